This is an optimization exercise on Yosys and OpenROAD, whose aim is small area and a short achievable clock period, not a production implementation.
At most, simulation tests tie the RTL to the original design; equivalence was not proved.
The runs stand in the order in which they began. Some may have run side by side, so a run need not build on the results above it, and the first need not be the original design.
Not every run is shown, and edits may drop behaviour that the tests do not exercise.
Function not checked in runs 2 to 6: the RTL went through the layout flow alone.

### flow/design.v
module dist_sort (
    input logic        clk, rst,
    input logic [63:0] query,
    input logic [63:0] search_0,
    input logic [63:0] search_1,
    input logic [63:0] search_2,
    input logic [63:0] search_3,
    input logic [63:0] search_4,
    input logic [63:0] search_5,
    input logic [63:0] search_6,
    input logic [63:0] search_7,
    input logic        in_valid,
    output logic [2:0] addr_1st,
    output logic [2:0] addr_2nd,
    output logic       out_valid
);
    localparam N_PIPELINE_STAGES = 4;
    logic [63:0] search_vectors_ff [7:0];
    logic [63:0] query_ff;
    logic [12:0] distances [7:0];
    logic [2:0]  indices [7:0];
    logic [12:0] min_distances_stage1 [3:0];
    logic [2:0]  min_indices_stage1 [3:0];
    logic [12:0] sec_distances_stage1 [3:0];
    logic [2:0]  sec_indices_stage1 [3:0];
    logic [12:0] min_distances_stage2 [1:0];
    logic [2:0]  min_indices_stage2 [1:0];
    logic [12:0] sec_distances_stage2 [1:0];
    logic [2:0]  sec_indices_stage2 [1:0];
    logic [12:0] overall_min_distance;
    logic [2:0]  overall_min_index;
    logic [12:0] overall_second_distance;
    logic [2:0]  overall_second_index;
    logic [N_PIPELINE_STAGES-1:0] pipeline_valid;
    logic in_valid_d1, in_valid_d2;
    always_ff @(posedge clk or posedge rst) begin
        if (rst) begin
            for (int i = 0; i < 8; i++) begin
                search_vectors_ff[i] <= '0;
            end
            query_ff     <= '0;
            in_valid_d1  <= 1'b0;
            in_valid_d2  <= 1'b0;
        end else begin
            search_vectors_ff[0] <= search_0;
            search_vectors_ff[1] <= search_1;
            search_vectors_ff[2] <= search_2;
            search_vectors_ff[3] <= search_3;
            search_vectors_ff[4] <= search_4;
            search_vectors_ff[5] <= search_5;
            search_vectors_ff[6] <= search_6;
            search_vectors_ff[7] <= search_7;
            query_ff             <= query;
            in_valid_d1          <= in_valid;
            in_valid_d2          <= in_valid_d1;
        end
    end
    generate
        genvar idx;
        for (idx = 0; idx < 8; idx = idx + 1) begin : assign_indices
            assign indices[idx] = idx[2:0];
        end
    endgenerate
    generate
        for (idx = 0; idx < 8; idx = idx + 1) begin : calc_dists
            calc_dist u_calc_dist (
                .clk(clk),
                .rst(rst),
                .q(query_ff),
                .s(search_vectors_ff[idx]),
                .distance(distances[idx])
            );
        end
    endgenerate
    always_ff @(posedge clk or posedge rst) begin
        if (rst) begin
            pipeline_valid <= '0;
        end else begin
            pipeline_valid[0] <= in_valid_d1;
            for (int i = 1; i < N_PIPELINE_STAGES; i = i + 1) begin
                pipeline_valid[i] <= pipeline_valid[i-1];
            end
        end
    end
    generate
        for (genvar i = 0; i < 4; i = i + 1) begin : stage1_blocks
            always_ff @(posedge clk or posedge rst) begin
                if (rst) begin
                    min_distances_stage1[i] <= '0;
                    min_indices_stage1[i]   <= '0;
                    sec_distances_stage1[i] <= '0;
                    sec_indices_stage1[i]   <= '0;
                end else if (pipeline_valid[0]) begin
                    if (distances[2*i] < distances[2*i+1] ||
                        (distances[2*i] == distances[2*i+1] && indices[2*i] <= indices[2*i+1])) begin
                        min_distances_stage1[i] <= distances[2*i];
                        min_indices_stage1[i]   <= indices[2*i];
                        sec_distances_stage1[i] <= distances[2*i+1];
                        sec_indices_stage1[i]   <= indices[2*i+1];
                    end else begin
                        min_distances_stage1[i] <= distances[2*i+1];
                        min_indices_stage1[i]   <= indices[2*i+1];
                        sec_distances_stage1[i] <= distances[2*i];
                        sec_indices_stage1[i]   <= indices[2*i];
                    end
                end
            end
        end
    endgenerate
    generate
        for (genvar i = 0; i < 2; i = i + 1) begin : stage2_blocks
            always_ff @(posedge clk or posedge rst) begin
                logic [12:0] dist0, dist1, dist2, dist3;
                logic [2:0]  idx0, idx1, idx2, idx3;
                logic [12:0] min_dist, sec_dist;
                logic [2:0]  min_idx, sec_idx;
                if (rst) begin
                    min_distances_stage2[i] <= '0;
                    min_indices_stage2[i]   <= '0;
                    sec_distances_stage2[i] <= '0;
                    sec_indices_stage2[i]   <= '0;
                end else if (pipeline_valid[1]) begin
                    dist0 = min_distances_stage1[2*i];
                    idx0  = min_indices_stage1[2*i];
                    dist1 = sec_distances_stage1[2*i];
                    idx1  = sec_indices_stage1[2*i];
                    dist2 = min_distances_stage1[2*i+1];
                    idx2  = min_indices_stage1[2*i+1];
                    dist3 = sec_distances_stage1[2*i+1];
                    idx3  = sec_indices_stage1[2*i+1];
                    if (dist0 < dist2 || (dist0 == dist2 && idx0 <= idx2)) begin
                        min_dist = dist0;
                        min_idx  = idx0;
                        sec_dist = dist2;
                        sec_idx  = idx2;
                    end else begin
                        min_dist = dist2;
                        min_idx  = idx2;
                        sec_dist = dist0;
                        sec_idx  = idx0;
                    end
                    if (dist1 < min_dist || (dist1 == min_dist && idx1 < min_idx)) begin
                        sec_dist = min_dist;
                        sec_idx  = min_idx;
                        min_dist = dist1;
                        min_idx  = idx1;
                    end else if ((dist1 < sec_dist || (dist1 == sec_dist && idx1 < sec_idx)) && idx1 != min_idx) begin
                        sec_dist = dist1;
                        sec_idx  = idx1;
                    end
                    if (dist3 < min_dist || (dist3 == min_dist && idx3 < min_idx)) begin
                        sec_dist = min_dist;
                        sec_idx  = min_idx;
                        min_dist = dist3;
                        min_idx  = idx3;
                    end else if ((dist3 < sec_dist || (dist3 == sec_dist && idx3 < sec_idx)) && idx3 != min_idx) begin
                        sec_dist = dist3;
                        sec_idx  = idx3;
                    end
                    if (min_idx == sec_idx) begin
                        sec_dist = 13'h1FFF;
                        sec_idx  = 3'b111;
                        if ((dist0 < sec_dist || (dist0 == sec_dist && idx0 < sec_idx)) && idx0 != min_idx) begin
                            sec_dist = dist0;
                            sec_idx  = idx0;
                        end
                        if ((dist1 < sec_dist || (dist1 == sec_dist && idx1 < sec_idx)) && idx1 != min_idx) begin
                            sec_dist = dist1;
                            sec_idx  = idx1;
                        end
                        if ((dist2 < sec_dist || (dist2 == sec_dist && idx2 < sec_idx)) && idx2 != min_idx) begin
                            sec_dist = dist2;
                            sec_idx  = idx2;
                        end
                        if ((dist3 < sec_dist || (dist3 == sec_dist && idx3 < sec_idx)) && idx3 != min_idx) begin
                            sec_dist = dist3;
                            sec_idx  = idx3;
                        end
                    end
                    min_distances_stage2[i] <= min_dist;
                    min_indices_stage2[i]   <= min_idx;
                    sec_distances_stage2[i] <= sec_dist;
                    sec_indices_stage2[i]   <= sec_idx;
                end
            end
        end
    endgenerate
    always_ff @(posedge clk or posedge rst) begin
        logic [12:0] dist0, dist1, dist2, dist3;
        logic [2:0]  idx0, idx1, idx2, idx3;
        logic [12:0] min_dist, sec_dist;
        logic [2:0]  min_idx, sec_idx;
        if (rst) begin
            overall_min_distance    <= '0;
            overall_min_index       <= '0;
            overall_second_distance <= '0;
            overall_second_index    <= '0;
        end else if (pipeline_valid[2]) begin
            dist0 = min_distances_stage2[0];
            idx0  = min_indices_stage2[0];
            dist1 = sec_distances_stage2[0];
            idx1  = sec_indices_stage2[0];
            dist2 = min_distances_stage2[1];
            idx2  = min_indices_stage2[1];
            dist3 = sec_distances_stage2[1];
            idx3  = sec_indices_stage2[1];
            if (dist0 < dist2 || (dist0 == dist2 && idx0 <= idx2)) begin
                min_dist = dist0;
                min_idx  = idx0;
                sec_dist = dist2;
                sec_idx  = idx2;
            end else begin
                min_dist = dist2;
                min_idx  = idx2;
                sec_dist = dist0;
                sec_idx  = idx0;
            end
            if (dist1 < min_dist || (dist1 == min_dist && idx1 < min_idx)) begin
                sec_dist = min_dist;
                sec_idx  = min_idx;
                min_dist = dist1;
                min_idx  = idx1;
            end else if ((dist1 < sec_dist || (dist1 == sec_dist && idx1 < sec_idx)) && idx1 != min_idx) begin
                sec_dist = dist1;
                sec_idx  = idx1;
            end
            if (dist3 < min_dist || (dist3 == min_dist && idx3 < min_idx)) begin
                sec_dist = min_dist;
                sec_idx  = min_idx;
                min_dist = dist3;
                min_idx  = idx3;
            end else if ((dist3 < sec_dist || (dist3 == sec_dist && idx3 < sec_idx)) && idx3 != min_idx) begin
                sec_dist = dist3;
                sec_idx  = idx3;
            end
            if (min_idx == sec_idx) begin
                sec_dist = 13'h1FFF;
                sec_idx  = 3'b111;
                if ((dist0 < sec_dist || (dist0 == sec_dist && idx0 < sec_idx)) && idx0 != min_idx) begin
                    sec_dist = dist0;
                    sec_idx  = idx0;
                end
                if ((dist1 < sec_dist || (dist1 == sec_dist && idx1 < sec_idx)) && idx1 != min_idx) begin
                    sec_dist = dist1;
                    sec_idx  = idx1;
                end
                if ((dist2 < sec_dist || (dist2 == sec_dist && idx2 < sec_idx)) && idx2 != min_idx) begin
                    sec_dist = dist2;
                    sec_idx  = idx2;
                end
                if ((dist3 < sec_dist || (dist3 == sec_dist && idx3 < sec_idx)) && idx3 != min_idx) begin
                    sec_dist = dist3;
                    sec_idx  = idx3;
                end
            end
            overall_min_distance    <= min_dist;
            overall_min_index       <= min_idx;
            overall_second_distance <= sec_dist;
            overall_second_index    <= sec_idx;
        end
    end
    always_ff @(posedge clk or posedge rst) begin
        if (rst) begin
            addr_1st  <= 3'd0;
            addr_2nd  <= 3'd0;
            out_valid <= 1'b0;
        end else if (pipeline_valid[N_PIPELINE_STAGES-1]) begin
            addr_1st  <= overall_min_index;
            addr_2nd  <= overall_second_index;
            out_valid <= 1'b1;
        end else begin
            addr_1st  <= 3'd0;
            addr_2nd  <= 3'd0;
            out_valid <= 1'b0;
        end
    end
endmodule
module calc_dist (
    input              clk, rst,
    input      [63:0]  q,  
    input      [63:0]  s,  
    output reg [12:0]  distance  
);
    wire [3:0] qi [15:0];
    wire [3:0] si [15:0];
    wire [4:0] qi_ext [15:0];
    wire [4:0] si_ext [15:0];
    wire signed [5:0] diff [15:0];
    wire [9:0] dist_squared [15:0];
    reg [12:0] temp_distance;
    generate
        genvar idx;
        for (idx = 0; idx < 16; idx = idx + 1) begin : compute_elements
            assign qi[idx] = q[63 - idx*4 -: 4];
            assign si[idx] = s[63 - idx*4 -: 4];
            assign qi_ext[idx] = {1'b0, qi[idx]};
            assign si_ext[idx] = {1'b0, si[idx]};
            assign diff[idx] = $signed(qi_ext[idx]) - $signed(si_ext[idx]);
            assign dist_squared[idx] = diff[idx] * diff[idx];
        end
    endgenerate
    always_ff @(posedge clk or posedge rst) begin
        if (rst) begin
            distance <= '0;
        end else begin
            temp_distance = 0;
            for (int i = 0; i < 16; i = i + 1) begin
                temp_distance = temp_distance + dist_squared[i];
            end
            distance <= temp_distance;
        end
    end
endmodule
### flow/run.sh
#!/bin/bash
# synth_recipe.tcl (not shown) runs the flow's synth.tcl, then flattens the netlist and writes it again
# the make line also repeats each setting of config.mk as NAME=value (left out here)
make -C /OpenROAD-flow-scripts/flow DESIGN_CONFIG=/design/flow/config.mk WORK_HOME=/design/flow/orfs CLKGATE_MAP_FILE= SYNTH_SCRIPT=/design/flow/synth_recipe.tcl finish
### flow/config.mk
export PLATFORM = sky130hd
export DESIGN_NAME = dist_sort
export DESIGN_NICKNAME = dist_sort
export VERILOG_FILES = /design/flow/design.v
export SDC_FILE = /design/flow/constraint.sdc
export NUM_CORES = 4
export LEC_CHECK = 0
export CAP_MARGIN = 20
export CORE_MARGIN = 2
export CORE_UTILIZATION = 40
export SLEW_MARGIN = 20
### flow/constraint.sdc
create_clock -name core_clock -period 17.0 [get_ports {clk}]
set_input_delay 3.4000 -clock core_clock [delete_from_list [all_inputs] [get_ports {clk}]]
set_output_delay 3.4000 -clock core_clock [all_outputs]
set_load 0.01 [all_outputs]
==> flow_metrics.tcl, run 1 <==
set metrics [dict create \
    critPathLaunchType "flop" \
    synth_top_family_by_area "adder cells" \
    seqCellArea_sq_um 21930 \
    antenna_found_initial 72 \
    dpl_cell_area_sq_um 189300 \
    wl_met2_um 240500 \
    synth-simple-area-share_pct 7.435 \
    synth_area_leaders "fa_1 33%, ha_1 19%, dfrtp_1 13%, inv_1 8.7%, xnor2_1 5.7%" \
    synth.distinct_cells 100 \
    cts_tree "done" \
    synth_top_flop_cell "dfrtp_1" \
    topRoutingLayerUsed "met5" \
    synth_compound_area_share_pct 10.02 \
    final_area_sq_um 193700 \
    wl_met3_um 26870 \
    synth_area_sq_um 173300 \
    crit_type "reg2reg" \
    clock-root-buffer "clkbuf_16" \
    yosysTopAreaCell "fa_1" \
    num-nets-final 24870 \
    hold_viol_final 0 \
    io_pins 586 \
    core_area_sq_um 431200 \
    htree_levels 3 \
    clock_skew_ns 0.06276 \
    wl_per_cell_um 21.12 \
    endpoint_kind "flop" \
    ys_warn_count 23 \
    gp_congestion 1.021 \
    io_buffers 585 \
    cts.path.max_buffers 4 \
    finalCriticalPeriod_ns 15.88 \
    status "no timing/DRC/antenna violations" \
    drt-met1-wl_um 236600 \
    die_h_um 662.1 \
    drc 0 \
    viasPerCell 4.868 \
    cp.required_ns 17.80 \
    synth.ff_latch_count 874 \
    cap_violations 0 \
    tightest_slew_ns 1.014 \
    setup-violations-final 0 \
    drive_gt1_share_pct 3.710 \
    grt_pass1_wl_um 782600 \
    dp.cells 24430 \
    syn_area_per_cell_sq_um 9.778 \
    arrival_ns 16.68 \
    dp_hpwl_um 445600 \
    yosysTopAreaCellShare_pct 32.54 \
    postCtsHoldBufs 0 \
    ant_nets 0 \
    syn_to_final_growth_pct 11.79 \
    post-route-period-util_pct 93.43 \
    clock_latency_ns 0.93 \
    wl_um 521500 \
    drtPass1Iterations 6 \
    worst_path_most_repeated_cell "o21a_1" \
    grt_max_degree 135 \
    track_usage_pct 24.23 \
    whs_ns 0.3650 \
    slew_viol_final 0 \
    rrSetupSlack_ns 1.12 \
    grt_pass1_vias 124100 \
    synth_mux_area_share_pct 1.418 \
    overflow 0 \
    synthAdderAreaFrac_pct 51.47 \
    synth_xor_area_share_pct 7.952 \
    placementRows 241 \
    fin_cells 24700 \
    ff2ff_path_depth 104 \
    slew-limit-headroom_pct 31.67 \
    start_util_pct 40.18 \
    fillers 41710 \
    critPathMaxStageDelay_ns 0.38 \
    final_common_cell "inv_1" \
    crit_fanout 24 \
    fmax_mhz 62.96 \
    hold_class "reg2reg" \
    clk_pin_slew_ns 0.06 \
    ys_seq_area_share_pct 12.62 \
    die_x_um 662.1 \
    cts_made_buffers 119 \
    final_cell_mix "4,008 x inv_1, 2,816 x fa_1, 2,619 x ha_1" \
    fin_tns_setup_ns 0 \
    drtIter0Drc 7076 \
    synth_edf_count 0 \
    async_reset_ff_share_pct 100.0 \
    synthCells 17720 \
    slowest_stage "dfrtp_1" \
    clock_sinks 874 \
    hold_depth 0 \
    die-area_sq_um 438400 \
    multi_input_area_sq_um 136900 \
    num_vias 120200 \
]
==> critical path: cells and delay by family, from the launching register on <==
kind / cells / cell delay (ns)
AND/OR/NAND/NOR: 25 / 2.65
multiplexers: 2 / 0.19
adder cells (fa/ha/maj): 6 / 1.75
buffers and inverters: 10 / 1.41
flip-flops: 1 / 0.38
AO/OA/AOI/OAI: 61 / 9.39
==> synth_stat cells (6+ instances only) <==
library cell	n
a211o_1	18
a211oi_1	12
a21o_1	757
a21oi_1	1128
a221o_1	13
a221oi_1	7
a311oi_1	6
a31o_2	6
a31oi_1	16
and2_1	428
and3_1	28
and4_1	10
buf_1	15
clkbuf_1	133
dfrtp_1	874
fa_1	2816
ha_1	2620
inv_1	4026
mux2_1	9
mux2_2	39
mux2i_1	190
nand2_1	698
nand2b_1	168
nand3_1	53
nand4_1	49
nand4b_1	11
nor2_1	821
nor2b_1	305
nor3_1	30
nor4_1	13
o211ai_1	11
o21a_1	101
o21ai_0	245
o21ai_1	14
o21bai_1	329
o221ai_1	7
o22ai_1	8
o31a_1	7
o31ai_1	11
or3_1	7
or4_1	9
xnor2_1	1137
xor2_1	436
==> stage by stage <==
step           utilization [%]  setup WS (ns)
5_1_grt                  44.90        -0.1175
2_1_floorplan                -        0.02781
3_5_place_dp             43.89         0.2726
3_3_place_gp             43.89         0.2067
4_1_cts                  44.84         0.1690
6_report                 44.92          1.116
==> routing by layer <==
layer | vias up | GRT usage, %
met4 | 20 | 7.128
met2 | 2322 | 39.25
met5 | - | 0
met3 | 452 | 2.679
met1 | 59860 | 34.17
li1 | 57580 | -
==> cells by family (layout without fill, tap and decap cells) <==
| family | count (synthesis) | after routing |
|---|---|---|
| buf+inv | 4184 | 5158 |
| flops | 874 | 874 |
| compound gates | 2747 | 2747 |
| simple gates | 2661 | 2662 |
| xor+xnor | 1573 | 1573 |
| mux | 239 | 239 |
| other cells | 2 | 297 |
| fa+ha+maj | 5438 | 5438 |
==> state kept, by name, indices dropped and copies added, names as in the netlist <==
| name | flops |
|---|---|
| search_vectors_ff | 512 |
| calc_dists.u_calc_dist.distance | 104 |
| query_ff | 64 |
| min_distances_stage1 | 52 |
| sec_distances_stage1 | 52 |
| min_distances_stage2 | 26 |
| sec_distances_stage2 | 26 |
| sec_indices_stage2 | 6 |
| min_indices_stage1 | 5 |
| min_indices_stage2 | 5 |
| pipeline_valid | 4 |
| sec_indices_stage1 | 4 |
| addr_1st | 3 |
| addr_2nd | 3 |
| overall_min_index | 3 |
| overall_second_index | 3 |
| in_valid_d1 | 1 |
| out_valid | 1 |
==> worst paths after layout <==
check                                           start                         end
setup / recovery           min_distances_stage1[1][1]  sec_distances_stage2[0][2]
hold / removal                            in_valid_d1           pipeline_valid[0]
setup reg to reg           min_distances_stage1[1][1]  sec_distances_stage2[0][2]
hold reg to reg                           in_valid_d1           pipeline_valid[0]
max in group asynchronous                         rst                query_ff[10]
min in group asynchronous                         rst                query_ff[40]
==> final cells by class <==
class                      count  area share (%)
clock buffer                 149           1.674
antenna                       41         0.05297
timing repair buffer         910           4.345
tap                         5710           3.689
multi-input combinational  12920           70.66
sequential                   874           11.32
inverter                    4031           7.814
clock inverter                68          0.4354
==> repair_timing <==
item,4_1_cts,5_1_grt
endpoints found under the setup margin,0,34
resized for setup,0,53
buffers inserted,0,4
Power of run 1 is left out: the tool's default activity adds up to more than one toggle a clock period on the data nets, which glitch-free logic cannot reach.
## Run 2: large edit since run 1, in outline
flow/design.v: 313 -> 1898 lines; modules unchanged: 0
  dist_sort: edited, 277 -> 1862 lines, shown in part
  sqdiff: new, 32 lines
  fa: new, 4 lines
  removed: calc_dist
==> module dist_sort as of run 2, first 53 of 1862 lines <==
module dist_sort (
    input logic        clk, rst,
    input logic [63:0] query,
    input logic [63:0] search_0,
    input logic [63:0] search_1,
    input logic [63:0] search_2,
    input logic [63:0] search_3,
    input logic [63:0] search_4,
    input logic [63:0] search_5,
    input logic [63:0] search_6,
    input logic [63:0] search_7,
    input logic        in_valid,
    output logic [2:0] addr_1st,
    output logic [2:0] addr_2nd,
    output logic       out_valid
);
    logic [63:0] q_r;
    logic [63:0] s_r [8];
    always_ff @(posedge clk) begin
        q_r <= query;
        s_r[0] <= search_0;
        s_r[1] <= search_1;
        s_r[2] <= search_2;
        s_r[3] <= search_3;
        s_r[4] <= search_4;
        s_r[5] <= search_5;
        s_r[6] <= search_6;
        s_r[7] <= search_7;
    end
    logic v0, v1, v2;
    always_ff @(posedge clk or posedge rst)
        if (rst) begin
            v0 <= 1'b0; v1 <= 1'b0; v2 <= 1'b0;
        end else begin
            v0 <= in_valid; v1 <= v0; v2 <= v1;
        end
    wire [63:0] nq = ~q_r;
    wire [6:0] sq_0_0;
    sqdiff u_sq_0_0 (.na(nq[3:0]), .b(s_r[0][3:0]), .y(sq_0_0));
    wire [6:0] sq_0_1;
    sqdiff u_sq_0_1 (.na(nq[7:4]), .b(s_r[0][7:4]), .y(sq_0_1));
    wire [6:0] sq_0_2;
    sqdiff u_sq_0_2 (.na(nq[11:8]), .b(s_r[0][11:8]), .y(sq_0_2));
    wire [6:0] sq_0_3;
    sqdiff u_sq_0_3 (.na(nq[15:12]), .b(s_r[0][15:12]), .y(sq_0_3));
    wire [6:0] sq_0_4;
    sqdiff u_sq_0_4 (.na(nq[19:16]), .b(s_r[0][19:16]), .y(sq_0_4));
    wire [6:0] sq_0_5;
    sqdiff u_sq_0_5 (.na(nq[23:20]), .b(s_r[0][23:20]), .y(sq_0_5));
    wire [6:0] sq_0_6;
    sqdiff u_sq_0_6 (.na(nq[27:24]), .b(s_r[0][27:24]), .y(sq_0_6));
    wire [6:0] sq_0_7;
    sqdiff u_sq_0_7 (.na(nq[31:28]), .b(s_r[0][31:28]), .y(sq_0_7));
==> module sqdiff as of run 2 <==
module sqdiff (input logic [3:0] na, input logic [3:0] b, output logic [6:0] y);
    logic [3:0] t; logic c1, c2, c3, c;
    assign t[0] = b[0] ^ na[0]; assign c1 = b[0] & na[0];
    fa u1 (.a(b[1]), .b(na[1]), .c(c1), .s(t[1]), .co(c2));
    fa u2 (.a(b[2]), .b(na[2]), .c(c2), .s(t[2]), .co(c3));
    fa u3 (.a(b[3]), .b(na[3]), .c(c3), .s(t[3]), .co(c));
    logic [3:0] m;
    assign m[0] = ~t[0];
    assign m[1] = ~(t[1] ^ (c & ~t[0]));
    assign m[2] = ~(t[2] ^ (c & ~(t[1] & t[0])));
    assign m[3] = ~(t[3] ^ (c & ~(t[2] & t[1] & t[0])));
    logic [7:0] sq;
    always_comb case (m)
        4'd0: sq = 8'd0;
        4'd1: sq = 8'd1;
        4'd2: sq = 8'd4;
        4'd3: sq = 8'd9;
        4'd4: sq = 8'd16;
        4'd5: sq = 8'd25;
        4'd6: sq = 8'd36;
        4'd7: sq = 8'd49;
        4'd8: sq = 8'd64;
        4'd9: sq = 8'd81;
        4'd10: sq = 8'd100;
        4'd11: sq = 8'd121;
        4'd12: sq = 8'd144;
        4'd13: sq = 8'd169;
        4'd14: sq = 8'd196;
        4'd15: sq = 8'd225;
    endcase
    assign y = {sq[7:2], sq[0]};
endmodule
==> module fa as of run 2 <==
module fa (input logic a, input logic b, input logic c, output logic s, output logic co);
    assign s = a ^ b ^ c;
    assign co = (a & b) | (c & (a ^ b));
endmodule
--- a/flow/config.mk
+++ b/flow/config.mk
@@ -9,3 +9,5 @@
 export CORE_MARGIN = 2
 export CORE_UTILIZATION = 40
 export SLEW_MARGIN = 20
+export SYNTH_HIERARCHICAL = 1
+export SYNTH_MINIMUM_KEEP_SIZE = 0
==> flow_metrics.tcl, run 2 <==
set metrics [dict create \
    status "no timing/DRC/antenna violations" \
    slowest_stage "fa_1" \
    yosysMostFrequentCell "fa_1" \
    die_x_um 425.3 \
    endpoint_kind "flop" \
    die_h_um 425.3 \
    fin_tns_setup_ns 0 \
    critPathMaxStageDelay_ns 0.55 \
    top_regs "s_r x512, ra x88, q_r x64" \
    worst_path_most_repeated_cell "fa_1" \
    setup-violations-final 0 \
    post_cts_buffers 0 \
    wl_um 256000 \
    slew-limit-headroom_pct 13.49 \
    tightest_slew_ns 1.281 \
    hold_viol_final 0 \
    antenna_found_initial 22 \
    track_usage_pct 28.30 \
    synth.ff_latch_count 729 \
    start_util_pct 40.27 \
    drtIter0Drc 4853 \
    critPathTopFamily "adder cells" \
    slew_viol_final 0 \
    cts_made_buffers 84 \
    drive_gt1_share_pct 7.669 \
    synthCells 6668 \
    hold_depth 0 \
    dp_hpwl_um 202500 \
    ys_seq_area_share_pct 20.57 \
    clock_sinks 729 \
    critPathLaunchType "flop" \
    synth_area_sq_um 71000 \
    finalCriticalPeriod_ns 6.597 \
    ys_warn_count 18 \
    viasPerCell 5.512 \
    clock_skew_ns 0.02872 \
    post-route-period-util_pct 38.80 \
    postCtsHoldBufs 0 \
    die-area_sq_um 180900 \
    syn_to_final_growth_pct 14.73 \
    cap_violations 0 \
    grt_pass1_vias 53360 \
    grt_pass1_wl_um 363900 \
    drc 0 \
    arrival_ns 7.20 \
    placementRows 154 \
    min_to "v2" \
    worstHoldStart "v1" \
    io_pins 586 \
    htree_levels 3 \
    clock-root-buffer "clkbuf_16" \
    whs_ns 0.3487 \
    core_area_sq_um 176300 \
    yosysTopAreaCell "fa_1" \
    rrSetupSlack_ns 10.40 \
    ant_nets 0 \
    fillers 16240 \
    synth_area_leaders "fa_1 33%, dfxtp_1 20%, ha_1 8.0%, a21oi_1 6.0%, xor2_1 3.5%" \
    rr_startpoint "ra[7][4]" \
    r2r-end "addr_2nd[1]" \
    clk_pin_slew_ns 0.06 \
    num-nets-final 9362 \
    fmax_mhz 151.6 \
    syn_area_per_cell_sq_um 10.65 \
    final_cell_mix "1,164 x fa_1, 851 x a21oi_1, 726 x dfxtp_1" \
    synth_edf_count 0 \
    synth.distinct_cells 88 \
    cts_tree "done" \
    largest_register_ffs 512 \
    path_buf_inv 3 \
    clock_latency_ns 0.74 \
    async_reset_ff_share_pct 0.4115 \
    synth_top_flop_cell "dfxtp_1" \
    grt_max_degree 19 \
    drtPass1Iterations 7 \
    regMostFlops "s_r" \
    cts.repair.resized 0 \
    ff2ff_path_depth 24 \
    cp.required_ns 17.61 \
    crit_fanout 7 \
    wl_per_cell_um 26.71 \
    overflow 0 \
    yosys-top-cells-count "1,164 x fa_1, 852 x a21oi_1, 726 x dfxtp_1, 453 x ha_1, 442 x inv_1" \
    cp_cell_sequence "ha_1, and3_1, a31oi_1, nor2_1, nor2_1, nor2b_1, o21a_1, o21ai_0, nand2_1, ha_1, a21o_1, maj3_1, nand2_1, o21ai_0, o32a_1, fa_1, inv_1, fa_1, inv_1, fa_1, inv_1, fa_1, nor3_1, or4_1" \
    cts.path.max_buffers 3 \
    crit_type "reg2reg" \
    rsz0062_at_grt "no" \
    num_vias 52820 \
    hold_class "reg2reg" \
    io_buffers 585 \
    final_common_cell "fa_1" \
    yosysTopAreaCellShare_pct 32.82 \
    gp_congestion 0.9923 \
]
==> run 2: cell count changes after synthesis, sizes merged, moves of 268 or more <==
cell,delta
inv,-3583
ha,-2167
fa,-1652
xnor2,-1040
dfrtp,-871
dfxtp,+726
a21o,-725
nor2,-622
and2,-428
nand2,-378
a21oi,-276
nor2b,-268
==> run 2: worst max-delay path by stage <==
stage	slack, ns	cells after the start	end	startpoint
6_report	10.40	24	addr_2nd[1]	ra[7][4]
5_1_grt	9.98	24	addr_2nd[1]	ra[7][4]
4_1_cts	10.44	24	addr_2nd[1]	ra[7][4]
3_5_place_dp	10.44	24	addr_2nd[1]	ra[7][4]
3_3_place_gp	10.45	24	addr_2nd[1]	ra[7][4]
2_1_floorplan	11.21	19	addr_2nd[2]	ra[5][6]
==> run 2: final cells by class <==
type / count / area, sq um / area share, %
well taps: 2340 / 2928 / 3.594
inverters: 448 / 1682 / 2.064
multi-input cells: 5215 / 52620 / 64.59
repair buffers: 688 / 6629 / 8.138
flip-flops and latches: 729 / 14610 / 17.93
clock buffers: 107 / 2362 / 2.900
clock inverters: 50 / 620.6 / 0.7618
diodes: 6 / 15.01 / 0.01843
==> run 2: layer usage <==
| metal | share of wire, % | global-route usage [%] |
|---|---|---|
| met1 | 42 | 37.59 |
| met2 | 45 | 43.98 |
| met3 | 7.7 | 5.652 |
| met4 | 5.5 | 14.09 |
| met5 | 0.040 | 0 |
==> run 2: cell families (layout without fill, tap and decap cells) <==
kind of cell	after synthesis	in the layout	share of synthesized area, %
compound gates	1626	1626	14.83
xor+xnor	384	384	4.895
fa+ha+maj	1779	1779	43.31
buf+inv	724	1293	5.427
flops	729	729	20.57
mux	2	2	0.02820
other cells	0	6	0
simple gates	1424	1424	10.93
==> run 2: modules after synthesis (local to each module, per instance) <==
module	cells inside	cell area (sq um)
sqdiff	26	172.7
dist_sort	2204	26160
fa	1	20.02
==> run 2: metrics by stage <==
stage                     std cells  worst slack, ns  utilization, %  instance area, sq um
after floorplan                6668            11.21               -                 71000
after global placement         9419            10.45           44.50                 78460
after detailed placement       9420            10.44           44.50                 78460
after CTS                      9577            10.44           46.20                 81450
after global routing           9580            9.975           46.20                 81450
final                          9583            10.40           46.20                 81460
Power of run 2 is left out for the same reason.
--- run 3: outline of the changes from run 2 ---
flow/design.v: 1898 -> 2265 lines; modules unchanged: 1
  dist_sort: edited, 1862 -> 2226 lines, shown in part
  absdiff: new, 13 lines
  square: new, 22 lines
  removed: sqdiff
==> module dist_sort, changes in run 3, first 41 of 3909 lines <==
@@ -14,1841 +14,2201 @@
     output logic [2:0] addr_2nd,
     output logic       out_valid
 );
-    logic [63:0] q_r;
-    logic [63:0] s_r [8];
+    wire [63:0] nq = ~query;
+    logic [3:0] m_r [8][16];
+    wire [3:0] m_0_0;
+    absdiff u_ad_0_0 (.na(nq[3:0]), .b(search_0[3:0]), .m(m_0_0));
+    wire [3:0] m_0_1;
+    absdiff u_ad_0_1 (.na(nq[7:4]), .b(search_0[7:4]), .m(m_0_1));
+    wire [3:0] m_0_2;
+    absdiff u_ad_0_2 (.na(nq[11:8]), .b(search_0[11:8]), .m(m_0_2));
+    wire [3:0] m_0_3;
+    absdiff u_ad_0_3 (.na(nq[15:12]), .b(search_0[15:12]), .m(m_0_3));
+    wire [3:0] m_0_4;
+    absdiff u_ad_0_4 (.na(nq[19:16]), .b(search_0[19:16]), .m(m_0_4));
+    wire [3:0] m_0_5;
+    absdiff u_ad_0_5 (.na(nq[23:20]), .b(search_0[23:20]), .m(m_0_5));
+    wire [3:0] m_0_6;
+    absdiff u_ad_0_6 (.na(nq[27:24]), .b(search_0[27:24]), .m(m_0_6));
+    wire [3:0] m_0_7;
+    absdiff u_ad_0_7 (.na(nq[31:28]), .b(search_0[31:28]), .m(m_0_7));
+    wire [3:0] m_0_8;
+    absdiff u_ad_0_8 (.na(nq[35:32]), .b(search_0[35:32]), .m(m_0_8));
+    wire [3:0] m_0_9;
+    absdiff u_ad_0_9 (.na(nq[39:36]), .b(search_0[39:36]), .m(m_0_9));
+    wire [3:0] m_0_10;
+    absdiff u_ad_0_10 (.na(nq[43:40]), .b(search_0[43:40]), .m(m_0_10));
+    wire [3:0] m_0_11;
+    absdiff u_ad_0_11 (.na(nq[47:44]), .b(search_0[47:44]), .m(m_0_11));
+    wire [3:0] m_0_12;
+    absdiff u_ad_0_12 (.na(nq[51:48]), .b(search_0[51:48]), .m(m_0_12));
+    wire [3:0] m_0_13;
+    absdiff u_ad_0_13 (.na(nq[55:52]), .b(search_0[55:52]), .m(m_0_13));
+    wire [3:0] m_0_14;
+    absdiff u_ad_0_14 (.na(nq[59:56]), .b(search_0[59:56]), .m(m_0_14));
+    wire [3:0] m_0_15;
+    absdiff u_ad_0_15 (.na(nq[63:60]), .b(search_0[63:60]), .m(m_0_15));
+    wire [3:0] m_1_0;
==> module absdiff as of run 3 <==
module absdiff (input logic [3:0] na, input logic [3:0] b, output logic [3:0] m);
    logic [3:0] t; logic c;
    logic c1, c2, c3;
    assign t[0] = b[0] ^ na[0];
    assign c1 = b[0] & na[0];
    fa u1 (.a(b[1]), .b(na[1]), .c(c1), .s(t[1]), .co(c2));
    fa u2 (.a(b[2]), .b(na[2]), .c(c2), .s(t[2]), .co(c3));
    fa u3 (.a(b[3]), .b(na[3]), .c(c3), .s(t[3]), .co(c));
    assign m[0] = ~t[0];
    assign m[1] = ~(t[1] ^ (c & ~t[0]));
    assign m[2] = ~(t[2] ^ (c & ~(t[1] & t[0])));
    assign m[3] = ~(t[3] ^ (c & ~(t[2] & t[1] & t[0])));
endmodule
==> module square as of run 3 <==
module square (input logic [3:0] m, output logic [6:0] y);
    logic [7:0] sq;
    always_comb case (m)
        4'd0: sq = 8'd0;
        4'd1: sq = 8'd1;
        4'd2: sq = 8'd4;
        4'd3: sq = 8'd9;
        4'd4: sq = 8'd16;
        4'd5: sq = 8'd25;
        4'd6: sq = 8'd36;
        4'd7: sq = 8'd49;
        4'd8: sq = 8'd64;
        4'd9: sq = 8'd81;
        4'd10: sq = 8'd100;
        4'd11: sq = 8'd121;
        4'd12: sq = 8'd144;
        4'd13: sq = 8'd169;
        4'd14: sq = 8'd196;
        4'd15: sq = 8'd225;
    endcase
    assign y = {sq[7:2], sq[0]};
endmodule
==> flow_metrics.tcl, run 3 <==
set metrics [dict create \
    status "no timing/DRC/antenna violations" \
    cts.repair.resized 0 \
    wl_um 241600 \
    syn_area_per_cell_sq_um 10.96 \
    synth.distinct_cells 86 \
    worstHoldStart "v[0]" \
    gp_congestion 0.9673 \
    wl_per_cell_um 27.05 \
    globalRouteMet1Util_pct 37.00 \
    fmax_mhz 169.0 \
    die_h_um 414.0 \
    rsz0062_at_grt "no" \
    cts_made_buffers 78 \
    ant_nets 0 \
    yosysTopAreaCell "fa_1" \
    setup-violations-final 0 \
    hold_class "reg2reg" \
    crit_type "in2reg" \
    clock_skew_ns 0.02954 \
    tightest_slew_ns 1.093 \
    crit_fanout 8 \
    yosysMostFrequentCell "fa_1" \
    cp.required_ns 17.61 \
    synth_compound_area_share_pct 9.346 \
    io_buffers 585 \
    start_util_pct 40.26 \
    met3_usage_pct 4.974 \
    drive_gt1_share_pct 7.469 \
    largest_register_ffs 512 \
    hold_viol_final 0 \
    viasPerCell 5.339 \
    syn_to_final_growth_pct 15.55 \
    critPathMaxStageDelay_ns 0.53 \
    fin_tns_setup_ns 0 \
    grt_max_degree 17 \
    die-area_sq_um 171400 \
    clock_sinks 617 \
    post_cts_buffers 0 \
    grt_most_used_layer "met2" \
    ys_seq_area_share_pct 18.39 \
    async_reset_ff_share_pct 0.4862 \
    htree_levels 3 \
    num-nets-final 8600 \
    use_met2_pct 45.92 \
    arrival_ns 6.52 \
    min_to "v[1]" \
    final_cell_mix "1,164 x fa_1, 614 x dfxtp_1, 585 x clkdlybuf4s50_1" \
    synth_mux_area_share_pct 7.859 \
    clock-root-buffer "clkbuf_16" \
    synth_edf_count 0 \
    r2r-end "d[4][9]" \
    ys_warn_count 16 \
    placementRows 150 \
    synth_xor_area_share_pct 5.848 \
    drtIter0Drc 3546 \
    finalCriticalPeriod_ns 5.916 \
    overflow 0 \
    drtPass1Iterations 8 \
    endpoint_kind "flop" \
    cts.path.max_buffers 3 \
    synth_top_family_by_area "adder cells" \
    critPathLaunchType "input pin" \
    yosysTopAreaCellShare_pct 34.65 \
    grt_pass1_vias 50040 \
    synthCells 6134 \
    synthAdderAreaFrac_pct 39.87 \
    slowest_stage "fa_1" \
    synth.ff_latch_count 617 \
    die_x_um 414.0 \
    rrSetupSlack_ns 11.17 \
    slew_viol_final 0 \
    yosys-top-cells-count "1,164 x fa_1, 614 x dfxtp_1, 436 x inv_1, 384 x mux2i_1, 365 x nand2_1" \
    synth_area_sq_um 67250 \
    fillers 15480 \
    clk_pin_slew_ns 0.06 \
    synth_top_flop_cell "dfxtp_1" \
    cap_violations 0 \
    dp_hpwl_um 197000 \
    cts_tree "done" \
    antenna_found_initial 23 \
    clock_latency_ns 0.69 \
    drc 0 \
    cp_cell_sequence "clkdlybuf4s50_1, inv_1, ha_1, fa_1, fa_1, fa_1, and2b_1, a211oi_2" \
    num_vias 47690 \
    ff2ff_path_depth 14 \
    slew-limit-headroom_pct 26.59 \
    track_usage_pct 28.23 \
    hold_depth 0 \
    postCtsHoldBufs 0 \
    regMostFlops "m_r" \
    synth_area_leaders "fa_1 35%, dfxtp_1 18%, mux2i_1 5.7%, xnor2_1 4.0%, ha_1 3.7%" \
    post-route-period-util_pct 34.80 \
    rr_startpoint "m_r[65][0]" \
    grt_pass1_wl_um 348300 \
    top_regs "m_r x512, d x96" \
    io_pins 586 \
    synth-simple-area-share_pct 14.32 \
    worst_path_most_repeated_cell "fa_1" \
    final_common_cell "fa_1" \
    core_area_sq_um 167000 \
]
[run 3: changes by cell type after synthesis, moves of 129 or more]
| cell | change |
|---|---|
| mux2i_1 | +382 |
| and2b_1 | +133 |
| ha_1 | -254 |
| clkbuf_2 | -129 |
| xor2_1 | -142 |
| xnor2_1 | +219 |
| a211oi_2 | +129 |
| o21bai_1 | -133 |
| nor3_1 | -133 |
| a21oi_1 | -772 |
[run 3: area by class of cell]
| class | instances | area, sq um | area share [%] |
|---|---|---|---|
| Tap cell | 2204 | 2758 | 3.549 |
| Antenna cell | 8 | 20.02 | 0.02576 |
| Timing Repair Buffer | 640 | 6289 | 8.093 |
| Inverter | 446 | 1674 | 2.155 |
| Multi-Input combinational cell | 4875 | 51950 | 66.86 |
| Clock buffer | 103 | 2167 | 2.789 |
| Sequential cell | 617 | 12370 | 15.92 |
| Clock inverter | 40 | 476.7 | 0.6135 |
[run 3: cell families after synthesis]
logic type,count (synthesis)
simple gates,1673
fa+ha+maj,1461
compound gates,780
buf+inv,642
flops,617
mux,512
xor+xnor,449
[run 3: per-stage QoR]
stage / cells / utilization (%) / hold slack, ns / area (sq um) / setup slack [ns]
after floorplan: 6134 / - / 0.3312 / 67250 / 11.61
after global placement: 8781 / 44.90 / 0.3388 / 75000 / 10.49
after detailed placement: 8782 / 44.92 / 0.3364 / 75030 / 10.44
after CTS: 8925 / 46.50 / 0.3600 / 77670 / 10.97
after global routing: 8928 / 46.51 / 0.3647 / 77690 / 10.83
final: 8933 / 46.52 / 0.3563 / 77700 / 11.08
[run 3: worst max-delay path by stage]
stage                   start     endpoint  slack, ns  depth (start not counted)
CTS                   d[0][0]  addr_2nd[2]      10.97                         18
detailed placement  query[16]  m_r[100][3]      10.44                          8
floorplan            query[0]    m_r[0][3]      11.61                          7
finish              query[16]  m_r[100][3]      11.08                          8
global placement    query[12]   m_r[51][3]      10.49                          8
global route          d[0][0]  addr_2nd[2]      10.83                         18
[run 3: Yosys stat by module, one instance, submodules excluded]
module / times used / cell area [sq um]
dist_sort: 1 / 21120
square: 128 / 93.84
absdiff: 128 / 88.84
fa: 1136 / 20.02
[run 3: metal layers]
metal / up-vias / wire [um]
met2: 1506 / 112600
met3: 367 / 14830
met4: 10 / 11350
met5: - / 55
met1: 24210 / 102800
li1: 21600 / -
[run 3: worst max-delay path: cells and delay by family]
kind / cells / cell delay [ns]
adder cells (fa/ha/maj): 4 / 1.74
AO/OA/AOI/OAI: 1 / 0.21
buffers and inverters: 2 / 0.93
AND/OR/NAND/NOR: 1 / 0.20
Power of run 3 is left out for the same reason.
==> inputs of run 4 (changes only) <==
--- a/flow/design.v
+++ b/flow/design.v
@@ -2190,16 +2190,10 @@
         d[7] <= ra_7 + rb_7;
     end
     logic le [8][8];
-    logic [11:0] nd [8];
-    always_comb for (int i = 0; i < 8; i++) nd[i] = ~d[i];
     always_comb begin
         for (int i = 0; i < 8; i++)
-            for (int j = 0; j < 8; j++) begin
-                logic cy;
-                cy = 1'b1;   
-                for (int k = 0; k < 12; k++) cy = (d[j][k] & nd[i][k]) | (cy & (d[j][k] | nd[i][k]));
-                le[i][j] = (i < j) ? cy : 1'b0;
-            end
+            for (int j = 0; j < 8; j++)
+                le[i][j] = (i < j) ? d[i] <= d[j] : 1'b0;
     end
     logic [7:0] first, second;
     always_comb begin
==> flow_metrics.tcl, run 4 <==
set metrics [dict create \
    overflow 0 \
    clock-root-buffer "clkbuf_16" \
    final_cell_mix "1,164 x fa_1, 614 x dfxtp_1, 585 x clkdlybuf4s50_1" \
    rr_startpoint "m_r[97][0]" \
    slew-limit-headroom_pct 18.51 \
    synth_edf_count 0 \
    slowest_stage "fa_1" \
    globalRouteMet1Util_pct 35.15 \
    syn_to_final_growth_pct 15.92 \
    placementRows 152 \
    cp.required_ns 17.59 \
    synth.distinct_cells 57 \
    clk_pin_slew_ns 0.06 \
    grt_max_degree 13 \
    synth-simple-area-share_pct 13.80 \
    ys_warn_count 14 \
    track_usage_pct 27.03 \
    synth_area_leaders "fa_1 34%, dfxtp_1 18%, ha_1 9.6%, mux2i_1 5.5%, xnor2_1 4.0%" \
    yosys-top-cells-count "1,164 x fa_1, 614 x dfxtp_1, 533 x ha_1, 441 x inv_1, 384 x mux2i_1" \
    clock_sinks 617 \
    grt_pass1_vias 50540 \
    viasPerCell 5.250 \
    async_reset_ff_share_pct 0.4862 \
    regMostFlops "m_r" \
    rsz0062_at_grt "no" \
    die_h_um 420.3 \
    htree_levels 3 \
    cap_violations 0 \
    status "no timing/DRC/antenna violations" \
    cts.repair.resized 0 \
    synth_area_sq_um 69330 \
    cts_made_buffers 80 \
    wl_um 238600 \
    endpoint_kind "flop" \
    synthCells 6187 \
    worst_path_most_repeated_cell "fa_1" \
    largest_register_ffs 512 \
    synth_top_flop_cell "dfxtp_1" \
    setup-violations-final 0 \
    synth.ff_latch_count 617 \
    crit_type "in2reg" \
    crit_fanout 8 \
    met3_usage_pct 4.616 \
    start_util_pct 40.32 \
    syn_area_per_cell_sq_um 11.21 \
    critPathMaxStageDelay_ns 0.54 \
    ant_nets 0 \
    synth_mux_area_share_pct 7.623 \
    synthAdderAreaFrac_pct 43.23 \
    synth_xor_area_share_pct 5.761 \
    io_buffers 585 \
    fmax_mhz 167.6 \
    yosysTopAreaCellShare_pct 33.61 \
    gp_congestion 0.9563 \
    cts_tree "done" \
    setup_ws_ns 11.03 \
    num_vias 48160 \
    wl_per_cell_um 26.01 \
    grt_pass1_wl_um 339900 \
    io_pins 586 \
    post_cts_buffers 0 \
    hold_class "reg2reg" \
    clock_latency_ns 0.70 \
    num-nets-final 9063 \
    postCtsHoldBufs 0 \
    clock_skew_ns 0.03542 \
    cp_cell_sequence "clkdlybuf4s50_1, inv_1, ha_1, fa_1, fa_1, fa_1, and2b_1, a211oi_2" \
    dp_hpwl_um 195800 \
    core_area_sq_um 171900 \
    slew_viol_final 0 \
    fin_tns_setup_ns 0 \
    worstHoldStart "v[1]" \
    die-area_sq_um 176700 \
    post-route-period-util_pct 35.10 \
    top_regs "m_r x512, d x96" \
    yosysMostFrequentCell "fa_1" \
    drtIter0Drc 3125 \
    crit_start "query[12]" \
    ys_seq_area_share_pct 17.84 \
    tightest_slew_ns 1.221 \
    fillers 15850 \
    yosysTopAreaCell "fa_1" \
    drc 0 \
    drtPass1Iterations 5 \
    drive_gt1_share_pct 6.682 \
    use_met2_pct 43.69 \
    finalCriticalPeriod_ns 5.968 \
    arrival_ns 6.56 \
    antenna_found_initial 20 \
    synth_top_family_by_area "adder cells" \
    cts.path.max_buffers 3 \
    grt_most_used_layer "met2" \
    die_x_um 420.3 \
    pre_cts_ws_ns 10.37 \
    synth_compound_area_share_pct 7.974 \
    final_common_cell "fa_1" \
    hold_viol_final 0 \
    critPathLaunchType "input pin" \
]
==> run 4: cell count changes in the layout (fill, tap and decap cells not counted), sizes merged, moves of 16 or more <==
| cell | change |
|---|---|
| nand3 | +20 |
| nand2 | -51 |
| o21ai | -24 |
| nand4 | +74 |
| a21oi | +63 |
| a21o | +23 |
| nand2b | -18 |
| nor2 | -62 |
| maj3 | -98 |
| o22ai | -19 |
| ha | +334 |
| a31oi | -16 |
==> run 4: worst max-delay path: cells and delay by family <==
family                   cells  cell delay [ns]
buffers and inverters        2             0.94
AND/OR/NAND/NOR              1             0.20
adder cells (fa/ha/maj)      4             1.77
AO/OA/AOI/OAI                1             0.22
==> run 4: logic make-up after synthesis <==
family | count (synthesis)
compound gates | 709
xor+xnor | 456
fa+ha+maj | 1697
buf+inv | 569
flops | 617
mux | 512
simple gates | 1627
==> run 4: through the flow <==
step	instances	utilization, %	hold slack, ns	cell area (sq um)
final	9174	46.74	0.3464	80360
after global routing	9169	46.73	0.3503	80350
after CTS	9164	46.73	0.3485	80340
after detailed placement	9015	45.12	0.3371	77570
after global placement	9015	45.12	0.3406	77570
after floorplan	6187	-	0.3312	69330
==> run 4: layer usage <==
metal	part of all wire (%)	wire, um
met5	0.10	239
met1	43	101600
met4	5.1	12080
met2	46	110400
met3	6.0	14350
==> run 4: cell type report <==
cell class / instances / area (sq um) / area share (%)
timing repair buffer: 646 / 6314 / 7.857
sequential: 617 / 12370 / 15.39
clock inverter: 46 / 571.8 / 0.7115
inverter: 441 / 1655 / 2.060
antenna: 10 / 25.02 / 0.03114
multi-input combinational: 5001 / 54350 / 67.63
tap: 2310 / 2890 / 3.597
clock buffer: 103 / 2190 / 2.725
==> run 4: worst paths after layout <==
kind / endpoint / slack [ns] / cells after the start
min in group asynchronous: v[1] / 2.91 / 2
worst max-delay path: m_r[19][3] / 11.03 / 8
worst max register to register: d[6][11] / 11.31 / 15
worst min register to register: v[2] / 0.35 / 0
worst min-delay path: v[2] / 0.35 / 0
max in group asynchronous: v[0] / 13.97 / 2
==> run 4: modules after synthesis (local to each module, per instance) <==
module     area, sq um  times used  cells inside
fa               20.02        1136             1
square           93.84         128            13
absdiff          88.84         128            11
dist_sort        23200           1          1979
Power of run 4 is left out for the same reason.
==> inputs of run 5 (changes only) <==
--- a/flow/design.v
+++ b/flow/design.v
@@ -403,261 +403,389 @@
         m_r[7][15] <= m_7_15;
     end
     wire [6:0] sq_0_0;
-    square u_sq_0_0 (.m(m_r[0][0]), .y(sq_0_0));
+    square u_sq_0_0 (.m(m_r[0][0]), .y(sq_0_0[6:1]));
+    assign sq_0_0[0] = m_r[0][0][0];
     wire [6:0] sq_0_1;
-    square u_sq_0_1 (.m(m_r[0][1]), .y(sq_0_1));
+    square u_sq_0_1 (.m(m_r[0][1]), .y(sq_0_1[6:1]));
+    assign sq_0_1[0] = m_r[0][1][0];
     wire [6:0] sq_0_2;
-    square u_sq_0_2 (.m(m_r[0][2]), .y(sq_0_2));
+    square u_sq_0_2 (.m(m_r[0][2]), .y(sq_0_2[6:1]));
+    assign sq_0_2[0] = m_r[0][2][0];
     wire [6:0] sq_0_3;
-    square u_sq_0_3 (.m(m_r[0][3]), .y(sq_0_3));
+    square u_sq_0_3 (.m(m_r[0][3]), .y(sq_0_3[6:1]));
+    assign sq_0_3[0] = m_r[0][3][0];
     wire [6:0] sq_0_4;
-    square u_sq_0_4 (.m(m_r[0][4]), .y(sq_0_4));
+    square u_sq_0_4 (.m(m_r[0][4]), .y(sq_0_4[6:1]));
+    assign sq_0_4[0] = m_r[0][4][0];
     wire [6:0] sq_0_5;
-    square u_sq_0_5 (.m(m_r[0][5]), .y(sq_0_5));
+    square u_sq_0_5 (.m(m_r[0][5]), .y(sq_0_5[6:1]));
+    assign sq_0_5[0] = m_r[0][5][0];
     wire [6:0] sq_0_6;
-    square u_sq_0_6 (.m(m_r[0][6]), .y(sq_0_6));
+    square u_sq_0_6 (.m(m_r[0][6]), .y(sq_0_6[6:1]));
+    assign sq_0_6[0] = m_r[0][6][0];
     wire [6:0] sq_0_7;
-    square u_sq_0_7 (.m(m_r[0][7]), .y(sq_0_7));
+    square u_sq_0_7 (.m(m_r[0][7]), .y(sq_0_7[6:1]));
+    assign sq_0_7[0] = m_r[0][7][0];
     wire [6:0] sq_0_8;
-    square u_sq_0_8 (.m(m_r[0][8]), .y(sq_0_8));
+    square u_sq_0_8 (.m(m_r[0][8]), .y(sq_0_8[6:1]));
+    assign sq_0_8[0] = m_r[0][8][0];
     wire [6:0] sq_0_9;
-    square u_sq_0_9 (.m(m_r[0][9]), .y(sq_0_9));
+    square u_sq_0_9 (.m(m_r[0][9]), .y(sq_0_9[6:1]));
+    assign sq_0_9[0] = m_r[0][9][0];
     wire [6:0] sq_0_10;
-    square u_sq_0_10 (.m(m_r[0][10]), .y(sq_0_10));
+    square u_sq_0_10 (.m(m_r[0][10]), .y(sq_0_10[6:1]));
+    assign sq_0_10[0] = m_r[0][10][0];
     wire [6:0] sq_0_11;
-    square u_sq_0_11 (.m(m_r[0][11]), .y(sq_0_11));
+    square u_sq_0_11 (.m(m_r[0][11]), .y(sq_0_11[6:1]));
+    assign sq_0_11[0] = m_r[0][11][0];
     wire [6:0] sq_0_12;
-    square u_sq_0_12 (.m(m_r[0][12]), .y(sq_0_12));
+    square u_sq_0_12 (.m(m_r[0][12]), .y(sq_0_12[6:1]));
+    assign sq_0_12[0] = m_r[0][12][0];
     wire [6:0] sq_0_13;
-    square u_sq_0_13 (.m(m_r[0][13]), .y(sq_0_13));
+    square u_sq_0_13 (.m(m_r[0][13]), .y(sq_0_13[6:1]));
+    assign sq_0_13[0] = m_r[0][13][0];
     wire [6:0] sq_0_14;
-    square u_sq_0_14 (.m(m_r[0][14]), .y(sq_0_14));
+    square u_sq_0_14 (.m(m_r[0][14]), .y(sq_0_14[6:1]));
+    assign sq_0_14[0] = m_r[0][14][0];
     wire [6:0] sq_0_15;
-    square u_sq_0_15 (.m(m_r[0][15]), .y(sq_0_15));
+    square u_sq_0_15 (.m(m_r[0][15]), .y(sq_0_15[6:1]));
+    assign sq_0_15[0] = m_r[0][15][0];
     wire [6:0] sq_1_0;
-    square u_sq_1_0 (.m(m_r[1][0]), .y(sq_1_0));
+    square u_sq_1_0 (.m(m_r[1][0]), .y(sq_1_0[6:1]));
+    assign sq_1_0[0] = m_r[1][0][0];
     wire [6:0] sq_1_1;
-    square u_sq_1_1 (.m(m_r[1][1]), .y(sq_1_1));
+    square u_sq_1_1 (.m(m_r[1][1]), .y(sq_1_1[6:1]));
+    assign sq_1_1[0] = m_r[1][1][0];
     wire [6:0] sq_1_2;
-    square u_sq_1_2 (.m(m_r[1][2]), .y(sq_1_2));
+    square u_sq_1_2 (.m(m_r[1][2]), .y(sq_1_2[6:1]));
+    assign sq_1_2[0] = m_r[1][2][0];
     wire [6:0] sq_1_3;
-    square u_sq_1_3 (.m(m_r[1][3]), .y(sq_1_3));
+    square u_sq_1_3 (.m(m_r[1][3]), .y(sq_1_3[6:1]));
+    assign sq_1_3[0] = m_r[1][3][0];
     wire [6:0] sq_1_4;
-    square u_sq_1_4 (.m(m_r[1][4]), .y(sq_1_4));
+    square u_sq_1_4 (.m(m_r[1][4]), .y(sq_1_4[6:1]));
+    assign sq_1_4[0] = m_r[1][4][0];
     wire [6:0] sq_1_5;
-    square u_sq_1_5 (.m(m_r[1][5]), .y(sq_1_5));
+    square u_sq_1_5 (.m(m_r[1][5]), .y(sq_1_5[6:1]));
+    assign sq_1_5[0] = m_r[1][5][0];
     wire [6:0] sq_1_6;
-    square u_sq_1_6 (.m(m_r[1][6]), .y(sq_1_6));
+    square u_sq_1_6 (.m(m_r[1][6]), .y(sq_1_6[6:1]));
+    assign sq_1_6[0] = m_r[1][6][0];
     wire [6:0] sq_1_7;
-    square u_sq_1_7 (.m(m_r[1][7]), .y(sq_1_7));
+    square u_sq_1_7 (.m(m_r[1][7]), .y(sq_1_7[6:1]));
+    assign sq_1_7[0] = m_r[1][7][0];
     wire [6:0] sq_1_8;
-    square u_sq_1_8 (.m(m_r[1][8]), .y(sq_1_8));
+    square u_sq_1_8 (.m(m_r[1][8]), .y(sq_1_8[6:1]));
+    assign sq_1_8[0] = m_r[1][8][0];
     wire [6:0] sq_1_9;
-    square u_sq_1_9 (.m(m_r[1][9]), .y(sq_1_9));
+    square u_sq_1_9 (.m(m_r[1][9]), .y(sq_1_9[6:1]));
+    assign sq_1_9[0] = m_r[1][9][0];
     wire [6:0] sq_1_10;
-    square u_sq_1_10 (.m(m_r[1][10]), .y(sq_1_10));
+    square u_sq_1_10 (.m(m_r[1][10]), .y(sq_1_10[6:1]));
+    assign sq_1_10[0] = m_r[1][10][0];
     wire [6:0] sq_1_11;
-    square u_sq_1_11 (.m(m_r[1][11]), .y(sq_1_11));
+    square u_sq_1_11 (.m(m_r[1][11]), .y(sq_1_11[6:1]));
+    assign sq_1_11[0] = m_r[1][11][0];
     wire [6:0] sq_1_12;
-    square u_sq_1_12 (.m(m_r[1][12]), .y(sq_1_12));
+    square u_sq_1_12 (.m(m_r[1][12]), .y(sq_1_12[6:1]));
+    assign sq_1_12[0] = m_r[1][12][0];
     wire [6:0] sq_1_13;
-    square u_sq_1_13 (.m(m_r[1][13]), .y(sq_1_13));
+    square u_sq_1_13 (.m(m_r[1][13]), .y(sq_1_13[6:1]));
+    assign sq_1_13[0] = m_r[1][13][0];
     wire [6:0] sq_1_14;
-    square u_sq_1_14 (.m(m_r[1][14]), .y(sq_1_14));
+    square u_sq_1_14 (.m(m_r[1][14]), .y(sq_1_14[6:1]));
+    assign sq_1_14[0] = m_r[1][14][0];
     wire [6:0] sq_1_15;
-    square u_sq_1_15 (.m(m_r[1][15]), .y(sq_1_15));
+    square u_sq_1_15 (.m(m_r[1][15]), .y(sq_1_15[6:1]));
+    assign sq_1_15[0] = m_r[1][15][0];
     wire [6:0] sq_2_0;
-    square u_sq_2_0 (.m(m_r[2][0]), .y(sq_2_0));
+    square u_sq_2_0 (.m(m_r[2][0]), .y(sq_2_0[6:1]));
+    assign sq_2_0[0] = m_r[2][0][0];
     wire [6:0] sq_2_1;
-    square u_sq_2_1 (.m(m_r[2][1]), .y(sq_2_1));
+    square u_sq_2_1 (.m(m_r[2][1]), .y(sq_2_1[6:1]));
+    assign sq_2_1[0] = m_r[2][1][0];
     wire [6:0] sq_2_2;
-    square u_sq_2_2 (.m(m_r[2][2]), .y(sq_2_2));
+    square u_sq_2_2 (.m(m_r[2][2]), .y(sq_2_2[6:1]));
+    assign sq_2_2[0] = m_r[2][2][0];
     wire [6:0] sq_2_3;
-    square u_sq_2_3 (.m(m_r[2][3]), .y(sq_2_3));
+    square u_sq_2_3 (.m(m_r[2][3]), .y(sq_2_3[6:1]));
+    assign sq_2_3[0] = m_r[2][3][0];
     wire [6:0] sq_2_4;
-    square u_sq_2_4 (.m(m_r[2][4]), .y(sq_2_4));
+    square u_sq_2_4 (.m(m_r[2][4]), .y(sq_2_4[6:1]));
+    assign sq_2_4[0] = m_r[2][4][0];
     wire [6:0] sq_2_5;
-    square u_sq_2_5 (.m(m_r[2][5]), .y(sq_2_5));
+    square u_sq_2_5 (.m(m_r[2][5]), .y(sq_2_5[6:1]));
+    assign sq_2_5[0] = m_r[2][5][0];
     wire [6:0] sq_2_6;
-    square u_sq_2_6 (.m(m_r[2][6]), .y(sq_2_6));
+    square u_sq_2_6 (.m(m_r[2][6]), .y(sq_2_6[6:1]));
+    assign sq_2_6[0] = m_r[2][6][0];
     wire [6:0] sq_2_7;
-    square u_sq_2_7 (.m(m_r[2][7]), .y(sq_2_7));
+    square u_sq_2_7 (.m(m_r[2][7]), .y(sq_2_7[6:1]));
+    assign sq_2_7[0] = m_r[2][7][0];
     wire [6:0] sq_2_8;
-    square u_sq_2_8 (.m(m_r[2][8]), .y(sq_2_8));
+    square u_sq_2_8 (.m(m_r[2][8]), .y(sq_2_8[6:1]));
+    assign sq_2_8[0] = m_r[2][8][0];
     wire [6:0] sq_2_9;
-    square u_sq_2_9 (.m(m_r[2][9]), .y(sq_2_9));
+    square u_sq_2_9 (.m(m_r[2][9]), .y(sq_2_9[6:1]));
+    assign sq_2_9[0] = m_r[2][9][0];
     wire [6:0] sq_2_10;
-    square u_sq_2_10 (.m(m_r[2][10]), .y(sq_2_10));
+    square u_sq_2_10 (.m(m_r[2][10]), .y(sq_2_10[6:1]));
+    assign sq_2_10[0] = m_r[2][10][0];
     wire [6:0] sq_2_11;
-    square u_sq_2_11 (.m(m_r[2][11]), .y(sq_2_11));
+    square u_sq_2_11 (.m(m_r[2][11]), .y(sq_2_11[6:1]));
+    assign sq_2_11[0] = m_r[2][11][0];
     wire [6:0] sq_2_12;
-    square u_sq_2_12 (.m(m_r[2][12]), .y(sq_2_12));
+    square u_sq_2_12 (.m(m_r[2][12]), .y(sq_2_12[6:1]));
+    assign sq_2_12[0] = m_r[2][12][0];
     wire [6:0] sq_2_13;
-    square u_sq_2_13 (.m(m_r[2][13]), .y(sq_2_13));
+    square u_sq_2_13 (.m(m_r[2][13]), .y(sq_2_13[6:1]));
+    assign sq_2_13[0] = m_r[2][13][0];
     wire [6:0] sq_2_14;
-    square u_sq_2_14 (.m(m_r[2][14]), .y(sq_2_14));
+    square u_sq_2_14 (.m(m_r[2][14]), .y(sq_2_14[6:1]));
+    assign sq_2_14[0] = m_r[2][14][0];
     wire [6:0] sq_2_15;
-    square u_sq_2_15 (.m(m_r[2][15]), .y(sq_2_15));
+    square u_sq_2_15 (.m(m_r[2][15]), .y(sq_2_15[6:1]));
+    assign sq_2_15[0] = m_r[2][15][0];
     wire [6:0] sq_3_0;
-    square u_sq_3_0 (.m(m_r[3][0]), .y(sq_3_0));
+    square u_sq_3_0 (.m(m_r[3][0]), .y(sq_3_0[6:1]));
+    assign sq_3_0[0] = m_r[3][0][0];
     wire [6:0] sq_3_1;
-    square u_sq_3_1 (.m(m_r[3][1]), .y(sq_3_1));
+    square u_sq_3_1 (.m(m_r[3][1]), .y(sq_3_1[6:1]));
+    assign sq_3_1[0] = m_r[3][1][0];
     wire [6:0] sq_3_2;
-    square u_sq_3_2 (.m(m_r[3][2]), .y(sq_3_2));
+    square u_sq_3_2 (.m(m_r[3][2]), .y(sq_3_2[6:1]));
+    assign sq_3_2[0] = m_r[3][2][0];
     wire [6:0] sq_3_3;
-    square u_sq_3_3 (.m(m_r[3][3]), .y(sq_3_3));
+    square u_sq_3_3 (.m(m_r[3][3]), .y(sq_3_3[6:1]));
+    assign sq_3_3[0] = m_r[3][3][0];
     wire [6:0] sq_3_4;
-    square u_sq_3_4 (.m(m_r[3][4]), .y(sq_3_4));
+    square u_sq_3_4 (.m(m_r[3][4]), .y(sq_3_4[6:1]));
+    assign sq_3_4[0] = m_r[3][4][0];
     wire [6:0] sq_3_5;
-    square u_sq_3_5 (.m(m_r[3][5]), .y(sq_3_5));
+    square u_sq_3_5 (.m(m_r[3][5]), .y(sq_3_5[6:1]));
+    assign sq_3_5[0] = m_r[3][5][0];
     wire [6:0] sq_3_6;
-    square u_sq_3_6 (.m(m_r[3][6]), .y(sq_3_6));
+    square u_sq_3_6 (.m(m_r[3][6]), .y(sq_3_6[6:1]));
+    assign sq_3_6[0] = m_r[3][6][0];
     wire [6:0] sq_3_7;
-    square u_sq_3_7 (.m(m_r[3][7]), .y(sq_3_7));
+    square u_sq_3_7 (.m(m_r[3][7]), .y(sq_3_7[6:1]));
+    assign sq_3_7[0] = m_r[3][7][0];
     wire [6:0] sq_3_8;
-    square u_sq_3_8 (.m(m_r[3][8]), .y(sq_3_8));
+    square u_sq_3_8 (.m(m_r[3][8]), .y(sq_3_8[6:1]));
+    assign sq_3_8[0] = m_r[3][8][0];
     wire [6:0] sq_3_9;
-    square u_sq_3_9 (.m(m_r[3][9]), .y(sq_3_9));
+    square u_sq_3_9 (.m(m_r[3][9]), .y(sq_3_9[6:1]));
+    assign sq_3_9[0] = m_r[3][9][0];
     wire [6:0] sq_3_10;
-    square u_sq_3_10 (.m(m_r[3][10]), .y(sq_3_10));
+    square u_sq_3_10 (.m(m_r[3][10]), .y(sq_3_10[6:1]));
+    assign sq_3_10[0] = m_r[3][10][0];
     wire [6:0] sq_3_11;
-    square u_sq_3_11 (.m(m_r[3][11]), .y(sq_3_11));
+    square u_sq_3_11 (.m(m_r[3][11]), .y(sq_3_11[6:1]));
+    assign sq_3_11[0] = m_r[3][11][0];
     wire [6:0] sq_3_12;
-    square u_sq_3_12 (.m(m_r[3][12]), .y(sq_3_12));
+    square u_sq_3_12 (.m(m_r[3][12]), .y(sq_3_12[6:1]));
+    assign sq_3_12[0] = m_r[3][12][0];
     wire [6:0] sq_3_13;
-    square u_sq_3_13 (.m(m_r[3][13]), .y(sq_3_13));
+    square u_sq_3_13 (.m(m_r[3][13]), .y(sq_3_13[6:1]));
+    assign sq_3_13[0] = m_r[3][13][0];
     wire [6:0] sq_3_14;
-    square u_sq_3_14 (.m(m_r[3][14]), .y(sq_3_14));
+    square u_sq_3_14 (.m(m_r[3][14]), .y(sq_3_14[6:1]));
+    assign sq_3_14[0] = m_r[3][14][0];
     wire [6:0] sq_3_15;
-    square u_sq_3_15 (.m(m_r[3][15]), .y(sq_3_15));
+    square u_sq_3_15 (.m(m_r[3][15]), .y(sq_3_15[6:1]));
+    assign sq_3_15[0] = m_r[3][15][0];
     wire [6:0] sq_4_0;
-    square u_sq_4_0 (.m(m_r[4][0]), .y(sq_4_0));
+    square u_sq_4_0 (.m(m_r[4][0]), .y(sq_4_0[6:1]));
+    assign sq_4_0[0] = m_r[4][0][0];
     wire [6:0] sq_4_1;
-    square u_sq_4_1 (.m(m_r[4][1]), .y(sq_4_1));
+    square u_sq_4_1 (.m(m_r[4][1]), .y(sq_4_1[6:1]));
+    assign sq_4_1[0] = m_r[4][1][0];
     wire [6:0] sq_4_2;
-    square u_sq_4_2 (.m(m_r[4][2]), .y(sq_4_2));
+    square u_sq_4_2 (.m(m_r[4][2]), .y(sq_4_2[6:1]));
+    assign sq_4_2[0] = m_r[4][2][0];
     wire [6:0] sq_4_3;
-    square u_sq_4_3 (.m(m_r[4][3]), .y(sq_4_3));
+    square u_sq_4_3 (.m(m_r[4][3]), .y(sq_4_3[6:1]));
+    assign sq_4_3[0] = m_r[4][3][0];
     wire [6:0] sq_4_4;
-    square u_sq_4_4 (.m(m_r[4][4]), .y(sq_4_4));
+    square u_sq_4_4 (.m(m_r[4][4]), .y(sq_4_4[6:1]));
+    assign sq_4_4[0] = m_r[4][4][0];
     wire [6:0] sq_4_5;
-    square u_sq_4_5 (.m(m_r[4][5]), .y(sq_4_5));
+    square u_sq_4_5 (.m(m_r[4][5]), .y(sq_4_5[6:1]));
+    assign sq_4_5[0] = m_r[4][5][0];
     wire [6:0] sq_4_6;
-    square u_sq_4_6 (.m(m_r[4][6]), .y(sq_4_6));
+    square u_sq_4_6 (.m(m_r[4][6]), .y(sq_4_6[6:1]));
+    assign sq_4_6[0] = m_r[4][6][0];
     wire [6:0] sq_4_7;
-    square u_sq_4_7 (.m(m_r[4][7]), .y(sq_4_7));
+    square u_sq_4_7 (.m(m_r[4][7]), .y(sq_4_7[6:1]));
+    assign sq_4_7[0] = m_r[4][7][0];
     wire [6:0] sq_4_8;
-    square u_sq_4_8 (.m(m_r[4][8]), .y(sq_4_8));
+    square u_sq_4_8 (.m(m_r[4][8]), .y(sq_4_8[6:1]));
+    assign sq_4_8[0] = m_r[4][8][0];
     wire [6:0] sq_4_9;
-    square u_sq_4_9 (.m(m_r[4][9]), .y(sq_4_9));
+    square u_sq_4_9 (.m(m_r[4][9]), .y(sq_4_9[6:1]));
+    assign sq_4_9[0] = m_r[4][9][0];
     wire [6:0] sq_4_10;
-    square u_sq_4_10 (.m(m_r[4][10]), .y(sq_4_10));
+    square u_sq_4_10 (.m(m_r[4][10]), .y(sq_4_10[6:1]));
+    assign sq_4_10[0] = m_r[4][10][0];
     wire [6:0] sq_4_11;
-    square u_sq_4_11 (.m(m_r[4][11]), .y(sq_4_11));
+    square u_sq_4_11 (.m(m_r[4][11]), .y(sq_4_11[6:1]));
+    assign sq_4_11[0] = m_r[4][11][0];
     wire [6:0] sq_4_12;
-    square u_sq_4_12 (.m(m_r[4][12]), .y(sq_4_12));
+    square u_sq_4_12 (.m(m_r[4][12]), .y(sq_4_12[6:1]));
+    assign sq_4_12[0] = m_r[4][12][0];
     wire [6:0] sq_4_13;
-    square u_sq_4_13 (.m(m_r[4][13]), .y(sq_4_13));
+    square u_sq_4_13 (.m(m_r[4][13]), .y(sq_4_13[6:1]));
+    assign sq_4_13[0] = m_r[4][13][0];
     wire [6:0] sq_4_14;
-    square u_sq_4_14 (.m(m_r[4][14]), .y(sq_4_14));
+    square u_sq_4_14 (.m(m_r[4][14]), .y(sq_4_14[6:1]));
+    assign sq_4_14[0] = m_r[4][14][0];
     wire [6:0] sq_4_15;
-    square u_sq_4_15 (.m(m_r[4][15]), .y(sq_4_15));
+    square u_sq_4_15 (.m(m_r[4][15]), .y(sq_4_15[6:1]));
+    assign sq_4_15[0] = m_r[4][15][0];
     wire [6:0] sq_5_0;
-    square u_sq_5_0 (.m(m_r[5][0]), .y(sq_5_0));
+    square u_sq_5_0 (.m(m_r[5][0]), .y(sq_5_0[6:1]));
+    assign sq_5_0[0] = m_r[5][0][0];
     wire [6:0] sq_5_1;
-    square u_sq_5_1 (.m(m_r[5][1]), .y(sq_5_1));
+    square u_sq_5_1 (.m(m_r[5][1]), .y(sq_5_1[6:1]));
+    assign sq_5_1[0] = m_r[5][1][0];
     wire [6:0] sq_5_2;
-    square u_sq_5_2 (.m(m_r[5][2]), .y(sq_5_2));
+    square u_sq_5_2 (.m(m_r[5][2]), .y(sq_5_2[6:1]));
+    assign sq_5_2[0] = m_r[5][2][0];
     wire [6:0] sq_5_3;
-    square u_sq_5_3 (.m(m_r[5][3]), .y(sq_5_3));
+    square u_sq_5_3 (.m(m_r[5][3]), .y(sq_5_3[6:1]));
+    assign sq_5_3[0] = m_r[5][3][0];
     wire [6:0] sq_5_4;
-    square u_sq_5_4 (.m(m_r[5][4]), .y(sq_5_4));
+    square u_sq_5_4 (.m(m_r[5][4]), .y(sq_5_4[6:1]));
+    assign sq_5_4[0] = m_r[5][4][0];
     wire [6:0] sq_5_5;
-    square u_sq_5_5 (.m(m_r[5][5]), .y(sq_5_5));
+    square u_sq_5_5 (.m(m_r[5][5]), .y(sq_5_5[6:1]));
+    assign sq_5_5[0] = m_r[5][5][0];
     wire [6:0] sq_5_6;
-    square u_sq_5_6 (.m(m_r[5][6]), .y(sq_5_6));
+    square u_sq_5_6 (.m(m_r[5][6]), .y(sq_5_6[6:1]));
+    assign sq_5_6[0] = m_r[5][6][0];
     wire [6:0] sq_5_7;
-    square u_sq_5_7 (.m(m_r[5][7]), .y(sq_5_7));
+    square u_sq_5_7 (.m(m_r[5][7]), .y(sq_5_7[6:1]));
+    assign sq_5_7[0] = m_r[5][7][0];
     wire [6:0] sq_5_8;
-    square u_sq_5_8 (.m(m_r[5][8]), .y(sq_5_8));
+    square u_sq_5_8 (.m(m_r[5][8]), .y(sq_5_8[6:1]));
+    assign sq_5_8[0] = m_r[5][8][0];
     wire [6:0] sq_5_9;
-    square u_sq_5_9 (.m(m_r[5][9]), .y(sq_5_9));
+    square u_sq_5_9 (.m(m_r[5][9]), .y(sq_5_9[6:1]));
+    assign sq_5_9[0] = m_r[5][9][0];
     wire [6:0] sq_5_10;
-    square u_sq_5_10 (.m(m_r[5][10]), .y(sq_5_10));
+    square u_sq_5_10 (.m(m_r[5][10]), .y(sq_5_10[6:1]));
+    assign sq_5_10[0] = m_r[5][10][0];
     wire [6:0] sq_5_11;
-    square u_sq_5_11 (.m(m_r[5][11]), .y(sq_5_11));
+    square u_sq_5_11 (.m(m_r[5][11]), .y(sq_5_11[6:1]));
+    assign sq_5_11[0] = m_r[5][11][0];
     wire [6:0] sq_5_12;
-    square u_sq_5_12 (.m(m_r[5][12]), .y(sq_5_12));
+    square u_sq_5_12 (.m(m_r[5][12]), .y(sq_5_12[6:1]));
+    assign sq_5_12[0] = m_r[5][12][0];
     wire [6:0] sq_5_13;
-    square u_sq_5_13 (.m(m_r[5][13]), .y(sq_5_13));
+    square u_sq_5_13 (.m(m_r[5][13]), .y(sq_5_13[6:1]));
+    assign sq_5_13[0] = m_r[5][13][0];
     wire [6:0] sq_5_14;
-    square u_sq_5_14 (.m(m_r[5][14]), .y(sq_5_14));
+    square u_sq_5_14 (.m(m_r[5][14]), .y(sq_5_14[6:1]));
+    assign sq_5_14[0] = m_r[5][14][0];
     wire [6:0] sq_5_15;
-    square u_sq_5_15 (.m(m_r[5][15]), .y(sq_5_15));
+    square u_sq_5_15 (.m(m_r[5][15]), .y(sq_5_15[6:1]));
+    assign sq_5_15[0] = m_r[5][15][0];
     wire [6:0] sq_6_0;
-    square u_sq_6_0 (.m(m_r[6][0]), .y(sq_6_0));
+    square u_sq_6_0 (.m(m_r[6][0]), .y(sq_6_0[6:1]));
+    assign sq_6_0[0] = m_r[6][0][0];
     wire [6:0] sq_6_1;
-    square u_sq_6_1 (.m(m_r[6][1]), .y(sq_6_1));
+    square u_sq_6_1 (.m(m_r[6][1]), .y(sq_6_1[6:1]));
+    assign sq_6_1[0] = m_r[6][1][0];
     wire [6:0] sq_6_2;
-    square u_sq_6_2 (.m(m_r[6][2]), .y(sq_6_2));
+    square u_sq_6_2 (.m(m_r[6][2]), .y(sq_6_2[6:1]));
+    assign sq_6_2[0] = m_r[6][2][0];
     wire [6:0] sq_6_3;
-    square u_sq_6_3 (.m(m_r[6][3]), .y(sq_6_3));
+    square u_sq_6_3 (.m(m_r[6][3]), .y(sq_6_3[6:1]));
+    assign sq_6_3[0] = m_r[6][3][0];
     wire [6:0] sq_6_4;
-    square u_sq_6_4 (.m(m_r[6][4]), .y(sq_6_4));
+    square u_sq_6_4 (.m(m_r[6][4]), .y(sq_6_4[6:1]));
+    assign sq_6_4[0] = m_r[6][4][0];
     wire [6:0] sq_6_5;
-    square u_sq_6_5 (.m(m_r[6][5]), .y(sq_6_5));
+    square u_sq_6_5 (.m(m_r[6][5]), .y(sq_6_5[6:1]));
+    assign sq_6_5[0] = m_r[6][5][0];
     wire [6:0] sq_6_6;
-    square u_sq_6_6 (.m(m_r[6][6]), .y(sq_6_6));
+    square u_sq_6_6 (.m(m_r[6][6]), .y(sq_6_6[6:1]));
+    assign sq_6_6[0] = m_r[6][6][0];
     wire [6:0] sq_6_7;
-    square u_sq_6_7 (.m(m_r[6][7]), .y(sq_6_7));
+    square u_sq_6_7 (.m(m_r[6][7]), .y(sq_6_7[6:1]));
+    assign sq_6_7[0] = m_r[6][7][0];
     wire [6:0] sq_6_8;
-    square u_sq_6_8 (.m(m_r[6][8]), .y(sq_6_8));
+    square u_sq_6_8 (.m(m_r[6][8]), .y(sq_6_8[6:1]));
+    assign sq_6_8[0] = m_r[6][8][0];
     wire [6:0] sq_6_9;
-    square u_sq_6_9 (.m(m_r[6][9]), .y(sq_6_9));
+    square u_sq_6_9 (.m(m_r[6][9]), .y(sq_6_9[6:1]));
+    assign sq_6_9[0] = m_r[6][9][0];
     wire [6:0] sq_6_10;
-    square u_sq_6_10 (.m(m_r[6][10]), .y(sq_6_10));
+    square u_sq_6_10 (.m(m_r[6][10]), .y(sq_6_10[6:1]));
+    assign sq_6_10[0] = m_r[6][10][0];
     wire [6:0] sq_6_11;
-    square u_sq_6_11 (.m(m_r[6][11]), .y(sq_6_11));
+    square u_sq_6_11 (.m(m_r[6][11]), .y(sq_6_11[6:1]));
+    assign sq_6_11[0] = m_r[6][11][0];
     wire [6:0] sq_6_12;
-    square u_sq_6_12 (.m(m_r[6][12]), .y(sq_6_12));
+    square u_sq_6_12 (.m(m_r[6][12]), .y(sq_6_12[6:1]));
+    assign sq_6_12[0] = m_r[6][12][0];
     wire [6:0] sq_6_13;
-    square u_sq_6_13 (.m(m_r[6][13]), .y(sq_6_13));
+    square u_sq_6_13 (.m(m_r[6][13]), .y(sq_6_13[6:1]));
+    assign sq_6_13[0] = m_r[6][13][0];
     wire [6:0] sq_6_14;
-    square u_sq_6_14 (.m(m_r[6][14]), .y(sq_6_14));
+    square u_sq_6_14 (.m(m_r[6][14]), .y(sq_6_14[6:1]));
+    assign sq_6_14[0] = m_r[6][14][0];
     wire [6:0] sq_6_15;
-    square u_sq_6_15 (.m(m_r[6][15]), .y(sq_6_15));
+    square u_sq_6_15 (.m(m_r[6][15]), .y(sq_6_15[6:1]));
+    assign sq_6_15[0] = m_r[6][15][0];
     wire [6:0] sq_7_0;
-    square u_sq_7_0 (.m(m_r[7][0]), .y(sq_7_0));
+    square u_sq_7_0 (.m(m_r[7][0]), .y(sq_7_0[6:1]));
+    assign sq_7_0[0] = m_r[7][0][0];
     wire [6:0] sq_7_1;
-    square u_sq_7_1 (.m(m_r[7][1]), .y(sq_7_1));
+    square u_sq_7_1 (.m(m_r[7][1]), .y(sq_7_1[6:1]));
+    assign sq_7_1[0] = m_r[7][1][0];
     wire [6:0] sq_7_2;
-    square u_sq_7_2 (.m(m_r[7][2]), .y(sq_7_2));
+    square u_sq_7_2 (.m(m_r[7][2]), .y(sq_7_2[6:1]));
+    assign sq_7_2[0] = m_r[7][2][0];
     wire [6:0] sq_7_3;
-    square u_sq_7_3 (.m(m_r[7][3]), .y(sq_7_3));
+    square u_sq_7_3 (.m(m_r[7][3]), .y(sq_7_3[6:1]));
+    assign sq_7_3[0] = m_r[7][3][0];
     wire [6:0] sq_7_4;
-    square u_sq_7_4 (.m(m_r[7][4]), .y(sq_7_4));
+    square u_sq_7_4 (.m(m_r[7][4]), .y(sq_7_4[6:1]));
+    assign sq_7_4[0] = m_r[7][4][0];
     wire [6:0] sq_7_5;
-    square u_sq_7_5 (.m(m_r[7][5]), .y(sq_7_5));
+    square u_sq_7_5 (.m(m_r[7][5]), .y(sq_7_5[6:1]));
+    assign sq_7_5[0] = m_r[7][5][0];
     wire [6:0] sq_7_6;
-    square u_sq_7_6 (.m(m_r[7][6]), .y(sq_7_6));
+    square u_sq_7_6 (.m(m_r[7][6]), .y(sq_7_6[6:1]));
+    assign sq_7_6[0] = m_r[7][6][0];
     wire [6:0] sq_7_7;
-    square u_sq_7_7 (.m(m_r[7][7]), .y(sq_7_7));
+    square u_sq_7_7 (.m(m_r[7][7]), .y(sq_7_7[6:1]));
+    assign sq_7_7[0] = m_r[7][7][0];
     wire [6:0] sq_7_8;
-    square u_sq_7_8 (.m(m_r[7][8]), .y(sq_7_8));
+    square u_sq_7_8 (.m(m_r[7][8]), .y(sq_7_8[6:1]));
+    assign sq_7_8[0] = m_r[7][8][0];
     wire [6:0] sq_7_9;
-    square u_sq_7_9 (.m(m_r[7][9]), .y(sq_7_9));
+    square u_sq_7_9 (.m(m_r[7][9]), .y(sq_7_9[6:1]));
+    assign sq_7_9[0] = m_r[7][9][0];
     wire [6:0] sq_7_10;
-    square u_sq_7_10 (.m(m_r[7][10]), .y(sq_7_10));
+    square u_sq_7_10 (.m(m_r[7][10]), .y(sq_7_10[6:1]));
+    assign sq_7_10[0] = m_r[7][10][0];
     wire [6:0] sq_7_11;
-    square u_sq_7_11 (.m(m_r[7][11]), .y(sq_7_11));
+    square u_sq_7_11 (.m(m_r[7][11]), .y(sq_7_11[6:1]));
+    assign sq_7_11[0] = m_r[7][11][0];
     wire [6:0] sq_7_12;
-    square u_sq_7_12 (.m(m_r[7][12]), .y(sq_7_12));
+    square u_sq_7_12 (.m(m_r[7][12]), .y(sq_7_12[6:1]));
+    assign sq_7_12[0] = m_r[7][12][0];
     wire [6:0] sq_7_13;
-    square u_sq_7_13 (.m(m_r[7][13]), .y(sq_7_13));
+    square u_sq_7_13 (.m(m_r[7][13]), .y(sq_7_13[6:1]));
+    assign sq_7_13[0] = m_r[7][13][0];
     wire [6:0] sq_7_14;
-    square u_sq_7_14 (.m(m_r[7][14]), .y(sq_7_14));
+    square u_sq_7_14 (.m(m_r[7][14]), .y(sq_7_14[6:1]));
+    assign sq_7_14[0] = m_r[7][14][0];
     wire [6:0] sq_7_15;
-    square u_sq_7_15 (.m(m_r[7][15]), .y(sq_7_15));
+    square u_sq_7_15 (.m(m_r[7][15]), .y(sq_7_15[6:1]));
+    assign sq_7_15[0] = m_r[7][15][0];
     wire t0_s1, t0_c1;
     fa u_t0_s1 (.a(sq_0_0[0]), .b(sq_0_1[0]), .c(sq_0_2[0]), .s(t0_s1), .co(t0_c1));
     wire t0_s2, t0_c2;
@@ -2190,10 +2318,16 @@
         d[7] <= ra_7 + rb_7;
     end
     logic le [8][8];
+    logic [11:0] nd [8];
+    always_comb for (int i = 0; i < 8; i++) nd[i] = ~d[i];
     always_comb begin
         for (int i = 0; i < 8; i++)
-            for (int j = 0; j < 8; j++)
-                le[i][j] = (i < j) ? d[i] <= d[j] : 1'b0;
+            for (int j = 0; j < 8; j++) begin
+                logic cy;
+                cy = 1'b1;   
+                for (int k = 0; k < 12; k++) cy = (d[j][k] & nd[i][k]) | (cy & (d[j][k] | nd[i][k]));
+                le[i][j] = (i < j) ? cy : 1'b0;
+            end
     end
     logic [7:0] first, second;
     always_comb begin
@@ -2235,7 +2369,7 @@
     assign m[2] = ~(t[2] ^ (c & ~(t[1] & t[0])));
     assign m[3] = ~(t[3] ^ (c & ~(t[2] & t[1] & t[0])));
 endmodule
-module square (input logic [3:0] m, output logic [6:0] y);
+module square (input logic [3:0] m, output logic [5:0] y);
     logic [7:0] sq;
     always_comb case (m)
         4'd0: sq = 8'd0;
@@ -2255,5 +2389,5 @@
         4'd14: sq = 8'd196;
         4'd15: sq = 8'd225;
     endcase
-    assign y = {sq[7:2], sq[0]};
+    assign y = sq[7:2];
 endmodule
--- a/flow/config.mk
+++ b/flow/config.mk
@@ -5,6 +5,7 @@
 export SDC_FILE = /design/flow/constraint.sdc
 export NUM_CORES = 4
 export LEC_CHECK = 0
+export ABC_AREA = 1
 export CAP_MARGIN = 20
 export CORE_MARGIN = 2
 export CORE_UTILIZATION = 40
==> flow_metrics.tcl, run 5 <==
set metrics [dict create \
    num-nets-final 10600 \
    synth.ff_latch_count 617 \
    io_buffers 585 \
    die_h_um 404.7 \
    clock_skew_ns 0.02831 \
    rsz0062_at_grt "no" \
    regMostFlops "m_r" \
    htree_levels 3 \
    cp.required_ns 17.56 \
    postCtsHoldBufs 0 \
    drtIter0Drc 4203 \
    viasPerCell 4.989 \
    fmax_mhz 172.4 \
    grt_pass1_vias 53820 \
    num_vias 53940 \
    synth_area_sq_um 64220 \
    largest_register_ffs 512 \
    clk_pin_slew_ns 0.06 \
    cts_made_buffers 79 \
    core_area_sq_um 160000 \
    ys_seq_area_share_pct 19.26 \
    wl_um 238200 \
    start_util_pct 40.13 \
    yosysTopAreaCellShare_pct 36.29 \
    wl_per_cell_um 22.03 \
    fillers 15410 \
    top_regs "m_r x512, d x96" \
    yosys-top-cells-count "2,522 x nand2_1, 1,196 x inv_1, 1,164 x fa_1, 838 x nand3_1, 614 x dfxtp_1" \
    drtPass1Iterations 6 \
    yosysMostFrequentCell "nand2_1" \
    drc 0 \
    endpoint_kind "flop" \
    hold_class "reg2reg" \
    crit_type "in2reg" \
    clock_sinks 617 \
    synth_edf_count 0 \
    slowest_stage "inv_1" \
    final_cell_mix "2,522 x nand2_1, 1,192 x inv_1, 1,164 x fa_1" \
    post_cts_buffers 0 \
    synthCells 7993 \
    slew_viol_final 0 \
    cts_tree "done" \
    setup-violations-final 0 \
    hold_viol_final 0 \
    grt_pass1_wl_um 344000 \
    slew-limit-headroom_pct 15.07 \
    arrival_ns 6.36 \
    finalCriticalPeriod_ns 5.800 \
    worst_path_most_repeated_cell "fa_1" \
    syn_area_per_cell_sq_um 8.034 \
    final_common_cell "nand2_1" \
    clock-root-buffer "clkbuf_16" \
    post-route-period-util_pct 34.12 \
    critPathMaxStageDelay_ns 0.54 \
    grt_max_degree 15 \
    overflow 0 \
    yosysTopAreaCell "fa_1" \
    track_usage_pct 29.22 \
    cp_cell_sequence "clkdlybuf4s50_1, inv_1, ha_1, fa_1, fa_1, fa_1, inv_1, nand3_1, nand2_1" \
    placementRows 147 \
    synth_top_flop_cell "dfxtp_1" \
    fin_tns_setup_ns 0 \
    antenna_found_initial 14 \
    syn_to_final_growth_pct 17.73 \
    synth.distinct_cells 42 \
    cts.repair.resized 0 \
    synth_area_leaders "fa_1 36%, dfxtp_1 19%, nand2_1 15%, inv_1 7.0%, nand3_1 6.5%" \
    status "no timing/DRC/antenna violations" \
    crit_fanout 8 \
    die-area_sq_um 163800 \
    dp_hpwl_um 196200 \
    drive_gt1_share_pct 7.166 \
    gp_congestion 0.9795 \
    die_x_um 404.7 \
    critPathLaunchType "input pin" \
    async_reset_ff_share_pct 0.4862 \
    cts.path.max_buffers 3 \
    cap_violations 0 \
    clock_latency_ns 0.69 \
    ant_nets 0 \
    io_pins 586 \
    ys_warn_count 16 \
    tightest_slew_ns 1.273 \
]
run 5: cell types whose count changed after synthesis, moves of 256 or more:
cell / previous run / this run
nand2_1: 314 / 2522
and2b_1: 256 / 0
nand3_1: 182 / 838
inv_2: 0 / 281
inv_1: 441 / 1196
ha_1: 533 / 199
mux2i_1: 384 / 0
xnor2_1: 313 / 6
run 5: routing by layer:
layer  global-route usage, %  share of wire, %  wire (um)
met1                   39.02                43     102100
met2                   44.84                44     104200
met3                   5.515               7.2      17060
met4                   15.91               6.2      14810
met5                       0            0.0055         13
run 5: final timing paths:
| kind | start | to | slack [ns] | depth (start not counted) |
|---|---|---|---|---|
| min reg2reg | v[1] | v[2] | 0.35 | 0 |
| max reg2reg | m_r[89][1] | d[5][11] | 11.32 | 18 |
| min | v[1] | v[2] | 0.35 | 0 |
| min in group asynchronous | rst | v[0] | 2.88 | 2 |
| max in group asynchronous | rst | v[2] | 13.99 | 2 |
| max | query[16] | m_r[116][3] | 11.20 | 9 |
run 5: area by class of cell:
type,count,area (sq um),area share (%)
antenna,4,10.01,0.01324
clock inverter,37,534.3,0.7067
timing repair buffer,645,6306,8.341
multi-input combinational,5831,45960,60.79
tap,2086,2610,3.452
inverter,1488,5587,7.389
sequential,617,12370,16.36
clock buffer,104,2233,2.954
run 5: logic make-up (layout without fill, tap and decap cells):
family / count (synthesis) / after routing / share of synthesized area, %
compound gates: 458 / 458 / 4.193
fa+ha+maj: 1363 / 1363 / 40.16
buf+inv: 1545 / 2274 / 9.177
xor+xnor: 199 / 199 / 2.714
other cells: 0 / 4 / 0
simple gates: 3811 / 3811 / 24.49
flops: 617 / 617 / 19.26
run 5: worst max-delay path, delay by kind of cell:
| family | cells | cell delay (ns) |
|---|---|---|
| adders and majority gates | 4 | 1.78 |
| and+or+nand+nor | 2 | 0.11 |
| buffers and inverters | 3 | 1.04 |
run 5: per-stage QoR:
step	setup slack, ns	hold slack, ns	cell area (sq um)	util, %	instances
after floorplan	11.80	0.3312	64220	-	7993
after global placement	10.64	0.3365	72830	45.51	10670
after detailed placement	10.61	0.3357	72830	45.51	10670
after CTS	11.33	0.3495	75590	47.24	10810
after global routing	11.17	0.3561	75590	47.24	10810
final	11.20	0.3462	75600	47.25	10810
run 5: per-module statistics from Yosys (local to each module, per instance):
module	copies in the design	cell area (sq um)
absdiff	128	78.83
square	128	81.33
fa	1136	20.02
dist_sort	1	20980
Power of run 5 is left out for the same reason.
==> inputs of run 6 (changes only) <==
--- a/flow/config.mk
+++ b/flow/config.mk
@@ -8,7 +8,8 @@
 export ABC_AREA = 1
 export CAP_MARGIN = 20
 export CORE_MARGIN = 2
-export CORE_UTILIZATION = 40
+export CORE_UTILIZATION = 60
+export CTS_BUF_LIST = sky130_fd_sc_hd__clkbuf_4 sky130_fd_sc_hd__clkbuf_8
 export SLEW_MARGIN = 20
 export SYNTH_HIERARCHICAL = 1
 export SYNTH_MINIMUM_KEEP_SIZE = 0
==> flow_metrics.tcl, run 6 <==
set metrics [dict create \
    slowest_stage "inv_1" \
    yosys-top-cells-count "2,522 x nand2_1, 1,196 x inv_1, 1,164 x fa_1, 838 x nand3_1, 614 x dfxtp_1" \
    synth_area_leaders "fa_1 36%, dfxtp_1 19%, nand2_1 15%, inv_1 7.0%, nand3_1 6.5%" \
    top_regs "m_r x512, d x96" \
    hold_viol_final 0 \
    synth_top_flop_cell "dfxtp_1" \
    htree_levels 3 \
    drtIter0Drc 5789 \
    synth_area_sq_um 64220 \
    wl_per_cell_um 22.09 \
    clock_skew_ns 0.05724 \
    slew-limit-headroom_pct 16.38 \
    yosysTopAreaCellShare_pct 36.29 \
    largest_register_ffs 512 \
    core_area_sq_um 106600 \
    die_h_um 331.2 \
    synth.distinct_cells 42 \
    yosysTopAreaCell "fa_1" \
    synth_edf_count 0 \
    final_common_cell "nand2_1" \
    overflow 0 \
    postCtsHoldBufs 0 \
    dp_hpwl_um 180200 \
    clock_sinks 617 \
    ys_seq_area_share_pct 19.26 \
    cap_violations 0 \
    finalCriticalPeriod_ns 5.719 \
    synthCells 7993 \
    critPathMaxStageDelay_ns 0.53 \
    gp_congestion 1.028 \
    drtPass1Iterations 8 \
    clock-root-buffer "clkbuf_8" \
    antenna_found_initial 13 \
    ant_nets 0 \
    syn_to_final_growth_pct 16.05 \
    fillers 8617 \
    status "no timing/DRC/antenna violations" \
    yosysMostFrequentCell "nand2_1" \
    wl_um 225200 \
    worst_path_most_repeated_cell "fa_1" \
    arrival_ns 6.42 \
    async_reset_ff_share_pct 0.4862 \
    cts.path.max_buffers 3 \
    clk_pin_slew_ns 0.06 \
    clock_latency_ns 0.81 \
    crit_type "in2reg" \
    critPathLaunchType "input pin" \
    ys_warn_count 16 \
    synth.ff_latch_count 617 \
    track_usage_pct 41.38 \
    drive_gt1_share_pct 7.946 \
    fin_tns_setup_ns 0 \
    grt_max_degree 16 \
    final_cell_mix "2,522 x nand2_1, 1,189 x inv_1, 1,164 x fa_1" \
    die-area_sq_um 109700 \
    post-route-period-util_pct 33.64 \
    drc 0 \
    io_pins 586 \
    hold_class "reg2reg" \
    tightest_slew_ns 1.253 \
    grt_pass1_wl_um 327600 \
    num-nets-final 10640 \
    cp_cell_sequence "clkdlybuf4s50_1, inv_1, ha_1, fa_1, fa_1, fa_1, nand2_1, nand3_1, nand2_1" \
    placementRows 120 \
    num_vias 55800 \
    cts_made_buffers 109 \
    die_x_um 331.2 \
    regMostFlops "m_r" \
    io_buffers 585 \
    endpoint_kind "flop" \
    crit_fanout 8 \
    cts_tree "done" \
    slew_viol_final 0 \
    rsz0062_at_grt "no" \
    cp.required_ns 17.71 \
    viasPerCell 5.473 \
    start_util_pct 60.24 \
    grt_pass1_vias 55000 \
    syn_area_per_cell_sq_um 8.034 \
    cts.repair.resized 0 \
    fmax_mhz 174.8 \
    post_cts_buffers 0 \
    setup-violations-final 0 \
]
[run 6: cell counts after synthesis]
Identical to the previous run, type by type.
[run 6: path summary, 6_finish.rpt]
check	end	depth (start not counted)	slack, ns	start
setup / recovery	m_r[111][3]	9	11.28	query[60]
hold / removal	v[2]	0	0.36	v[1]
setup reg to reg	d[5][11]	18	11.52	m_r[81][2]
hold reg to reg	v[2]	0	0.36	v[1]
max in group asynchronous	v[0]	2	14.12	rst
min in group asynchronous	v[1]	2	2.75	rst
[run 6: cell families after synthesis]
logic type / count (synthesis) / share of synthesized area, %
adder cells (fa/ha/maj): 1363 / 40.16
flip-flops: 617 / 19.26
XOR/XNOR: 199 / 2.714
AND/OR/NAND/NOR: 3811 / 24.49
buffers and inverters: 1545 / 9.177
AO/OA/AOI/OAI: 458 / 4.193
[run 6: area by class of cell]
class / instances / area [sq um] / share of cell area (%)
antenna: 9 / 22.52 / 0.03022
inverter: 1488 / 5587 / 7.497
multi-input combinational: 5831 / 45960 / 61.67
sequential: 617 / 12370 / 16.60
clock inverter: 52 / 579.3 / 0.7774
timing repair buffer: 647 / 6321 / 8.482
tap: 1403 / 1755 / 2.356
clock buffer: 149 / 1932 / 2.592
[run 6: routing by layer]
layer  global-route usage, %  wire, um  vias up  share of wire [%]
li1                        -         -    25850                  -
met1                   53.34     86730    26480                 39
met2                   61.43     96970     2847                 43
met3                   11.00     23690      624                 11
met4                   27.91     17780        6                7.9
met5                       0        34        -              0.015
[run 6: metrics by stage]
stage / setup WS [ns] / area, sq um / cells / util, % / hold WS, ns
finish: 11.28 / 74520 / 10200 / 69.90 / 0.3596
global route: 11.30 / 74500 / 10190 / 69.89 / 0.3724
CTS: 11.41 / 74500 / 10190 / 69.88 / 0.3661
detailed placement: 10.57 / 71990 / 9986 / 67.53 / 0.3435
global placement: 10.64 / 71990 / 9986 / 67.53 / 0.3358
floorplan: 11.80 / 64220 / 7993 / - / 0.3312
[run 6: Yosys stat by module, one instance, submodules excluded]
module	times used	flops+latches	cells	area, sq um
absdiff	128	0	16	78.83
dist_sort	1	617	2249	20980
fa	1136	0	1	20.02
square	128	0	20	81.33
[run 6: worst max-delay path, delay by kind of cell]
kind,cells,cell delay (ns)
adders and majority gates,4,1.74
buffers and inverters,2,0.98
and+or+nand+nor,3,0.29
Power of run 6 is left out for the same reason.
==> inputs of run 7 (changes only) <==
--- a/flow/design.v
+++ b/flow/design.v
@@ -2336,7 +2336,7 @@
             for (int i = 0; i < 8; i++)
                 lose[i] = (i < j) ? le[i][j] : (i > j) ? ~le[j][i] : 1'b0;
             first[j] = lose == 8'd0;
-            second[j] = $onehot(lose);
+            second[j] = (lose != 8'd0) && ((lose & (lose - 8'd1)) == 8'd0);
         end
     end
     function automatic logic [2:0] enc(input logic [7:0] oh);
--- a/flow/config.mk
+++ b/flow/config.mk
@@ -8,8 +8,7 @@
 export ABC_AREA = 1
 export CAP_MARGIN = 20
 export CORE_MARGIN = 2
-export CORE_UTILIZATION = 60
-export CTS_BUF_LIST = sky130_fd_sc_hd__clkbuf_4 sky130_fd_sc_hd__clkbuf_8
+export CORE_UTILIZATION = 40
 export SLEW_MARGIN = 20
 export SYNTH_HIERARCHICAL = 1
 export SYNTH_MINIMUM_KEEP_SIZE = 0
==> flow_metrics.tcl, run 7 <==
set metrics [dict create \
    largest_register_ffs 512 \
    viasPerCell 4.999 \
    fin_tns_setup_ns 0 \
    critPathLaunchType "input pin" \
    drtPass1Iterations 8 \
    ys_warn_count 16 \
    whs_ns 0.3573 \
    finalCriticalPeriod_ns 5.758 \
    syn_area_per_cell_sq_um 7.936 \
    htree_levels 3 \
    synthCells 8063 \
    antenna_found_initial 11 \
    ff2ff_path_depth 18 \
    grt_pass1_wl_um 354100 \
    die-area_sq_um 163200 \
    postCtsHoldBufs 0 \
    cts.path.max_buffers 3 \
    synth_area_leaders "fa_1 36%, dfxtp_1 19%, nand2_1 15%, inv_1 7.1%, nand3_1 6.7%" \
    synth_area_sq_um 63990 \
    overflow 0 \
    cap_violations 0 \
    yosysTopAreaCell "fa_1" \
    status "no timing/DRC/antenna violations" \
    dp_hpwl_um 198700 \
    crit_type "in2reg" \
    cts.repair.resized 0 \
    post-route-period-util_pct 33.87 \
    synth.ff_latch_count 617 \
    dp.cells 10700 \
    synth.distinct_cells 37 \
    utilization_pct 47.43 \
    slew-limit-headroom_pct 18.06 \
    core_area_sq_um 158600 \
    drtIter0Drc 4124 \
    rsz0062_at_grt "no" \
    ys_seq_area_share_pct 19.33 \
    hold_class "reg2reg" \
    syn_to_final_growth_pct 17.55 \
    endpoint_kind "flop" \
    rr_startpoint "m_r[32][2]" \
    ant_nets 0 \
    yosysMostFrequentCell "nand2_1" \
    io_pins 586 \
    synth_top_flop_cell "dfxtp_1" \
    cts_made_buffers 80 \
    placementRows 146 \
    top_regs "m_r x512, d x96" \
    worstHoldStart "v[1]" \
    crit_fanout 8 \
    grt_max_degree 15 \
    fin_cells 10860 \
    clock-root-buffer "clkbuf_16" \
    final_cell_mix "2,563 x nand2_1, 1,172 x inv_1, 1,136 x fa_1" \
    gp_congestion 0.9740 \
    synth_edf_count 0 \
    grt_pass1_vias 54600 \
    hold_depth 0 \
    async_reset_ff_share_pct 0.4862 \
    setup-violations-final 0 \
    num_vias 54270 \
    wl_um 245200 \
    hold_viol_final 0 \
    clock_skew_ns 0.04709 \
    rrSetupSlack_ns 11.46 \
    arrival_ns 6.32 \
    clock_latency_ns 0.70 \
    io_buffers 585 \
    start_util_pct 40.35 \
    post_cts_buffers 0 \
    cp.required_ns 17.56 \
    cts_tree "done" \
    regMostFlops "m_r" \
    fmax_mhz 173.7 \
    track_usage_pct 30.21 \
    final_common_cell "nand2_1" \
    min_to "v[2]" \
    drive_gt1_share_pct 7.101 \
    die_h_um 404.0 \
    clock_sinks 617 \
    drc 0 \
    clk_pin_slew_ns 0.06 \
    wl_per_cell_um 22.58 \
    slew_viol_final 0 \
    yosys-top-cells-count "2,563 x nand2_1, 1,205 x inv_1, 1,136 x fa_1, 861 x nand3_1, 614 x dfxtp_1" \
    tightest_slew_ns 1.228 \
    num-nets-final 10620 \
    die_x_um 404.0 \
    yosysTopAreaCellShare_pct 35.54 \
    r2r-end "d[2][11]" \
]
-- run 7: cell types whose count changed after synthesis, moves of 14 or more --
cell / previous run / this run
buf_2: 20 / 39
fa_1: 1164 / 1136
nand2_1: 2522 / 2563
nand3_1: 838 / 861
nor2_1: 307 / 333
o21ai_0: 42 / 28
o22ai_1: 195 / 212
-- run 7: cell families (layout without fill, tap and decap cells) --
family / Yosys count / in the layout / share of synthesized area [%]
flops: 617 / 617 / 19.33
xor+xnor: 197 / 197 / 2.697
fa+ha+maj: 1328 / 1328 / 39.30
other cells: 0 / 11 / 0
simple gates: 3911 / 3911 / 25.24
buf+inv: 1547 / 2258 / 9.204
compound gates: 463 / 463 / 4.230
-- run 7: worst max path at each step --
stage	startpoint	endpoint	slack, ns	cells past startpoint
final	query[48]	m_r[92][3]	11.24	9
after floorplan	query[0]	m_r[0][3]	11.80	8
after CTS	query[48]	m_r[92][3]	11.33	9
after detailed placement	query[48]	m_r[92][3]	10.59	9
after global routing	m_r[32][2]	d[2][11]	11.00	19
after global placement	query[56]	m_r[78][3]	10.65	9
-- run 7: per-module statistics from Yosys, one instance, submodules excluded --
module | flops+latches | copies in the design | area, sq um
fa | 0 | 1136 | 20.02
square | 0 | 128 | 81.33
dist_sort | 617 | 1 | 20740
absdiff | 0 | 128 | 78.83
-- run 7: worst max-delay path, stage by stage --
cell and delay (ns):
clkdlybuf4s50_1 0.45, inv_1 0.50, ha_1 0.45, fa_1 0.39, fa_1 0.40, fa_1 0.52
inv_1 0.05, nand3_1 0.07, nand2_1 0.06
-- run 7: metrics by stage --
step	cell area, sq um	worst slack (ns)
final	75210	11.24
after global routing	75190	11.00
after CTS	75190	11.33
after detailed placement	72430	10.59
after global placement	72430	10.65
after floorplan	63990	11.80
-- run 7: cell type report --
cell class	count	area, sq um
flip-flops and latches	617	12370
clock inverters	42	486.7
diodes	11	27.53
clock buffers	104	2266
inverters	1485	5574
multi-input cells	5899	45730
fillers	15280	83350
repair buffers	627	6171
well taps	2072	2592
-- run 7: per-layer routing --
layer	track usage [%]	share of wire, %
met2	47.54	44
met3	5.869	6.5
met1	39.84	43
met5	0	0
met4	14.87	6.0
Power of run 7 is left out for the same reason.
==> inputs of run 8 (changes only) <==
==> flow/flow/run.sh (new file) <==
#!/bin/bash
# The standard layout (standard.sh: synthesis to final layout), with every input and
# output port buffered by the platform's smallest buffer instead of the default choice.
set -euo pipefail
export BUFFER_PORTS_ARGS="-buffer_cell sky130_fd_sc_hd__buf_1"
bash standard.sh > standard.log 2>&1
==> flow/standard.sh (new file) <==
#!/bin/bash
# synth_recipe.tcl (not shown) runs the flow's synth.tcl, then flattens the netlist and writes it again
# the make line also repeats each setting of config.mk as NAME=value (left out here)
make -C /OpenROAD-flow-scripts/flow DESIGN_CONFIG=/design/flow/config.mk WORK_HOME=/design/flow/orfs CLKGATE_MAP_FILE= SYNTH_SCRIPT=/design/flow/synth_recipe.tcl "${@:-finish}"
removed: flow/run.sh
==> flow_metrics.tcl, run 8 <==
set metrics [dict create \
    status "no timing/DRC/antenna violations" \
    grt_pass1_wl_um 346300 \
    synth_top_flop_cell "dfxtp_1" \
    cp_cell_sequence "nand2_2, nand3_1, nand2_1, fa_1, fa_1, fa_1, fa_1, fa_1, fa_1, ha_1, nand2_1, o21bai_1, a21oi_1, o21bai_1, a21oi_1, o21bai_1" \
    placementRows 146 \
    synthCells 8063 \
    syn_to_final_growth_pct 11.56 \
    dp_hpwl_um 194300 \
    synth_area_leaders "fa_1 36%, dfxtp_1 19%, nand2_1 15%, inv_1 7.1%, nand3_1 6.7%" \
    clock_skew_ns 0.03500 \
    hold_class "reg2reg" \
    wl_um 238800 \
    start_util_pct 40.35 \
    cts.path.max_buffers 3 \
    drive_gt1_share_pct 6.982 \
    io_buffers 585 \
    crit_fanout 5 \
    cp.required_ns 17.48 \
    async_reset_ff_share_pct 0.4862 \
    synth.ff_latch_count 617 \
    yosysMostFrequentCell "nand2_1" \
    synth.distinct_cells 37 \
    synth_area_sq_um 63990 \
    clock-root-buffer "clkbuf_16" \
    track_usage_pct 29.42 \
    htree_levels 3 \
    ant_nets 0 \
    pre_cts_ws_ns 10.96 \
    finalCriticalPeriod_ns 5.457 \
    gp_congestion 0.9979 \
    multi_input_area_sq_um 45730 \
    final_cell_mix "2,563 x nand2_1, 1,172 x inv_1, 1,136 x fa_1" \
    cts.repair.resized 0 \
    io_pins 586 \
    postCtsHoldBufs 0 \
    endpoint_kind "flop" \
    utilization_pct 45.02 \
    clock_sinks 617 \
    drtPass1Iterations 7 \
    num_vias 54350 \
    yosysTopAreaCell "fa_1" \
    slew_viol_final 0 \
    fillers 15700 \
    clk_pin_slew_ns 0.06 \
    post-route-period-util_pct 32.10 \
    antenna_found_initial 13 \
    grt_max_degree 15 \
    yosys-top-cells-count "2,563 x nand2_1, 1,205 x inv_1, 1,136 x fa_1, 861 x nand3_1, 614 x dfxtp_1" \
    worst_path_most_repeated_cell "fa_1" \
    cts_tree "done" \
    cap_violations 0 \
    die_h_um 404.0 \
    wl_per_cell_um 22.03 \
    setup-violations-final 0 \
    path_buf_inv 0 \
    slowest_stage "o21bai_1" \
    synth_edf_count 0 \
    fin_tns_setup_ns 0 \
    critPathMaxStageDelay_ns 0.66 \
    regMostFlops "m_r" \
    final_common_cell "nand2_1" \
    hold_viol_final 0 \
    viasPerCell 5.014 \
    seqCellArea_sq_um 12370 \
    ys_warn_count 16 \
    rsz0062_at_grt "no" \
    slew-limit-headroom_pct 19.95 \
    yosysTopAreaCellShare_pct 35.54 \
    ys_seq_area_share_pct 19.33 \
    crit_type "reg2reg" \
    num-nets-final 10610 \
    fmax_mhz 183.3 \
    die-area_sq_um 163200 \
    crit_cells 16 \
    arrival_ns 5.93 \
    overflow 0 \
    critPathLaunchType "flop" \
    cts_made_buffers 77 \
    top_regs "m_r x512, d x96" \
    drc 0 \
    hold_depth 0 \
    syn_area_per_cell_sq_um 7.936 \
    die_x_um 404.0 \
    largest_register_ffs 512 \
    grt_pass1_vias 54570 \
    post_cts_buffers 0 \
    setup_ws_ns 11.54 \
    drtIter0Drc 4042 \
    critPathTopFamily "adder cells" \
    core_area_sq_um 158600 \
    tightest_slew_ns 1.201 \
    clock_latency_ns 0.70 \
    ff2ff_path_depth 16 \
]
[run 8: worst paths after layout]
kind | startpoint | to | slack [ns]
max in group asynchronous | rst | v[2] | 14.32
max reg2reg | m_r[16][2] | d[1][11] | 11.54
min in group asynchronous | rst | v[0] | 2.55
max | m_r[16][2] | d[1][11] | 11.54
min reg2reg | v[1] | v[2] | 0.35
min | v[1] | v[2] | 0.35
[run 8: layout make-up]
| type | count | area share, % |
|---|---|---|
| diodes | 2 | 0.007011 |
| clock buffers | 103 | 3.048 |
| clock inverters | 34 | 0.5977 |
| inverters | 1485 | 7.809 |
| multi-input cells | 5899 | 64.06 |
| flip-flops and latches | 617 | 17.33 |
| well taps | 2072 | 3.632 |
| repair buffers | 627 | 3.518 |
[run 8: cell families (layout without fill, tap and decap cells)]
| family | after synthesis | after routing | synth area share [%] |
|---|---|---|---|
| compound gates | 463 | 463 | 4.230 |
| xor+xnor | 197 | 197 | 2.697 |
| fa+ha+maj | 1328 | 1328 | 39.30 |
| buf+inv | 1547 | 2249 | 9.204 |
| flops | 617 | 617 | 19.33 |
| other cells | 0 | 2 | 0 |
| simple gates | 3911 | 3911 | 25.24 |
[run 8: worst register-to-register path, stage by stage, from the launching register on]
cell	delay [ns]
dfxtp_1	0.42
nand2_2	0.10
nand3_1	0.09
nand2_1	0.07
fa_1	0.56
fa_1	0.47
fa_1	0.50
fa_1	0.41
fa_1	0.51
fa_1	0.43
ha_1	0.34
nand2_1	0.06
o21bai_1	0.22
a21oi_1	0.10
o21bai_1	0.20
a21oi_1	0.09
o21bai_1	0.66
[run 8: modules after synthesis (local to each module, per instance)]
module / cells / times used / flops+latches / cell area [sq um]
dist_sort: 2319 / 1 / 617 / 20740
square: 20 / 128 / 0 / 81.33
absdiff: 16 / 128 / 0 / 78.83
fa: 1 / 1136 / 0 / 20.02
[run 8: per-stage QoR]
stage / hold WS, ns / std cells / instance area, sq um
CTS: 0.3521 / 10840 / 71380
detailed placement: 0.3397 / 10700 / 68770
floorplan: 0.3312 / 8063 / 63990
finish: 0.3497 / 10840 / 71380
global placement: 0.3371 / 10700 / 68770
global route: 0.3667 / 10840 / 71380
[run 8: layer usage]
metal  GRT usage (%)  up-vias  share of wire (%)  wire, um
li1                -    25910                  -         -
met1           38.53    26200                 42    100800
met2           46.57     1843                 45    107200
met3           6.165      390                7.3     17470
met4           13.86       10                5.6     13320
met5               0        -              0.029        69
Power of run 8 is left out for the same reason.
==> inputs of run 9 (changes only) <==
--- a/flow/config.mk
+++ b/flow/config.mk
@@ -9,6 +9,6 @@
 export CAP_MARGIN = 20
 export CORE_MARGIN = 2
 export CORE_UTILIZATION = 40
-export SLEW_MARGIN = 20
+export SLEW_MARGIN = 80
 export SYNTH_HIERARCHICAL = 1
 export SYNTH_MINIMUM_KEEP_SIZE = 0
==> flow_metrics.tcl, run 9 <==
set metrics [dict create \
    clock_latency_ns 0.69 \
    antenna_found_initial 12 \
    final_cell_mix "2,562 x nand2_1, 1,156 x inv_1, 1,136 x fa_1" \
    die_x_um 404.0 \
    cts.repair.resized 0 \
    arrival_ns 5.84 \
    rr_startpoint "m_r[118][2]" \
    setup_ws_ns 11.75 \
    yosysMostFrequentCell "nand2_1" \
    syn_area_per_cell_sq_um 7.936 \
    critPathLaunchType "flop" \
    io_buffers 585 \
    start_util_pct 40.35 \
    rrSetupSlack_ns 11.75 \
    clock-root-buffer "clkbuf_16" \
    wl_per_cell_um 21.98 \
    met3_usage_pct 6.141 \
    num-nets-final 10670 \
    clock_skew_ns 0.03554 \
    hold_viol_final 0 \
    fmax_mhz 190.3 \
    crit_fanout 5 \
    clock_sinks 617 \
    placementRows 146 \
    die-area_sq_um 163200 \
    yosysTopAreaCellShare_pct 35.54 \
    die_h_um 404.0 \
    crit_end "d[7][10]" \
    ys_seq_area_share_pct 19.33 \
    postCtsHoldBufs 0 \
    cts.path.max_buffers 3 \
    largest_register_ffs 512 \
    pre_cts_ws_ns 11.23 \
    post_cts_buffers 0 \
    cp_cell_sequence "inv_1, nand2_1, nand2_1, nand2_1, inv_1, fa_1, fa_1, fa_1, fa_1, fa_1, fa_1, ha_1, nand2_1, inv_1, a21oi_1, inv_1, a21oi_2, inv_1, a21oi_1, nor2_1, nor2_1, xor2_2" \
    track_usage_pct 29.67 \
    cp.required_ns 17.59 \
    ys_warn_count 16 \
    slew_viol_final 0 \
    cap_violations 0 \
    ff2ff_path_depth 22 \
    synthCells 8063 \
    core_area_sq_um 158600 \
    dp_hpwl_um 208500 \
    num_vias 54710 \
    endpoint_kind "flop" \
    top_regs "m_r x512, d x96" \
    drtIter0Drc 4176 \
    status "no timing/DRC/antenna violations" \
    yosys-top-cells-count "2,563 x nand2_1, 1,205 x inv_1, 1,136 x fa_1, 861 x nand3_1, 614 x dfxtp_1" \
    fin_cells 10900 \
    cts_made_buffers 78 \
    cts_tree "done" \
    synth.ff_latch_count 617 \
    setup-violations-final 0 \
    fin_tns_setup_ns 0 \
    async_reset_ff_share_pct 0.4862 \
    crit_start "m_r[118][2]" \
    grt_max_degree 15 \
    finalCriticalPeriod_ns 5.254 \
    r2r-end "d[7][10]" \
    synth_area_sq_um 63990 \
    synth_top_flop_cell "dfxtp_1" \
    grt_most_used_layer "met2" \
    critPathMaxStageDelay_ns 0.58 \
    crit_type "reg2reg" \
    slew-limit-headroom_pct 77.95 \
    rsz0062_at_grt "no" \
    post-route-period-util_pct 30.90 \
    dp.cells 10750 \
    gp_congestion 0.9979 \
    drive_gt1_share_pct 10.44 \
    clk_pin_slew_ns 0.06 \
    slowest_stage "fa_1" \
    wl_um 239700 \
    tightest_slew_ns 0.3308 \
    globalRouteMet1Util_pct 38.83 \
    grt_pass1_vias 55250 \
    hold_class "reg2reg" \
    final_common_cell "nand2_1" \
    synth_area_leaders "fa_1 36%, dfxtp_1 19%, nand2_1 15%, inv_1 7.1%, nand3_1 6.7%" \
    synth.distinct_cells 37 \
    regMostFlops "m_r" \
    use_met2_pct 46.90 \
    syn_to_final_growth_pct 15.57 \
    drtPass1Iterations 6 \
    ant_nets 0 \
    viasPerCell 5.019 \
    grt_pass1_wl_um 349800 \
    htree_levels 3 \
    yosysTopAreaCell "fa_1" \
    synth_edf_count 0 \
    drc 0 \
    overflow 0 \
    worst_path_most_repeated_cell "fa_1" \
    io_pins 586 \
]
==> run 9: cell families after synthesis <==
logic type / share of synthesized area, %
and+or+nand+nor: 25.24
buffers and inverters: 9.204
DFF: 19.33
xor gates and xnor gates: 2.697
adders and majority gates: 39.30
AOI/OAI and AO/OA: 4.230
==> run 9: worst min path at each step <==
stage | startpoint | end | cells after the start | slack (ns)
after floorplan | v[0] | v[1] | 0 | 0.33
after global placement | v[1] | v[2] | 0 | 0.34
after detailed placement | v[1] | v[2] | 0 | 0.34
after CTS | v[0] | v[1] | 0 | 0.36
after global routing | v[0] | v[1] | 0 | 0.36
final | v[0] | v[1] | 0 | 0.35
==> run 9: metrics by stage <==
stage	hold WS (ns)	utilization [%]	instance area, sq um
2_1_floorplan	0.3312	-	63990
3_3_place_gp	0.3371	43.37	68770
3_5_place_dp	0.3371	44.79	71020
4_1_cts	0.3606	46.50	73740
5_1_grt	0.3636	46.63	73930
6_report	0.3548	46.64	73950
==> run 9: area by class of cell <==
cell class              count  area, sq um
clock inverters            29        410.4
repair buffers            683         4158
inverters                1485         5738
fillers                 15430        84610
well taps                2072         2592
multi-input cells        5899        46190
flip-flops and latches    617        12540
clock buffers             112         2306
diodes                      5        12.51
==> run 9: per-module statistics from Yosys, one instance, submodules excluded <==
| module | cells inside | times used | cell area (sq um) |
|---|---|---|---|
| dist_sort | 2319 | 1 | 20740 |
| absdiff | 16 | 128 | 78.83 |
| square | 20 | 128 | 81.33 |
| fa | 1 | 1136 | 20.02 |
==> run 9: worst max-delay path, delay by kind of cell (launching register included) <==
family | cells | cell delay, ns
adder cells (fa/ha/maj) | 7 | 3.21
AO/OA/AOI/OAI | 3 | 0.47
AND/OR/NAND/NOR | 6 | 0.43
flip-flops | 1 | 0.42
buffers and inverters | 5 | 0.35
XOR/XNOR | 1 | 0.25
==> run 9: routing by layer <==
metal,part of all wire (%),vias to the layer above
li1,-,26030
met1,42,26420
met2,45,1883
met3,7.2,377
met4,5.5,2
met5,0.0058,-
Power of run 9 is left out for the same reason.
==> inputs of run 10 (changes only) <==
--- a/flow/config.mk
+++ b/flow/config.mk
@@ -6,9 +6,10 @@
 export NUM_CORES = 4
 export LEC_CHECK = 0
 export ABC_AREA = 1
-export CAP_MARGIN = 20
+export CAP_MARGIN = 50
 export CORE_MARGIN = 2
-export CORE_UTILIZATION = 40
-export SLEW_MARGIN = 80
+export CORE_UTILIZATION = 55
+export CTS_BUF_LIST = sky130_fd_sc_hd__clkbuf_4 sky130_fd_sc_hd__clkbuf_8
+export SLEW_MARGIN = 70
 export SYNTH_HIERARCHICAL = 1
 export SYNTH_MINIMUM_KEEP_SIZE = 0
==> flow_metrics.tcl, run 10 <==
set metrics [dict create \
    setup-violations-final 0 \
    die_h_um 345.1 \
    drtPass1Iterations 9 \
    slowest_stage "fa_1" \
    track_usage_pct 37.19 \
    antenna_found_initial 16 \
    regMostFlops "m_r" \
    top_regs "m_r x512, d x96" \
    largest_register_ffs 512 \
    yosys-top-cells-count "2,563 x nand2_1, 1,205 x inv_1, 1,136 x fa_1, 861 x nand3_1, 614 x dfxtp_1" \
    post-route-period-util_pct 31.60 \
    synth_compound_area_share_pct 4.230 \
    critPathMaxStageDelay_ns 0.54 \
    grt_pass1_wl_um 322700 \
    die-area_sq_um 119100 \
    slew_viol_final 0 \
    gp_congestion 1.009 \
    yosysTopAreaCellShare_pct 35.54 \
    cts.path.max_buffers 3 \
    wl_per_cell_um 21.23 \
    synthCells 8063 \
    start_util_pct 55.29 \
    fin_tns_setup_ns 0 \
    overflow 0 \
    final_cell_mix "2,563 x nand2_1, 1,178 x inv_1, 1,136 x fa_1" \
    drive_gt1_share_pct 8.280 \
    clock_latency_ns 0.82 \
    critPathTopFamily "adder cells" \
    rsz0062_at_grt "no" \
    clk_pin_slew_ns 0.06 \
    path_buf_inv 5 \
    cp.required_ns 17.63 \
    clock_sinks 617 \
    grt_max_degree 17 \
    synth_xor_area_share_pct 2.697 \
    cts_made_buffers 110 \
    endpoint_kind "flop" \
    crit_type "reg2reg" \
    clock-root-buffer "clkbuf_8" \
    cap_violations 0 \
    dp_hpwl_um 176900 \
    crit_fanout 5 \
    hold_class "reg2reg" \
    clock_skew_ns 0.05065 \
    synth_area_sq_um 63990 \
    yosysTopAreaCell "fa_1" \
    tightest_slew_ns 0.4912 \
    core_area_sq_um 115700 \
    num-nets-final 10660 \
    grt_pass1_vias 53090 \
    synth_edf_count 0 \
    worst_path_most_repeated_cell "fa_1" \
    cp_cell_sequence "inv_1, nand2_1, nand2_1, nand2_1, inv_1, fa_1, fa_1, fa_1, fa_1, fa_1, fa_1, ha_1, nand2_1, inv_1, a21oi_1, inv_1, a21oi_1, inv_1, a21oi_1, nor2_1, nor2_1, xor2_1" \
    arrival_ns 6.00 \
    viasPerCell 5.301 \
    wl_um 220300 \
    synth-simple-area-share_pct 25.24 \
    synth.ff_latch_count 617 \
    synth_mux_area_share_pct 0 \
    drtIter0Drc 4751 \
    io_buffers 585 \
    synth_area_leaders "fa_1 36%, dfxtp_1 19%, nand2_1 15%, inv_1 7.1%, nand3_1 6.7%" \
    die_x_um 345.1 \
    yosysMostFrequentCell "nand2_1" \
    final_common_cell "nand2_1" \
    postCtsHoldBufs 0 \
    io_pins 586 \
    synthAdderAreaFrac_pct 39.30 \
    syn_area_per_cell_sq_um 7.936 \
    placementRows 125 \
    ys_warn_count 16 \
    critPathLaunchType "flop" \
    slew-limit-headroom_pct 67.26 \
    hold_viol_final 0 \
    synth_top_family_by_area "adder cells" \
    cts.repair.resized 0 \
    drc 0 \
    ant_nets 0 \
    htree_levels 3 \
    status "no timing/DRC/antenna violations" \
    num_vias 55010 \
    post_cts_buffers 0 \
    synth_top_flop_cell "dfxtp_1" \
    ys_seq_area_share_pct 19.33 \
    async_reset_ff_share_pct 0.4862 \
    finalCriticalPeriod_ns 5.371 \
    cts_tree "done" \
    fmax_mhz 186.2 \
    synth.distinct_cells 37 \
    syn_to_final_growth_pct 11.33 \
]
## run 10: cell counts after synthesis
No cell type changed its count.
## run 10: modules after synthesis, one instance, submodules excluded
module	flip-flops and latches	times used
dist_sort	617	1
square	0	128
absdiff	0	128
fa	0	1136
## run 10: final cells by class
type,count,area (sq um)
Timing Repair Buffer,642,2826
Inverter,1485,5613
Clock inverter,42,590.6
Tap cell,1524,1907
Clock buffer,156,2022
Fill cell,10440,44500
Sequential cell,617,12390
Antenna cell,13,32.53
Multi-Input combinational cell,5899,45850
## run 10: through the flow
stage	util, %	instance area [sq um]	hold WS [ns]	setup WS, ns	cells
floorplan	-	63990	0.3312	11.80	8063
global placement	58.91	68190	0.3345	11.04	10170
detailed placement	59.21	68520	0.3410	11.34	10170
CTS	61.46	71140	0.3510	11.67	10360
global route	61.53	71210	0.3621	11.38	10370
finish	61.55	71230	0.3456	11.63	10380
## run 10: per-layer routing
layer	vias to the layer above	track usage (%)	wire, um
li1	26040	-	-
met5	-	0	70
met4	12	24.36	17020
met1	26110	49.62	90060
met3	531	8.310	20090
met2	2322	54.74	93090
## run 10: worst paths after layout
path,from,to,slack [ns],depth (start not counted)
max,m_r[112][2],d[7][10],11.63,22
min,v[0],v[1],0.35,0
max reg2reg,m_r[112][2],d[7][10],11.63,22
min reg2reg,v[0],v[1],0.35,0
max in group asynchronous,rst,v[0],14.46,2
min in group asynchronous,rst,v[2],2.41,2
## run 10: kinds of logic after synthesis
logic type               after synthesis
flip-flops                           617
buffers and inverters               1547
adder cells (fa/ha/maj)             1328
XOR/XNOR                             197
AO/OA/AOI/OAI                        463
AND/OR/NAND/NOR                     3911
## run 10: worst register-to-register path, cell delays in order (launching register included)
cell and delay, ns:
dfxtp_1 0.41, inv_1 0.08, nand2_1 0.06, nand2_1 0.05, nand2_1 0.05, inv_1 0.05, fa_1 0.54, fa_1 0.47
fa_1 0.45, fa_1 0.45, fa_1 0.51, fa_1 0.42, ha_1 0.30, nand2_1 0.07, inv_1 0.07, a21oi_1 0.15
inv_1 0.05, a21oi_1 0.25, inv_1 0.08, a21oi_1 0.15, nor2_1 0.06, nor2_1 0.11, xor2_1 0.38
Power of run 10 is left out for the same reason.
==> inputs of run 11 (changes only) <==
--- a/flow/design.v
+++ b/flow/design.v
@@ -817,13 +817,13 @@
     wire t0_s15, t0_c15;
     fa u_t0_s15 (.a(sq_0_12[1]), .b(sq_0_13[1]), .c(sq_0_14[1]), .s(t0_s15), .co(t0_c15));
     wire t0_s16, t0_c16;
-    fa u_t0_s16 (.a(sq_0_15[1]), .b(t0_s11), .c(t0_s12), .s(t0_s16), .co(t0_c16));
+    fa u_t0_s16 (.a(sq_0_15[1]), .b(t0_c8), .c(t0_s11), .s(t0_s16), .co(t0_c16));
     wire t0_s17, t0_c17;
-    fa u_t0_s17 (.a(t0_s13), .b(t0_s14), .c(t0_s15), .s(t0_s17), .co(t0_c17));
+    fa u_t0_s17 (.a(t0_s12), .b(t0_s13), .c(t0_s14), .s(t0_s17), .co(t0_c17));
     wire t0_s18, t0_c18;
-    fa u_t0_s18 (.a(t0_c8), .b(t0_s16), .c(t0_s17), .s(t0_s18), .co(t0_c18));
+    fa u_t0_s18 (.a(t0_s15), .b(t0_c9), .c(t0_s16), .s(t0_s18), .co(t0_c18));
     wire t0_s19, t0_c19;
-    fa u_t0_s19 (.a(t0_c9), .b(t0_s18), .c(t0_c10), .s(t0_s19), .co(t0_c19));
+    fa u_t0_s19 (.a(t0_s17), .b(t0_c10), .c(t0_s18), .s(t0_s19), .co(t0_c19));
     wire t0_s20, t0_c20;
     fa u_t0_s20 (.a(sq_0_0[2]), .b(sq_0_1[2]), .c(sq_0_2[2]), .s(t0_s20), .co(t0_c20));
     wire t0_s21, t0_c21;
@@ -841,13 +841,13 @@
     wire t0_s27, t0_c27;
     fa u_t0_s27 (.a(t0_s20), .b(t0_s21), .c(t0_s22), .s(t0_s27), .co(t0_c27));
     wire t0_s28, t0_c28;
-    fa u_t0_s28 (.a(t0_s23), .b(t0_s24), .c(t0_c16), .s(t0_s28), .co(t0_c28));
+    fa u_t0_s28 (.a(t0_s23), .b(t0_s24), .c(t0_s25), .s(t0_s28), .co(t0_c28));
     wire t0_s29, t0_c29;
-    fa u_t0_s29 (.a(t0_c17), .b(t0_s25), .c(t0_s26), .s(t0_s29), .co(t0_c29));
+    fa u_t0_s29 (.a(t0_s26), .b(t0_c16), .c(t0_c17), .s(t0_s29), .co(t0_c29));
     wire t0_s30, t0_c30;
     fa u_t0_s30 (.a(t0_s27), .b(t0_c18), .c(t0_s28), .s(t0_s30), .co(t0_c30));
     wire t0_s31, t0_c31;
-    fa u_t0_s31 (.a(t0_s29), .b(t0_s30), .c(t0_c19), .s(t0_s31), .co(t0_c31));
+    fa u_t0_s31 (.a(t0_s29), .b(t0_c19), .c(t0_s30), .s(t0_s31), .co(t0_c31));
     wire t0_s32, t0_c32;
     fa u_t0_s32 (.a(sq_0_0[3]), .b(sq_0_1[3]), .c(sq_0_2[3]), .s(t0_s32), .co(t0_c32));
     wire t0_s33, t0_c33;
@@ -867,13 +867,13 @@
     wire t0_s40, t0_c40;
     fa u_t0_s40 (.a(t0_s35), .b(t0_s36), .c(t0_c25), .s(t0_s40), .co(t0_c40));
     wire t0_s41, t0_c41;
-    fa u_t0_s41 (.a(t0_c26), .b(t0_c27), .c(t0_s37), .s(t0_s41), .co(t0_c41));
+    fa u_t0_s41 (.a(t0_c26), .b(t0_s37), .c(t0_s38), .s(t0_s41), .co(t0_c41));
     wire t0_s42, t0_c42;
-    fa u_t0_s42 (.a(t0_s38), .b(t0_s39), .c(t0_c28), .s(t0_s42), .co(t0_c42));
+    fa u_t0_s42 (.a(t0_c27), .b(t0_s39), .c(t0_s40), .s(t0_s42), .co(t0_c42));
     wire t0_s43, t0_c43;
-    fa u_t0_s43 (.a(t0_c29), .b(t0_s40), .c(t0_s41), .s(t0_s43), .co(t0_c43));
+    fa u_t0_s43 (.a(t0_c28), .b(t0_c29), .c(t0_s41), .s(t0_s43), .co(t0_c43));
     wire t0_s44, t0_c44;
-    fa u_t0_s44 (.a(t0_s42), .b(t0_c30), .c(t0_s43), .s(t0_s44), .co(t0_c44));
+    fa u_t0_s44 (.a(t0_c30), .b(t0_s42), .c(t0_s43), .s(t0_s44), .co(t0_c44));
     wire t0_s45, t0_c45;
     fa u_t0_s45 (.a(sq_0_0[4]), .b(sq_0_1[4]), .c(sq_0_2[4]), .s(t0_s45), .co(t0_c45));
     wire t0_s46, t0_c46;
@@ -893,11 +893,11 @@
     wire t0_s53, t0_c53;
     fa u_t0_s53 (.a(t0_s48), .b(t0_s49), .c(t0_c37), .s(t0_s53), .co(t0_c53));
     wire t0_s54, t0_c54;
-    fa u_t0_s54 (.a(t0_c38), .b(t0_c39), .c(t0_s50), .s(t0_s54), .co(t0_c54));
+    fa u_t0_s54 (.a(t0_c38), .b(t0_s50), .c(t0_s51), .s(t0_s54), .co(t0_c54));
     wire t0_s55, t0_c55;
-    fa u_t0_s55 (.a(t0_s51), .b(t0_s52), .c(t0_c40), .s(t0_s55), .co(t0_c55));
+    fa u_t0_s55 (.a(t0_c39), .b(t0_s52), .c(t0_c40), .s(t0_s55), .co(t0_c55));
     wire t0_s56, t0_c56;
-    fa u_t0_s56 (.a(t0_c41), .b(t0_s53), .c(t0_s54), .s(t0_s56), .co(t0_c56));
+    fa u_t0_s56 (.a(t0_s53), .b(t0_c41), .c(t0_s54), .s(t0_s56), .co(t0_c56));
     wire t0_s57, t0_c57;
     fa u_t0_s57 (.a(t0_c42), .b(t0_s55), .c(t0_c43), .s(t0_s57), .co(t0_c57));
     wire t0_s58, t0_c58;
@@ -921,11 +921,11 @@
     wire t0_s67, t0_c67;
     fa u_t0_s67 (.a(t0_s62), .b(t0_s63), .c(t0_c50), .s(t0_s67), .co(t0_c67));
     wire t0_s68, t0_c68;
-    fa u_t0_s68 (.a(t0_c51), .b(t0_c52), .c(t0_s64), .s(t0_s68), .co(t0_c68));
+    fa u_t0_s68 (.a(t0_c51), .b(t0_s64), .c(t0_s65), .s(t0_s68), .co(t0_c68));
     wire t0_s69, t0_c69;
-    fa u_t0_s69 (.a(t0_s65), .b(t0_s66), .c(t0_c53), .s(t0_s69), .co(t0_c69));
+    fa u_t0_s69 (.a(t0_c52), .b(t0_s66), .c(t0_c53), .s(t0_s69), .co(t0_c69));
     wire t0_s70, t0_c70;
-    fa u_t0_s70 (.a(t0_c54), .b(t0_s67), .c(t0_s68), .s(t0_s70), .co(t0_c70));
+    fa u_t0_s70 (.a(t0_s67), .b(t0_c54), .c(t0_s68), .s(t0_s70), .co(t0_c70));
     wire t0_s71, t0_c71;
     fa u_t0_s71 (.a(t0_c55), .b(t0_s69), .c(t0_c56), .s(t0_s71), .co(t0_c71));
     wire t0_s72, t0_c72;
@@ -949,11 +949,11 @@
     wire t0_s81, t0_c81;
     fa u_t0_s81 (.a(t0_s76), .b(t0_s77), .c(t0_c64), .s(t0_s81), .co(t0_c81));
     wire t0_s82, t0_c82;
-    fa u_t0_s82 (.a(t0_c65), .b(t0_c66), .c(t0_s78), .s(t0_s82), .co(t0_c82));
+    fa u_t0_s82 (.a(t0_c65), .b(t0_s78), .c(t0_s79), .s(t0_s82), .co(t0_c82));
     wire t0_s83, t0_c83;
-    fa u_t0_s83 (.a(t0_s79), .b(t0_s80), .c(t0_c67), .s(t0_s83), .co(t0_c83));
+    fa u_t0_s83 (.a(t0_c66), .b(t0_s80), .c(t0_c67), .s(t0_s83), .co(t0_c83));
     wire t0_s84, t0_c84;
-    fa u_t0_s84 (.a(t0_c68), .b(t0_s81), .c(t0_s82), .s(t0_s84), .co(t0_c84));
+    fa u_t0_s84 (.a(t0_s81), .b(t0_c68), .c(t0_s82), .s(t0_s84), .co(t0_c84));
     wire t0_s85, t0_c85;
     fa u_t0_s85 (.a(t0_c69), .b(t0_s83), .c(t0_c70), .s(t0_s85), .co(t0_c85));
     wire t0_s86, t0_c86;
@@ -963,13 +963,13 @@
     wire t0_s88, t0_c88;
     fa u_t0_s88 (.a(t0_c76), .b(t0_c77), .c(t0_c78), .s(t0_s88), .co(t0_c88));
     wire t0_s89, t0_c89;
-    fa u_t0_s89 (.a(t0_c79), .b(t0_c80), .c(t0_s87), .s(t0_s89), .co(t0_c89));
+    fa u_t0_s89 (.a(t0_c79), .b(t0_s87), .c(t0_c80), .s(t0_s89), .co(t0_c89));
     wire t0_s90, t0_c90;
-    fa u_t0_s90 (.a(t0_c81), .b(t0_c82), .c(t0_s88), .s(t0_s90), .co(t0_c90));
+    fa u_t0_s90 (.a(t0_c81), .b(t0_s88), .c(t0_c82), .s(t0_s90), .co(t0_c90));
     wire t0_s91, t0_c91;
-    fa u_t0_s91 (.a(t0_s89), .b(t0_c83), .c(t0_s90), .s(t0_s91), .co(t0_c91));
+    fa u_t0_s91 (.a(t0_s89), .b(t0_c83), .c(t0_c84), .s(t0_s91), .co(t0_c91));
     wire t0_s92, t0_c92;
-    fa u_t0_s92 (.a(t0_c84), .b(t0_c85), .c(t0_s91), .s(t0_s92), .co(t0_c92));
+    fa u_t0_s92 (.a(t0_s90), .b(t0_c85), .c(t0_s91), .s(t0_s92), .co(t0_c92));
     wire t0_s93, t0_c93;
     fa u_t0_s93 (.a(t0_c87), .b(t0_c88), .c(t0_c89), .s(t0_s93), .co(t0_c93));
     wire t0_s94, t0_c94;
@@ -1005,13 +1005,13 @@
     wire t1_s109, t1_c109;
     fa u_t1_s109 (.a(sq_1_12[1]), .b(sq_1_13[1]), .c(sq_1_14[1]), .s(t1_s109), .co(t1_c109));
     wire t1_s110, t1_c110;
-    fa u_t1_s110 (.a(sq_1_15[1]), .b(t1_s105), .c(t1_s106), .s(t1_s110), .co(t1_c110));
+    fa u_t1_s110 (.a(sq_1_15[1]), .b(t1_c102), .c(t1_s105), .s(t1_s110), .co(t1_c110));
     wire t1_s111, t1_c111;
-    fa u_t1_s111 (.a(t1_s107), .b(t1_s108), .c(t1_s109), .s(t1_s111), .co(t1_c111));
+    fa u_t1_s111 (.a(t1_s106), .b(t1_s107), .c(t1_s108), .s(t1_s111), .co(t1_c111));
     wire t1_s112, t1_c112;
-    fa u_t1_s112 (.a(t1_c102), .b(t1_s110), .c(t1_s111), .s(t1_s112), .co(t1_c112));
+    fa u_t1_s112 (.a(t1_s109), .b(t1_c103), .c(t1_s110), .s(t1_s112), .co(t1_c112));
     wire t1_s113, t1_c113;
-    fa u_t1_s113 (.a(t1_c103), .b(t1_s112), .c(t1_c104), .s(t1_s113), .co(t1_c113));
+    fa u_t1_s113 (.a(t1_s111), .b(t1_c104), .c(t1_s112), .s(t1_s113), .co(t1_c113));
     wire t1_s114, t1_c114;
     fa u_t1_s114 (.a(sq_1_0[2]), .b(sq_1_1[2]), .c(sq_1_2[2]), .s(t1_s114), .co(t1_c114));
     wire t1_s115, t1_c115;
@@ -1029,13 +1029,13 @@
     wire t1_s121, t1_c121;
     fa u_t1_s121 (.a(t1_s114), .b(t1_s115), .c(t1_s116), .s(t1_s121), .co(t1_c121));
     wire t1_s122, t1_c122;
-    fa u_t1_s122 (.a(t1_s117), .b(t1_s118), .c(t1_c110), .s(t1_s122), .co(t1_c122));
+    fa u_t1_s122 (.a(t1_s117), .b(t1_s118), .c(t1_s119), .s(t1_s122), .co(t1_c122));
     wire t1_s123, t1_c123;
-    fa u_t1_s123 (.a(t1_c111), .b(t1_s119), .c(t1_s120), .s(t1_s123), .co(t1_c123));
+    fa u_t1_s123 (.a(t1_s120), .b(t1_c110), .c(t1_c111), .s(t1_s123), .co(t1_c123));
     wire t1_s124, t1_c124;
     fa u_t1_s124 (.a(t1_s121), .b(t1_c112), .c(t1_s122), .s(t1_s124), .co(t1_c124));
     wire t1_s125, t1_c125;
-    fa u_t1_s125 (.a(t1_s123), .b(t1_s124), .c(t1_c113), .s(t1_s125), .co(t1_c125));
+    fa u_t1_s125 (.a(t1_s123), .b(t1_c113), .c(t1_s124), .s(t1_s125), .co(t1_c125));
     wire t1_s126, t1_c126;
     fa u_t1_s126 (.a(sq_1_0[3]), .b(sq_1_1[3]), .c(sq_1_2[3]), .s(t1_s126), .co(t1_c126));
     wire t1_s127, t1_c127;
@@ -1055,13 +1055,13 @@
     wire t1_s134, t1_c134;
     fa u_t1_s134 (.a(t1_s129), .b(t1_s130), .c(t1_c119), .s(t1_s134), .co(t1_c134));
     wire t1_s135, t1_c135;
-    fa u_t1_s135 (.a(t1_c120), .b(t1_c121), .c(t1_s131), .s(t1_s135), .co(t1_c135));
+    fa u_t1_s135 (.a(t1_c120), .b(t1_s131), .c(t1_s132), .s(t1_s135), .co(t1_c135));
     wire t1_s136, t1_c136;
-    fa u_t1_s136 (.a(t1_s132), .b(t1_s133), .c(t1_c122), .s(t1_s136), .co(t1_c136));
+    fa u_t1_s136 (.a(t1_c121), .b(t1_s133), .c(t1_s134), .s(t1_s136), .co(t1_c136));
     wire t1_s137, t1_c137;
-    fa u_t1_s137 (.a(t1_c123), .b(t1_s134), .c(t1_s135), .s(t1_s137), .co(t1_c137));
+    fa u_t1_s137 (.a(t1_c122), .b(t1_c123), .c(t1_s135), .s(t1_s137), .co(t1_c137));
     wire t1_s138, t1_c138;
-    fa u_t1_s138 (.a(t1_s136), .b(t1_c124), .c(t1_s137), .s(t1_s138), .co(t1_c138));
+    fa u_t1_s138 (.a(t1_c124), .b(t1_s136), .c(t1_s137), .s(t1_s138), .co(t1_c138));
     wire t1_s139, t1_c139;
     fa u_t1_s139 (.a(sq_1_0[4]), .b(sq_1_1[4]), .c(sq_1_2[4]), .s(t1_s139), .co(t1_c139));
     wire t1_s140, t1_c140;
@@ -1081,11 +1081,11 @@
     wire t1_s147, t1_c147;
     fa u_t1_s147 (.a(t1_s142), .b(t1_s143), .c(t1_c131), .s(t1_s147), .co(t1_c147));
     wire t1_s148, t1_c148;
-    fa u_t1_s148 (.a(t1_c132), .b(t1_c133), .c(t1_s144), .s(t1_s148), .co(t1_c148));
+    fa u_t1_s148 (.a(t1_c132), .b(t1_s144), .c(t1_s145), .s(t1_s148), .co(t1_c148));
     wire t1_s149, t1_c149;
-    fa u_t1_s149 (.a(t1_s145), .b(t1_s146), .c(t1_c134), .s(t1_s149), .co(t1_c149));
+    fa u_t1_s149 (.a(t1_c133), .b(t1_s146), .c(t1_c134), .s(t1_s149), .co(t1_c149));
     wire t1_s150, t1_c150;
-    fa u_t1_s150 (.a(t1_c135), .b(t1_s147), .c(t1_s148), .s(t1_s150), .co(t1_c150));
+    fa u_t1_s150 (.a(t1_s147), .b(t1_c135), .c(t1_s148), .s(t1_s150), .co(t1_c150));
     wire t1_s151, t1_c151;
     fa u_t1_s151 (.a(t1_c136), .b(t1_s149), .c(t1_c137), .s(t1_s151), .co(t1_c151));
     wire t1_s152, t1_c152;
@@ -1109,11 +1109,11 @@
     wire t1_s161, t1_c161;
     fa u_t1_s161 (.a(t1_s156), .b(t1_s157), .c(t1_c144), .s(t1_s161), .co(t1_c161));
     wire t1_s162, t1_c162;
-    fa u_t1_s162 (.a(t1_c145), .b(t1_c146), .c(t1_s158), .s(t1_s162), .co(t1_c162));
+    fa u_t1_s162 (.a(t1_c145), .b(t1_s158), .c(t1_s159), .s(t1_s162), .co(t1_c162));
     wire t1_s163, t1_c163;
-    fa u_t1_s163 (.a(t1_s159), .b(t1_s160), .c(t1_c147), .s(t1_s163), .co(t1_c163));
+    fa u_t1_s163 (.a(t1_c146), .b(t1_s160), .c(t1_c147), .s(t1_s163), .co(t1_c163));
     wire t1_s164, t1_c164;
-    fa u_t1_s164 (.a(t1_c148), .b(t1_s161), .c(t1_s162), .s(t1_s164), .co(t1_c164));
+    fa u_t1_s164 (.a(t1_s161), .b(t1_c148), .c(t1_s162), .s(t1_s164), .co(t1_c164));
     wire t1_s165, t1_c165;
     fa u_t1_s165 (.a(t1_c149), .b(t1_s163), .c(t1_c150), .s(t1_s165), .co(t1_c165));
     wire t1_s166, t1_c166;
@@ -1137,11 +1137,11 @@
     wire t1_s175, t1_c175;
     fa u_t1_s175 (.a(t1_s170), .b(t1_s171), .c(t1_c158), .s(t1_s175), .co(t1_c175));
     wire t1_s176, t1_c176;
-    fa u_t1_s176 (.a(t1_c159), .b(t1_c160), .c(t1_s172), .s(t1_s176), .co(t1_c176));
+    fa u_t1_s176 (.a(t1_c159), .b(t1_s172), .c(t1_s173), .s(t1_s176), .co(t1_c176));
     wire t1_s177, t1_c177;
-    fa u_t1_s177 (.a(t1_s173), .b(t1_s174), .c(t1_c161), .s(t1_s177), .co(t1_c177));
+    fa u_t1_s177 (.a(t1_c160), .b(t1_s174), .c(t1_c161), .s(t1_s177), .co(t1_c177));
     wire t1_s178, t1_c178;
-    fa u_t1_s178 (.a(t1_c162), .b(t1_s175), .c(t1_s176), .s(t1_s178), .co(t1_c178));
+    fa u_t1_s178 (.a(t1_s175), .b(t1_c162), .c(t1_s176), .s(t1_s178), .co(t1_c178));
     wire t1_s179, t1_c179;
     fa u_t1_s179 (.a(t1_c163), .b(t1_s177), .c(t1_c164), .s(t1_s179), .co(t1_c179));
     wire t1_s180, t1_c180;
@@ -1151,13 +1151,13 @@
     wire t1_s182, t1_c182;
     fa u_t1_s182 (.a(t1_c170), .b(t1_c171), .c(t1_c172), .s(t1_s182), .co(t1_c182));
     wire t1_s183, t1_c183;
-    fa u_t1_s183 (.a(t1_c173), .b(t1_c174), .c(t1_s181), .s(t1_s183), .co(t1_c183));
+    fa u_t1_s183 (.a(t1_c173), .b(t1_s181), .c(t1_c174), .s(t1_s183), .co(t1_c183));
     wire t1_s184, t1_c184;
-    fa u_t1_s184 (.a(t1_c175), .b(t1_c176), .c(t1_s182), .s(t1_s184), .co(t1_c184));
+    fa u_t1_s184 (.a(t1_c175), .b(t1_s182), .c(t1_c176), .s(t1_s184), .co(t1_c184));
     wire t1_s185, t1_c185;
-    fa u_t1_s185 (.a(t1_s183), .b(t1_c177), .c(t1_s184), .s(t1_s185), .co(t1_c185));
+    fa u_t1_s185 (.a(t1_s183), .b(t1_c177), .c(t1_c178), .s(t1_s185), .co(t1_c185));
     wire t1_s186, t1_c186;
-    fa u_t1_s186 (.a(t1_c178), .b(t1_c179), .c(t1_s185), .s(t1_s186), .co(t1_c186));
+    fa u_t1_s186 (.a(t1_s184), .b(t1_c179), .c(t1_s185), .s(t1_s186), .co(t1_c186));
     wire t1_s187, t1_c187;
     fa u_t1_s187 (.a(t1_c181), .b(t1_c182), .c(t1_c183), .s(t1_s187), .co(t1_c187));
     wire t1_s188, t1_c188;
@@ -1193,13 +1193,13 @@
     wire t2_s203, t2_c203;
     fa u_t2_s203 (.a(sq_2_12[1]), .b(sq_2_13[1]), .c(sq_2_14[1]), .s(t2_s203), .co(t2_c203));
     wire t2_s204, t2_c204;
-    fa u_t2_s204 (.a(sq_2_15[1]), .b(t2_s199), .c(t2_s200), .s(t2_s204), .co(t2_c204));
+    fa u_t2_s204 (.a(sq_2_15[1]), .b(t2_c196), .c(t2_s199), .s(t2_s204), .co(t2_c204));
     wire t2_s205, t2_c205;
-    fa u_t2_s205 (.a(t2_s201), .b(t2_s202), .c(t2_s203), .s(t2_s205), .co(t2_c205));
+    fa u_t2_s205 (.a(t2_s200), .b(t2_s201), .c(t2_s202), .s(t2_s205), .co(t2_c205));
     wire t2_s206, t2_c206;
-    fa u_t2_s206 (.a(t2_c196), .b(t2_s204), .c(t2_s205), .s(t2_s206), .co(t2_c206));
+    fa u_t2_s206 (.a(t2_s203), .b(t2_c197), .c(t2_s204), .s(t2_s206), .co(t2_c206));
     wire t2_s207, t2_c207;
-    fa u_t2_s207 (.a(t2_c197), .b(t2_s206), .c(t2_c198), .s(t2_s207), .co(t2_c207));
+    fa u_t2_s207 (.a(t2_s205), .b(t2_c198), .c(t2_s206), .s(t2_s207), .co(t2_c207));
     wire t2_s208, t2_c208;
     fa u_t2_s208 (.a(sq_2_0[2]), .b(sq_2_1[2]), .c(sq_2_2[2]), .s(t2_s208), .co(t2_c208));
     wire t2_s209, t2_c209;
@@ -1217,13 +1217,13 @@
     wire t2_s215, t2_c215;
     fa u_t2_s215 (.a(t2_s208), .b(t2_s209), .c(t2_s210), .s(t2_s215), .co(t2_c215));
     wire t2_s216, t2_c216;
-    fa u_t2_s216 (.a(t2_s211), .b(t2_s212), .c(t2_c204), .s(t2_s216), .co(t2_c216));
+    fa u_t2_s216 (.a(t2_s211), .b(t2_s212), .c(t2_s213), .s(t2_s216), .co(t2_c216));
     wire t2_s217, t2_c217;
-    fa u_t2_s217 (.a(t2_c205), .b(t2_s213), .c(t2_s214), .s(t2_s217), .co(t2_c217));
+    fa u_t2_s217 (.a(t2_s214), .b(t2_c204), .c(t2_c205), .s(t2_s217), .co(t2_c217));
     wire t2_s218, t2_c218;
     fa u_t2_s218 (.a(t2_s215), .b(t2_c206), .c(t2_s216), .s(t2_s218), .co(t2_c218));
     wire t2_s219, t2_c219;
-    fa u_t2_s219 (.a(t2_s217), .b(t2_s218), .c(t2_c207), .s(t2_s219), .co(t2_c219));
+    fa u_t2_s219 (.a(t2_s217), .b(t2_c207), .c(t2_s218), .s(t2_s219), .co(t2_c219));
     wire t2_s220, t2_c220;
     fa u_t2_s220 (.a(sq_2_0[3]), .b(sq_2_1[3]), .c(sq_2_2[3]), .s(t2_s220), .co(t2_c220));
     wire t2_s221, t2_c221;
@@ -1243,13 +1243,13 @@
     wire t2_s228, t2_c228;
     fa u_t2_s228 (.a(t2_s223), .b(t2_s224), .c(t2_c213), .s(t2_s228), .co(t2_c228));
     wire t2_s229, t2_c229;
-    fa u_t2_s229 (.a(t2_c214), .b(t2_c215), .c(t2_s225), .s(t2_s229), .co(t2_c229));
+    fa u_t2_s229 (.a(t2_c214), .b(t2_s225), .c(t2_s226), .s(t2_s229), .co(t2_c229));
     wire t2_s230, t2_c230;
-    fa u_t2_s230 (.a(t2_s226), .b(t2_s227), .c(t2_c216), .s(t2_s230), .co(t2_c230));
+    fa u_t2_s230 (.a(t2_c215), .b(t2_s227), .c(t2_s228), .s(t2_s230), .co(t2_c230));
     wire t2_s231, t2_c231;
-    fa u_t2_s231 (.a(t2_c217), .b(t2_s228), .c(t2_s229), .s(t2_s231), .co(t2_c231));
+    fa u_t2_s231 (.a(t2_c216), .b(t2_c217), .c(t2_s229), .s(t2_s231), .co(t2_c231));
     wire t2_s232, t2_c232;
-    fa u_t2_s232 (.a(t2_s230), .b(t2_c218), .c(t2_s231), .s(t2_s232), .co(t2_c232));
+    fa u_t2_s232 (.a(t2_c218), .b(t2_s230), .c(t2_s231), .s(t2_s232), .co(t2_c232));
     wire t2_s233, t2_c233;
     fa u_t2_s233 (.a(sq_2_0[4]), .b(sq_2_1[4]), .c(sq_2_2[4]), .s(t2_s233), .co(t2_c233));
     wire t2_s234, t2_c234;
@@ -1269,11 +1269,11 @@
     wire t2_s241, t2_c241;
     fa u_t2_s241 (.a(t2_s236), .b(t2_s237), .c(t2_c225), .s(t2_s241), .co(t2_c241));
     wire t2_s242, t2_c242;
-    fa u_t2_s242 (.a(t2_c226), .b(t2_c227), .c(t2_s238), .s(t2_s242), .co(t2_c242));
+    fa u_t2_s242 (.a(t2_c226), .b(t2_s238), .c(t2_s239), .s(t2_s242), .co(t2_c242));
     wire t2_s243, t2_c243;
-    fa u_t2_s243 (.a(t2_s239), .b(t2_s240), .c(t2_c228), .s(t2_s243), .co(t2_c243));
+    fa u_t2_s243 (.a(t2_c227), .b(t2_s240), .c(t2_c228), .s(t2_s243), .co(t2_c243));
     wire t2_s244, t2_c244;
-    fa u_t2_s244 (.a(t2_c229), .b(t2_s241), .c(t2_s242), .s(t2_s244), .co(t2_c244));
+    fa u_t2_s244 (.a(t2_s241), .b(t2_c229), .c(t2_s242), .s(t2_s244), .co(t2_c244));
     wire t2_s245, t2_c245;
     fa u_t2_s245 (.a(t2_c230), .b(t2_s243), .c(t2_c231), .s(t2_s245), .co(t2_c245));
     wire t2_s246, t2_c246;
@@ -1297,11 +1297,11 @@
     wire t2_s255, t2_c255;
     fa u_t2_s255 (.a(t2_s250), .b(t2_s251), .c(t2_c238), .s(t2_s255), .co(t2_c255));
     wire t2_s256, t2_c256;
-    fa u_t2_s256 (.a(t2_c239), .b(t2_c240), .c(t2_s252), .s(t2_s256), .co(t2_c256));
+    fa u_t2_s256 (.a(t2_c239), .b(t2_s252), .c(t2_s253), .s(t2_s256), .co(t2_c256));
     wire t2_s257, t2_c257;
-    fa u_t2_s257 (.a(t2_s253), .b(t2_s254), .c(t2_c241), .s(t2_s257), .co(t2_c257));
+    fa u_t2_s257 (.a(t2_c240), .b(t2_s254), .c(t2_c241), .s(t2_s257), .co(t2_c257));
     wire t2_s258, t2_c258;
-    fa u_t2_s258 (.a(t2_c242), .b(t2_s255), .c(t2_s256), .s(t2_s258), .co(t2_c258));
+    fa u_t2_s258 (.a(t2_s255), .b(t2_c242), .c(t2_s256), .s(t2_s258), .co(t2_c258));
     wire t2_s259, t2_c259;
     fa u_t2_s259 (.a(t2_c243), .b(t2_s257), .c(t2_c244), .s(t2_s259), .co(t2_c259));
     wire t2_s260, t2_c260;
@@ -1325,11 +1325,11 @@
     wire t2_s269, t2_c269;
     fa u_t2_s269 (.a(t2_s264), .b(t2_s265), .c(t2_c252), .s(t2_s269), .co(t2_c269));
     wire t2_s270, t2_c270;
-    fa u_t2_s270 (.a(t2_c253), .b(t2_c254), .c(t2_s266), .s(t2_s270), .co(t2_c270));
+    fa u_t2_s270 (.a(t2_c253), .b(t2_s266), .c(t2_s267), .s(t2_s270), .co(t2_c270));
     wire t2_s271, t2_c271;
-    fa u_t2_s271 (.a(t2_s267), .b(t2_s268), .c(t2_c255), .s(t2_s271), .co(t2_c271));
+    fa u_t2_s271 (.a(t2_c254), .b(t2_s268), .c(t2_c255), .s(t2_s271), .co(t2_c271));
     wire t2_s272, t2_c272;
-    fa u_t2_s272 (.a(t2_c256), .b(t2_s269), .c(t2_s270), .s(t2_s272), .co(t2_c272));
+    fa u_t2_s272 (.a(t2_s269), .b(t2_c256), .c(t2_s270), .s(t2_s272), .co(t2_c272));
     wire t2_s273, t2_c273;
     fa u_t2_s273 (.a(t2_c257), .b(t2_s271), .c(t2_c258), .s(t2_s273), .co(t2_c273));
     wire t2_s274, t2_c274;
@@ -1339,13 +1339,13 @@
     wire t2_s276, t2_c276;
     fa u_t2_s276 (.a(t2_c264), .b(t2_c265), .c(t2_c266), .s(t2_s276), .co(t2_c276));
     wire t2_s277, t2_c277;
-    fa u_t2_s277 (.a(t2_c267), .b(t2_c268), .c(t2_s275), .s(t2_s277), .co(t2_c277));
+    fa u_t2_s277 (.a(t2_c267), .b(t2_s275), .c(t2_c268), .s(t2_s277), .co(t2_c277));
     wire t2_s278, t2_c278;
-    fa u_t2_s278 (.a(t2_c269), .b(t2_c270), .c(t2_s276), .s(t2_s278), .co(t2_c278));
+    fa u_t2_s278 (.a(t2_c269), .b(t2_s276), .c(t2_c270), .s(t2_s278), .co(t2_c278));
     wire t2_s279, t2_c279;
-    fa u_t2_s279 (.a(t2_s277), .b(t2_c271), .c(t2_s278), .s(t2_s279), .co(t2_c279));
+    fa u_t2_s279 (.a(t2_s277), .b(t2_c271), .c(t2_c272), .s(t2_s279), .co(t2_c279));
     wire t2_s280, t2_c280;
-    fa u_t2_s280 (.a(t2_c272), .b(t2_c273), .c(t2_s279), .s(t2_s280), .co(t2_c280));
+    fa u_t2_s280 (.a(t2_s278), .b(t2_c273), .c(t2_s279), .s(t2_s280), .co(t2_c280));
     wire t2_s281, t2_c281;
     fa u_t2_s281 (.a(t2_c275), .b(t2_c276), .c(t2_c277), .s(t2_s281), .co(t2_c281));
     wire t2_s282, t2_c282;
@@ -1381,13 +1381,13 @@
     wire t3_s297, t3_c297;
     fa u_t3_s297 (.a(sq_3_12[1]), .b(sq_3_13[1]), .c(sq_3_14[1]), .s(t3_s297), .co(t3_c297));
     wire t3_s298, t3_c298;
-    fa u_t3_s298 (.a(sq_3_15[1]), .b(t3_s293), .c(t3_s294), .s(t3_s298), .co(t3_c298));
+    fa u_t3_s298 (.a(sq_3_15[1]), .b(t3_c290), .c(t3_s293), .s(t3_s298), .co(t3_c298));
     wire t3_s299, t3_c299;
-    fa u_t3_s299 (.a(t3_s295), .b(t3_s296), .c(t3_s297), .s(t3_s299), .co(t3_c299));
+    fa u_t3_s299 (.a(t3_s294), .b(t3_s295), .c(t3_s296), .s(t3_s299), .co(t3_c299));
     wire t3_s300, t3_c300;
-    fa u_t3_s300 (.a(t3_c290), .b(t3_s298), .c(t3_s299), .s(t3_s300), .co(t3_c300));
+    fa u_t3_s300 (.a(t3_s297), .b(t3_c291), .c(t3_s298), .s(t3_s300), .co(t3_c300));
     wire t3_s301, t3_c301;
-    fa u_t3_s301 (.a(t3_c291), .b(t3_s300), .c(t3_c292), .s(t3_s301), .co(t3_c301));
+    fa u_t3_s301 (.a(t3_s299), .b(t3_c292), .c(t3_s300), .s(t3_s301), .co(t3_c301));
     wire t3_s302, t3_c302;
     fa u_t3_s302 (.a(sq_3_0[2]), .b(sq_3_1[2]), .c(sq_3_2[2]), .s(t3_s302), .co(t3_c302));
     wire t3_s303, t3_c303;
@@ -1405,13 +1405,13 @@
     wire t3_s309, t3_c309;
     fa u_t3_s309 (.a(t3_s302), .b(t3_s303), .c(t3_s304), .s(t3_s309), .co(t3_c309));
     wire t3_s310, t3_c310;
-    fa u_t3_s310 (.a(t3_s305), .b(t3_s306), .c(t3_c298), .s(t3_s310), .co(t3_c310));
+    fa u_t3_s310 (.a(t3_s305), .b(t3_s306), .c(t3_s307), .s(t3_s310), .co(t3_c310));
     wire t3_s311, t3_c311;
-    fa u_t3_s311 (.a(t3_c299), .b(t3_s307), .c(t3_s308), .s(t3_s311), .co(t3_c311));
+    fa u_t3_s311 (.a(t3_s308), .b(t3_c298), .c(t3_c299), .s(t3_s311), .co(t3_c311));
     wire t3_s312, t3_c312;
     fa u_t3_s312 (.a(t3_s309), .b(t3_c300), .c(t3_s310), .s(t3_s312), .co(t3_c312));
     wire t3_s313, t3_c313;
-    fa u_t3_s313 (.a(t3_s311), .b(t3_s312), .c(t3_c301), .s(t3_s313), .co(t3_c313));
+    fa u_t3_s313 (.a(t3_s311), .b(t3_c301), .c(t3_s312), .s(t3_s313), .co(t3_c313));
     wire t3_s314, t3_c314;
     fa u_t3_s314 (.a(sq_3_0[3]), .b(sq_3_1[3]), .c(sq_3_2[3]), .s(t3_s314), .co(t3_c314));
     wire t3_s315, t3_c315;
@@ -1431,13 +1431,13 @@
     wire t3_s322, t3_c322;
     fa u_t3_s322 (.a(t3_s317), .b(t3_s318), .c(t3_c307), .s(t3_s322), .co(t3_c322));
     wire t3_s323, t3_c323;
-    fa u_t3_s323 (.a(t3_c308), .b(t3_c309), .c(t3_s319), .s(t3_s323), .co(t3_c323));
+    fa u_t3_s323 (.a(t3_c308), .b(t3_s319), .c(t3_s320), .s(t3_s323), .co(t3_c323));
     wire t3_s324, t3_c324;
-    fa u_t3_s324 (.a(t3_s320), .b(t3_s321), .c(t3_c310), .s(t3_s324), .co(t3_c324));
+    fa u_t3_s324 (.a(t3_c309), .b(t3_s321), .c(t3_s322), .s(t3_s324), .co(t3_c324));
     wire t3_s325, t3_c325;
-    fa u_t3_s325 (.a(t3_c311), .b(t3_s322), .c(t3_s323), .s(t3_s325), .co(t3_c325));
+    fa u_t3_s325 (.a(t3_c310), .b(t3_c311), .c(t3_s323), .s(t3_s325), .co(t3_c325));
     wire t3_s326, t3_c326;
-    fa u_t3_s326 (.a(t3_s324), .b(t3_c312), .c(t3_s325), .s(t3_s326), .co(t3_c326));
+    fa u_t3_s326 (.a(t3_c312), .b(t3_s324), .c(t3_s325), .s(t3_s326), .co(t3_c326));
     wire t3_s327, t3_c327;
     fa u_t3_s327 (.a(sq_3_0[4]), .b(sq_3_1[4]), .c(sq_3_2[4]), .s(t3_s327), .co(t3_c327));
     wire t3_s328, t3_c328;
@@ -1457,11 +1457,11 @@
     wire t3_s335, t3_c335;
     fa u_t3_s335 (.a(t3_s330), .b(t3_s331), .c(t3_c319), .s(t3_s335), .co(t3_c335));
     wire t3_s336, t3_c336;
-    fa u_t3_s336 (.a(t3_c320), .b(t3_c321), .c(t3_s332), .s(t3_s336), .co(t3_c336));
+    fa u_t3_s336 (.a(t3_c320), .b(t3_s332), .c(t3_s333), .s(t3_s336), .co(t3_c336));
     wire t3_s337, t3_c337;
-    fa u_t3_s337 (.a(t3_s333), .b(t3_s334), .c(t3_c322), .s(t3_s337), .co(t3_c337));
+    fa u_t3_s337 (.a(t3_c321), .b(t3_s334), .c(t3_c322), .s(t3_s337), .co(t3_c337));
     wire t3_s338, t3_c338;
-    fa u_t3_s338 (.a(t3_c323), .b(t3_s335), .c(t3_s336), .s(t3_s338), .co(t3_c338));
+    fa u_t3_s338 (.a(t3_s335), .b(t3_c323), .c(t3_s336), .s(t3_s338), .co(t3_c338));
     wire t3_s339, t3_c339;
     fa u_t3_s339 (.a(t3_c324), .b(t3_s337), .c(t3_c325), .s(t3_s339), .co(t3_c339));
     wire t3_s340, t3_c340;
@@ -1485,11 +1485,11 @@
     wire t3_s349, t3_c349;
     fa u_t3_s349 (.a(t3_s344), .b(t3_s345), .c(t3_c332), .s(t3_s349), .co(t3_c349));
     wire t3_s350, t3_c350;
-    fa u_t3_s350 (.a(t3_c333), .b(t3_c334), .c(t3_s346), .s(t3_s350), .co(t3_c350));
+    fa u_t3_s350 (.a(t3_c333), .b(t3_s346), .c(t3_s347), .s(t3_s350), .co(t3_c350));
     wire t3_s351, t3_c351;
-    fa u_t3_s351 (.a(t3_s347), .b(t3_s348), .c(t3_c335), .s(t3_s351), .co(t3_c351));
+    fa u_t3_s351 (.a(t3_c334), .b(t3_s348), .c(t3_c335), .s(t3_s351), .co(t3_c351));
     wire t3_s352, t3_c352;
-    fa u_t3_s352 (.a(t3_c336), .b(t3_s349), .c(t3_s350), .s(t3_s352), .co(t3_c352));
+    fa u_t3_s352 (.a(t3_s349), .b(t3_c336), .c(t3_s350), .s(t3_s352), .co(t3_c352));
     wire t3_s353, t3_c353;
     fa u_t3_s353 (.a(t3_c337), .b(t3_s351), .c(t3_c338), .s(t3_s353), .co(t3_c353));
     wire t3_s354, t3_c354;
@@ -1513,11 +1513,11 @@
     wire t3_s363, t3_c363;
     fa u_t3_s363 (.a(t3_s358), .b(t3_s359), .c(t3_c346), .s(t3_s363), .co(t3_c363));
     wire t3_s364, t3_c364;
-    fa u_t3_s364 (.a(t3_c347), .b(t3_c348), .c(t3_s360), .s(t3_s364), .co(t3_c364));
+    fa u_t3_s364 (.a(t3_c347), .b(t3_s360), .c(t3_s361), .s(t3_s364), .co(t3_c364));
     wire t3_s365, t3_c365;
-    fa u_t3_s365 (.a(t3_s361), .b(t3_s362), .c(t3_c349), .s(t3_s365), .co(t3_c365));
+    fa u_t3_s365 (.a(t3_c348), .b(t3_s362), .c(t3_c349), .s(t3_s365), .co(t3_c365));
     wire t3_s366, t3_c366;
-    fa u_t3_s366 (.a(t3_c350), .b(t3_s363), .c(t3_s364), .s(t3_s366), .co(t3_c366));
+    fa u_t3_s366 (.a(t3_s363), .b(t3_c350), .c(t3_s364), .s(t3_s366), .co(t3_c366));
     wire t3_s367, t3_c367;
     fa u_t3_s367 (.a(t3_c351), .b(t3_s365), .c(t3_c352), .s(t3_s367), .co(t3_c367));
     wire t3_s368, t3_c368;
@@ -1527,13 +1527,13 @@
     wire t3_s370, t3_c370;
     fa u_t3_s370 (.a(t3_c358), .b(t3_c359), .c(t3_c360), .s(t3_s370), .co(t3_c370));
     wire t3_s371, t3_c371;
-    fa u_t3_s371 (.a(t3_c361), .b(t3_c362), .c(t3_s369), .s(t3_s371), .co(t3_c371));
+    fa u_t3_s371 (.a(t3_c361), .b(t3_s369), .c(t3_c362), .s(t3_s371), .co(t3_c371));
     wire t3_s372, t3_c372;
-    fa u_t3_s372 (.a(t3_c363), .b(t3_c364), .c(t3_s370), .s(t3_s372), .co(t3_c372));
+    fa u_t3_s372 (.a(t3_c363), .b(t3_s370), .c(t3_c364), .s(t3_s372), .co(t3_c372));
     wire t3_s373, t3_c373;
-    fa u_t3_s373 (.a(t3_s371), .b(t3_c365), .c(t3_s372), .s(t3_s373), .co(t3_c373));
+    fa u_t3_s373 (.a(t3_s371), .b(t3_c365), .c(t3_c366), .s(t3_s373), .co(t3_c373));
     wire t3_s374, t3_c374;
-    fa u_t3_s374 (.a(t3_c366), .b(t3_c367), .c(t3_s373), .s(t3_s374), .co(t3_c374));
+    fa u_t3_s374 (.a(t3_s372), .b(t3_c367), .c(t3_s373), .s(t3_s374), .co(t3_c374));
     wire t3_s375, t3_c375;
     fa u_t3_s375 (.a(t3_c369), .b(t3_c370), .c(t3_c371), .s(t3_s375), .co(t3_c375));
     wire t3_s376, t3_c376;
@@ -1569,13 +1569,13 @@
     wire t4_s391, t4_c391;
     fa u_t4_s391 (.a(sq_4_12[1]), .b(sq_4_13[1]), .c(sq_4_14[1]), .s(t4_s391), .co(t4_c391));
     wire t4_s392, t4_c392;
-    fa u_t4_s392 (.a(sq_4_15[1]), .b(t4_s387), .c(t4_s388), .s(t4_s392), .co(t4_c392));
+    fa u_t4_s392 (.a(sq_4_15[1]), .b(t4_c384), .c(t4_s387), .s(t4_s392), .co(t4_c392));
     wire t4_s393, t4_c393;
-    fa u_t4_s393 (.a(t4_s389), .b(t4_s390), .c(t4_s391), .s(t4_s393), .co(t4_c393));
+    fa u_t4_s393 (.a(t4_s388), .b(t4_s389), .c(t4_s390), .s(t4_s393), .co(t4_c393));
     wire t4_s394, t4_c394;
-    fa u_t4_s394 (.a(t4_c384), .b(t4_s392), .c(t4_s393), .s(t4_s394), .co(t4_c394));
+    fa u_t4_s394 (.a(t4_s391), .b(t4_c385), .c(t4_s392), .s(t4_s394), .co(t4_c394));
     wire t4_s395, t4_c395;
-    fa u_t4_s395 (.a(t4_c385), .b(t4_s394), .c(t4_c386), .s(t4_s395), .co(t4_c395));
+    fa u_t4_s395 (.a(t4_s393), .b(t4_c386), .c(t4_s394), .s(t4_s395), .co(t4_c395));
     wire t4_s396, t4_c396;
     fa u_t4_s396 (.a(sq_4_0[2]), .b(sq_4_1[2]), .c(sq_4_2[2]), .s(t4_s396), .co(t4_c396));
     wire t4_s397, t4_c397;
@@ -1593,13 +1593,13 @@
     wire t4_s403, t4_c403;
     fa u_t4_s403 (.a(t4_s396), .b(t4_s397), .c(t4_s398), .s(t4_s403), .co(t4_c403));
     wire t4_s404, t4_c404;
-    fa u_t4_s404 (.a(t4_s399), .b(t4_s400), .c(t4_c392), .s(t4_s404), .co(t4_c404));
+    fa u_t4_s404 (.a(t4_s399), .b(t4_s400), .c(t4_s401), .s(t4_s404), .co(t4_c404));
     wire t4_s405, t4_c405;
-    fa u_t4_s405 (.a(t4_c393), .b(t4_s401), .c(t4_s402), .s(t4_s405), .co(t4_c405));
+    fa u_t4_s405 (.a(t4_s402), .b(t4_c392), .c(t4_c393), .s(t4_s405), .co(t4_c405));
     wire t4_s406, t4_c406;
     fa u_t4_s406 (.a(t4_s403), .b(t4_c394), .c(t4_s404), .s(t4_s406), .co(t4_c406));
     wire t4_s407, t4_c407;
-    fa u_t4_s407 (.a(t4_s405), .b(t4_s406), .c(t4_c395), .s(t4_s407), .co(t4_c407));
+    fa u_t4_s407 (.a(t4_s405), .b(t4_c395), .c(t4_s406), .s(t4_s407), .co(t4_c407));
     wire t4_s408, t4_c408;
     fa u_t4_s408 (.a(sq_4_0[3]), .b(sq_4_1[3]), .c(sq_4_2[3]), .s(t4_s408), .co(t4_c408));
     wire t4_s409, t4_c409;
@@ -1619,13 +1619,13 @@
     wire t4_s416, t4_c416;
     fa u_t4_s416 (.a(t4_s411), .b(t4_s412), .c(t4_c401), .s(t4_s416), .co(t4_c416));
     wire t4_s417, t4_c417;
-    fa u_t4_s417 (.a(t4_c402), .b(t4_c403), .c(t4_s413), .s(t4_s417), .co(t4_c417));
+    fa u_t4_s417 (.a(t4_c402), .b(t4_s413), .c(t4_s414), .s(t4_s417), .co(t4_c417));
     wire t4_s418, t4_c418;
-    fa u_t4_s418 (.a(t4_s414), .b(t4_s415), .c(t4_c404), .s(t4_s418), .co(t4_c418));
+    fa u_t4_s418 (.a(t4_c403), .b(t4_s415), .c(t4_s416), .s(t4_s418), .co(t4_c418));
     wire t4_s419, t4_c419;
-    fa u_t4_s419 (.a(t4_c405), .b(t4_s416), .c(t4_s417), .s(t4_s419), .co(t4_c419));
+    fa u_t4_s419 (.a(t4_c404), .b(t4_c405), .c(t4_s417), .s(t4_s419), .co(t4_c419));
     wire t4_s420, t4_c420;
-    fa u_t4_s420 (.a(t4_s418), .b(t4_c406), .c(t4_s419), .s(t4_s420), .co(t4_c420));
+    fa u_t4_s420 (.a(t4_c406), .b(t4_s418), .c(t4_s419), .s(t4_s420), .co(t4_c420));
     wire t4_s421, t4_c421;
     fa u_t4_s421 (.a(sq_4_0[4]), .b(sq_4_1[4]), .c(sq_4_2[4]), .s(t4_s421), .co(t4_c421));
     wire t4_s422, t4_c422;
@@ -1645,11 +1645,11 @@
     wire t4_s429, t4_c429;
     fa u_t4_s429 (.a(t4_s424), .b(t4_s425), .c(t4_c413), .s(t4_s429), .co(t4_c429));
     wire t4_s430, t4_c430;
-    fa u_t4_s430 (.a(t4_c414), .b(t4_c415), .c(t4_s426), .s(t4_s430), .co(t4_c430));
+    fa u_t4_s430 (.a(t4_c414), .b(t4_s426), .c(t4_s427), .s(t4_s430), .co(t4_c430));
     wire t4_s431, t4_c431;
-    fa u_t4_s431 (.a(t4_s427), .b(t4_s428), .c(t4_c416), .s(t4_s431), .co(t4_c431));
+    fa u_t4_s431 (.a(t4_c415), .b(t4_s428), .c(t4_c416), .s(t4_s431), .co(t4_c431));
     wire t4_s432, t4_c432;
-    fa u_t4_s432 (.a(t4_c417), .b(t4_s429), .c(t4_s430), .s(t4_s432), .co(t4_c432));
+    fa u_t4_s432 (.a(t4_s429), .b(t4_c417), .c(t4_s430), .s(t4_s432), .co(t4_c432));
     wire t4_s433, t4_c433;
     fa u_t4_s433 (.a(t4_c418), .b(t4_s431), .c(t4_c419), .s(t4_s433), .co(t4_c433));
     wire t4_s434, t4_c434;
@@ -1673,11 +1673,11 @@
     wire t4_s443, t4_c443;
     fa u_t4_s443 (.a(t4_s438), .b(t4_s439), .c(t4_c426), .s(t4_s443), .co(t4_c443));
     wire t4_s444, t4_c444;
-    fa u_t4_s444 (.a(t4_c427), .b(t4_c428), .c(t4_s440), .s(t4_s444), .co(t4_c444));
+    fa u_t4_s444 (.a(t4_c427), .b(t4_s440), .c(t4_s441), .s(t4_s444), .co(t4_c444));
     wire t4_s445, t4_c445;
-    fa u_t4_s445 (.a(t4_s441), .b(t4_s442), .c(t4_c429), .s(t4_s445), .co(t4_c445));
+    fa u_t4_s445 (.a(t4_c428), .b(t4_s442), .c(t4_c429), .s(t4_s445), .co(t4_c445));
     wire t4_s446, t4_c446;
-    fa u_t4_s446 (.a(t4_c430), .b(t4_s443), .c(t4_s444), .s(t4_s446), .co(t4_c446));
+    fa u_t4_s446 (.a(t4_s443), .b(t4_c430), .c(t4_s444), .s(t4_s446), .co(t4_c446));
     wire t4_s447, t4_c447;
     fa u_t4_s447 (.a(t4_c431), .b(t4_s445), .c(t4_c432), .s(t4_s447), .co(t4_c447));
     wire t4_s448, t4_c448;
@@ -1701,11 +1701,11 @@
     wire t4_s457, t4_c457;
     fa u_t4_s457 (.a(t4_s452), .b(t4_s453), .c(t4_c440), .s(t4_s457), .co(t4_c457));
     wire t4_s458, t4_c458;
-    fa u_t4_s458 (.a(t4_c441), .b(t4_c442), .c(t4_s454), .s(t4_s458), .co(t4_c458));
+    fa u_t4_s458 (.a(t4_c441), .b(t4_s454), .c(t4_s455), .s(t4_s458), .co(t4_c458));
     wire t4_s459, t4_c459;
-    fa u_t4_s459 (.a(t4_s455), .b(t4_s456), .c(t4_c443), .s(t4_s459), .co(t4_c459));
+    fa u_t4_s459 (.a(t4_c442), .b(t4_s456), .c(t4_c443), .s(t4_s459), .co(t4_c459));
     wire t4_s460, t4_c460;
-    fa u_t4_s460 (.a(t4_c444), .b(t4_s457), .c(t4_s458), .s(t4_s460), .co(t4_c460));
+    fa u_t4_s460 (.a(t4_s457), .b(t4_c444), .c(t4_s458), .s(t4_s460), .co(t4_c460));
     wire t4_s461, t4_c461;
     fa u_t4_s461 (.a(t4_c445), .b(t4_s459), .c(t4_c446), .s(t4_s461), .co(t4_c461));
     wire t4_s462, t4_c462;
@@ -1715,13 +1715,13 @@
     wire t4_s464, t4_c464;
     fa u_t4_s464 (.a(t4_c452), .b(t4_c453), .c(t4_c454), .s(t4_s464), .co(t4_c464));
     wire t4_s465, t4_c465;
-    fa u_t4_s465 (.a(t4_c455), .b(t4_c456), .c(t4_s463), .s(t4_s465), .co(t4_c465));
+    fa u_t4_s465 (.a(t4_c455), .b(t4_s463), .c(t4_c456), .s(t4_s465), .co(t4_c465));
     wire t4_s466, t4_c466;
-    fa u_t4_s466 (.a(t4_c457), .b(t4_c458), .c(t4_s464), .s(t4_s466), .co(t4_c466));
+    fa u_t4_s466 (.a(t4_c457), .b(t4_s464), .c(t4_c458), .s(t4_s466), .co(t4_c466));
     wire t4_s467, t4_c467;
-    fa u_t4_s467 (.a(t4_s465), .b(t4_c459), .c(t4_s466), .s(t4_s467), .co(t4_c467));
+    fa u_t4_s467 (.a(t4_s465), .b(t4_c459), .c(t4_c460), .s(t4_s467), .co(t4_c467));
     wire t4_s468, t4_c468;
-    fa u_t4_s468 (.a(t4_c460), .b(t4_c461), .c(t4_s467), .s(t4_s468), .co(t4_c468));
+    fa u_t4_s468 (.a(t4_s466), .b(t4_c461), .c(t4_s467), .s(t4_s468), .co(t4_c468));
     wire t4_s469, t4_c469;
     fa u_t4_s469 (.a(t4_c463), .b(t4_c464), .c(t4_c465), .s(t4_s469), .co(t4_c469));
     wire t4_s470, t4_c470;
@@ -1757,13 +1757,13 @@
     wire t5_s485, t5_c485;
     fa u_t5_s485 (.a(sq_5_12[1]), .b(sq_5_13[1]), .c(sq_5_14[1]), .s(t5_s485), .co(t5_c485));
     wire t5_s486, t5_c486;
-    fa u_t5_s486 (.a(sq_5_15[1]), .b(t5_s481), .c(t5_s482), .s(t5_s486), .co(t5_c486));
+    fa u_t5_s486 (.a(sq_5_15[1]), .b(t5_c478), .c(t5_s481), .s(t5_s486), .co(t5_c486));
     wire t5_s487, t5_c487;
-    fa u_t5_s487 (.a(t5_s483), .b(t5_s484), .c(t5_s485), .s(t5_s487), .co(t5_c487));
+    fa u_t5_s487 (.a(t5_s482), .b(t5_s483), .c(t5_s484), .s(t5_s487), .co(t5_c487));
     wire t5_s488, t5_c488;
-    fa u_t5_s488 (.a(t5_c478), .b(t5_s486), .c(t5_s487), .s(t5_s488), .co(t5_c488));
+    fa u_t5_s488 (.a(t5_s485), .b(t5_c479), .c(t5_s486), .s(t5_s488), .co(t5_c488));
     wire t5_s489, t5_c489;
-    fa u_t5_s489 (.a(t5_c479), .b(t5_s488), .c(t5_c480), .s(t5_s489), .co(t5_c489));
+    fa u_t5_s489 (.a(t5_s487), .b(t5_c480), .c(t5_s488), .s(t5_s489), .co(t5_c489));
     wire t5_s490, t5_c490;
     fa u_t5_s490 (.a(sq_5_0[2]), .b(sq_5_1[2]), .c(sq_5_2[2]), .s(t5_s490), .co(t5_c490));
     wire t5_s491, t5_c491;
@@ -1781,13 +1781,13 @@
     wire t5_s497, t5_c497;
     fa u_t5_s497 (.a(t5_s490), .b(t5_s491), .c(t5_s492), .s(t5_s497), .co(t5_c497));
     wire t5_s498, t5_c498;
-    fa u_t5_s498 (.a(t5_s493), .b(t5_s494), .c(t5_c486), .s(t5_s498), .co(t5_c498));
+    fa u_t5_s498 (.a(t5_s493), .b(t5_s494), .c(t5_s495), .s(t5_s498), .co(t5_c498));
     wire t5_s499, t5_c499;
-    fa u_t5_s499 (.a(t5_c487), .b(t5_s495), .c(t5_s496), .s(t5_s499), .co(t5_c499));
+    fa u_t5_s499 (.a(t5_s496), .b(t5_c486), .c(t5_c487), .s(t5_s499), .co(t5_c499));
     wire t5_s500, t5_c500;
     fa u_t5_s500 (.a(t5_s497), .b(t5_c488), .c(t5_s498), .s(t5_s500), .co(t5_c500));
     wire t5_s501, t5_c501;
-    fa u_t5_s501 (.a(t5_s499), .b(t5_s500), .c(t5_c489), .s(t5_s501), .co(t5_c501));
+    fa u_t5_s501 (.a(t5_s499), .b(t5_c489), .c(t5_s500), .s(t5_s501), .co(t5_c501));
     wire t5_s502, t5_c502;
     fa u_t5_s502 (.a(sq_5_0[3]), .b(sq_5_1[3]), .c(sq_5_2[3]), .s(t5_s502), .co(t5_c502));
     wire t5_s503, t5_c503;
@@ -1807,13 +1807,13 @@
     wire t5_s510, t5_c510;
     fa u_t5_s510 (.a(t5_s505), .b(t5_s506), .c(t5_c495), .s(t5_s510), .co(t5_c510));
     wire t5_s511, t5_c511;
-    fa u_t5_s511 (.a(t5_c496), .b(t5_c497), .c(t5_s507), .s(t5_s511), .co(t5_c511));
+    fa u_t5_s511 (.a(t5_c496), .b(t5_s507), .c(t5_s508), .s(t5_s511), .co(t5_c511));
     wire t5_s512, t5_c512;
-    fa u_t5_s512 (.a(t5_s508), .b(t5_s509), .c(t5_c498), .s(t5_s512), .co(t5_c512));
+    fa u_t5_s512 (.a(t5_c497), .b(t5_s509), .c(t5_s510), .s(t5_s512), .co(t5_c512));
     wire t5_s513, t5_c513;
-    fa u_t5_s513 (.a(t5_c499), .b(t5_s510), .c(t5_s511), .s(t5_s513), .co(t5_c513));
+    fa u_t5_s513 (.a(t5_c498), .b(t5_c499), .c(t5_s511), .s(t5_s513), .co(t5_c513));
     wire t5_s514, t5_c514;
-    fa u_t5_s514 (.a(t5_s512), .b(t5_c500), .c(t5_s513), .s(t5_s514), .co(t5_c514));
+    fa u_t5_s514 (.a(t5_c500), .b(t5_s512), .c(t5_s513), .s(t5_s514), .co(t5_c514));
     wire t5_s515, t5_c515;
     fa u_t5_s515 (.a(sq_5_0[4]), .b(sq_5_1[4]), .c(sq_5_2[4]), .s(t5_s515), .co(t5_c515));
     wire t5_s516, t5_c516;
@@ -1833,11 +1833,11 @@
     wire t5_s523, t5_c523;
     fa u_t5_s523 (.a(t5_s518), .b(t5_s519), .c(t5_c507), .s(t5_s523), .co(t5_c523));
     wire t5_s524, t5_c524;
-    fa u_t5_s524 (.a(t5_c508), .b(t5_c509), .c(t5_s520), .s(t5_s524), .co(t5_c524));
+    fa u_t5_s524 (.a(t5_c508), .b(t5_s520), .c(t5_s521), .s(t5_s524), .co(t5_c524));
     wire t5_s525, t5_c525;
-    fa u_t5_s525 (.a(t5_s521), .b(t5_s522), .c(t5_c510), .s(t5_s525), .co(t5_c525));
+    fa u_t5_s525 (.a(t5_c509), .b(t5_s522), .c(t5_c510), .s(t5_s525), .co(t5_c525));
     wire t5_s526, t5_c526;
-    fa u_t5_s526 (.a(t5_c511), .b(t5_s523), .c(t5_s524), .s(t5_s526), .co(t5_c526));
+    fa u_t5_s526 (.a(t5_s523), .b(t5_c511), .c(t5_s524), .s(t5_s526), .co(t5_c526));
     wire t5_s527, t5_c527;
     fa u_t5_s527 (.a(t5_c512), .b(t5_s525), .c(t5_c513), .s(t5_s527), .co(t5_c527));
     wire t5_s528, t5_c528;
@@ -1861,11 +1861,11 @@
     wire t5_s537, t5_c537;
     fa u_t5_s537 (.a(t5_s532), .b(t5_s533), .c(t5_c520), .s(t5_s537), .co(t5_c537));
     wire t5_s538, t5_c538;
-    fa u_t5_s538 (.a(t5_c521), .b(t5_c522), .c(t5_s534), .s(t5_s538), .co(t5_c538));
+    fa u_t5_s538 (.a(t5_c521), .b(t5_s534), .c(t5_s535), .s(t5_s538), .co(t5_c538));
     wire t5_s539, t5_c539;
-    fa u_t5_s539 (.a(t5_s535), .b(t5_s536), .c(t5_c523), .s(t5_s539), .co(t5_c539));
+    fa u_t5_s539 (.a(t5_c522), .b(t5_s536), .c(t5_c523), .s(t5_s539), .co(t5_c539));
     wire t5_s540, t5_c540;
-    fa u_t5_s540 (.a(t5_c524), .b(t5_s537), .c(t5_s538), .s(t5_s540), .co(t5_c540));
+    fa u_t5_s540 (.a(t5_s537), .b(t5_c524), .c(t5_s538), .s(t5_s540), .co(t5_c540));
     wire t5_s541, t5_c541;
     fa u_t5_s541 (.a(t5_c525), .b(t5_s539), .c(t5_c526), .s(t5_s541), .co(t5_c541));
     wire t5_s542, t5_c542;
@@ -1889,11 +1889,11 @@
     wire t5_s551, t5_c551;
     fa u_t5_s551 (.a(t5_s546), .b(t5_s547), .c(t5_c534), .s(t5_s551), .co(t5_c551));
     wire t5_s552, t5_c552;
-    fa u_t5_s552 (.a(t5_c535), .b(t5_c536), .c(t5_s548), .s(t5_s552), .co(t5_c552));
+    fa u_t5_s552 (.a(t5_c535), .b(t5_s548), .c(t5_s549), .s(t5_s552), .co(t5_c552));
     wire t5_s553, t5_c553;
-    fa u_t5_s553 (.a(t5_s549), .b(t5_s550), .c(t5_c537), .s(t5_s553), .co(t5_c553));
+    fa u_t5_s553 (.a(t5_c536), .b(t5_s550), .c(t5_c537), .s(t5_s553), .co(t5_c553));
     wire t5_s554, t5_c554;
-    fa u_t5_s554 (.a(t5_c538), .b(t5_s551), .c(t5_s552), .s(t5_s554), .co(t5_c554));
+    fa u_t5_s554 (.a(t5_s551), .b(t5_c538), .c(t5_s552), .s(t5_s554), .co(t5_c554));
     wire t5_s555, t5_c555;
     fa u_t5_s555 (.a(t5_c539), .b(t5_s553), .c(t5_c540), .s(t5_s555), .co(t5_c555));
     wire t5_s556, t5_c556;
@@ -1903,13 +1903,13 @@
     wire t5_s558, t5_c558;
     fa u_t5_s558 (.a(t5_c546), .b(t5_c547), .c(t5_c548), .s(t5_s558), .co(t5_c558));
     wire t5_s559, t5_c559;
-    fa u_t5_s559 (.a(t5_c549), .b(t5_c550), .c(t5_s557), .s(t5_s559), .co(t5_c559));
+    fa u_t5_s559 (.a(t5_c549), .b(t5_s557), .c(t5_c550), .s(t5_s559), .co(t5_c559));
     wire t5_s560, t5_c560;
-    fa u_t5_s560 (.a(t5_c551), .b(t5_c552), .c(t5_s558), .s(t5_s560), .co(t5_c560));
+    fa u_t5_s560 (.a(t5_c551), .b(t5_s558), .c(t5_c552), .s(t5_s560), .co(t5_c560));
     wire t5_s561, t5_c561;
-    fa u_t5_s561 (.a(t5_s559), .b(t5_c553), .c(t5_s560), .s(t5_s561), .co(t5_c561));
+    fa u_t5_s561 (.a(t5_s559), .b(t5_c553), .c(t5_c554), .s(t5_s561), .co(t5_c561));
     wire t5_s562, t5_c562;
-    fa u_t5_s562 (.a(t5_c554), .b(t5_c555), .c(t5_s561), .s(t5_s562), .co(t5_c562));
+    fa u_t5_s562 (.a(t5_s560), .b(t5_c555), .c(t5_s561), .s(t5_s562), .co(t5_c562));
     wire t5_s563, t5_c563;
     fa u_t5_s563 (.a(t5_c557), .b(t5_c558), .c(t5_c559), .s(t5_s563), .co(t5_c563));
     wire t5_s564, t5_c564;
@@ -1945,13 +1945,13 @@
     wire t6_s579, t6_c579;
     fa u_t6_s579 (.a(sq_6_12[1]), .b(sq_6_13[1]), .c(sq_6_14[1]), .s(t6_s579), .co(t6_c579));
     wire t6_s580, t6_c580;
-    fa u_t6_s580 (.a(sq_6_15[1]), .b(t6_s575), .c(t6_s576), .s(t6_s580), .co(t6_c580));
+    fa u_t6_s580 (.a(sq_6_15[1]), .b(t6_c572), .c(t6_s575), .s(t6_s580), .co(t6_c580));
     wire t6_s581, t6_c581;
-    fa u_t6_s581 (.a(t6_s577), .b(t6_s578), .c(t6_s579), .s(t6_s581), .co(t6_c581));
+    fa u_t6_s581 (.a(t6_s576), .b(t6_s577), .c(t6_s578), .s(t6_s581), .co(t6_c581));
     wire t6_s582, t6_c582;
-    fa u_t6_s582 (.a(t6_c572), .b(t6_s580), .c(t6_s581), .s(t6_s582), .co(t6_c582));
+    fa u_t6_s582 (.a(t6_s579), .b(t6_c573), .c(t6_s580), .s(t6_s582), .co(t6_c582));
     wire t6_s583, t6_c583;
-    fa u_t6_s583 (.a(t6_c573), .b(t6_s582), .c(t6_c574), .s(t6_s583), .co(t6_c583));
+    fa u_t6_s583 (.a(t6_s581), .b(t6_c574), .c(t6_s582), .s(t6_s583), .co(t6_c583));
     wire t6_s584, t6_c584;
     fa u_t6_s584 (.a(sq_6_0[2]), .b(sq_6_1[2]), .c(sq_6_2[2]), .s(t6_s584), .co(t6_c584));
     wire t6_s585, t6_c585;
@@ -1969,13 +1969,13 @@
     wire t6_s591, t6_c591;
     fa u_t6_s591 (.a(t6_s584), .b(t6_s585), .c(t6_s586), .s(t6_s591), .co(t6_c591));
     wire t6_s592, t6_c592;
-    fa u_t6_s592 (.a(t6_s587), .b(t6_s588), .c(t6_c580), .s(t6_s592), .co(t6_c592));
+    fa u_t6_s592 (.a(t6_s587), .b(t6_s588), .c(t6_s589), .s(t6_s592), .co(t6_c592));
     wire t6_s593, t6_c593;
-    fa u_t6_s593 (.a(t6_c581), .b(t6_s589), .c(t6_s590), .s(t6_s593), .co(t6_c593));
+    fa u_t6_s593 (.a(t6_s590), .b(t6_c580), .c(t6_c581), .s(t6_s593), .co(t6_c593));
     wire t6_s594, t6_c594;
     fa u_t6_s594 (.a(t6_s591), .b(t6_c582), .c(t6_s592), .s(t6_s594), .co(t6_c594));
     wire t6_s595, t6_c595;
-    fa u_t6_s595 (.a(t6_s593), .b(t6_s594), .c(t6_c583), .s(t6_s595), .co(t6_c595));
+    fa u_t6_s595 (.a(t6_s593), .b(t6_c583), .c(t6_s594), .s(t6_s595), .co(t6_c595));
     wire t6_s596, t6_c596;
     fa u_t6_s596 (.a(sq_6_0[3]), .b(sq_6_1[3]), .c(sq_6_2[3]), .s(t6_s596), .co(t6_c596));
     wire t6_s597, t6_c597;
@@ -1995,13 +1995,13 @@
     wire t6_s604, t6_c604;
     fa u_t6_s604 (.a(t6_s599), .b(t6_s600), .c(t6_c589), .s(t6_s604), .co(t6_c604));
     wire t6_s605, t6_c605;
-    fa u_t6_s605 (.a(t6_c590), .b(t6_c591), .c(t6_s601), .s(t6_s605), .co(t6_c605));
+    fa u_t6_s605 (.a(t6_c590), .b(t6_s601), .c(t6_s602), .s(t6_s605), .co(t6_c605));
     wire t6_s606, t6_c606;
-    fa u_t6_s606 (.a(t6_s602), .b(t6_s603), .c(t6_c592), .s(t6_s606), .co(t6_c606));
+    fa u_t6_s606 (.a(t6_c591), .b(t6_s603), .c(t6_s604), .s(t6_s606), .co(t6_c606));
     wire t6_s607, t6_c607;
-    fa u_t6_s607 (.a(t6_c593), .b(t6_s604), .c(t6_s605), .s(t6_s607), .co(t6_c607));
+    fa u_t6_s607 (.a(t6_c592), .b(t6_c593), .c(t6_s605), .s(t6_s607), .co(t6_c607));
     wire t6_s608, t6_c608;
-    fa u_t6_s608 (.a(t6_s606), .b(t6_c594), .c(t6_s607), .s(t6_s608), .co(t6_c608));
+    fa u_t6_s608 (.a(t6_c594), .b(t6_s606), .c(t6_s607), .s(t6_s608), .co(t6_c608));
     wire t6_s609, t6_c609;
     fa u_t6_s609 (.a(sq_6_0[4]), .b(sq_6_1[4]), .c(sq_6_2[4]), .s(t6_s609), .co(t6_c609));
     wire t6_s610, t6_c610;
@@ -2021,11 +2021,11 @@
     wire t6_s617, t6_c617;
     fa u_t6_s617 (.a(t6_s612), .b(t6_s613), .c(t6_c601), .s(t6_s617), .co(t6_c617));
     wire t6_s618, t6_c618;
-    fa u_t6_s618 (.a(t6_c602), .b(t6_c603), .c(t6_s614), .s(t6_s618), .co(t6_c618));
+    fa u_t6_s618 (.a(t6_c602), .b(t6_s614), .c(t6_s615), .s(t6_s618), .co(t6_c618));
     wire t6_s619, t6_c619;
-    fa u_t6_s619 (.a(t6_s615), .b(t6_s616), .c(t6_c604), .s(t6_s619), .co(t6_c619));
+    fa u_t6_s619 (.a(t6_c603), .b(t6_s616), .c(t6_c604), .s(t6_s619), .co(t6_c619));
     wire t6_s620, t6_c620;
-    fa u_t6_s620 (.a(t6_c605), .b(t6_s617), .c(t6_s618), .s(t6_s620), .co(t6_c620));
+    fa u_t6_s620 (.a(t6_s617), .b(t6_c605), .c(t6_s618), .s(t6_s620), .co(t6_c620));
     wire t6_s621, t6_c621;
     fa u_t6_s621 (.a(t6_c606), .b(t6_s619), .c(t6_c607), .s(t6_s621), .co(t6_c621));
     wire t6_s622, t6_c622;
@@ -2049,11 +2049,11 @@
     wire t6_s631, t6_c631;
     fa u_t6_s631 (.a(t6_s626), .b(t6_s627), .c(t6_c614), .s(t6_s631), .co(t6_c631));
     wire t6_s632, t6_c632;
-    fa u_t6_s632 (.a(t6_c615), .b(t6_c616), .c(t6_s628), .s(t6_s632), .co(t6_c632));
+    fa u_t6_s632 (.a(t6_c615), .b(t6_s628), .c(t6_s629), .s(t6_s632), .co(t6_c632));
     wire t6_s633, t6_c633;
-    fa u_t6_s633 (.a(t6_s629), .b(t6_s630), .c(t6_c617), .s(t6_s633), .co(t6_c633));
+    fa u_t6_s633 (.a(t6_c616), .b(t6_s630), .c(t6_c617), .s(t6_s633), .co(t6_c633));
     wire t6_s634, t6_c634;
-    fa u_t6_s634 (.a(t6_c618), .b(t6_s631), .c(t6_s632), .s(t6_s634), .co(t6_c634));
+    fa u_t6_s634 (.a(t6_s631), .b(t6_c618), .c(t6_s632), .s(t6_s634), .co(t6_c634));
     wire t6_s635, t6_c635;
     fa u_t6_s635 (.a(t6_c619), .b(t6_s633), .c(t6_c620), .s(t6_s635), .co(t6_c635));
     wire t6_s636, t6_c636;
@@ -2077,11 +2077,11 @@
     wire t6_s645, t6_c645;
     fa u_t6_s645 (.a(t6_s640), .b(t6_s641), .c(t6_c628), .s(t6_s645), .co(t6_c645));
     wire t6_s646, t6_c646;
-    fa u_t6_s646 (.a(t6_c629), .b(t6_c630), .c(t6_s642), .s(t6_s646), .co(t6_c646));
+    fa u_t6_s646 (.a(t6_c629), .b(t6_s642), .c(t6_s643), .s(t6_s646), .co(t6_c646));
     wire t6_s647, t6_c647;
-    fa u_t6_s647 (.a(t6_s643), .b(t6_s644), .c(t6_c631), .s(t6_s647), .co(t6_c647));
+    fa u_t6_s647 (.a(t6_c630), .b(t6_s644), .c(t6_c631), .s(t6_s647), .co(t6_c647));
     wire t6_s648, t6_c648;
-    fa u_t6_s648 (.a(t6_c632), .b(t6_s645), .c(t6_s646), .s(t6_s648), .co(t6_c648));
+    fa u_t6_s648 (.a(t6_s645), .b(t6_c632), .c(t6_s646), .s(t6_s648), .co(t6_c648));
     wire t6_s649, t6_c649;
     fa u_t6_s649 (.a(t6_c633), .b(t6_s647), .c(t6_c634), .s(t6_s649), .co(t6_c649));
     wire t6_s650, t6_c650;
@@ -2091,13 +2091,13 @@
     wire t6_s652, t6_c652;
     fa u_t6_s652 (.a(t6_c640), .b(t6_c641), .c(t6_c642), .s(t6_s652), .co(t6_c652));
     wire t6_s653, t6_c653;
-    fa u_t6_s653 (.a(t6_c643), .b(t6_c644), .c(t6_s651), .s(t6_s653), .co(t6_c653));
+    fa u_t6_s653 (.a(t6_c643), .b(t6_s651), .c(t6_c644), .s(t6_s653), .co(t6_c653));
     wire t6_s654, t6_c654;
-    fa u_t6_s654 (.a(t6_c645), .b(t6_c646), .c(t6_s652), .s(t6_s654), .co(t6_c654));
+    fa u_t6_s654 (.a(t6_c645), .b(t6_s652), .c(t6_c646), .s(t6_s654), .co(t6_c654));
     wire t6_s655, t6_c655;
-    fa u_t6_s655 (.a(t6_s653), .b(t6_c647), .c(t6_s654), .s(t6_s655), .co(t6_c655));
+    fa u_t6_s655 (.a(t6_s653), .b(t6_c647), .c(t6_c648), .s(t6_s655), .co(t6_c655));
     wire t6_s656, t6_c656;
-    fa u_t6_s656 (.a(t6_c648), .b(t6_c649), .c(t6_s655), .s(t6_s656), .co(t6_c656));
+    fa u_t6_s656 (.a(t6_s654), .b(t6_c649), .c(t6_s655), .s(t6_s656), .co(t6_c656));
     wire t6_s657, t6_c657;
     fa u_t6_s657 (.a(t6_c651), .b(t6_c652), .c(t6_c653), .s(t6_s657), .co(t6_c657));
     wire t6_s658, t6_c658;
@@ -2133,13 +2133,13 @@
     wire t7_s673, t7_c673;
     fa u_t7_s673 (.a(sq_7_12[1]), .b(sq_7_13[1]), .c(sq_7_14[1]), .s(t7_s673), .co(t7_c673));
     wire t7_s674, t7_c674;
-    fa u_t7_s674 (.a(sq_7_15[1]), .b(t7_s669), .c(t7_s670), .s(t7_s674), .co(t7_c674));
+    fa u_t7_s674 (.a(sq_7_15[1]), .b(t7_c666), .c(t7_s669), .s(t7_s674), .co(t7_c674));
     wire t7_s675, t7_c675;
-    fa u_t7_s675 (.a(t7_s671), .b(t7_s672), .c(t7_s673), .s(t7_s675), .co(t7_c675));
+    fa u_t7_s675 (.a(t7_s670), .b(t7_s671), .c(t7_s672), .s(t7_s675), .co(t7_c675));
     wire t7_s676, t7_c676;
-    fa u_t7_s676 (.a(t7_c666), .b(t7_s674), .c(t7_s675), .s(t7_s676), .co(t7_c676));
+    fa u_t7_s676 (.a(t7_s673), .b(t7_c667), .c(t7_s674), .s(t7_s676), .co(t7_c676));
     wire t7_s677, t7_c677;
-    fa u_t7_s677 (.a(t7_c667), .b(t7_s676), .c(t7_c668), .s(t7_s677), .co(t7_c677));
+    fa u_t7_s677 (.a(t7_s675), .b(t7_c668), .c(t7_s676), .s(t7_s677), .co(t7_c677));
     wire t7_s678, t7_c678;
     fa u_t7_s678 (.a(sq_7_0[2]), .b(sq_7_1[2]), .c(sq_7_2[2]), .s(t7_s678), .co(t7_c678));
     wire t7_s679, t7_c679;
@@ -2157,13 +2157,13 @@
     wire t7_s685, t7_c685;
     fa u_t7_s685 (.a(t7_s678), .b(t7_s679), .c(t7_s680), .s(t7_s685), .co(t7_c685));
     wire t7_s686, t7_c686;
-    fa u_t7_s686 (.a(t7_s681), .b(t7_s682), .c(t7_c674), .s(t7_s686), .co(t7_c686));
+    fa u_t7_s686 (.a(t7_s681), .b(t7_s682), .c(t7_s683), .s(t7_s686), .co(t7_c686));
     wire t7_s687, t7_c687;
-    fa u_t7_s687 (.a(t7_c675), .b(t7_s683), .c(t7_s684), .s(t7_s687), .co(t7_c687));
+    fa u_t7_s687 (.a(t7_s684), .b(t7_c674), .c(t7_c675), .s(t7_s687), .co(t7_c687));
     wire t7_s688, t7_c688;
     fa u_t7_s688 (.a(t7_s685), .b(t7_c676), .c(t7_s686), .s(t7_s688), .co(t7_c688));
     wire t7_s689, t7_c689;
-    fa u_t7_s689 (.a(t7_s687), .b(t7_s688), .c(t7_c677), .s(t7_s689), .co(t7_c689));
+    fa u_t7_s689 (.a(t7_s687), .b(t7_c677), .c(t7_s688), .s(t7_s689), .co(t7_c689));
     wire t7_s690, t7_c690;
     fa u_t7_s690 (.a(sq_7_0[3]), .b(sq_7_1[3]), .c(sq_7_2[3]), .s(t7_s690), .co(t7_c690));
     wire t7_s691, t7_c691;
@@ -2183,13 +2183,13 @@
     wire t7_s698, t7_c698;
     fa u_t7_s698 (.a(t7_s693), .b(t7_s694), .c(t7_c683), .s(t7_s698), .co(t7_c698));
     wire t7_s699, t7_c699;
-    fa u_t7_s699 (.a(t7_c684), .b(t7_c685), .c(t7_s695), .s(t7_s699), .co(t7_c699));
+    fa u_t7_s699 (.a(t7_c684), .b(t7_s695), .c(t7_s696), .s(t7_s699), .co(t7_c699));
     wire t7_s700, t7_c700;
-    fa u_t7_s700 (.a(t7_s696), .b(t7_s697), .c(t7_c686), .s(t7_s700), .co(t7_c700));
+    fa u_t7_s700 (.a(t7_c685), .b(t7_s697), .c(t7_s698), .s(t7_s700), .co(t7_c700));
     wire t7_s701, t7_c701;
-    fa u_t7_s701 (.a(t7_c687), .b(t7_s698), .c(t7_s699), .s(t7_s701), .co(t7_c701));
+    fa u_t7_s701 (.a(t7_c686), .b(t7_c687), .c(t7_s699), .s(t7_s701), .co(t7_c701));
     wire t7_s702, t7_c702;
-    fa u_t7_s702 (.a(t7_s700), .b(t7_c688), .c(t7_s701), .s(t7_s702), .co(t7_c702));
+    fa u_t7_s702 (.a(t7_c688), .b(t7_s700), .c(t7_s701), .s(t7_s702), .co(t7_c702));
     wire t7_s703, t7_c703;
     fa u_t7_s703 (.a(sq_7_0[4]), .b(sq_7_1[4]), .c(sq_7_2[4]), .s(t7_s703), .co(t7_c703));
     wire t7_s704, t7_c704;
@@ -2209,11 +2209,11 @@
     wire t7_s711, t7_c711;
     fa u_t7_s711 (.a(t7_s706), .b(t7_s707), .c(t7_c695), .s(t7_s711), .co(t7_c711));
     wire t7_s712, t7_c712;
-    fa u_t7_s712 (.a(t7_c696), .b(t7_c697), .c(t7_s708), .s(t7_s712), .co(t7_c712));
+    fa u_t7_s712 (.a(t7_c696), .b(t7_s708), .c(t7_s709), .s(t7_s712), .co(t7_c712));
     wire t7_s713, t7_c713;
-    fa u_t7_s713 (.a(t7_s709), .b(t7_s710), .c(t7_c698), .s(t7_s713), .co(t7_c713));
+    fa u_t7_s713 (.a(t7_c697), .b(t7_s710), .c(t7_c698), .s(t7_s713), .co(t7_c713));
     wire t7_s714, t7_c714;
-    fa u_t7_s714 (.a(t7_c699), .b(t7_s711), .c(t7_s712), .s(t7_s714), .co(t7_c714));
+    fa u_t7_s714 (.a(t7_s711), .b(t7_c699), .c(t7_s712), .s(t7_s714), .co(t7_c714));
     wire t7_s715, t7_c715;
     fa u_t7_s715 (.a(t7_c700), .b(t7_s713), .c(t7_c701), .s(t7_s715), .co(t7_c715));
     wire t7_s716, t7_c716;
@@ -2237,11 +2237,11 @@
     wire t7_s725, t7_c725;
     fa u_t7_s725 (.a(t7_s720), .b(t7_s721), .c(t7_c708), .s(t7_s725), .co(t7_c725));
     wire t7_s726, t7_c726;
-    fa u_t7_s726 (.a(t7_c709), .b(t7_c710), .c(t7_s722), .s(t7_s726), .co(t7_c726));
+    fa u_t7_s726 (.a(t7_c709), .b(t7_s722), .c(t7_s723), .s(t7_s726), .co(t7_c726));
     wire t7_s727, t7_c727;
-    fa u_t7_s727 (.a(t7_s723), .b(t7_s724), .c(t7_c711), .s(t7_s727), .co(t7_c727));
+    fa u_t7_s727 (.a(t7_c710), .b(t7_s724), .c(t7_c711), .s(t7_s727), .co(t7_c727));
     wire t7_s728, t7_c728;
-    fa u_t7_s728 (.a(t7_c712), .b(t7_s725), .c(t7_s726), .s(t7_s728), .co(t7_c728));
+    fa u_t7_s728 (.a(t7_s725), .b(t7_c712), .c(t7_s726), .s(t7_s728), .co(t7_c728));
     wire t7_s729, t7_c729;
     fa u_t7_s729 (.a(t7_c713), .b(t7_s727), .c(t7_c714), .s(t7_s729), .co(t7_c729));
     wire t7_s730, t7_c730;
@@ -2265,11 +2265,11 @@
     wire t7_s739, t7_c739;
     fa u_t7_s739 (.a(t7_s734), .b(t7_s735), .c(t7_c722), .s(t7_s739), .co(t7_c739));
     wire t7_s740, t7_c740;
-    fa u_t7_s740 (.a(t7_c723), .b(t7_c724), .c(t7_s736), .s(t7_s740), .co(t7_c740));
+    fa u_t7_s740 (.a(t7_c723), .b(t7_s736), .c(t7_s737), .s(t7_s740), .co(t7_c740));
     wire t7_s741, t7_c741;
-    fa u_t7_s741 (.a(t7_s737), .b(t7_s738), .c(t7_c725), .s(t7_s741), .co(t7_c741));
+    fa u_t7_s741 (.a(t7_c724), .b(t7_s738), .c(t7_c725), .s(t7_s741), .co(t7_c741));
     wire t7_s742, t7_c742;
-    fa u_t7_s742 (.a(t7_c726), .b(t7_s739), .c(t7_s740), .s(t7_s742), .co(t7_c742));
+    fa u_t7_s742 (.a(t7_s739), .b(t7_c726), .c(t7_s740), .s(t7_s742), .co(t7_c742));
     wire t7_s743, t7_c743;
     fa u_t7_s743 (.a(t7_c727), .b(t7_s741), .c(t7_c728), .s(t7_s743), .co(t7_c743));
     wire t7_s744, t7_c744;
@@ -2279,44 +2279,220 @@
     wire t7_s746, t7_c746;
     fa u_t7_s746 (.a(t7_c734), .b(t7_c735), .c(t7_c736), .s(t7_s746), .co(t7_c746));
     wire t7_s747, t7_c747;
-    fa u_t7_s747 (.a(t7_c737), .b(t7_c738), .c(t7_s745), .s(t7_s747), .co(t7_c747));
+    fa u_t7_s747 (.a(t7_c737), .b(t7_s745), .c(t7_c738), .s(t7_s747), .co(t7_c747));
     wire t7_s748, t7_c748;
-    fa u_t7_s748 (.a(t7_c739), .b(t7_c740), .c(t7_s746), .s(t7_s748), .co(t7_c748));
+    fa u_t7_s748 (.a(t7_c739), .b(t7_s746), .c(t7_c740), .s(t7_s748), .co(t7_c748));
     wire t7_s749, t7_c749;
-    fa u_t7_s749 (.a(t7_s747), .b(t7_c741), .c(t7_s748), .s(t7_s749), .co(t7_c749));
+    fa u_t7_s749 (.a(t7_s747), .b(t7_c741), .c(t7_c742), .s(t7_s749), .co(t7_c749));
     wire t7_s750, t7_c750;
-    fa u_t7_s750 (.a(t7_c742), .b(t7_c743), .c(t7_s749), .s(t7_s750), .co(t7_c750));
+    fa u_t7_s750 (.a(t7_s748), .b(t7_c743), .c(t7_s749), .s(t7_s750), .co(t7_c750));
     wire t7_s751, t7_c751;
     fa u_t7_s751 (.a(t7_c745), .b(t7_c746), .c(t7_c747), .s(t7_s751), .co(t7_c751));
     wire t7_s752, t7_c752;
     fa u_t7_s752 (.a(t7_c748), .b(t7_s751), .c(t7_c749), .s(t7_s752), .co(t7_c752));
-    wire [11:0] ra_0 = {1'b0, t0_c93, t0_c92, t0_c86, t0_c72, t0_c58, t0_s58, t0_s44, t0_s31, t0_s19, t0_s10, t0_s6};
-    wire [11:0] rb_0 = {1'b0, t0_c94, t0_s94, t0_s92, t0_s86, t0_s72, 1'b0, t0_c31, 1'b0, 1'b0, 1'b0, t0_s7};
-    wire [11:0] ra_1 = {1'b0, t1_c187, t1_c186, t1_c180, t1_c166, t1_c152, t1_s152, t1_s138, t1_s125, t1_s113, t1_s104, t1_s100};
-    wire [11:0] rb_1 = {1'b0, t1_c188, t1_s188, t1_s186, t1_s180, t1_s166, 1'b0, t1_c125, 1'b0, 1'b0, 1'b0, t1_s101};
-    wire [11:0] ra_2 = {1'b0, t2_c281, t2_c280, t2_c274, t2_c260, t2_c246, t2_s246, t2_s232, t2_s219, t2_s207, t2_s198, t2_s194};
-    wire [11:0] rb_2 = {1'b0, t2_c282, t2_s282, t2_s280, t2_s274, t2_s260, 1'b0, t2_c219, 1'b0, 1'b0, 1'b0, t2_s195};
-    wire [11:0] ra_3 = {1'b0, t3_c375, t3_c374, t3_c368, t3_c354, t3_c340, t3_s340, t3_s326, t3_s313, t3_s301, t3_s292, t3_s288};
-    wire [11:0] rb_3 = {1'b0, t3_c376, t3_s376, t3_s374, t3_s368, t3_s354, 1'b0, t3_c313, 1'b0, 1'b0, 1'b0, t3_s289};
-    wire [11:0] ra_4 = {1'b0, t4_c469, t4_c468, t4_c462, t4_c448, t4_c434, t4_s434, t4_s420, t4_s407, t4_s395, t4_s386, t4_s382};
-    wire [11:0] rb_4 = {1'b0, t4_c470, t4_s470, t4_s468, t4_s462, t4_s448, 1'b0, t4_c407, 1'b0, 1'b0, 1'b0, t4_s383};
-    wire [11:0] ra_5 = {1'b0, t5_c563, t5_c562, t5_c556, t5_c542, t5_c528, t5_s528, t5_s514, t5_s501, t5_s489, t5_s480, t5_s476};
-    wire [11:0] rb_5 = {1'b0, t5_c564, t5_s564, t5_s562, t5_s556, t5_s542, 1'b0, t5_c501, 1'b0, 1'b0, 1'b0, t5_s477};
-    wire [11:0] ra_6 = {1'b0, t6_c657, t6_c656, t6_c650, t6_c636, t6_c622, t6_s622, t6_s608, t6_s595, t6_s583, t6_s574, t6_s570};
-    wire [11:0] rb_6 = {1'b0, t6_c658, t6_s658, t6_s656, t6_s650, t6_s636, 1'b0, t6_c595, 1'b0, 1'b0, 1'b0, t6_s571};
-    wire [11:0] ra_7 = {1'b0, t7_c751, t7_c750, t7_c744, t7_c730, t7_c716, t7_s716, t7_s702, t7_s689, t7_s677, t7_s668, t7_s664};
-    wire [11:0] rb_7 = {1'b0, t7_c752, t7_s752, t7_s750, t7_s744, t7_s730, 1'b0, t7_c689, 1'b0, 1'b0, 1'b0, t7_s665};
-    logic [11:0] d [8];
+    logic [1:0] p0_0;
+    logic [0:0] p0_1;
+    logic [0:0] p0_2;
+    logic [0:0] p0_3;
+    logic [1:0] p0_4;
+    logic [0:0] p0_5;
+    logic [1:0] p0_6;
+    logic [1:0] p0_7;
+    logic [1:0] p0_8;
+    logic [1:0] p0_9;
+    logic [1:0] p0_10;
+    logic [1:0] p1_0;
+    logic [0:0] p1_1;
+    logic [0:0] p1_2;
+    logic [0:0] p1_3;
+    logic [1:0] p1_4;
+    logic [0:0] p1_5;
+    logic [1:0] p1_6;
+    logic [1:0] p1_7;
+    logic [1:0] p1_8;
+    logic [1:0] p1_9;
+    logic [1:0] p1_10;
+    logic [1:0] p2_0;
+    logic [0:0] p2_1;
+    logic [0:0] p2_2;
+    logic [0:0] p2_3;
+    logic [1:0] p2_4;
+    logic [0:0] p2_5;
+    logic [1:0] p2_6;
+    logic [1:0] p2_7;
+    logic [1:0] p2_8;
+    logic [1:0] p2_9;
+    logic [1:0] p2_10;
+    logic [1:0] p3_0;
+    logic [0:0] p3_1;
+    logic [0:0] p3_2;
+    logic [0:0] p3_3;
+    logic [1:0] p3_4;
+    logic [0:0] p3_5;
+    logic [1:0] p3_6;
+    logic [1:0] p3_7;
+    logic [1:0] p3_8;
+    logic [1:0] p3_9;
+    logic [1:0] p3_10;
+    logic [1:0] p4_0;
+    logic [0:0] p4_1;
+    logic [0:0] p4_2;
+    logic [0:0] p4_3;
+    logic [1:0] p4_4;
+    logic [0:0] p4_5;
+    logic [1:0] p4_6;
+    logic [1:0] p4_7;
+    logic [1:0] p4_8;
+    logic [1:0] p4_9;
+    logic [1:0] p4_10;
+    logic [1:0] p5_0;
+    logic [0:0] p5_1;
+    logic [0:0] p5_2;
+    logic [0:0] p5_3;
+    logic [1:0] p5_4;
+    logic [0:0] p5_5;
+    logic [1:0] p5_6;
+    logic [1:0] p5_7;
+    logic [1:0] p5_8;
+    logic [1:0] p5_9;
+    logic [1:0] p5_10;
+    logic [1:0] p6_0;
+    logic [0:0] p6_1;
+    logic [0:0] p6_2;
+    logic [0:0] p6_3;
+    logic [1:0] p6_4;
+    logic [0:0] p6_5;
+    logic [1:0] p6_6;
+    logic [1:0] p6_7;
+    logic [1:0] p6_8;
+    logic [1:0] p6_9;
+    logic [1:0] p6_10;
+    logic [1:0] p7_0;
+    logic [0:0] p7_1;
+    logic [0:0] p7_2;
+    logic [0:0] p7_3;
+    logic [1:0] p7_4;
+    logic [0:0] p7_5;
+    logic [1:0] p7_6;
+    logic [1:0] p7_7;
+    logic [1:0] p7_8;
+    logic [1:0] p7_9;
+    logic [1:0] p7_10;
     always_ff @(posedge clk) begin
-        d[0] <= ra_0 + rb_0;
-        d[1] <= ra_1 + rb_1;
-        d[2] <= ra_2 + rb_2;
-        d[3] <= ra_3 + rb_3;
-        d[4] <= ra_4 + rb_4;
-        d[5] <= ra_5 + rb_5;
-        d[6] <= ra_6 + rb_6;
-        d[7] <= ra_7 + rb_7;
+        p0_0 <= {t0_s7, t0_s6};
+        p0_1 <= {t0_s10};
+        p0_2 <= {t0_s19};
+        p0_3 <= {t0_s31};
+        p0_4 <= {t0_s44, t0_c31};
+        p0_5 <= {t0_s58};
+        p0_6 <= {t0_s72, t0_c58};
+        p0_7 <= {t0_s86, t0_c72};
+        p0_8 <= {t0_s92, t0_c86};
+        p0_9 <= {t0_s94, t0_c92};
+        p0_10 <= {t0_c94, t0_c93};
+        p1_0 <= {t1_s101, t1_s100};
+        p1_1 <= {t1_s104};
+        p1_2 <= {t1_s113};
+        p1_3 <= {t1_s125};
+        p1_4 <= {t1_s138, t1_c125};
+        p1_5 <= {t1_s152};
+        p1_6 <= {t1_s166, t1_c152};
+        p1_7 <= {t1_s180, t1_c166};
+        p1_8 <= {t1_s186, t1_c180};
+        p1_9 <= {t1_s188, t1_c186};
+        p1_10 <= {t1_c188, t1_c187};
+        p2_0 <= {t2_s195, t2_s194};
+        p2_1 <= {t2_s198};
+        p2_2 <= {t2_s207};
+        p2_3 <= {t2_s219};
+        p2_4 <= {t2_s232, t2_c219};
+        p2_5 <= {t2_s246};
+        p2_6 <= {t2_s260, t2_c246};
+        p2_7 <= {t2_s274, t2_c260};
+        p2_8 <= {t2_s280, t2_c274};
+        p2_9 <= {t2_s282, t2_c280};
+        p2_10 <= {t2_c282, t2_c281};
+        p3_0 <= {t3_s289, t3_s288};
+        p3_1 <= {t3_s292};
+        p3_2 <= {t3_s301};
+        p3_3 <= {t3_s313};
+        p3_4 <= {t3_s326, t3_c313};
+        p3_5 <= {t3_s340};
+        p3_6 <= {t3_s354, t3_c340};
+        p3_7 <= {t3_s368, t3_c354};
+        p3_8 <= {t3_s374, t3_c368};
+        p3_9 <= {t3_s376, t3_c374};
+        p3_10 <= {t3_c376, t3_c375};
+        p4_0 <= {t4_s383, t4_s382};
+        p4_1 <= {t4_s386};
+        p4_2 <= {t4_s395};
+        p4_3 <= {t4_s407};
+        p4_4 <= {t4_s420, t4_c407};
+        p4_5 <= {t4_s434};
+        p4_6 <= {t4_s448, t4_c434};
+        p4_7 <= {t4_s462, t4_c448};
+        p4_8 <= {t4_s468, t4_c462};
+        p4_9 <= {t4_s470, t4_c468};
+        p4_10 <= {t4_c470, t4_c469};
+        p5_0 <= {t5_s477, t5_s476};
+        p5_1 <= {t5_s480};
+        p5_2 <= {t5_s489};
+        p5_3 <= {t5_s501};
+        p5_4 <= {t5_s514, t5_c501};
+        p5_5 <= {t5_s528};
+        p5_6 <= {t5_s542, t5_c528};
+        p5_7 <= {t5_s556, t5_c542};
+        p5_8 <= {t5_s562, t5_c556};
+        p5_9 <= {t5_s564, t5_c562};
+        p5_10 <= {t5_c564, t5_c563};
+        p6_0 <= {t6_s571, t6_s570};
+        p6_1 <= {t6_s574};
+        p6_2 <= {t6_s583};
+        p6_3 <= {t6_s595};
+        p6_4 <= {t6_s608, t6_c595};
+        p6_5 <= {t6_s622};
+        p6_6 <= {t6_s636, t6_c622};
+        p6_7 <= {t6_s650, t6_c636};
+        p6_8 <= {t6_s656, t6_c650};
+        p6_9 <= {t6_s658, t6_c656};
+        p6_10 <= {t6_c658, t6_c657};
+        p7_0 <= {t7_s665, t7_s664};
+        p7_1 <= {t7_s668};
+        p7_2 <= {t7_s677};
+        p7_3 <= {t7_s689};
+        p7_4 <= {t7_s702, t7_c689};
+        p7_5 <= {t7_s716};
+        p7_6 <= {t7_s730, t7_c716};
+        p7_7 <= {t7_s744, t7_c730};
+        p7_8 <= {t7_s750, t7_c744};
+        p7_9 <= {t7_s752, t7_c750};
+        p7_10 <= {t7_c752, t7_c751};
     end
+    wire [11:0] ra_0 = {1'b0, p0_10[0], p0_9[0], p0_8[0], p0_7[0], p0_6[0], p0_5[0], p0_4[0], p0_3[0], p0_2[0], p0_1[0], p0_0[0]};
+    wire [11:0] rb_0 = {1'b0, p0_10[1], p0_9[1], p0_8[1], p0_7[1], p0_6[1], 1'b0, p0_4[1], 1'b0, 1'b0, 1'b0, p0_0[1]};
+    wire [11:0] ra_1 = {1'b0, p1_10[0], p1_9[0], p1_8[0], p1_7[0], p1_6[0], p1_5[0], p1_4[0], p1_3[0], p1_2[0], p1_1[0], p1_0[0]};
+    wire [11:0] rb_1 = {1'b0, p1_10[1], p1_9[1], p1_8[1], p1_7[1], p1_6[1], 1'b0, p1_4[1], 1'b0, 1'b0, 1'b0, p1_0[1]};
+    wire [11:0] ra_2 = {1'b0, p2_10[0], p2_9[0], p2_8[0], p2_7[0], p2_6[0], p2_5[0], p2_4[0], p2_3[0], p2_2[0], p2_1[0], p2_0[0]};
+    wire [11:0] rb_2 = {1'b0, p2_10[1], p2_9[1], p2_8[1], p2_7[1], p2_6[1], 1'b0, p2_4[1], 1'b0, 1'b0, 1'b0, p2_0[1]};
+    wire [11:0] ra_3 = {1'b0, p3_10[0], p3_9[0], p3_8[0], p3_7[0], p3_6[0], p3_5[0], p3_4[0], p3_3[0], p3_2[0], p3_1[0], p3_0[0]};
+    wire [11:0] rb_3 = {1'b0, p3_10[1], p3_9[1], p3_8[1], p3_7[1], p3_6[1], 1'b0, p3_4[1], 1'b0, 1'b0, 1'b0, p3_0[1]};
+    wire [11:0] ra_4 = {1'b0, p4_10[0], p4_9[0], p4_8[0], p4_7[0], p4_6[0], p4_5[0], p4_4[0], p4_3[0], p4_2[0], p4_1[0], p4_0[0]};
+    wire [11:0] rb_4 = {1'b0, p4_10[1], p4_9[1], p4_8[1], p4_7[1], p4_6[1], 1'b0, p4_4[1], 1'b0, 1'b0, 1'b0, p4_0[1]};
+    wire [11:0] ra_5 = {1'b0, p5_10[0], p5_9[0], p5_8[0], p5_7[0], p5_6[0], p5_5[0], p5_4[0], p5_3[0], p5_2[0], p5_1[0], p5_0[0]};
+    wire [11:0] rb_5 = {1'b0, p5_10[1], p5_9[1], p5_8[1], p5_7[1], p5_6[1], 1'b0, p5_4[1], 1'b0, 1'b0, 1'b0, p5_0[1]};
+    wire [11:0] ra_6 = {1'b0, p6_10[0], p6_9[0], p6_8[0], p6_7[0], p6_6[0], p6_5[0], p6_4[0], p6_3[0], p6_2[0], p6_1[0], p6_0[0]};
+    wire [11:0] rb_6 = {1'b0, p6_10[1], p6_9[1], p6_8[1], p6_7[1], p6_6[1], 1'b0, p6_4[1], 1'b0, 1'b0, 1'b0, p6_0[1]};
+    wire [11:0] ra_7 = {1'b0, p7_10[0], p7_9[0], p7_8[0], p7_7[0], p7_6[0], p7_5[0], p7_4[0], p7_3[0], p7_2[0], p7_1[0], p7_0[0]};
+    wire [11:0] rb_7 = {1'b0, p7_10[1], p7_9[1], p7_8[1], p7_7[1], p7_6[1], 1'b0, p7_4[1], 1'b0, 1'b0, 1'b0, p7_0[1]};
+    logic [11:0] d [8];
+    assign d[0] = ra_0 + rb_0;
+    assign d[1] = ra_1 + rb_1;
+    assign d[2] = ra_2 + rb_2;
+    assign d[3] = ra_3 + rb_3;
+    assign d[4] = ra_4 + rb_4;
+    assign d[5] = ra_5 + rb_5;
+    assign d[6] = ra_6 + rb_6;
+    assign d[7] = ra_7 + rb_7;
     logic le [8][8];
     logic [11:0] nd [8];
     always_comb for (int i = 0; i < 8; i++) nd[i] = ~d[i];
--- a/flow/config.mk
+++ b/flow/config.mk
@@ -8,7 +8,7 @@
 export ABC_AREA = 1
 export CAP_MARGIN = 50
 export CORE_MARGIN = 2
-export CORE_UTILIZATION = 55
+export CORE_UTILIZATION = 65
 export CTS_BUF_LIST = sky130_fd_sc_hd__clkbuf_4 sky130_fd_sc_hd__clkbuf_8
 export SLEW_MARGIN = 70
 export SYNTH_HIERARCHICAL = 1
==> flow_metrics.tcl, run 11 <==
set metrics [dict create \
    drive_gt1_share_pct 8.845 \
    overflow 0 \
    globalRouteMet1Util_pct 56.42 \
    synth.ff_latch_count 665 \
    syn_to_final_growth_pct 12.13 \
    yosys-top-cells-count "2,962 x nand2_1, 1,136 x fa_1, 1,054 x inv_1, 1,014 x nand3_1, 662 x dfxtp_1" \
    clock_latency_ns 0.83 \
    fin_tns_setup_ns 0 \
    fmax_mhz 195.7 \
    htree_levels 3 \
    drc 0 \
    synth_top_flop_cell "dfxtp_1" \
    grt_most_used_layer "met2" \
    die-area_sq_um 104400 \
    clk_pin_slew_ns 0.06 \
    yosysTopAreaCell "fa_1" \
    drtIter0Drc 6915 \
    viasPerCell 5.651 \
    post_cts_buffers 0 \
    grt_pass1_wl_um 348000 \
    crit_type "in2reg" \
    arrival_ns 5.80 \
    syn_area_per_cell_sq_um 7.875 \
    largest_register_ffs 512 \
    clock_skew_ns 0.06738 \
    die_x_um 323.1 \
    synth_xor_area_share_pct 2.472 \
    synth_area_leaders "fa_1 34%, dfxtp_1 20%, nand2_1 17%, nand3_1 7.7%, inv_1 6.0%" \
    io_buffers 585 \
    status "no timing/DRC/antenna violations" \
    cp.required_ns 17.69 \
    start_util_pct 65.32 \
    final_cell_mix "2,954 x nand2_1, 1,136 x fa_1, 1,048 x inv_1" \
    synth_compound_area_share_pct 2.958 \
    clock-root-buffer "clkbuf_8" \
    clock_sinks 665 \
    async_reset_ff_share_pct 0.4511 \
    cap_violations 0 \
    setup-violations-final 0 \
    core_area_sq_um 101300 \
    cts.path.max_buffers 3 \
    io_pins 586 \
    synth_edf_count 0 \
    crit_fanout 8 \
    regMostFlops "m_r" \
    antenna_found_initial 18 \
    final_common_cell "nand2_1" \
    synth_mux_area_share_pct 0 \
    use_met2_pct 65.88 \
    synth.distinct_cells 43 \
    num-nets-final 11080 \
    slew_viol_final 0 \
    cts_tree "done" \
    placementRows 117 \
    rsz0062_at_grt "no" \
    ant_nets 0 \
    hold_viol_final 0 \
    cts_made_buffers 112 \
    dp_hpwl_um 188800 \
    hold_class "reg2reg" \
    synthCells 8402 \
    critPathLaunchType "input pin" \
    synth-simple-area-share_pct 28.66 \
    endpoint_kind "flop" \
    wl_um 237500 \
    finalCriticalPeriod_ns 5.110 \
    met3_usage_pct 17.61 \
    num_vias 60160 \
    die_h_um 323.1 \
    drtPass1Iterations 7 \
    slew-limit-headroom_pct 66.41 \
    ys_warn_count 16 \
    synth_top_family_by_area "adder cells" \
    tightest_slew_ns 0.5039 \
    yosysMostFrequentCell "nand2_1" \
    wl_per_cell_um 22.31 \
    ys_seq_area_share_pct 20.14 \
    track_usage_pct 45.97 \
    post-route-period-util_pct 30.06 \
    cts.repair.resized 0 \
    synth_area_sq_um 66170 \
    synthAdderAreaFrac_pct 38.10 \
    grt_max_degree 16 \
    gp_congestion 1.047 \
    postCtsHoldBufs 0 \
    yosysTopAreaCellShare_pct 34.37 \
    grt_pass1_vias 59280 \
]
## run 11: cell count changes after synthesis, moves of 33 or more
cell     change
a22oi_1     +55
buf_2       -33
dfxtp_1     +48
inv_1      -151
nand2_1    +399
nand3_1    +153
nor2_1      +53
o22ai_1    -212
xor2_1      -46
## run 11: worst paths after layout
check	start	to	slack [ns]	depth (start not counted)
worst max-delay path	query[28]	m_r[71][1]	11.89	9
worst min-delay path	v[1]	v[2]	0.36	0
worst max register to register	p2_0[0]	addr_2nd[1]	13.01	26
worst min register to register	v[1]	v[2]	0.36	0
max in group asynchronous	rst	v[0]	14.44	2
min in group asynchronous	rst	v[1]	2.44	2
## run 11: area by class of cell
type | instances | area, sq um
flip-flops and latches | 665 | 13330
multi-input cells | 6388 | 48210
repair buffers | 657 | 2997
well taps | 1368 | 1712
diodes | 18 | 45.04
clock inverters | 42 | 713.2
fillers | 7665 | 27110
inverters | 1339 | 5044
clock buffers | 168 | 2137
## run 11: worst max-delay path: stages
cell     delay (ns)
buf_1          0.07
inv_1          0.03
buf_4          0.29
ha_1           0.27
fa_1           0.39
fa_1           0.41
fa_1           0.48
nand2_1        0.19
xor2_1         0.27
## run 11: metal layers
layer  share of wire (%)  up-vias  routed length [um]
met3                  14     1003               33260
met2                  41     3667               97940
met5                0.14        -                 335
li1                    -    27290                   -
met4                 9.0       10               21300
met1                  36    28190               84670
## run 11: modules after synthesis (local to each module, per instance)
module     copies in the design  flops+latches  cells  area, sq um
square                      128              0     20        81.33
dist_sort                     1            665   2658        22920
absdiff                     128              0     16        78.83
fa                         1136              0      1        20.02
## run 11: kinds of logic after synthesis
kind of cell | Yosys count
buffers and inverters | 1349
adders and majority gates | 1333
xor gates and xnor gates | 164
and+or+nand+nor | 4565
DFF | 665
AOI/OAI and AO/OA | 326
## run 11: per-stage QoR
| stage | std cells | hold slack (ns) | worst slack [ns] | utilization (%) | instance area, sq um |
|---|---|---|---|---|---|
| global placement | 10410 | 0.3393 | 11.02 | 69.58 | 70490 |
| finish | 10650 | 0.3560 | 11.89 | 73.24 | 74190 |
| detailed placement | 10410 | 0.3363 | 11.32 | 70.18 | 71090 |
| global route | 10640 | 0.3648 | 11.94 | 73.22 | 74170 |
| floorplan | 8402 | 0.3312 | 11.80 | - | 66170 |
| CTS | 10620 | 0.3629 | 12.15 | 72.99 | 73940 |
Power of run 11 is not shown: the default activity estimate is doubtful for this run.
==> inputs of run 12 (changes only) <==
--- a/flow/config.mk
+++ b/flow/config.mk
@@ -8,7 +8,7 @@
 export ABC_AREA = 1
 export CAP_MARGIN = 50
 export CORE_MARGIN = 2
-export CORE_UTILIZATION = 65
+export CORE_UTILIZATION = 55
 export CTS_BUF_LIST = sky130_fd_sc_hd__clkbuf_4 sky130_fd_sc_hd__clkbuf_8
 export SLEW_MARGIN = 70
 export SYNTH_HIERARCHICAL = 1
==> flow_metrics.tcl, run 12 <==
set metrics [dict create \
    clock_latency_ns 0.88 \
    die-area_sq_um 123100 \
    cp.required_ns 17.75 \
    rr_startpoint "m_r[7][1]" \
    arrival_ns 5.64 \
    hold_class "reg2reg" \
    fmax_mhz 204.8 \
    io_pins 586 \
    die_x_um 350.8 \
    post-route-period-util_pct 28.72 \
    drtPass1Iterations 6 \
    yosys-top-cells-count "2,962 x nand2_1, 1,136 x fa_1, 1,054 x inv_1, 1,014 x nand3_1, 662 x dfxtp_1" \
    yosysMostFrequentCell "nand2_1" \
    viasPerCell 5.367 \
    slew-limit-headroom_pct 67.26 \
    drc 0 \
    grt_pass1_vias 56660 \
    ys_seq_area_share_pct 20.14 \
    synthCells 8402 \
    track_usage_pct 38.53 \
    synth_edf_count 0 \
    clock_skew_ns 0.05938 \
    rsz0062_at_grt "no" \
    die_h_um 350.8 \
    grt_max_degree 17 \
    synth_top_flop_cell "dfxtp_1" \
    dp_hpwl_um 191600 \
    gp_congestion 1.026 \
    utilization_pct 62.15 \
    grt_pass1_wl_um 342000 \
    worstHoldStart "v[1]" \
    endpoint_kind "flop" \
    status "no timing/DRC/antenna violations" \
    crit_fanout 5 \
    cts.path.max_buffers 3 \
    critPathLaunchType "input pin" \
    htree_levels 3 \
    cts_made_buffers 117 \
    placementRows 127 \
    async_reset_ff_share_pct 0.4511 \
    yosysTopAreaCell "fa_1" \
    cts_tree "done" \
    postCtsHoldBufs 0 \
    clock_sinks 665 \
    syn_area_per_cell_sq_um 7.875 \
    cts.repair.resized 0 \
    yosysTopAreaCellShare_pct 34.37 \
    synth_area_leaders "fa_1 34%, dfxtp_1 20%, nand2_1 17%, nand3_1 7.7%, inv_1 6.0%" \
    drive_gt1_share_pct 8.962 \
    num-nets-final 11090 \
    core_area_sq_um 119700 \
    wl_um 234900 \
    ys_warn_count 16 \
    wl_per_cell_um 21.58 \
    synth.ff_latch_count 665 \
    setup-violations-final 0 \
    regMostFlops "m_r" \
    final_common_cell "nand2_1" \
    synth_area_sq_um 66170 \
    post_cts_buffers 0 \
    cap_violations 0 \
    clock-root-buffer "clkbuf_8" \
    ant_nets 0 \
    clk_pin_slew_ns 0.06 \
    syn_to_final_growth_pct 12.39 \
    io_buffers 585 \
    antenna_found_initial 14 \
    largest_register_ffs 512 \
    finalCriticalPeriod_ns 4.883 \
    hold_viol_final 0 \
    fin_cells 10890 \
    drtIter0Drc 5238 \
    num_vias 58430 \
    tightest_slew_ns 0.4911 \
    start_util_pct 55.30 \
    final_cell_mix "2,950 x nand2_1, 1,136 x fa_1, 1,043 x inv_1" \
    dp.cells 10660 \
    synth.distinct_cells 43 \
    crit_start "query[4]" \
    slew_viol_final 0 \
    fin_tns_setup_ns 0 \
    overflow 0 \
    crit_type "in2reg" \
]
run 12: Yosys stat by module, one instance, submodules excluded:
module     copies in the design  area [sq um]
dist_sort                     1         22920
fa                         1136         20.02
square                      128         81.33
absdiff                     128         78.83
run 12: kinds of logic after synthesis:
group | after synthesis | synth area share (%)
AOI/OAI and AO/OA | 326 | 2.958
adders and majority gates | 1333 | 38.10
and+or+nand+nor | 4565 | 28.66
xor gates and xnor gates | 164 | 2.472
buffers and inverters | 1349 | 7.668
DFF | 665 | 20.14
run 12: final timing paths:
| kind | end | slack (ns) | cells after the start |
|---|---|---|---|
| worst max register to register | p0_6[1] | 13.15 | 11 |
| worst max-delay path | m_r[113][1] | 12.12 | 10 |
| max in group asynchronous | v[0] | 14.50 | 2 |
| worst min register to register | v[2] | 0.36 | 0 |
| worst min-delay path | v[2] | 0.36 | 0 |
| min in group asynchronous | v[1] | 2.38 | 2 |
run 12: per-stage QoR:
| step | hold WS [ns] | cell area (sq um) | setup WS [ns] |
|---|---|---|---|
| after detailed placement | 0.3371 | 71510 | 11.31 |
| final | 0.3578 | 74370 | 12.12 |
| after global routing | 0.3674 | 74350 | 12.06 |
| after CTS | 0.3613 | 74130 | 12.18 |
| after global placement | 0.3412 | 70820 | 11.00 |
| after floorplan | 0.3312 | 66170 | 11.80 |
run 12: final cells by class:
type	count	area [sq um]
multi-input cells	6388	48290
fillers	10730	45290
flip-flops and latches	665	13330
inverters	1339	5034
repair buffers	662	3042
clock buffers	176	2278
well taps	1612	2017
clock inverters	31	346.6
diodes	13	32.53
run 12: per-layer routing:
metal  share of wire (%)  GRT usage (%)  wire, um  vias to the layer above
met2                  42          56.43     98920                     2689
met5               0.066         0.3925       155                        -
li1                    -              -         -                    27310
met4                 6.4          23.03     15090                        8
met1                  41          50.59     96080                    27850
met3                  10          11.32     24620                      566
run 12: worst max-delay path: stages:
cell and delay, ns:
buf_1 0.06, inv_1 0.04, buf_4 0.19, buf_16 0.18
ha_1 0.22, fa_1 0.40, fa_1 0.39, fa_1 0.46
nand2_1 0.13, xor2_1 0.15
Power of run 12 is not shown: the default activity estimate is doubtful for this run.
==> inputs of run 13 (changes only) <==
--- a/flow/config.mk
+++ b/flow/config.mk
@@ -10,6 +10,7 @@
 export CORE_MARGIN = 2
 export CORE_UTILIZATION = 55
 export CTS_BUF_LIST = sky130_fd_sc_hd__clkbuf_4 sky130_fd_sc_hd__clkbuf_8
+export PLACE_DENSITY = 0.7
 export SLEW_MARGIN = 70
 export SYNTH_HIERARCHICAL = 1
 export SYNTH_MINIMUM_KEEP_SIZE = 0
==> flow_metrics.tcl, run 13 <==
set metrics [dict create \
    endpoint_kind "flop" \
    post_cts_buffers 0 \
    slew_viol_final 0 \
    dp.cells 10670 \
    yosysTopAreaCell "fa_1" \
    largest_register_ffs 512 \
    die-area_sq_um 123100 \
    fin_tns_setup_ns 0 \
    final_cell_mix "2,950 x nand2_1, 1,136 x fa_1, 1,052 x inv_1" \
    postCtsHoldBufs 0 \
    start_util_pct 55.30 \
    viasPerCell 5.356 \
    wl_um 237500 \
    final_common_cell "nand2_1" \
    num_vias 58380 \
    htree_levels 3 \
    io_pins 586 \
    fin_cells 10900 \
    crit_fanout 5 \
    slew-limit-headroom_pct 66.76 \
    antenna_found_initial 19 \
    placementRows 127 \
    drtIter0Drc 5669 \
    crit_type "in2reg" \
    rsz0062_at_grt "no" \
    clock_skew_ns 0.07456 \
    grt_pass1_wl_um 345300 \
    grt_max_degree 19 \
    wl_per_cell_um 21.79 \
    yosys-top-cells-count "2,962 x nand2_1, 1,136 x fa_1, 1,054 x inv_1, 1,014 x nand3_1, 662 x dfxtp_1" \
    setup-violations-final 0 \
    hold_viol_final 0 \
    ys_warn_count 16 \
    cts.path.max_buffers 3 \
    final_area_sq_um 74640 \
    syn_area_per_cell_sq_um 7.875 \
    grt_pass1_vias 56310 \
    clock_latency_ns 0.85 \
    clock-root-buffer "clkbuf_8" \
    die_x_um 350.8 \
    drtPass1Iterations 8 \
    cts_tree "done" \
    yosysMostFrequentCell "nand2_1" \
    ys_seq_area_share_pct 20.14 \
    fillers 10600 \
    clock_sinks 665 \
    drc 0 \
    async_reset_ff_share_pct 0.4511 \
    num-nets-final 11090 \
    clk_pin_slew_ns 0.06 \
    setup_ws_ns 11.97 \
    overflow 0 \
    drive_gt1_share_pct 9.107 \
    cts_made_buffers 118 \
    finalCriticalPeriod_ns 5.025 \
    track_usage_pct 38.89 \
    regMostFlops "m_r" \
    syn_to_final_growth_pct 12.81 \
    tightest_slew_ns 0.4986 \
    yosysTopAreaCellShare_pct 34.37 \
    synth_top_flop_cell "dfxtp_1" \
    ant_nets 0 \
    core_area_sq_um 119700 \
    synth_edf_count 0 \
    cap_violations 0 \
    post-route-period-util_pct 29.56 \
    status "no timing/DRC/antenna violations" \
    synth_area_leaders "fa_1 34%, dfxtp_1 20%, nand2_1 17%, nand3_1 7.7%, inv_1 6.0%" \
    synth.distinct_cells 43 \
    fmax_mhz 199.0 \
    pre_cts_ws_ns 11.22 \
    die_h_um 350.8 \
    io_buffers 585 \
    synth_area_sq_um 66170 \
    hold_class "reg2reg" \
    dpl_cell_area_sq_um 71710 \
    synthCells 8402 \
    critPathLaunchType "input pin" \
    gp_congestion 1.012 \
    dp_hpwl_um 191700 \
    arrival_ns 5.71 \
    synth.ff_latch_count 665 \
    cts.repair.resized 0 \
    cp.required_ns 17.68 \
]
run 13: cell counts after synthesis:
Identical to the previous run, type by type.
run 13: critical path, stage by stage:
cell and delay, ns:
buf_1 0.09, inv_2 0.19, buf_4 0.32, ha_1 0.23, fa_1 0.38, fa_1 0.40
fa_1 0.52, inv_1 0.05, nand3_1 0.07, nand2_1 0.05
run 13: layout make-up:
cell class / count / area, sq um / area share [%]
Inverter: 1339 / 5031 / 6.740
Multi-Input combinational cell: 6388 / 48310 / 64.72
Tap cell: 1612 / 2017 / 2.702
Antenna cell: 8 / 20.02 / 0.02682
Clock buffer: 175 / 2221 / 2.975
Sequential cell: 665 / 13330 / 17.86
Clock inverter: 46 / 596.8 / 0.7996
Timing Repair Buffer: 666 / 3120 / 4.181
run 13: cell families after synthesis:
family          synth area share, %
compound gates                2.958
xor+xnor                      2.472
fa+ha+maj                     38.10
buf+inv                       7.668
flops                         20.14
simple gates                  28.66
run 13: path summary, 6_finish.rpt:
| check | depth (start not counted) | start | slack, ns | endpoint |
|---|---|---|---|---|
| setup / recovery | 10 | query[16] | 11.97 | m_r[52][3] |
| hold / removal | 0 | v[1] | 0.36 | v[2] |
| setup reg to reg | 7 | m_r[32][0] | 13.13 | p2_5 |
| hold reg to reg | 0 | v[1] | 0.36 | v[2] |
| max in group asynchronous | 2 | rst | 14.47 | v[0] |
| min in group asynchronous | 2 | rst | 2.40 | v[1] |
run 13: modules after synthesis, one instance, submodules excluded:
| module | flip-flops and latches | cells inside | area, sq um | copies in the design |
|---|---|---|---|---|
| absdiff | 0 | 16 | 78.83 | 128 |
| dist_sort | 665 | 2658 | 22920 | 1 |
| fa | 0 | 1 | 20.02 | 1136 |
| square | 0 | 20 | 81.33 | 128 |
run 13: per-stage QoR:
stage	utilization (%)	hold slack, ns
2_1_floorplan	-	0.3312
3_3_place_gp	59.19	0.3424
3_5_place_dp	59.93	0.3418
4_1_cts	62.29	0.3596
5_1_grt	62.37	0.3620
6_report	62.38	0.3566
run 13: per-layer routing:
layer	part of all wire, %	up-vias	GRT usage, %
li1	-	27310	-
met4	6.7	12	21.84
met3	10	625	11.54
met5	0.045	-	0.2355
met2	43	2649	58.25
met1	40	27780	50.44
Power of run 13 is not shown: the default activity estimate is doubtful for this run.
==> inputs of run 14 (changes only) <==
--- a/flow/config.mk
+++ b/flow/config.mk
@@ -8,9 +8,8 @@
 export ABC_AREA = 1
 export CAP_MARGIN = 50
 export CORE_MARGIN = 2
-export CORE_UTILIZATION = 55
+export CORE_UTILIZATION = 48
 export CTS_BUF_LIST = sky130_fd_sc_hd__clkbuf_4 sky130_fd_sc_hd__clkbuf_8
-export PLACE_DENSITY = 0.7
 export SLEW_MARGIN = 70
 export SYNTH_HIERARCHICAL = 1
 export SYNTH_MINIMUM_KEEP_SIZE = 0
==> flow_metrics.tcl, run 14 <==
set metrics [dict create \
    status "no timing/DRC/antenna violations" \
    yosysMostFrequentCell "nand2_1" \
    die_x_um 375.3 \
    largest_register_ffs 512 \
    drtIter0Drc 4825 \
    synth_edf_count 0 \
    yosys-top-cells-count "2,962 x nand2_1, 1,136 x fa_1, 1,054 x inv_1, 1,014 x nand3_1, 662 x dfxtp_1" \
    drive_gt1_share_pct 9.007 \
    cts.path.max_buffers 3 \
    post_cts_buffers 0 \
    final_cell_mix "2,952 x nand2_1, 1,136 x fa_1, 1,036 x inv_1" \
    postCtsHoldBufs 0 \
    syn_area_per_cell_sq_um 7.875 \
    core_area_sq_um 137200 \
    slew_viol_final 0 \
    dp_hpwl_um 196600 \
    synth_top_flop_cell "dfxtp_1" \
    synth.distinct_cells 43 \
    grt_pass1_vias 55730 \
    clock_latency_ns 0.86 \
    overflow 0 \
    die-area_sq_um 140800 \
    num-nets-final 11080 \
    regMostFlops "m_r" \
    async_reset_ff_share_pct 0.4511 \
    viasPerCell 5.180 \
    clock_sinks 665 \
    syn_to_final_growth_pct 12.91 \
    drc 0 \
    synthCells 8402 \
    grt_pass1_wl_um 350900 \
    tightest_slew_ns 0.4865 \
    whs_ns 0.3570 \
    slew-limit-headroom_pct 67.57 \
    crit_fanout 8 \
    arrival_ns 5.52 \
    cts_tree "done" \
    clock-root-buffer "clkbuf_8" \
    cts_made_buffers 119 \
    clock_skew_ns 0.08243 \
    utilization_pct 54.47 \
    die_h_um 375.3 \
    wl_um 241700 \
    num_vias 57360 \
    start_util_pct 48.24 \
    setup-violations-final 0 \
    ant_nets 0 \
    fin_tns_setup_ns 0 \
    drtPass1Iterations 7 \
    io_buffers 585 \
    yosysTopAreaCell "fa_1" \
    hold_class "reg2reg" \
    htree_levels 3 \
    cts.repair.resized 0 \
    track_usage_pct 34.36 \
    endpoint_kind "flop" \
    crit_type "in2reg" \
    antenna_found_initial 12 \
    io_pins 586 \
    hold_viol_final 0 \
    synth.ff_latch_count 665 \
    ys_seq_area_share_pct 20.14 \
    grt_max_degree 18 \
    critPathLaunchType "input pin" \
    final_common_cell "nand2_1" \
    fmax_mhz 207.7 \
    final_area_sq_um 74710 \
    synth_area_leaders "fa_1 34%, dfxtp_1 20%, nand2_1 17%, nand3_1 7.7%, inv_1 6.0%" \
    gp_congestion 0.9930 \
    ys_warn_count 16 \
    synth_area_sq_um 66170 \
    placementRows 136 \
    clk_pin_slew_ns 0.06 \
    post-route-period-util_pct 28.32 \
    fillers 12930 \
    wl_per_cell_um 21.82 \
    rsz0062_at_grt "no" \
    dpl_cell_area_sq_um 71850 \
    yosysTopAreaCellShare_pct 34.37 \
    cp.required_ns 17.71 \
    cap_violations 0 \
    finalCriticalPeriod_ns 4.815 \
]
run 14: cell counts after synthesis:
No cell type changed its count.
run 14: per-layer routing:
metal  global-route usage, %  wire length (um)  up-vias
li1                        -                 -    27280
met1                   47.08            103700    27440
met2                   52.50            104700     2209
met3                   6.185             19200      421
met4                   17.08             14100        0
met5                       0                 0        -
run 14: area by class of cell:
class | count | area (sq um) | area share [%]
diodes | 8 | 20.02 | 0.02680
clock buffers | 163 | 2118 | 2.836
clock inverters | 58 | 618.1 | 0.8274
inverters | 1339 | 5059 | 6.771
multi-input cells | 6388 | 48280 | 64.63
flip-flops and latches | 665 | 13330 | 17.84
well taps | 1794 | 2245 | 3.005
repair buffers | 658 | 3038 | 4.067
run 14: logic make-up after synthesis:
group           after synthesis  share of synthesized area [%]
fa+ha+maj                  1333                          38.10
buf+inv                    1349                          7.668
compound gates              326                          2.958
simple gates               4565                          28.66
flops                       665                          20.14
xor+xnor                    164                          2.472
run 14: final timing paths:
path,startpoint,endpoint,slack [ns],cells past startpoint
worst max-delay path,query[0],m_r[0][1],12.19,9
worst min register to register,v[1],v[2],0.36,0
min in group asynchronous,rst,v[0],2.41,2
worst min-delay path,v[1],v[2],0.36,0
worst max register to register,m_r[32][0],p2_5,13.09,7
max in group asynchronous,rst,v[1],14.46,2
run 14: metrics by stage:
step / setup slack, ns / cells
6_report: 12.19 / 11070
5_1_grt: 12.14 / 11070
4_1_cts: 12.20 / 11060
3_5_place_dp: 11.37 / 10840
3_3_place_gp: 11.33 / 10830
2_1_floorplan: 11.80 / 8402
run 14: critical path, stage by stage:
cell and delay, ns:
buf_1 0.06, inv_1 0.04, buf_6 0.21, ha_1 0.25, fa_1 0.38, fa_1 0.39, fa_1 0.45, nand2_1 0.12
xor2_1 0.16
run 14: modules after synthesis (local to each module, per instance):
module     flops+latches  copies in the design
absdiff                0                   128
fa                     0                  1136
dist_sort            665                     1
square                 0                   128
Power of run 14 is not shown: the default activity estimate is doubtful for this run.
==> inputs of run 15 (changes only) <==
--- a/flow/config.mk
+++ b/flow/config.mk
@@ -6,10 +6,10 @@
 export NUM_CORES = 4
 export LEC_CHECK = 0
 export ABC_AREA = 1
-export CAP_MARGIN = 50
+export CAP_MARGIN = 60
 export CORE_MARGIN = 2
 export CORE_UTILIZATION = 48
 export CTS_BUF_LIST = sky130_fd_sc_hd__clkbuf_4 sky130_fd_sc_hd__clkbuf_8
-export SLEW_MARGIN = 70
+export SLEW_MARGIN = 80
 export SYNTH_HIERARCHICAL = 1
 export SYNTH_MINIMUM_KEEP_SIZE = 0
==> flow_metrics.tcl, run 15 <==
set metrics [dict create \
    status "no timing/DRC/antenna violations" \
    fmax_mhz 204.6 \
    fin_tns_setup_ns 0 \
    start_util_pct 48.24 \
    die_x_um 375.3 \
    gp_congestion 0.9930 \
    viasPerCell 5.179 \
    dp.cells 10940 \
    die-area_sq_um 140800 \
    critPathMaxStageDelay_ns 0.47 \
    finalCriticalPeriod_ns 4.888 \
    post-route-period-util_pct 28.76 \
    seqCellArea_sq_um 13390 \
    async_reset_ff_share_pct 0.4511 \
    num_vias 57860 \
    crit_type "in2reg" \
    regMostFlops "m_r" \
    postCtsHoldBufs 0 \
    largest_register_ffs 512 \
    drtPass1Iterations 7 \
    clock_sinks 665 \
    synth_top_flop_cell "dfxtp_1" \
    placementRows 136 \
    worst_path_most_repeated_cell "fa_1" \
    synth.ff_latch_count 665 \
    yosys-top-cells-count "2,962 x nand2_1, 1,136 x fa_1, 1,054 x inv_1, 1,014 x nand3_1, 662 x dfxtp_1" \
    io_pins 586 \
    arrival_ns 5.67 \
    htree_levels 3 \
    core_area_sq_um 137200 \
    clock-root-buffer "clkbuf_8" \
    num-nets-final 11180 \
    die_h_um 375.3 \
    wl_um 243000 \
    wl_per_cell_um 21.75 \
    ys_warn_count 16 \
    synth_area_leaders "fa_1 34%, dfxtp_1 20%, nand2_1 17%, nand3_1 7.7%, inv_1 6.0%" \
    drc 0 \
    yosysTopAreaCell "fa_1" \
    endpoint_kind "flop" \
    ys_seq_area_share_pct 20.14 \
    rsz0062_at_grt "no" \
    syn_to_final_growth_pct 16.18 \
    hold_viol_final 0 \
    overflow 0 \
    synth.distinct_cells 43 \
    grt_max_degree 18 \
    drtIter0Drc 5006 \
    yosysTopAreaCellShare_pct 34.37 \
    setup-violations-final 0 \
    slew-limit-headroom_pct 78.87 \
    cp_cell_sequence "buf_1, inv_1, buf_8, buf_12, ha_1, fa_1, fa_1, fa_1, nand2_1, xor2_1" \
    tightest_slew_ns 0.3170 \
    cts_made_buffers 120 \
    track_usage_pct 34.61 \
    rrSetupSlack_ns 13.13 \
    dp_hpwl_um 212500 \
    post_cts_buffers 0 \
    yosysMostFrequentCell "nand2_1" \
    synthCells 8402 \
    antenna_found_initial 12 \
    cts_tree "done" \
    grt_pass1_vias 56850 \
    slowest_stage "fa_1" \
    slew_viol_final 0 \
    ff2ff_path_depth 7 \
    clock_latency_ns 0.87 \
    clock_skew_ns 0.08301 \
    synth_area_sq_um 66170 \
    cap_violations 0 \
    cts.path.max_buffers 3 \
    hold_depth 0 \
    io_buffers 585 \
    clk_pin_slew_ns 0.06 \
    syn_area_per_cell_sq_um 7.875 \
    fillers 12780 \
    critPathLaunchType "input pin" \
    crit_fanout 5 \
    cts.repair.resized 0 \
    synth_edf_count 0 \
    multi_input_area_sq_um 48580 \
    drive_gt1_share_pct 11.52 \
    final_cell_mix "2,923 x nand2_1, 1,136 x fa_1, 1,026 x inv_1" \
    ant_nets 0 \
    hold_class "reg2reg" \
    grt_pass1_wl_um 354100 \
    cp.required_ns 17.78 \
    fin_cells 11170 \
    final_common_cell "nand2_1" \
]
run 15: changes by cell type in the layout (fill, tap and decap cells not counted), moves of 22 or more:
cell,before,now
buf_6,54,0
buf_2,4,79
dfxtp_1,662,616
buf_8,5,58
dfxtp_2,0,46
buf_1,581,546
buf_12,2,24
nand2_2,163,187
nand2_1,2952,2923
buf_16,1,29
run 15: final timing paths:
check                            from     endpoint
setup / recovery            query[40]  m_r[122][1]
setup reg to reg           m_r[32][0]         p2_5
max in group asynchronous         rst         v[1]
hold reg to reg                  v[0]         v[1]
hold / removal                   v[0]         v[1]
min in group asynchronous         rst         v[2]
run 15: final cells by class:
| cell class | count | share of cell area [%] |
|---|---|---|
| Multi-Input combinational cell | 6388 | 63.19 |
| Sequential cell | 665 | 17.41 |
| Inverter | 1339 | 6.602 |
| Timing Repair Buffer | 758 | 6.160 |
| Tap cell | 1794 | 2.920 |
| Clock buffer | 170 | 2.905 |
| Clock inverter | 52 | 0.7878 |
| Antenna cell | 7 | 0.02279 |
run 15: modules after synthesis, one instance, submodules excluded:
module     cell area (sq um)  copies in the design  cells inside  flip-flops and latches
fa                     20.02                  1136             1                       0
square                 81.33                   128            20                       0
dist_sort              22920                     1          2658                     665
absdiff                78.83                   128            16                       0
run 15: per-layer routing:
metal	GRT usage [%]	vias to the layer above	wire, um
li1	-	27490	-
met3	6.697	440	18730
met2	53.02	2181	106400
met1	46.87	27740	103900
met4	17.59	8	13930
met5	0	-	55
run 15: kinds of logic after synthesis:
group / after synthesis / share of synthesized area [%]
AO/OA/AOI/OAI: 326 / 2.958
XOR/XNOR: 164 / 2.472
adder cells (fa/ha/maj): 1333 / 38.10
buffers and inverters: 1349 / 7.668
flip-flops: 665 / 20.14
AND/OR/NAND/NOR: 4565 / 28.66
run 15: worst max-delay path, delay by kind of cell:
kind / cells / cell delay [ns]
xor gates and xnor gates: 1 / 0.13
and+or+nand+nor: 1 / 0.12
adders and majority gates: 4 / 1.50
buffers and inverters: 4 / 0.47
run 15: per-stage QoR:
step                      utilization (%)  setup slack [ns]  area (sq um)  hold WS (ns)
after floorplan                         -             11.80         66170        0.3312
after global placement              51.78             11.33         71020        0.3453
after detailed placement            53.86             11.29         73880        0.3418
after CTS                           55.93             12.20         76710        0.3603
after global routing                56.04             12.07         76860        0.3750
final                               56.05             12.11         76870        0.3544
Power of run 15 is not shown: the default activity estimate is doubtful for this run.
==> inputs of run 16 (changes only) <==
==> flow/config.mk (replaced) <==
export PLATFORM = sky130hd
export DESIGN_NAME = dist_sort
export DESIGN_NICKNAME = dist_sort
export VERILOG_FILES = /design/flow/design.v
export SDC_FILE = /design/flow/constraint.sdc
export NUM_CORES = 4
export LEC_CHECK = 0
export ABC_AREA = 1
export CAP_MARGIN = 50
export CORE_MARGIN = 2
export CORE_UTILIZATION = 48
export SLEW_MARGIN = 70
export SYNTH_HIERARCHICAL = 1
export SYNTH_MINIMUM_KEEP_SIZE = 0
==> flow_metrics.tcl, run 16 <==
set metrics [dict create \
    yosysTopAreaCell "fa_1" \
    status "no timing/DRC/antenna violations" \
    yosysTopAreaCellShare_pct 34.37 \
    drc 0 \
    cts.path.max_buffers 3 \
    met3_usage_pct 5.901 \
    num_vias 57170 \
    cts_tree "done" \
    wl_per_cell_um 21.99 \
    final_common_cell "nand2_1" \
    grt_most_used_layer "met2" \
    die-area_sq_um 140800 \
    dp_hpwl_um 196600 \
    synth.ff_latch_count 665 \
    grt_pass1_vias 55410 \
    post-route-period-util_pct 29.26 \
    clock_skew_ns 0.05398 \
    start_util_pct 48.24 \
    overflow 0 \
    grt_max_degree 15 \
    drtPass1Iterations 8 \
    clk_pin_slew_ns 0.06 \
    syn_area_per_cell_sq_um 7.875 \
    post_cts_buffers 0 \
    slew_viol_final 0 \
    synth_edf_count 0 \
    yosysMostFrequentCell "nand2_1" \
    wl_um 241900 \
    largest_register_ffs 512 \
    fin_tns_setup_ns 0 \
    yosys-top-cells-count "2,962 x nand2_1, 1,136 x fa_1, 1,054 x inv_1, 1,014 x nand3_1, 662 x dfxtp_1" \
    die_h_um 375.3 \
    regMostFlops "m_r" \
    synth_area_sq_um 66170 \
    synth.distinct_cells 43 \
    use_met2_pct 52.74 \
    viasPerCell 5.198 \
    dpl_cell_area_sq_um 71850 \
    clock-root-buffer "clkbuf_16" \
    ant_nets 0 \
    track_usage_pct 34.34 \
    clock_latency_ns 0.73 \
    arrival_ns 5.54 \
    placementRows 136 \
    min_to "v[2]" \
    slew-limit-headroom_pct 68.21 \
    clock_sinks 665 \
    final_area_sq_um 74590 \
    globalRouteMet1Util_pct 47.39 \
    core_area_sq_um 137200 \
    cts_made_buffers 79 \
    worstHoldStart "v[1]" \
    rsz0062_at_grt "no" \
    async_reset_ff_share_pct 0.4511 \
    ff2ff_path_depth 7 \
    rrSetupSlack_ns 13.12 \
    io_pins 586 \
    syn_to_final_growth_pct 12.73 \
    postCtsHoldBufs 0 \
    synthCells 8402 \
    drtIter0Drc 4962 \
    crit_type "in2reg" \
    crit_fanout 15 \
    synth_top_flop_cell "dfxtp_1" \
    htree_levels 3 \
    hold_viol_final 0 \
    num-nets-final 11040 \
    tightest_slew_ns 0.4761 \
    hold_depth 0 \
    synth_area_leaders "fa_1 34%, dfxtp_1 20%, nand2_1 17%, nand3_1 7.7%, inv_1 6.0%" \
    r2r-end "p0_5" \
    cap_violations 0 \
    ys_warn_count 16 \
    cts.repair.resized 0 \
    cp.required_ns 17.56 \
    antenna_found_initial 11 \
    drive_gt1_share_pct 8.105 \
    grt_pass1_wl_um 350500 \
    endpoint_kind "flop" \
    fmax_mhz 201.0 \
    final_cell_mix "2,952 x nand2_1, 1,136 x fa_1, 1,036 x inv_1" \
    ys_seq_area_share_pct 20.14 \
    io_buffers 585 \
    gp_congestion 0.9930 \
    hold_class "reg2reg" \
    finalCriticalPeriod_ns 4.975 \
    critPathLaunchType "input pin" \
    fillers 12880 \
    die_x_um 375.3 \
    rr_startpoint "m_r[0][0]" \
    setup-violations-final 0 \
]
[run 16: stage by stage]
| step | hold WS [ns] | setup WS [ns] | std cells | util [%] |
|---|---|---|---|---|
| floorplan | 0.3312 | 11.80 | 8402 | - |
| global placement | 0.3453 | 11.33 | 10830 | 51.78 |
| detailed placement | 0.3404 | 11.37 | 10840 | 52.39 |
| CTS | 0.3586 | 12.13 | 10980 | 54.31 |
| global route | 0.3768 | 11.99 | 10990 | 54.37 |
| finish | 0.3590 | 12.03 | 11000 | 54.39 |
[run 16: Yosys stat by module, one instance, submodules excluded]
module     cells inside  flops+latches
square               20              0
dist_sort          2658            665
fa                    1              0
absdiff              16              0
[run 16: worst max path at each step]
stage	start	to	slack, ns	depth (start not counted)
after floorplan	query[0]	m_r[0][3]	11.80	8
after global placement	query[36]	m_r[41][3]	11.33	10
after detailed placement	query[48]	m_r[28][1]	11.37	9
after CTS	query[40]	m_r[10][1]	12.13	9
after global routing	query[4]	m_r[49][1]	11.99	9
final	query[40]	m_r[122][3]	12.03	10
[run 16: layer usage]
layer,wire (um),vias to the layer above
li1,-,27180
met1,104000,27380
met2,105700,2197
met3,18500,407
met4,13670,0
met5,0,-
[run 16: worst max-delay path, cell delays in order]
cell and delay [ns]:
buf_1 0.06, inv_1 0.04, buf_6 0.23, ha_1 0.26
fa_1 0.39, fa_1 0.41, fa_1 0.52, inv_1 0.05
nand3_1 0.07, nand2_1 0.05
[run 16: layout make-up]
cell class	count	area (sq um)	area share (%)
multi-input combinational	6388	48280	64.73
sequential	665	13330	17.87
inverter	1339	5059	6.782
timing repair buffer	657	3019	4.048
tap	1794	2245	3.009
clock buffer	100	2146	2.877
clock inverter	43	485.5	0.6508
antenna	12	30.03	0.04026
[run 16: logic make-up after synthesis]
family	share of synthesized area, %
and+or+nand+nor	28.66
AOI/OAI and AO/OA	2.958
buffers and inverters	7.668
DFF	20.14
adders and majority gates	38.10
xor gates and xnor gates	2.472
Power of run 16 is not shown: the default activity estimate is doubtful for this run.
## Run 17: large edit since run 16, in outline
flow/design.v: 2569 -> 2827 lines; modules unchanged: 2
  dist_sort: edited, 2530 -> 2787 lines, shown in part
  sub4: new, 8 lines
  absm: new, 6 lines
  removed: absdiff
==> module dist_sort as of run 17, first 40 of 2787 lines <==
module dist_sort (
    input logic        clk, rst,
    input logic [63:0] query,
    input logic [63:0] search_0,
    input logic [63:0] search_1,
    input logic [63:0] search_2,
    input logic [63:0] search_3,
    input logic [63:0] search_4,
    input logic [63:0] search_5,
    input logic [63:0] search_6,
    input logic [63:0] search_7,
    input logic        in_valid,
    output logic [2:0] addr_1st,
    output logic [2:0] addr_2nd,
    output logic       out_valid
);
    wire [63:0] nq = ~query;
    logic [3:0] t_r [8][16];
    logic       c_r [8][16];
    wire [3:0] t_0_0; wire c_0_0;
    sub4 u_sb_0_0 (.na(nq[3:0]), .b(search_0[3:0]), .t(t_0_0), .c(c_0_0));
    wire [3:0] t_0_1; wire c_0_1;
    sub4 u_sb_0_1 (.na(nq[7:4]), .b(search_0[7:4]), .t(t_0_1), .c(c_0_1));
    wire [3:0] t_0_2; wire c_0_2;
    sub4 u_sb_0_2 (.na(nq[11:8]), .b(search_0[11:8]), .t(t_0_2), .c(c_0_2));
    wire [3:0] t_0_3; wire c_0_3;
    sub4 u_sb_0_3 (.na(nq[15:12]), .b(search_0[15:12]), .t(t_0_3), .c(c_0_3));
    wire [3:0] t_0_4; wire c_0_4;
    sub4 u_sb_0_4 (.na(nq[19:16]), .b(search_0[19:16]), .t(t_0_4), .c(c_0_4));
    wire [3:0] t_0_5; wire c_0_5;
    sub4 u_sb_0_5 (.na(nq[23:20]), .b(search_0[23:20]), .t(t_0_5), .c(c_0_5));
    wire [3:0] t_0_6; wire c_0_6;
    sub4 u_sb_0_6 (.na(nq[27:24]), .b(search_0[27:24]), .t(t_0_6), .c(c_0_6));
    wire [3:0] t_0_7; wire c_0_7;
    sub4 u_sb_0_7 (.na(nq[31:28]), .b(search_0[31:28]), .t(t_0_7), .c(c_0_7));
    wire [3:0] t_0_8; wire c_0_8;
    sub4 u_sb_0_8 (.na(nq[35:32]), .b(search_0[35:32]), .t(t_0_8), .c(c_0_8));
    wire [3:0] t_0_9; wire c_0_9;
    sub4 u_sb_0_9 (.na(nq[39:36]), .b(search_0[39:36]), .t(t_0_9), .c(c_0_9));
    wire [3:0] t_0_10; wire c_0_10;
==> module sub4 as of run 17 <==
module sub4 (input logic [3:0] na, input logic [3:0] b, output logic [3:0] t, output logic c);
    logic c1, c2, c3;
    assign t[0] = b[0] ^ na[0];
    assign c1 = b[0] & na[0];
    fa u1 (.a(b[1]), .b(na[1]), .c(c1), .s(t[1]), .co(c2));
    fa u2 (.a(b[2]), .b(na[2]), .c(c2), .s(t[2]), .co(c3));
    fa u3 (.a(b[3]), .b(na[3]), .c(c3), .s(t[3]), .co(c));
endmodule
==> module absm as of run 17 <==
module absm (input logic [3:0] t, input logic c, output logic [3:0] m);
    assign m[0] = ~t[0];
    assign m[1] = ~(t[1] ^ (c & ~t[0]));
    assign m[2] = ~(t[2] ^ (c & ~(t[1] & t[0])));
    assign m[3] = ~(t[3] ^ (c & ~(t[2] & t[1] & t[0])));
endmodule
==> flow_metrics.tcl, run 17 <==
set metrics [dict create \
    status "no timing/DRC/antenna violations" \
    clock-root-buffer "clkbuf_16" \
    clock_sinks 793 \
    htree_levels 3 \
    post_cts_buffers 0 \
    viasPerCell 5.172 \
    synth_top_flop_cell "dfxtp_1" \
    cap_violations 0 \
    largest_register_ffs 512 \
    die_h_um 382.4 \
    placementRows 138 \
    synth.ff_latch_count 793 \
    ys_warn_count 18 \
    ys_seq_area_share_pct 23.12 \
    ff2ff_path_depth 14 \
    clk_pin_slew_ns 0.06 \
    setup-violations-final 0 \
    cts.repair.resized 0 \
    wl_per_cell_um 21.53 \
    critPathLaunchType "input pin" \
    yosysMostFrequentCell "nand2_1" \
    hold_viol_final 0 \
    ant_nets 0 \
    top_regs "t_r x512, c_r x128" \
    endpoint_kind "flop" \
    drtIter0Drc 5002 \
    core_area_sq_um 141800 \
    yosys-top-cells-count "2,962 x nand2_1, 1,136 x fa_1, 1,054 x inv_1, 1,014 x nand3_1, 790 x dfxtp_1" \
    io_buffers 585 \
    synth.distinct_cells 43 \
    overflow 0 \
    cp.required_ns 17.59 \
    gp_congestion 1.005 \
    track_usage_pct 33.25 \
    post-route-period-util_pct 27.91 \
    fmax_mhz 210.8 \
    async_reset_ff_share_pct 0.3783 \
    clock_latency_ns 0.74 \
    fin_tns_setup_ns 0 \
    cts_tree "done" \
    grt_pass1_vias 56980 \
    die_x_um 382.4 \
    drive_gt1_share_pct 8.429 \
    syn_area_per_cell_sq_um 8.057 \
    grt_pass1_wl_um 352900 \
    regMostFlops "t_r" \
    num-nets-final 11180 \
    arrival_ns 5.34 \
    cts.path.max_buffers 3 \
    io_pins 586 \
    synth_edf_count 0 \
    clock_skew_ns 0.03128 \
    drtPass1Iterations 6 \
    drc 0 \
    grt_max_degree 15 \
    synthCells 8530 \
    slew_viol_final 0 \
    postCtsHoldBufs 0 \
    tightest_slew_ns 0.4735 \
    hold_class "reg2reg" \
    num_vias 58150 \
    final_common_cell "nand2_1" \
    final_cell_mix "2,947 x nand2_1, 1,136 x fa_1, 1,040 x inv_1" \
    finalCriticalPeriod_ns 4.744 \
    yosysTopAreaCell "fa_1" \
    synth_area_leaders "fa_1 33%, dfxtp_1 23%, nand2_1 16%, nand3_1 7.4%, inv_1 5.8%" \
    slew-limit-headroom_pct 68.44 \
    syn_to_final_growth_pct 13.56 \
    crit_type "in2reg" \
    cts_made_buffers 95 \
    die-area_sq_um 146200 \
    whs_ns 0.3568 \
    synth_area_sq_um 68730 \
    wl_um 242000 \
    hold_depth 0 \
    dp_hpwl_um 196800 \
    crit_fanout 5 \
    antenna_found_initial 9 \
    start_util_pct 48.48 \
    rsz0062_at_grt "no" \
    yosysTopAreaCellShare_pct 33.09 \
]
-- run 17: changes by cell type after synthesis --
cell	previous run	this run
dfxtp_1	662	790
-- run 17: worst paths after layout --
check / start / to / slack (ns)
setup / recovery: query[48] / t_r[44][3] / 12.26
hold / removal: v[0] / v[1] / 0.36
setup reg to reg: t_r[49][0] / p3_5 / 12.58
hold reg to reg: v[0] / v[1] / 0.36
max in group asynchronous: rst / v[2] / 14.36
min in group asynchronous: rst / v[0] / 2.52
-- run 17: metal layers --
layer | GRT usage, % | vias to the layer above | wire length [um]
li1 | - | 27600 | -
met1 | 46.06 | 28100 | 105300
met2 | 51.27 | 2086 | 107400
met3 | 6.379 | 358 | 18380
met4 | 13.64 | 6 | 10910
met5 | 0 | - | 38
-- run 17: final cells by class --
cell class	instances	area (sq um)
clock inverter	56	793.3
multi-input combinational	6388	48370
timing repair buffer	653	2933
antenna	3	7.507
fill	13210	63710
tap	1890	2365
sequential	793	15890
inverter	1339	5081
clock buffer	120	2611
-- run 17: logic make-up after synthesis --
family          count (synthesis)  share of synthesized area, %
simple gates                 4565                         27.60
buf+inv                      1349                         7.382
fa+ha+maj                    1333                         36.68
flops                         793                         23.12
compound gates                326                         2.847
xor+xnor                      164                         2.379
-- run 17: Yosys stat by module (local to each module, per instance) --
module | area [sq um] | flops+latches | copies in the design
square | 81.33 | 0 | 128
dist_sort | 25490 | 793 | 1
fa | 20.02 | 0 | 1136
absm | 66.31 | 0 | 128
sub4 | 12.51 | 0 | 128
-- run 17: through the flow --
| stage | area [sq um] | utilization (%) | cells | worst slack (ns) |
|---|---|---|---|---|
| global placement | 73680 | 51.98 | 11050 | 11.26 |
| finish | 78050 | 55.06 | 11240 | 12.26 |
| CTS | 77870 | 54.93 | 11240 | 12.31 |
| floorplan | 68730 | - | 8530 | 12.00 |
| global route | 78040 | 55.05 | 11240 | 12.25 |
| detailed placement | 74470 | 52.53 | 11060 | 11.53 |
-- run 17: critical path, stage by stage --
cell	delay (ns)
buf_1	0.07
inv_1	0.04
buf_4	0.19
buf_16	0.18
ha_1	0.21
fa_1	0.38
fa_1	0.40
fa_1	0.44
Power of run 17 is not shown: the default activity estimate is doubtful for this run.
==> inputs of run 18 (changes only) <==
--- a/flow/config.mk
+++ b/flow/config.mk
@@ -8,7 +8,7 @@
 export ABC_AREA = 1
 export CAP_MARGIN = 50
 export CORE_MARGIN = 2
-export CORE_UTILIZATION = 48
+export CORE_UTILIZATION = 55
 export SLEW_MARGIN = 70
 export SYNTH_HIERARCHICAL = 1
 export SYNTH_MINIMUM_KEEP_SIZE = 0
==> flow_metrics.tcl, run 18 <==
set metrics [dict create \
    status "no timing/DRC/antenna violations" \
    synth.ff_latch_count 793 \
    top_regs "t_r x512, c_r x128" \
    grt_pass1_vias 56980 \
    regMostFlops "t_r" \
    cts_made_buffers 89 \
    drtIter0Drc 5244 \
    post_cts_buffers 0 \
    fmax_mhz 211.1 \
    clk_pin_slew_ns 0.06 \
    track_usage_pct 37.18 \
    syn_to_final_growth_pct 12.84 \
    postCtsHoldBufs 0 \
    post-route-period-util_pct 27.86 \
    viasPerCell 5.282 \
    drc 0 \
    largest_register_ffs 512 \
    synth_mux_area_share_pct 0 \
    wl_per_cell_um 21.38 \
    grt_pass1_wl_um 342600 \
    synth_top_family_by_area "adder cells" \
    critPathLaunchType "input pin" \
    yosysTopAreaCell "fa_1" \
    drive_gt1_share_pct 8.357 \
    cts.repair.resized 0 \
    synth_edf_count 0 \
    core_area_sq_um 123800 \
    io_buffers 585 \
    synthAdderAreaFrac_pct 36.68 \
    clock_sinks 793 \
    fillers 10890 \
    setup-violations-final 0 \
    final_common_cell "nand2_1" \
    yosysMostFrequentCell "nand2_1" \
    synth.distinct_cells 43 \
    final_cell_mix "2,950 x nand2_1, 1,136 x fa_1, 1,035 x inv_1" \
    die_h_um 357.5 \
    tightest_slew_ns 0.4923 \
    clock_skew_ns 0.04487 \
    finalCriticalPeriod_ns 4.737 \
    antenna_found_initial 14 \
    crit_type "in2reg" \
    ant_nets 0 \
    rsz0062_at_grt "no" \
    syn_area_per_cell_sq_um 8.057 \
    synth_area_leaders "fa_1 33%, dfxtp_1 23%, nand2_1 16%, nand3_1 7.4%, inv_1 5.8%" \
    wl_um 235000 \
    htree_levels 3 \
    crit_fanout 9 \
    grt_max_degree 15 \
    clock-root-buffer "clkbuf_16" \
    die_x_um 357.5 \
    num-nets-final 11190 \
    worst_path_most_repeated_cell "fa_1" \
    yosysTopAreaCellShare_pct 33.09 \
    ys_seq_area_share_pct 23.12 \
    fin_tns_setup_ns 0 \
    synth_top_flop_cell "dfxtp_1" \
    start_util_pct 55.52 \
    ys_warn_count 18 \
    dp_hpwl_um 190500 \
    drtPass1Iterations 9 \
    synth_compound_area_share_pct 2.847 \
    hold_class "reg2reg" \
    hold_viol_final 0 \
    synthCells 8530 \
    critPathMaxStageDelay_ns 0.43 \
    yosys-top-cells-count "2,962 x nand2_1, 1,136 x fa_1, 1,054 x inv_1, 1,014 x nand3_1, 790 x dfxtp_1" \
    cp.required_ns 17.58 \
    endpoint_kind "flop" \
    cts_tree "done" \
    cap_violations 0 \
    clock_latency_ns 0.73 \
    cts.path.max_buffers 3 \
    placementRows 129 \
    io_pins 586 \
    gp_congestion 1.040 \
    synth_area_sq_um 68730 \
    async_reset_ff_share_pct 0.3783 \
    synth-simple-area-share_pct 27.60 \
    slew-limit-headroom_pct 67.18 \
    die-area_sq_um 127800 \
    overflow 0 \
    slew_viol_final 0 \
    arrival_ns 5.32 \
    multi_input_area_sq_um 48360 \
    cp_cell_sequence "buf_1, inv_1, buf_4, ha_1, fa_1, fa_1, fa_1" \
    synth_xor_area_share_pct 2.379 \
    seqCellArea_sq_um 15890 \
    num_vias 58070 \
    slowest_stage "fa_1" \
]
[run 18: cell counts after synthesis]
No cell type changed its count.
[run 18: Yosys stat by module (local to each module, per instance)]
module / flip-flops and latches / cell area (sq um) / times used
absm: 0 / 66.31 / 128
dist_sort: 793 / 25490 / 1
fa: 0 / 20.02 / 1136
square: 0 / 81.33 / 128
sub4: 0 / 12.51 / 128
[run 18: critical path, delay by kind of cell]
kind                       cells  cell delay, ns
adders and majority gates      4            1.49
buffers and inverters          3            0.39
[run 18: logic make-up (layout without fill, tap and decap cells)]
group	Yosys count	after routing
AOI/OAI and AO/OA	326	326
xor gates and xnor gates	164	164
other	0	11
buffers and inverters	1349	2165
DFF	793	793
and+or+nand+nor	4565	4565
adders and majority gates	1333	1333
[run 18: per-stage QoR]
stage | setup WS [ns] | instance area, sq um | hold WS, ns | utilization, % | instances
finish | 12.26 | 77550 | 0.3482 | 62.64 | 10990
global route | 12.26 | 77520 | 0.3574 | 62.62 | 10980
CTS | 12.34 | 77420 | 0.3490 | 62.54 | 10980
detailed placement | 11.58 | 74290 | 0.3364 | 60.01 | 10820
global placement | 11.26 | 73380 | 0.3333 | 59.28 | 10800
floorplan | 12.00 | 68730 | 0.3312 | - | 8530
[run 18: routing by layer]
layer,part of all wire [%],vias to the layer above,routed length [um],global-route usage [%]
li1,-,27630,-,-
met5,0.031,-,73,0
met4,6.3,10,14720,20.58
met2,44,2339,102300,56.37
met1,41,27630,95180,48.86
met3,9.7,462,22710,9.552
[run 18: layout make-up]
cell class	instances	area share, %
Antenna cell	11	0.03549
Clock buffer	123	3.296
Clock inverter	40	0.7309
Inverter	1339	6.510
Multi-Input combinational cell	6388	62.36
Sequential cell	793	20.49
Tap cell	1637	2.641
Timing Repair Buffer	663	3.938
[run 18: worst paths after layout]
check                           start    endpoint  slack, ns  depth (start not counted)
setup / recovery            query[60]  t_r[31][3]      12.26                          7
hold / removal                   v[0]        v[1]       0.35                          0
setup reg to reg           t_r[32][0]        p2_5      12.55                         14
hold reg to reg                  v[0]        v[1]       0.35                          0
max in group asynchronous         rst        v[1]      14.34                          2
min in group asynchronous         rst        v[0]       2.54                          2
Power of run 18 is not shown: the default activity estimate is doubtful for this run.
==> inputs of run 19 (changes only) <==
--- a/flow/config.mk
+++ b/flow/config.mk
@@ -9,6 +9,7 @@
 export CAP_MARGIN = 50
 export CORE_MARGIN = 2
 export CORE_UTILIZATION = 55
+export GPL_ROUTABILITY_DRIVEN = 0
 export SLEW_MARGIN = 70
 export SYNTH_HIERARCHICAL = 1
 export SYNTH_MINIMUM_KEEP_SIZE = 0
==> flow_metrics.tcl, run 19 <==
set metrics [dict create \
    postCtsHoldBufs 0 \
    start_util_pct 55.52 \
    slew-limit-headroom_pct 66.62 \
    crit_fanout 8 \
    cts.path.max_buffers 3 \
    ant_nets 0 \
    io_buffers 585 \
    syn_to_final_growth_pct 12.82 \
    ys_warn_count 18 \
    grt_pass1_wl_um 339200 \
    die-area_sq_um 127800 \
    rsz0062_at_grt "no" \
    syn_area_per_cell_sq_um 8.057 \
    cap_violations 0 \
    num_vias 58060 \
    seqCellArea_sq_um 15890 \
    multi_input_area_sq_um 48330 \
    io_pins 586 \
    worst_path_most_repeated_cell "fa_1" \
    wl_um 232400 \
    crit_start "query[60]" \
    dp_hpwl_um 188300 \
    clk_pin_slew_ns 0.06 \
    cts_made_buffers 91 \
    yosys-top-cells-count "2,962 x nand2_1, 1,136 x fa_1, 1,054 x inv_1, 1,014 x nand3_1, 790 x dfxtp_1" \
    crit_type "in2reg" \
    status "no timing/DRC/antenna violations" \
    endpoint_kind "flop" \
    finalCriticalPeriod_ns 4.759 \
    drtIter0Drc 5291 \
    worstHoldStart "v[0]" \
    critPathLaunchType "input pin" \
    synthCells 8530 \
    htree_levels 3 \
    cts_tree "done" \
    viasPerCell 5.284 \
    overflow 0 \
    rr_startpoint "t_r[32][0]" \
    synth_top_flop_cell "dfxtp_1" \
    drive_gt1_share_pct 8.325 \
    final_common_cell "nand2_1" \
    clock_skew_ns 0.04702 \
    fmax_mhz 210.2 \
    fin_tns_setup_ns 0 \
    post_cts_buffers 0 \
    clock_latency_ns 0.72 \
    yosysMostFrequentCell "nand2_1" \
    cp_cell_sequence "buf_1, inv_1, buf_4, ha_1, fa_1, fa_1, fa_1" \
    final_cell_mix "2,947 x nand2_1, 1,136 x fa_1, 1,034 x inv_1" \
    setup-violations-final 0 \
    regMostFlops "t_r" \
    die_h_um 357.5 \
    synth.ff_latch_count 793 \
    top_regs "t_r x512, c_r x128" \
    async_reset_ff_share_pct 0.3783 \
    yosysTopAreaCell "fa_1" \
    placementRows 129 \
    post-route-period-util_pct 27.99 \
    grt_pass1_vias 56380 \
    core_area_sq_um 123800 \
    synth_area_sq_um 68730 \
    critPathMaxStageDelay_ns 0.44 \
    synth_edf_count 0 \
    hold_class "reg2reg" \
    clock-root-buffer "clkbuf_16" \
    synth.distinct_cells 43 \
    num-nets-final 11190 \
    clock_sinks 793 \
    wl_per_cell_um 21.15 \
    hold_viol_final 0 \
    arrival_ns 5.33 \
    fillers 11040 \
    cts.repair.resized 0 \
    grt_max_degree 15 \
    antenna_found_initial 5 \
    tightest_slew_ns 0.5007 \
    slew_viol_final 0 \
    largest_register_ffs 512 \
    cp.required_ns 17.57 \
    yosysTopAreaCellShare_pct 33.09 \
    die_x_um 357.5 \
    ys_seq_area_share_pct 23.12 \
    slowest_stage "fa_1" \
    track_usage_pct 36.74 \
    drtPass1Iterations 6 \
    synth_area_leaders "fa_1 33%, dfxtp_1 23%, nand2_1 16%, nand3_1 7.4%, inv_1 5.8%" \
    drc 0 \
]
## run 19: kinds of logic after synthesis
family                   count (synthesis)  share of synthesized area, %
AND/OR/NAND/NOR                       4565                         27.60
buffers and inverters                 1349                         7.382
adder cells (fa/ha/maj)               1333                         36.68
flip-flops                             793                         23.12
AO/OA/AOI/OAI                          326                         2.847
XOR/XNOR                               164                         2.379
## run 19: cell type report
| class | instances | share of cell area [%] |
|---|---|---|
| multi-input combinational | 6388 | 62.33 |
| clock inverter | 45 | 0.8100 |
| timing repair buffer | 661 | 3.924 |
| inverter | 1339 | 6.514 |
| sequential | 793 | 20.49 |
| antenna | 6 | 0.01936 |
| clock buffer | 119 | 3.269 |
| tap | 1637 | 2.641 |
## run 19: metal layers
| metal | global-route usage, % | vias up | share of wire (%) |
|---|---|---|---|
| met4 | 20.07 | 4 | 6.5 |
| met3 | 8.575 | 479 | 9.4 |
| met5 | 0 | - | 0.013 |
| met2 | 55.34 | 2290 | 43 |
| li1 | - | 27610 | - |
| met1 | 49.26 | 27680 | 41 |
## run 19: worst max-delay path: cells and delay by family
family,cells,cell delay (ns)
buffers and inverters,3,0.39
adders and majority gates,4,1.50
## run 19: final timing paths
| check | slack [ns] | cells past startpoint | endpoint |
|---|---|---|---|
| worst min register to register | 0.35 | 0 | v[1] |
| min in group asynchronous | 2.54 | 2 | v[0] |
| max in group asynchronous | 14.33 | 2 | v[2] |
| worst min-delay path | 0.35 | 0 | v[1] |
| worst max-delay path | 12.24 | 7 | t_r[127][3] |
| worst max register to register | 12.56 | 14 | p2_5 |
## run 19: stage by stage
| step | hold WS (ns) | setup slack [ns] | utilization, % | cell area [sq um] | std cells |
|---|---|---|---|---|---|
| 2_1_floorplan | 0.3312 | 12.00 | - | 68730 | 8530 |
| 5_1_grt | 0.3650 | 12.26 | 62.62 | 77530 | 10980 |
| 6_report | 0.3521 | 12.24 | 62.64 | 77540 | 10990 |
| 4_1_cts | 0.3551 | 12.29 | 62.50 | 77370 | 10980 |
| 3_5_place_dp | 0.3472 | 11.54 | 59.94 | 74210 | 10810 |
| 3_3_place_gp | 0.3368 | 11.15 | 59.28 | 73390 | 10800 |
## run 19: per-module statistics from Yosys, one instance, submodules excluded
module	times used	cell area (sq um)
absm	128	66.31
dist_sort	1	25490
fa	1136	20.02
square	128	81.33
sub4	128	12.51
Power of run 19 is not shown: the default activity estimate is doubtful for this run.

port drivers added, routing unchanged:
The flow's constraints put no driver on any port. The routed layouts listed below were extracted and timed again, unchanged, in two steps.
Step 1 (the two cells are an assumption about what drives the block):
set clk [get_ports {clk}]
set_driving_cell -lib_cell sky130_fd_sc_hd__clkbuf_16 $clk
set_driving_cell -lib_cell sky130_fd_sc_hd__buf_2 [delete_from_list [all_inputs] $clk]
Step 2 times the ports against the registers' clock, not the clock port: input delays grow and output delays shrink by t, the midpoint of the rising clock arrivals with the driver on.
Three values: ideal, step 1, step 2; two values: the first two.
| run | shift t [ns] | slack for setup (ns) | clock arrival spread, ns | worst slew at a driven data input, ns |
|---|---|---|---|---|
| run 1 | 1.020 | 1.116 / 1.116 / 1.116 | 0.075 / 0.075 | 0.11 |
| run 2 | 0.816 | 10.403 / 10.403 / 10.403 | 0.033 / 0.033 | 0.13 |
| run 3 | 0.760 | 11.084 / 11.146 / 10.386 | 0.035 / 0.035 | 0.17 |
| run 4 | 0.758 | 11.032 / 11.080 / 10.323 | 0.043 / 0.043 | 0.22 |
| run 5 | 0.754 | 11.199 / 11.255 / 10.501 | 0.029 / 0.029 | 0.20 |
| run 6 | 0.855 | 11.281 / 11.323 / 10.469 | 0.067 / 0.067 | 0.11 |
| run 7 | 0.756 | 11.242 / 11.299 / 10.543 | 0.047 / 0.047 | 0.09 |
| run 8 | 0.762 | 11.543 / 11.543 / 10.926 | 0.040 / 0.039 | 0.09 |
| run 9 | 0.764 | 11.746 / 11.746 / 11.212 | 0.046 / 0.047 | 0.09 |
| run 10 | 0.871 | 11.629 / 11.629 / 11.281 | 0.050 / 0.051 | 0.15 |
| run 11 | 0.878 | 11.890 / 11.948 / 11.070 | 0.069 / 0.070 | 0.14 |
| run 12 | 0.923 | 12.117 / 12.166 / 11.243 | 0.064 / 0.064 | 0.13 |
| run 13 | 0.908 | 11.975 / 12.006 / 11.098 | 0.094 / 0.094 | 0.13 |
| run 14 | 0.904 | 12.185 / 12.228 / 11.342 | 0.098 / 0.097 | 0.08 |
| run 15 | 0.914 | 12.112 / 12.169 / 11.254 | 0.087 / 0.087 | 0.09 |
| run 16 | 0.778 | 12.025 / 12.088 / 11.310 | 0.069 / 0.069 | 0.08 |
| run 17 | 0.810 | 12.256 / 12.312 / 11.510 | 0.037 / 0.036 | 0.13 |
| run 18 | 0.794 | 12.263 / 12.323 / 11.528 | 0.047 / 0.047 | 0.12 |
| run 19 | 0.783 | 12.242 / 12.301 / 11.518 | 0.055 / 0.054 | 0.12 |
After both steps setup and hold are still met in every run listed. The setup slack of run 13, which loses most, moves by +0.031 ns with the drivers and by -0.877 ns with both steps.
